This design comes from an exercise in tuning for small area on the open sky130 flow, not from production work.
RTL that was checked went through simulation tests only; none was proved equivalent to the original.
Runs are listed by start time; runs that overlapped did not see each other's results, and the first one shown may already differ from the original design.
Not every run is shown, and edits may drop behaviour that the tests do not exercise.
No functional check of the RTL was part of runs 2 to 4.
Power figures rest on the tool's default switching activity, not on a simulated workload.

==> design/flow/design.v <==
module	CoinsMatrixBitMap	(	
					input	logic	clk,
					input	logic	resetN,
					input	logic	[10:0] offsetX, 
					input	logic	[10:0] offsetY,
					input	logic	InsideRectangle,  
					input	logic	coinCollision,
					input logic [4:0] randomMapLocationX,
					input logic [3:0] randomMapLocationY,
					input logic placeCoin,		 
					input logic placeMoneyBag,	 
					input logic placeTimeBoost,	 
					output	logic	drawingRequest,  
					output	logic	[7:0] RGBout,   
					output	logic upScore,			 
					output	logic upTime			 
 ) ;
localparam logic [7:0] TRANSPARENT_ENCODING = 8'h00 ; 
localparam  int MAZE_NUMBER_OF_X_LOGICS = 18;
localparam  int MAZE_NUMBER_OF_Y_LOGICS = 12;     
logic pick_anotherCoin_flag ;  
logic pick_anotherMoneyBag_flag ;
logic [3:0] Y_adjustment ;
assign Y_adjustment = (randomMapLocationY[3] & randomMapLocationY[2]) ? {1'b0,randomMapLocationY[2:0]} : randomMapLocationY[3:0] ;
logic offset_inMap ;
logic random_inMap ;
logic [2:0] offsetTile ;
logic [2:0] randomTile ;
assign offset_inMap = (offsetX[9:5] < MAZE_NUMBER_OF_X_LOGICS) && (offsetY[8:5] < MAZE_NUMBER_OF_Y_LOGICS) ;
assign random_inMap = (randomMapLocationX[4:0] < MAZE_NUMBER_OF_X_LOGICS) ;
logic [2:0] MazeBitMapMask [0:MAZE_NUMBER_OF_Y_LOGICS-1] [0:MAZE_NUMBER_OF_X_LOGICS-1] ;
assign offsetTile = offset_inMap ? MazeBitMapMask[offsetY[8:5]][offsetX[9:5]] : 3'h4 ;
assign randomTile = random_inMap ? MazeBitMapMask[Y_adjustment[3:0]][randomMapLocationX[4:0]] : 3'h4 ;
logic [0:MAZE_NUMBER_OF_Y_LOGICS-1] [0:MAZE_NUMBER_OF_X_LOGICS-1] [2:0]  starting_MazeBitMapMask ;
assign starting_MazeBitMapMask = STARTING_MAZE_FLAT ;
localparam logic [MAZE_NUMBER_OF_Y_LOGICS*MAZE_NUMBER_OF_X_LOGICS*3-1:0]  STARTING_MAZE_FLAT= 
{{3'h01, 3'h01, 3'h01, 3'h01, 3'h01, 3'h01, 3'h01, 3'h01, 3'h04, 3'h04, 3'h01, 3'h01, 3'h01, 3'h01, 3'h01, 3'h01, 3'h01, 3'h01},
 {3'h01, 3'h04, 3'h04, 3'h04, 3'h01, 3'h01, 3'h01, 3'h01, 3'h04, 3'h04, 3'h01, 3'h01, 3'h04, 3'h01, 3'h01, 3'h04, 3'h04, 3'h01},
 {3'h01, 3'h01, 3'h01, 3'h01, 3'h01, 3'h01, 3'h01, 3'h01, 3'h01, 3'h01, 3'h01, 3'h01, 3'h01, 3'h01, 3'h01, 3'h01, 3'h01, 3'h01},
 {3'h04, 3'h04, 3'h04, 3'h04, 3'h01, 3'h01, 3'h04, 3'h04, 3'h01, 3'h01, 3'h04, 3'h04, 3'h01, 3'h01, 3'h04, 3'h04, 3'h04, 3'h04},
 {3'h02, 3'h02, 3'h02, 3'h04, 3'h01, 3'h01, 3'h04, 3'h01, 3'h01, 3'h01, 3'h01, 3'h04, 3'h01, 3'h01, 3'h04, 3'h01, 3'h01, 3'h01},
 {3'h02, 3'h04, 3'h02, 3'h04, 3'h01, 3'h01, 3'h01, 3'h01, 3'h04, 3'h04, 3'h01, 3'h01, 3'h01, 3'h01, 3'h04, 3'h01, 3'h04, 3'h01},
 {3'h02, 3'h02, 3'h02, 3'h04, 3'h01, 3'h01, 3'h04, 3'h01, 3'h01, 3'h01, 3'h01, 3'h04, 3'h01, 3'h01, 3'h04, 3'h04, 3'h04, 3'h01},
 {3'h02, 3'h04, 3'h02, 3'h04, 3'h01, 3'h01, 3'h04, 3'h04, 3'h01, 3'h01, 3'h04, 3'h04, 3'h01, 3'h01, 3'h01, 3'h01, 3'h01, 3'h01},
 {3'h02, 3'h04, 3'h02, 3'h04, 3'h01, 3'h01, 3'h01, 3'h01, 3'h01, 3'h01, 3'h01, 3'h01, 3'h01, 3'h01, 3'h01, 3'h01, 3'h01, 3'h01},
 {3'h02, 3'h02, 3'h02, 3'h01, 3'h01, 3'h01, 3'h01, 3'h01, 3'h01, 3'h01, 3'h01, 3'h01, 3'h01, 3'h01, 3'h01, 3'h01, 3'h01, 3'h01},
 {3'h02, 3'h04, 3'h02, 3'h01, 3'h01, 3'h01, 3'h04, 3'h04, 3'h01, 3'h01, 3'h01, 3'h04, 3'h04, 3'h01, 3'h01, 3'h04, 3'h04, 3'h01},
 {3'h02, 3'h02, 3'h02, 3'h04, 3'h01, 3'h01, 3'h01, 3'h01, 3'h01, 3'h01, 3'h01, 3'h01, 3'h01, 3'h01, 3'h01, 3'h01, 3'h01, 3'h01}
 };
logic [11:0] spriteAddr ;
logic [7:0]  spritePixel ;
assign spriteAddr = {offsetTile[1:0] - 2'd1, offsetY[4:0], offsetX[4:0]} ;
always_comb begin
	case (spriteAddr)
		12'h1ad: spritePixel = 8'hfe ;
		12'h1ae: spritePixel = 8'hf8 ;
		12'h1af: spritePixel = 8'hf8 ;
		12'h1b0: spritePixel = 8'hfe ;
		12'h1cc: spritePixel = 8'hfe ;
		12'h1cd: spritePixel = 8'hf8 ;
		12'h1ce: spritePixel = 8'hfd ;
		12'h1cf: spritePixel = 8'hfd ;
		12'h1d0: spritePixel = 8'hf8 ;
		12'h1d1: spritePixel = 8'hfe ;
		12'h1ec: spritePixel = 8'hfe ;
		12'h1ed: spritePixel = 8'hf8 ;
		12'h1ee: spritePixel = 8'hfd ;
		12'h1ef: spritePixel = 8'hf9 ;
		12'h1f0: spritePixel = 8'hf8 ;
		12'h1f1: spritePixel = 8'hf9 ;
		12'h20d: spritePixel = 8'hf9 ;
		12'h20e: spritePixel = 8'hf8 ;
		12'h20f: spritePixel = 8'hf8 ;
		12'h210: spritePixel = 8'hf8 ;
		12'h211: spritePixel = 8'hfe ;
		12'h22e: spritePixel = 8'hf9 ;
		12'h22f: spritePixel = 8'hf9 ;
		12'h230: spritePixel = 8'hfe ;
		12'h46a: spritePixel = 8'h6c ;
		12'h46b: spritePixel = 8'h8c ;
		12'h46c: spritePixel = 8'h8c ;
		12'h46d: spritePixel = 8'hd9 ;
		12'h46e: spritePixel = 8'hf9 ;
		12'h46f: spritePixel = 8'hf9 ;
		12'h470: spritePixel = 8'hd9 ;
		12'h471: spritePixel = 8'hf8 ;
		12'h472: spritePixel = 8'h8d ;
		12'h473: spritePixel = 8'h8c ;
		12'h474: spritePixel = 8'h8c ;
		12'h48a: spritePixel = 8'hf9 ;
		12'h48b: spritePixel = 8'hf9 ;
		12'h48c: spritePixel = 8'hfe ;
		12'h48d: spritePixel = 8'hd4 ;
		12'h48e: spritePixel = 8'hb4 ;
		12'h48f: spritePixel = 8'hd4 ;
		12'h490: spritePixel = 8'hb4 ;
		12'h491: spritePixel = 8'hd4 ;
		12'h492: spritePixel = 8'hfe ;
		12'h493: spritePixel = 8'hfd ;
		12'h494: spritePixel = 8'hf9 ;
		12'h495: spritePixel = 8'h6c ;
		12'h4aa: spritePixel = 8'hd9 ;
		12'h4ab: spritePixel = 8'hb4 ;
		12'h4ad: spritePixel = 8'hb4 ;
		12'h4ae: spritePixel = 8'h90 ;
		12'h4af: spritePixel = 8'h90 ;
		12'h4b0: spritePixel = 8'h90 ;
		12'h4b1: spritePixel = 8'hd5 ;
		12'h4b3: spritePixel = 8'hb4 ;
		12'h4b4: spritePixel = 8'hf9 ;
		12'h4b5: spritePixel = 8'h6c ;
		12'h4cb: spritePixel = 8'hf9 ;
		12'h4cc: spritePixel = 8'hd4 ;
		12'h4d2: spritePixel = 8'hf9 ;
		12'h4d3: spritePixel = 8'hf9 ;
		12'h4eb: spritePixel = 8'hd9 ;
		12'h4ec: spritePixel = 8'hd4 ;
		12'h4ed: spritePixel = 8'hd9 ;
		12'h4ee: spritePixel = 8'hf9 ;
		12'h4ef: spritePixel = 8'hf9 ;
		12'h4f0: spritePixel = 8'hf9 ;
		12'h4f1: spritePixel = 8'hf9 ;
		12'h4f2: spritePixel = 8'hb4 ;
		12'h4f3: spritePixel = 8'hd9 ;
		12'h506: spritePixel = 8'h6c ;
		12'h507: spritePixel = 8'h90 ;
		12'h508: spritePixel = 8'hf9 ;
		12'h509: spritePixel = 8'hf9 ;
		12'h50a: spritePixel = 8'hb4 ;
		12'h50c: spritePixel = 8'hd4 ;
		12'h50d: spritePixel = 8'h90 ;
		12'h50e: spritePixel = 8'hd4 ;
		12'h50f: spritePixel = 8'hd4 ;
		12'h510: spritePixel = 8'hf9 ;
		12'h511: spritePixel = 8'h90 ;
		12'h512: spritePixel = 8'hd5 ;
		12'h514: spritePixel = 8'hb4 ;
		12'h515: spritePixel = 8'hf9 ;
		12'h516: spritePixel = 8'hf9 ;
		12'h517: spritePixel = 8'hf9 ;
		12'h526: spritePixel = 8'hf9 ;
		12'h527: spritePixel = 8'hd8 ;
		12'h528: spritePixel = 8'hd4 ;
		12'h529: spritePixel = 8'hd4 ;
		12'h52a: spritePixel = 8'hb4 ;
		12'h52b: spritePixel = 8'h90 ;
		12'h52e: spritePixel = 8'h90 ;
		12'h52f: spritePixel = 8'hd9 ;
		12'h530: spritePixel = 8'hb0 ;
		12'h533: spritePixel = 8'hd5 ;
		12'h534: spritePixel = 8'hfd ;
		12'h535: spritePixel = 8'hf9 ;
		12'h536: spritePixel = 8'hf9 ;
		12'h537: spritePixel = 8'hfe ;
		12'h538: spritePixel = 8'hd9 ;
		12'h545: spritePixel = 8'hfe ;
		12'h546: spritePixel = 8'hd4 ;
		12'h547: spritePixel = 8'hd4 ;
		12'h548: spritePixel = 8'hb4 ;
		12'h549: spritePixel = 8'hb4 ;
		12'h54a: spritePixel = 8'h90 ;
		12'h54b: spritePixel = 8'hd4 ;
		12'h54c: spritePixel = 8'h90 ;
		12'h54d: spritePixel = 8'h90 ;
		12'h551: spritePixel = 8'h90 ;
		12'h552: spritePixel = 8'h90 ;
		12'h553: spritePixel = 8'hfd ;
		12'h554: spritePixel = 8'hfe ;
		12'h555: spritePixel = 8'hfe ;
		12'h556: spritePixel = 8'hfe ;
		12'h557: spritePixel = 8'hd9 ;
		12'h558: spritePixel = 8'hfe ;
		12'h559: spritePixel = 8'hf9 ;
		12'h565: spritePixel = 8'hfe ;
		12'h566: spritePixel = 8'hd4 ;
		12'h567: spritePixel = 8'hd4 ;
		12'h568: spritePixel = 8'hb4 ;
		12'h569: spritePixel = 8'h8c ;
		12'h56a: spritePixel = 8'hd4 ;
		12'h56b: spritePixel = 8'hd4 ;
		12'h56c: spritePixel = 8'hf9 ;
		12'h56d: spritePixel = 8'hd4 ;
		12'h56e: spritePixel = 8'h90 ;
		12'h56f: spritePixel = 8'hb0 ;
		12'h570: spritePixel = 8'h8c ;
		12'h571: spritePixel = 8'hf9 ;
		12'h572: spritePixel = 8'hf9 ;
		12'h573: spritePixel = 8'hfe ;
		12'h574: spritePixel = 8'hfe ;
		12'h575: spritePixel = 8'hfe ;
		12'h576: spritePixel = 8'hfe ;
		12'h577: spritePixel = 8'hfe ;
		12'h578: spritePixel = 8'hf9 ;
		12'h579: spritePixel = 8'hfe ;
		12'h584: spritePixel = 8'hd9 ;
		12'h585: spritePixel = 8'hb4 ;
		12'h586: spritePixel = 8'hd4 ;
		12'h587: spritePixel = 8'hb0 ;
		12'h588: spritePixel = 8'h8c ;
		12'h589: spritePixel = 8'hd4 ;
		12'h58a: spritePixel = 8'hd4 ;
		12'h58b: spritePixel = 8'hd4 ;
		12'h58c: spritePixel = 8'hb4 ;
		12'h58d: spritePixel = 8'hf9 ;
		12'h58f: spritePixel = 8'hd9 ;
		12'h591: spritePixel = 8'hf9 ;
		12'h592: spritePixel = 8'hfe ;
		12'h593: spritePixel = 8'hfe ;
		12'h594: spritePixel = 8'hfe ;
		12'h595: spritePixel = 8'hfe ;
		12'h596: spritePixel = 8'hfe ;
		12'h597: spritePixel = 8'hfe ;
		12'h598: spritePixel = 8'hfe ;
		12'h599: spritePixel = 8'hfd ;
		12'h59a: spritePixel = 8'hf9 ;
		12'h5a4: spritePixel = 8'hd9 ;
		12'h5a5: spritePixel = 8'hb4 ;
		12'h5a6: spritePixel = 8'h90 ;
		12'h5a7: spritePixel = 8'hb0 ;
		12'h5a8: spritePixel = 8'hd4 ;
		12'h5a9: spritePixel = 8'h8c ;
		12'h5aa: spritePixel = 8'hb4 ;
		12'h5ab: spritePixel = 8'hd4 ;
		12'h5ac: spritePixel = 8'hf9 ;
		12'h5ad: spritePixel = 8'hd4 ;
		12'h5af: spritePixel = 8'hfd ;
		12'h5b1: spritePixel = 8'hf9 ;
		12'h5b2: spritePixel = 8'hfe ;
		12'h5b3: spritePixel = 8'hfe ;
		12'h5b4: spritePixel = 8'hfe ;
		12'h5b5: spritePixel = 8'hfe ;
		12'h5b6: spritePixel = 8'hfe ;
		12'h5b7: spritePixel = 8'hfe ;
		12'h5b8: spritePixel = 8'hf9 ;
		12'h5b9: spritePixel = 8'hfe ;
		12'h5ba: spritePixel = 8'hfd ;
		12'h5c4: spritePixel = 8'hd9 ;
		12'h5c5: spritePixel = 8'hb4 ;
		12'h5c6: spritePixel = 8'hb4 ;
		12'h5c7: spritePixel = 8'hd9 ;
		12'h5c8: spritePixel = 8'hb4 ;
		12'h5c9: spritePixel = 8'hd4 ;
		12'h5ca: spritePixel = 8'hb4 ;
		12'h5cb: spritePixel = 8'hd4 ;
		12'h5cc: spritePixel = 8'hb4 ;
		12'h5d2: spritePixel = 8'hfe ;
		12'h5d3: spritePixel = 8'hfe ;
		12'h5d4: spritePixel = 8'hfe ;
		12'h5d5: spritePixel = 8'hfe ;
		12'h5d6: spritePixel = 8'hfe ;
		12'h5d7: spritePixel = 8'hfd ;
		12'h5d8: spritePixel = 8'hfe ;
		12'h5d9: spritePixel = 8'hf9 ;
		12'h5da: spritePixel = 8'hd9 ;
		12'h5e4: spritePixel = 8'hd9 ;
		12'h5e5: spritePixel = 8'hb4 ;
		12'h5e6: spritePixel = 8'h90 ;
		12'h5e7: spritePixel = 8'hd9 ;
		12'h5e8: spritePixel = 8'hf9 ;
		12'h5e9: spritePixel = 8'hb4 ;
		12'h5ea: spritePixel = 8'hb0 ;
		12'h5eb: spritePixel = 8'hb4 ;
		12'h5ed: spritePixel = 8'hd4 ;
		12'h5ef: spritePixel = 8'hd9 ;
		12'h5f1: spritePixel = 8'hfe ;
		12'h5f3: spritePixel = 8'hfe ;
		12'h5f4: spritePixel = 8'hfe ;
		12'h5f5: spritePixel = 8'hfa ;
		12'h5f6: spritePixel = 8'hfd ;
		12'h5f7: spritePixel = 8'hfe ;
		12'h5f8: spritePixel = 8'hd9 ;
		12'h5f9: spritePixel = 8'hfd ;
		12'h5fa: spritePixel = 8'hd9 ;
		12'h604: spritePixel = 8'hd9 ;
		12'h605: spritePixel = 8'hb4 ;
		12'h606: spritePixel = 8'hd4 ;
		12'h607: spritePixel = 8'hb0 ;
		12'h608: spritePixel = 8'h90 ;
		12'h609: spritePixel = 8'hb4 ;
		12'h60a: spritePixel = 8'h90 ;
		12'h60b: spritePixel = 8'hd4 ;
		12'h60d: spritePixel = 8'hd9 ;
		12'h60f: spritePixel = 8'hd9 ;
		12'h611: spritePixel = 8'hfe ;
		12'h613: spritePixel = 8'hfe ;
		12'h614: spritePixel = 8'hf9 ;
		12'h615: spritePixel = 8'hfd ;
		12'h616: spritePixel = 8'hfd ;
		12'h617: spritePixel = 8'hfd ;
		12'h618: spritePixel = 8'hfd ;
		12'h619: spritePixel = 8'hf9 ;
		12'h61a: spritePixel = 8'hf9 ;
		12'h624: spritePixel = 8'hd9 ;
		12'h625: spritePixel = 8'hb4 ;
		12'h626: spritePixel = 8'hb0 ;
		12'h627: spritePixel = 8'hb4 ;
		12'h628: spritePixel = 8'hd4 ;
		12'h629: spritePixel = 8'h8c ;
		12'h62a: spritePixel = 8'hd4 ;
		12'h62b: spritePixel = 8'hd4 ;
		12'h62c: spritePixel = 8'hd4 ;
		12'h62f: spritePixel = 8'hb4 ;
		12'h631: spritePixel = 8'hd9 ;
		12'h632: spritePixel = 8'hf9 ;
		12'h633: spritePixel = 8'hf9 ;
		12'h634: spritePixel = 8'hf9 ;
		12'h635: spritePixel = 8'hf9 ;
		12'h636: spritePixel = 8'hfd ;
		12'h637: spritePixel = 8'hd9 ;
		12'h638: spritePixel = 8'hd9 ;
		12'h639: spritePixel = 8'hd9 ;
		12'h63a: spritePixel = 8'hf9 ;
		12'h644: spritePixel = 8'hd9 ;
		12'h645: spritePixel = 8'hb4 ;
		12'h646: spritePixel = 8'hd4 ;
		12'h647: spritePixel = 8'hb4 ;
		12'h648: spritePixel = 8'h90 ;
		12'h649: spritePixel = 8'hd4 ;
		12'h64a: spritePixel = 8'h90 ;
		12'h64b: spritePixel = 8'hd4 ;
		12'h64c: spritePixel = 8'hd4 ;
		12'h64d: spritePixel = 8'hb4 ;
		12'h651: spritePixel = 8'hd9 ;
		12'h652: spritePixel = 8'hf9 ;
		12'h653: spritePixel = 8'hd9 ;
		12'h654: spritePixel = 8'hf9 ;
		12'h655: spritePixel = 8'hf9 ;
		12'h656: spritePixel = 8'hf9 ;
		12'h657: spritePixel = 8'hf9 ;
		12'h658: spritePixel = 8'hf9 ;
		12'h659: spritePixel = 8'hd4 ;
		12'h65a: spritePixel = 8'hf9 ;
		12'h664: spritePixel = 8'hd9 ;
		12'h665: spritePixel = 8'hb4 ;
		12'h666: spritePixel = 8'h90 ;
		12'h667: spritePixel = 8'hb0 ;
		12'h668: spritePixel = 8'hd4 ;
		12'h669: spritePixel = 8'h90 ;
		12'h66a: spritePixel = 8'hd4 ;
		12'h66b: spritePixel = 8'h90 ;
		12'h66c: spritePixel = 8'hb4 ;
		12'h66d: spritePixel = 8'hb4 ;
		12'h66f: spritePixel = 8'hd4 ;
		12'h672: spritePixel = 8'hd9 ;
		12'h673: spritePixel = 8'hb4 ;
		12'h674: spritePixel = 8'hf9 ;
		12'h675: spritePixel = 8'hd4 ;
		12'h676: spritePixel = 8'hd4 ;
		12'h677: spritePixel = 8'hf9 ;
		12'h678: spritePixel = 8'hd4 ;
		12'h679: spritePixel = 8'hf9 ;
		12'h67a: spritePixel = 8'hd9 ;
		12'h684: spritePixel = 8'hd9 ;
		12'h685: spritePixel = 8'hb4 ;
		12'h686: spritePixel = 8'hd4 ;
		12'h687: spritePixel = 8'hb0 ;
		12'h688: spritePixel = 8'h90 ;
		12'h689: spritePixel = 8'hd4 ;
		12'h68a: spritePixel = 8'h90 ;
		12'h68b: spritePixel = 8'hd4 ;
		12'h68d: spritePixel = 8'hd4 ;
		12'h68f: spritePixel = 8'hd4 ;
		12'h691: spritePixel = 8'hd9 ;
		12'h693: spritePixel = 8'hf9 ;
		12'h694: spritePixel = 8'hb4 ;
		12'h695: spritePixel = 8'hf9 ;
		12'h696: spritePixel = 8'hf9 ;
		12'h697: spritePixel = 8'hd4 ;
		12'h698: spritePixel = 8'hd9 ;
		12'h699: spritePixel = 8'hd4 ;
		12'h69a: spritePixel = 8'hd9 ;
		12'h6a4: spritePixel = 8'hd9 ;
		12'h6a5: spritePixel = 8'hb4 ;
		12'h6a6: spritePixel = 8'hd4 ;
		12'h6a7: spritePixel = 8'hd4 ;
		12'h6a8: spritePixel = 8'hb4 ;
		12'h6a9: spritePixel = 8'h8c ;
		12'h6aa: spritePixel = 8'hd4 ;
		12'h6ab: spritePixel = 8'h90 ;
		12'h6ad: spritePixel = 8'h90 ;
		12'h6af: spritePixel = 8'hb4 ;
		12'h6b1: spritePixel = 8'hb4 ;
		12'h6b3: spritePixel = 8'hd5 ;
		12'h6b4: spritePixel = 8'hd4 ;
		12'h6b5: spritePixel = 8'hd4 ;
		12'h6b6: spritePixel = 8'hd4 ;
		12'h6b7: spritePixel = 8'hd4 ;
		12'h6b8: spritePixel = 8'hd4 ;
		12'h6b9: spritePixel = 8'hd4 ;
		12'h6ba: spritePixel = 8'hd9 ;
		12'h6c5: spritePixel = 8'h90 ;
		12'h6c6: spritePixel = 8'h24 ;
		12'h6c7: spritePixel = 8'h8c ;
		12'h6c8: spritePixel = 8'hd4 ;
		12'h6c9: spritePixel = 8'hb4 ;
		12'h6ca: spritePixel = 8'h8c ;
		12'h6cb: spritePixel = 8'hd4 ;
		12'h6cc: spritePixel = 8'h90 ;
		12'h6d2: spritePixel = 8'hb4 ;
		12'h6d3: spritePixel = 8'hb4 ;
		12'h6d4: spritePixel = 8'hb4 ;
		12'h6d5: spritePixel = 8'hd4 ;
		12'h6d6: spritePixel = 8'hd0 ;
		12'h6d7: spritePixel = 8'hb4 ;
		12'h6d9: spritePixel = 8'hd4 ;
		12'h6e5: spritePixel = 8'hd5 ;
		12'h6e6: spritePixel = 8'h90 ;
		12'h6e7: spritePixel = 8'h24 ;
		12'h6e9: spritePixel = 8'hd4 ;
		12'h6ea: spritePixel = 8'hb4 ;
		12'h6eb: spritePixel = 8'h90 ;
		12'h6ec: spritePixel = 8'hd4 ;
		12'h6ed: spritePixel = 8'h90 ;
		12'h6ef: spritePixel = 8'h90 ;
		12'h6f1: spritePixel = 8'h90 ;
		12'h6f2: spritePixel = 8'hd4 ;
		12'h6f3: spritePixel = 8'hb0 ;
		12'h6f4: spritePixel = 8'hd4 ;
		12'h6f5: spritePixel = 8'hd4 ;
		12'h6f6: spritePixel = 8'hd5 ;
		12'h6f8: spritePixel = 8'hb0 ;
		12'h6f9: spritePixel = 8'hb4 ;
		12'h705: spritePixel = 8'h90 ;
		12'h706: spritePixel = 8'h24 ;
		12'h707: spritePixel = 8'h8c ;
		12'h708: spritePixel = 8'hd4 ;
		12'h709: spritePixel = 8'h90 ;
		12'h70a: spritePixel = 8'h90 ;
		12'h70b: spritePixel = 8'hd4 ;
		12'h70c: spritePixel = 8'h90 ;
		12'h70d: spritePixel = 8'hb4 ;
		12'h70f: spritePixel = 8'hd4 ;
		12'h711: spritePixel = 8'hb0 ;
		12'h712: spritePixel = 8'hb0 ;
		12'h713: spritePixel = 8'hd4 ;
		12'h714: spritePixel = 8'h90 ;
		12'h715: spritePixel = 8'h90 ;
		12'h716: spritePixel = 8'h90 ;
		12'h717: spritePixel = 8'hb4 ;
		12'h719: spritePixel = 8'h90 ;
		12'h726: spritePixel = 8'hd5 ;
		12'h727: spritePixel = 8'hb4 ;
		12'h728: spritePixel = 8'hd4 ;
		12'h729: spritePixel = 8'hd4 ;
		12'h72a: spritePixel = 8'hb4 ;
		12'h72b: spritePixel = 8'h90 ;
		12'h72c: spritePixel = 8'h90 ;
		12'h72d: spritePixel = 8'h90 ;
		12'h72e: spritePixel = 8'h90 ;
		12'h72f: spritePixel = 8'h90 ;
		12'h730: spritePixel = 8'h90 ;
		12'h731: spritePixel = 8'hb0 ;
		12'h732: spritePixel = 8'h90 ;
		12'h733: spritePixel = 8'h90 ;
		12'h734: spritePixel = 8'hd4 ;
		12'h735: spritePixel = 8'hd4 ;
		12'h736: spritePixel = 8'hb0 ;
		12'h737: spritePixel = 8'hd4 ;
		12'h738: spritePixel = 8'hb4 ;
		12'h74b: spritePixel = 8'hd4 ;
		12'h74c: spritePixel = 8'hd4 ;
		12'h74d: spritePixel = 8'hd4 ;
		12'h74e: spritePixel = 8'hd4 ;
		12'h74f: spritePixel = 8'hd4 ;
		12'h750: spritePixel = 8'hd4 ;
		12'h751: spritePixel = 8'hd4 ;
		12'h752: spritePixel = 8'hd4 ;
		12'h753: spritePixel = 8'hd4 ;
		12'h8ed: spritePixel = 8'h64 ;
		12'h8ee: spritePixel = 8'h6c ;
		12'h8ef: spritePixel = 8'h6c ;
		12'h8f0: spritePixel = 8'h64 ;
		12'h8f1: spritePixel = 8'h64 ;
		12'h8f2: spritePixel = 8'h24 ;
		12'h90d: spritePixel = 8'hcc ;
		12'h90e: spritePixel = 8'hf8 ;
		12'h90f: spritePixel = 8'hf8 ;
		12'h910: spritePixel = 8'hfc ;
		12'h911: spritePixel = 8'hfc ;
		12'h912: spritePixel = 8'h90 ;
		12'h92d: spritePixel = 8'h20 ;
		12'h92e: spritePixel = 8'h64 ;
		12'h92f: spritePixel = 8'hf0 ;
		12'h930: spritePixel = 8'hd0 ;
		12'h931: spritePixel = 8'h24 ;
		12'h932: spritePixel = 8'h20 ;
		12'h94f: spritePixel = 8'h6c ;
		12'h950: spritePixel = 8'h24 ;
		12'h96c: spritePixel = 8'h20 ;
		12'h96d: spritePixel = 8'h60 ;
		12'h96e: spritePixel = 8'ha0 ;
		12'h96f: spritePixel = 8'ha0 ;
		12'h970: spritePixel = 8'ha0 ;
		12'h971: spritePixel = 8'ha0 ;
		12'h972: spritePixel = 8'h60 ;
		12'h98b: spritePixel = 8'h60 ;
		12'h98c: spritePixel = 8'h80 ;
		12'h98d: spritePixel = 8'ha0 ;
		12'h98e: spritePixel = 8'ha4 ;
		12'h98f: spritePixel = 8'hd6 ;
		12'h990: spritePixel = 8'hd6 ;
		12'h991: spritePixel = 8'ha0 ;
		12'h992: spritePixel = 8'hc0 ;
		12'h993: spritePixel = 8'h80 ;
		12'h994: spritePixel = 8'h60 ;
		12'h9aa: spritePixel = 8'h60 ;
		12'h9ab: spritePixel = 8'ha0 ;
		12'h9ac: spritePixel = 8'hac ;
		12'h9ad: spritePixel = 8'hfa ;
		12'h9ae: spritePixel = 8'hff ;
		12'h9af: spritePixel = 8'hff ;
		12'h9b1: spritePixel = 8'hff ;
		12'h9b2: spritePixel = 8'hd1 ;
		12'h9b3: spritePixel = 8'ha4 ;
		12'h9b4: spritePixel = 8'hc0 ;
		12'h9b5: spritePixel = 8'h60 ;
		12'h9ca: spritePixel = 8'ha0 ;
		12'h9cb: spritePixel = 8'hd1 ;
		12'h9cc: spritePixel = 8'hff ;
		12'h9cd: spritePixel = 8'hff ;
		12'h9ce: spritePixel = 8'hff ;
		12'h9cf: spritePixel = 8'hff ;
		12'h9d1: spritePixel = 8'hff ;
		12'h9d2: spritePixel = 8'hff ;
		12'h9d3: spritePixel = 8'hff ;
		12'h9d4: spritePixel = 8'had ;
		12'h9d5: spritePixel = 8'ha0 ;
		12'h9e9: spritePixel = 8'h80 ;
		12'h9ea: spritePixel = 8'ha4 ;
		12'h9eb: spritePixel = 8'hff ;
		12'h9ec: spritePixel = 8'hff ;
		12'h9ed: spritePixel = 8'hff ;
		12'h9ee: spritePixel = 8'hff ;
		12'h9ef: spritePixel = 8'hff ;
		12'h9f1: spritePixel = 8'hff ;
		12'h9f2: spritePixel = 8'hff ;
		12'h9f3: spritePixel = 8'hff ;
		12'h9f4: spritePixel = 8'hd6 ;
		12'h9f5: spritePixel = 8'hc0 ;
		12'h9f6: spritePixel = 8'h60 ;
		12'ha08: spritePixel = 8'h20 ;
		12'ha09: spritePixel = 8'ha0 ;
		12'ha0a: spritePixel = 8'had ;
		12'ha0b: spritePixel = 8'hff ;
		12'ha0c: spritePixel = 8'hff ;
		12'ha0d: spritePixel = 8'hff ;
		12'ha0e: spritePixel = 8'hff ;
		12'ha0f: spritePixel = 8'hff ;
		12'ha11: spritePixel = 8'hff ;
		12'ha12: spritePixel = 8'hff ;
		12'ha13: spritePixel = 8'hff ;
		12'ha14: spritePixel = 8'hff ;
		12'ha15: spritePixel = 8'ha4 ;
		12'ha16: spritePixel = 8'hc0 ;
		12'ha17: spritePixel = 8'h20 ;
		12'ha28: spritePixel = 8'h20 ;
		12'ha29: spritePixel = 8'h80 ;
		12'ha2a: spritePixel = 8'hff ;
		12'ha2c: spritePixel = 8'hff ;
		12'ha2d: spritePixel = 8'hff ;
		12'ha31: spritePixel = 8'hff ;
		12'ha32: spritePixel = 8'hff ;
		12'ha33: spritePixel = 8'hff ;
		12'ha35: spritePixel = 8'hfa ;
		12'ha36: spritePixel = 8'ha0 ;
		12'ha37: spritePixel = 8'h20 ;
		12'ha48: spritePixel = 8'h20 ;
		12'ha49: spritePixel = 8'h80 ;
		12'ha4a: spritePixel = 8'hff ;
		12'ha4c: spritePixel = 8'hff ;
		12'ha4d: spritePixel = 8'hff ;
		12'ha4e: spritePixel = 8'hff ;
		12'ha4f: spritePixel = 8'hff ;
		12'ha50: spritePixel = 8'hff ;
		12'ha51: spritePixel = 8'hff ;
		12'ha52: spritePixel = 8'hff ;
		12'ha53: spritePixel = 8'hff ;
		12'ha55: spritePixel = 8'ha4 ;
		12'ha56: spritePixel = 8'ha0 ;
		12'ha57: spritePixel = 8'h20 ;
		12'ha68: spritePixel = 8'h20 ;
		12'ha69: spritePixel = 8'ha0 ;
		12'ha6a: spritePixel = 8'had ;
		12'ha6b: spritePixel = 8'hff ;
		12'ha6c: spritePixel = 8'hff ;
		12'ha6d: spritePixel = 8'hff ;
		12'ha6e: spritePixel = 8'hff ;
		12'ha6f: spritePixel = 8'hff ;
		12'ha70: spritePixel = 8'hff ;
		12'ha71: spritePixel = 8'hff ;
		12'ha72: spritePixel = 8'hff ;
		12'ha73: spritePixel = 8'hff ;
		12'ha74: spritePixel = 8'hff ;
		12'ha75: spritePixel = 8'ha4 ;
		12'ha76: spritePixel = 8'ha0 ;
		12'ha77: spritePixel = 8'h20 ;
		12'ha89: spritePixel = 8'h80 ;
		12'ha8a: spritePixel = 8'ha0 ;
		12'ha8b: spritePixel = 8'hff ;
		12'ha8c: spritePixel = 8'hff ;
		12'ha8d: spritePixel = 8'hff ;
		12'ha8e: spritePixel = 8'hff ;
		12'ha8f: spritePixel = 8'hff ;
		12'ha90: spritePixel = 8'hff ;
		12'ha91: spritePixel = 8'hff ;
		12'ha92: spritePixel = 8'hff ;
		12'ha93: spritePixel = 8'hff ;
		12'ha94: spritePixel = 8'hd6 ;
		12'ha95: spritePixel = 8'hc0 ;
		12'ha96: spritePixel = 8'h60 ;
		12'haaa: spritePixel = 8'ha0 ;
		12'haab: spritePixel = 8'hd1 ;
		12'haac: spritePixel = 8'hff ;
		12'haad: spritePixel = 8'hff ;
		12'haae: spritePixel = 8'hff ;
		12'haaf: spritePixel = 8'hff ;
		12'hab0: spritePixel = 8'hff ;
		12'hab1: spritePixel = 8'hff ;
		12'hab2: spritePixel = 8'hff ;
		12'hab3: spritePixel = 8'hff ;
		12'hab4: spritePixel = 8'had ;
		12'hab5: spritePixel = 8'ha0 ;
		12'haca: spritePixel = 8'h60 ;
		12'hacb: spritePixel = 8'ha0 ;
		12'hacc: spritePixel = 8'ha4 ;
		12'hacd: spritePixel = 8'hfa ;
		12'hace: spritePixel = 8'hff ;
		12'had1: spritePixel = 8'hff ;
		12'had2: spritePixel = 8'hd5 ;
		12'had3: spritePixel = 8'ha4 ;
		12'had4: spritePixel = 8'hc0 ;
		12'had5: spritePixel = 8'h60 ;
		12'haeb: spritePixel = 8'h60 ;
		12'haec: spritePixel = 8'h80 ;
		12'haed: spritePixel = 8'ha0 ;
		12'haee: spritePixel = 8'h84 ;
		12'haef: spritePixel = 8'hd1 ;
		12'haf0: spritePixel = 8'hd1 ;
		12'haf1: spritePixel = 8'ha0 ;
		12'haf2: spritePixel = 8'hc0 ;
		12'haf3: spritePixel = 8'h80 ;
		12'haf4: spritePixel = 8'h60 ;
		12'hb0c: spritePixel = 8'h20 ;
		12'hb0d: spritePixel = 8'h60 ;
		12'hb0e: spritePixel = 8'ha0 ;
		12'hb0f: spritePixel = 8'ha0 ;
		12'hb10: spritePixel = 8'ha0 ;
		12'hb11: spritePixel = 8'ha0 ;
		12'hb12: spritePixel = 8'h60 ;
		default: spritePixel = 8'h00 ;
	endcase
end
always_ff@(posedge clk or negedge resetN)
begin
	if(!resetN) begin
		RGBout <=	8'h00;
		for (int y = 0; y < MAZE_NUMBER_OF_Y_LOGICS; y++)
			for (int x = 0; x < MAZE_NUMBER_OF_X_LOGICS; x++)
				MazeBitMapMask[y][x] <= starting_MazeBitMapMask[y][x] ;
		pick_anotherCoin_flag <= 1'b0 ;
		pick_anotherMoneyBag_flag <= 1'b0 ;
		upScore <= 1'b0 ;
		upTime <= 1'b0 ;
	end  
	else begin
		RGBout <= TRANSPARENT_ENCODING ; 
		pick_anotherCoin_flag <= 1'b0 ;
		pick_anotherMoneyBag_flag <= 1'b0 ; 
		upScore <= 1'b0 ;
		upTime <= 1'b0 ;
		if (InsideRectangle == 1'b1 ) begin
			case (offsetTile)
				3'h01 : RGBout <= spritePixel ;	 
				3'h02 : RGBout <= spritePixel ;	 
				3'h03 : RGBout <= spritePixel ;	 
				default: RGBout <= TRANSPARENT_ENCODING ;
			endcase
			if (coinCollision == 1'b1) begin									  
				if (offset_inMap)
					MazeBitMapMask[offsetY[8:5]][offsetX[9:5]] <= 0	;		 
				case (offsetTile)
					3'h02 : upScore <= 1'b1 ;
					3'h03 : upTime <= 1'b1 ;
					default: begin
									upScore <= 1'b0 ;
									upTime <= 1'b0 ;
					end  
				endcase
			end
		end  
		if ( placeCoin	|| pick_anotherCoin_flag ) begin	
			if (randomTile == 0) begin
				MazeBitMapMask[Y_adjustment[3:0]][randomMapLocationX[4:0]] <= 3'h01;
				pick_anotherCoin_flag <= 1'b0 ;
			end
			else pick_anotherCoin_flag <= 1'b1;
		end  
		if ( placeMoneyBag	|| pick_anotherMoneyBag_flag ) begin	
			if (randomTile == 0) begin
				MazeBitMapMask[Y_adjustment[3:0]][randomMapLocationX[4:0]] <= 3'h02;
				pick_anotherMoneyBag_flag <= 1'b0;
			end
			else pick_anotherMoneyBag_flag <= 1'b1;
		end  
		if ( placeTimeBoost == 1'b1 )
			MazeBitMapMask[5][15] <= 3'h03;
	end  
end  
assign drawingRequest = (RGBout != TRANSPARENT_ENCODING ) ? 1'b1 : 1'b0 ;  
endmodule
==> design/flow/run.sh <==
#!/bin/bash
# synth_recipe.tcl (not shown) runs the flow's synth.tcl, then flattens the netlist and writes it again
# the make line also repeats each setting of config.mk as NAME=value (left out here)
make -C /OpenROAD-flow-scripts/flow DESIGN_CONFIG=/design/flow/config.mk WORK_HOME=/design/flow/orfs CLKGATE_MAP_FILE= SYNTH_SCRIPT=/design/flow/synth_recipe.tcl finish
==> design/flow/config.mk <==
export PLATFORM = sky130hd
export DESIGN_NAME = CoinsMatrixBitMap
export DESIGN_NICKNAME = CoinsMatrixBitMap
export VERILOG_FILES = /design/flow/design.v
export SDC_FILE = /design/flow/constraint.sdc
export NUM_CORES = 8
export LEC_CHECK = 0
export CAP_MARGIN = 20
export CORE_MARGIN = 2
export CORE_UTILIZATION = 30
export PLACE_DENSITY = 0.5
export SLEW_MARGIN = 20
==> design/flow/constraint.sdc <==
create_clock -name core_clock -period 12.0 [get_ports {clk}]
set_input_delay 2.4000 -clock core_clock [delete_from_list [all_inputs] [get_ports {clk}]]
set_output_delay 2.4000 -clock core_clock [all_outputs]
set_load 0.01 [all_outputs]
==> results by group, run 1 <==
Placement
  • Port Buffers: 45
  • Placed Cells: 6978
  • HPWL after detailed placement: 322000 um
  • GP Congestion: 1.16

STA
  • Fmax achieved: 97.2 MHz
  • Setup_tns: 0 ns
  • Max_slew headroom: 8.27%
  • Unrepaired setup endpoints after global routing: no
  • Slew Limit Fails: 0
  • Tcrit/Tclk final: 85.7%
  • Final hold viol count: 0
  • Clock Skew: 0.0708 ns
  • Final min period: 10.28 ns
  • Final setup fails: 0
  • Worst Tran Pin Value: 1.37 ns
  • Hold_ws: 0.470 ns

Synth
  • Post-synth EDFFs: 0
  • Area leader, netlist: dfrtp_1
  • Synthesis Warnings: 2
  • Synthesized cell area: 43600 um2
  • Yosys top cell area share: 25.5%
  • Primary FF master, synth: dfrtp_1
  • Top post-synthesis cells by area: dfrtp_1 25%, dfstp_2 13%, o21ai_0 6.1%
  • Most common library cells after synthesis: 527 x o21ai_0, 490 x nand2_1, 456 x clkbuf_1
  • Post-synthesis sequential area ratio: 38.5%
  • Synthesized flop and latch total: 660
  • Mean post-synth cell area: 8.35 um2
  • Mapped Nets: 5272
  • Yosys cell types: 98
  • Top-count cell post-synth: o21ai_0
  • Async set-reset flop share out of synthesis: 100%
  • Cells after Synth: 5219

Layout
  • Fillers: 15100
  • Layout cells sized above 1: 18.3%
  • Area grow syn2layout: 17.8%
  • Non-Filler Instances: 7229
  • Final #Nets: 5219

GRT
  • Number of global-route vias before repair: 52400
  • Largest net degree at the start of global routing: 148
  • GRT overflow: 0
  • First-pass GRT wire length: 576000 um
  • GRT Overall Usage: 59.8%
  • Antenna violations before repair: 106

Setup path
  • Crit Path Class: input pin to register
  • Crit Path Max Fanout: 28
  • Critical Path RT: 12.61 ns
  • Arrival time worst endpoint: 10.89 ns
  • R2R cell count: 12
  • Setup crit start kind: input pin
  • Critical Path End Type: register

Clock network
  • H-Tree Depth: 3
  • Clock Tree Root: clkbuf_16
  • Cts bufs inserted: 84
  • CTS tree: yes
  • Post-CTS setup repair buffer count: 0
  • Post-CTS Hold Buffers: 0
  • Clk slew on worst S/H paths: 0.07 ns
  • Clock Path Buffers: 3
  • Clock sink total: 660
  • # resized after CTS: 0
  • Clock latency on the worst-skew pair: 0.78 ns

Pwr
  • VDD IR max: 0.000123 V
  • Static Leak: 18.0 nW
  • Overall Power: 7.40 mW
  • Pwr per Cell Area: 144 nW/um2

Die
  • Chip Width: 385 um
  • Die Footprint: 148000 um2
  • IO Pins: 49
  • Row cnt: 139
  • Area of the core: 144000 um2
  • Starting Density: 30.3%
  • Die H: 385 um

Worst hold path
  • Hold Path Depth: 1
  • Min-Delay Path Class: register to register

Detailed routing
  • DR pass1 iterations: 10
  • DRC viols: 0
  • Detailed Route Iter0 Violations: 12600
  • Routed WL: 455000 um
  • Routed len/inst: 62.9 um
  • Via density: 8.26
  • Antenna Nets Post-Route: 0
  • Via count: 59700

Flow run
  • Max Cap Violations: 0

Run status
  • Status: timing/DRC/antenna clean
## critical path: stages
cell             delay [ns]
clkdlybuf4s50_1        0.78
nor2b_1                0.33
ha_1                   0.22
ha_1                   0.56
nand2_1                0.23
xnor2_2                0.15
buf_4                  0.30
nor3_1                 0.23
o21ai_1                0.93
o21ai_0                0.49
o41ai_1                0.67
nand3_1                0.15
a211oi_1               0.65
nand4_1                0.47
nor4_1                 0.49
a21o_4                 0.39
buf_12                 0.25
buf_4                  0.48
a31oi_1                0.21
a31oi_1                0.42
## layout by cell type (no fill, tap or decap), types with 90 or more instances in the layout
| master | count |
|---|---|
| dfrtp_1 | 444 |
| diode_2 | 90 |
| o21ai_0 | 524 |
| a31oi_1 | 272 |
| a22oi_1 | 211 |
| nor3_1 | 103 |
| o22ai_1 | 102 |
| buf_4 | 364 |
| dfstp_2 | 216 |
| nor2_1 | 211 |
| a2bb2oi_1 | 93 |
| nand2_1 | 475 |
| a21boi_0 | 126 |
| nand4_1 | 124 |
| o21a_1 | 110 |
| nand3_1 | 203 |
| a21oi_1 | 205 |
## metrics by stage
stage / utilization (%) / worst slack (ns) / cell area [um2]
4_1_cts: 35.4 / 2.54 / 51000
3_5_place_dp: 33.4 / 1.80 / 48100
5_1_grt: 35.5 / 2.02 / 51200
2_1_floorplan: - / 5.01 / 43600
6_report: 35.7 / 1.72 / 51400
3_3_place_gp: 33.4 / 1.79 / 48100
## cell type report
cell class,instances,area [um2],share of cell area [%]
well taps,1903,2380,4.64
diodes,90,225,0.438
clock buffers,116,2360,4.60
repair buffers,436,3700,7.21
flip-flops and latches,660,16800,32.7
inverters,15,56.3,0.110
clock inverters,40,542,1.05
multi-input cells,3969,25300,49.3
## state kept, by name, summed over array words and instances, names as in the netlist
register and cells:
pick_anotherCoin_flag 1, pick_anotherMoneyBag_flag 1, MazeBitMapMask 648, upTime 1, upScore 1, RGBout 8
## report_power, final
group	internal [mW]	leakage [nW]	switching, mW
combinational	0.407	8.19	1.94
sequential	2.24	8.40	0.0179
clock	1.59	1.42	1.21
total	4.23	18.0	3.17
## cells by family (layout without fill, tap and decap cells)
family,Yosys count,count (layout),synth area share [%]
XOR/XNOR,19,19,0.525
other,0,90,0
AO/OA/AOI/OAI,2341,2341,36.6
adder cells (fa/ha/maj),15,15,0.465
AND/OR/NAND/NOR,1533,1533,17.1
buffers and inverters,590,607,5.39
multiplexers,61,61,1.46
flip-flops,660,660,38.5
## per-layer routing
layer / routed length, um / track usage (%) / vias to the layer above / share of wire [%]
li1: - / - / 20300 / -
met1: 160000 / 68.2 / 29900 / 35
met2: 166000 / 75.7 / 7034 / 37
met3: 76000 / 38.0 / 2353 / 17
met4: 50800 / 50.4 / 86 / 11
met5: 1500 / 6.82 / - / 0.33
## worst paths after layout
path / from / endpoint / slack (ns)
max: randomMapLocationY[3] / MazeBitMapMask[29][0] / 1.72
min: MazeBitMapMask[187][2] / MazeBitMapMask[187][2] / 0.47
max reg2reg: MazeBitMapMask[182][0] / MazeBitMapMask[29][0] / 6.13
min reg2reg: MazeBitMapMask[187][2] / MazeBitMapMask[187][2] / 0.47
max in group asynchronous: resetN / RGBout[5] / 7.71
min in group asynchronous: resetN / MazeBitMapMask[105][2] / 1.68
==> inputs of run 2 (changes only) <==
--- a/design/flow/design.v
+++ b/design/flow/design.v
@@ -17,37 +17,41 @@
  ) ;
-localparam logic [7:0] TRANSPARENT_ENCODING = 8'h00 ; 
-localparam  int MAZE_NUMBER_OF_X_LOGICS = 18;
-localparam  int MAZE_NUMBER_OF_Y_LOGICS = 12;     
-logic pick_anotherCoin_flag ;  
+localparam int NX = 18 ;
+localparam int NY = 12 ;
+localparam logic [NX*NY-1:0] P_INIT = 216'hfffde673dffffffff5fccd637b7af3d7b7b70ccc3ffff9b3c7fcff ;
+localparam logic [NX*NY-1:0] Q_INIT = 216'h3d98c70001c000f0333dc84f50c3c484ff333c000064c380300 ;
+localparam logic [NX*NY-1:0] PQ_TILE = 216'h2198c200000000a03329c84870c284848f333c000064c380300 ;
+logic [NX*NY-1:0] P, Q, nonEmpty ;
+logic pick_anotherCoin_flag ;
 logic pick_anotherMoneyBag_flag ;
-logic [3:0] Y_adjustment ;
-assign Y_adjustment = (randomMapLocationY[3] & randomMapLocationY[2]) ? {1'b0,randomMapLocationY[2:0]} : randomMapLocationY[3:0] ;
+logic [4:0] oX ; logic [3:0] oY ;
+assign oX = offsetX[9:5] ;
+assign oY = offsetY[8:5] ;
 logic offset_inMap ;
+assign offset_inMap = (oX < NX) && (oY < NY) ;
+logic [3:0] rY ; logic [4:0] rX ;
+assign rY = (randomMapLocationY[3] & randomMapLocationY[2]) ? {1'b0,randomMapLocationY[2:0]} : randomMapLocationY ;
+assign rX = randomMapLocationX ;
 logic random_inMap ;
-logic [2:0] offsetTile ;
-logic [2:0] randomTile ;
-assign offset_inMap = (offsetX[9:5] < MAZE_NUMBER_OF_X_LOGICS) && (offsetY[8:5] < MAZE_NUMBER_OF_Y_LOGICS) ;
-assign random_inMap = (randomMapLocationX[4:0] < MAZE_NUMBER_OF_X_LOGICS) ;
-logic [2:0] MazeBitMapMask [0:MAZE_NUMBER_OF_Y_LOGICS-1] [0:MAZE_NUMBER_OF_X_LOGICS-1] ;
-assign offsetTile = offset_inMap ? MazeBitMapMask[offsetY[8:5]][offsetX[9:5]] : 3'h4 ;
-assign randomTile = random_inMap ? MazeBitMapMask[Y_adjustment[3:0]][randomMapLocationX[4:0]] : 3'h4 ;
-logic [0:MAZE_NUMBER_OF_Y_LOGICS-1] [0:MAZE_NUMBER_OF_X_LOGICS-1] [2:0]  starting_MazeBitMapMask ;
-assign starting_MazeBitMapMask = STARTING_MAZE_FLAT ;
-localparam logic [MAZE_NUMBER_OF_Y_LOGICS*MAZE_NUMBER_OF_X_LOGICS*3-1:0]  STARTING_MAZE_FLAT= 
-{{3'h01, 3'h01, 3'h01, 3'h01, 3'h01, 3'h01, 3'h01, 3'h01, 3'h04, 3'h04, 3'h01, 3'h01, 3'h01, 3'h01, 3'h01, 3'h01, 3'h01, 3'h01},
- {3'h01, 3'h04, 3'h04, 3'h04, 3'h01, 3'h01, 3'h01, 3'h01, 3'h04, 3'h04, 3'h01, 3'h01, 3'h04, 3'h01, 3'h01, 3'h04, 3'h04, 3'h01},
- {3'h01, 3'h01, 3'h01, 3'h01, 3'h01, 3'h01, 3'h01, 3'h01, 3'h01, 3'h01, 3'h01, 3'h01, 3'h01, 3'h01, 3'h01, 3'h01, 3'h01, 3'h01},
- {3'h04, 3'h04, 3'h04, 3'h04, 3'h01, 3'h01, 3'h04, 3'h04, 3'h01, 3'h01, 3'h04, 3'h04, 3'h01, 3'h01, 3'h04, 3'h04, 3'h04, 3'h04},
- {3'h02, 3'h02, 3'h02, 3'h04, 3'h01, 3'h01, 3'h04, 3'h01, 3'h01, 3'h01, 3'h01, 3'h04, 3'h01, 3'h01, 3'h04, 3'h01, 3'h01, 3'h01},
- {3'h02, 3'h04, 3'h02, 3'h04, 3'h01, 3'h01, 3'h01, 3'h01, 3'h04, 3'h04, 3'h01, 3'h01, 3'h01, 3'h01, 3'h04, 3'h01, 3'h04, 3'h01},
- {3'h02, 3'h02, 3'h02, 3'h04, 3'h01, 3'h01, 3'h04, 3'h01, 3'h01, 3'h01, 3'h01, 3'h04, 3'h01, 3'h01, 3'h04, 3'h04, 3'h04, 3'h01},
- {3'h02, 3'h04, 3'h02, 3'h04, 3'h01, 3'h01, 3'h04, 3'h04, 3'h01, 3'h01, 3'h04, 3'h04, 3'h01, 3'h01, 3'h01, 3'h01, 3'h01, 3'h01},
- {3'h02, 3'h04, 3'h02, 3'h04, 3'h01, 3'h01, 3'h01, 3'h01, 3'h01, 3'h01, 3'h01, 3'h01, 3'h01, 3'h01, 3'h01, 3'h01, 3'h01, 3'h01},
- {3'h02, 3'h02, 3'h02, 3'h01, 3'h01, 3'h01, 3'h01, 3'h01, 3'h01, 3'h01, 3'h01, 3'h01, 3'h01, 3'h01, 3'h01, 3'h01, 3'h01, 3'h01},
- {3'h02, 3'h04, 3'h02, 3'h01, 3'h01, 3'h01, 3'h04, 3'h04, 3'h01, 3'h01, 3'h01, 3'h04, 3'h04, 3'h01, 3'h01, 3'h04, 3'h04, 3'h01},
- {3'h02, 3'h02, 3'h02, 3'h04, 3'h01, 3'h01, 3'h01, 3'h01, 3'h01, 3'h01, 3'h01, 3'h01, 3'h01, 3'h01, 3'h01, 3'h01, 3'h01, 3'h01}
- };
+assign random_inMap = (rX < NX) ;
+logic oP, oQ, rNonEmpty ;
+logic [1:0] oPQ ;
+logic [NX-1:0] Prow [NY] ; logic [NX-1:0] Qrow [NY] ; logic [NX-1:0] Nrow [NY] ;
+logic [NY-1:0] Pc, Qc, Nc ;
+always_comb for (int y = 0; y < NY; y++) begin
+  Prow[y] = P[y*NX +: NX] ; Qrow[y] = Q[y*NX +: NX] ; Nrow[y] = nonEmpty[y*NX +: NX] ;
+  Pc[y] = Prow[y][oX] ; Qc[y] = Qrow[y][oX] ; Nc[y] = Nrow[y][rX] ;
+end
+assign oPQ = offset_inMap ? {Pc[oY], Qc[oY]} : 2'b01 ;
+assign oP = oPQ[1] ;
+assign oQ = oPQ[0] ;
+assign rNonEmpty = random_inMap ? Nc[rY] : 1'b1 ;
+logic is515 ;
+assign is515 = (oY == 4'd5) && (oX == 5'd15) ;
+logic code1, code2, code3 ;
+assign code1 = oP & ~oQ ;
+assign code2 = oP & oQ ;
+assign code3 = ~oP & oQ & is515 ;
 logic [11:0] spriteAddr ;
 logic [7:0]  spritePixel ;
-assign spriteAddr = {offsetTile[1:0] - 2'd1, offsetY[4:0], offsetX[4:0]} ;
+assign spriteAddr = {~oP, code2, offsetY[4:0], offsetX[4:0]} ;
 always_comb begin
@@ -652,2 +656,60 @@
 end
+logic erase, coinTry, bagTry, randEmpty, wrCoin, wrBag, wrRand ;
+assign erase = InsideRectangle & coinCollision ;
+assign coinTry = placeCoin | pick_anotherCoin_flag ;
+assign bagTry = placeMoneyBag | pick_anotherMoneyBag_flag ;
+assign randEmpty = ~rNonEmpty ;
+assign wrCoin = coinTry & randEmpty ;
+assign wrBag = bagTry & randEmpty ;
+assign wrRand = wrCoin | wrBag ;
+logic [NX-1:0] colO, colR ;
+logic [NY-1:0] rowO, rowR ;
+always_comb begin
+	for (int x = 0; x < NX; x++) begin
+		colO[x] = (oX == x) ;
+		colR[x] = (rX == x) ;
+	end
+	for (int y = 0; y < NY; y++) begin
+		rowO[y] = (oY == y) ;
+		rowR[y] = (rY == y) ;
+	end
+end
+logic [NY-1:0] rowRW, rowRB, rowOE ;
+assign rowRW = rowR & {NY{wrRand}} ;
+assign rowRB = rowR & {NY{wrBag}} ;
+assign rowOE = rowO & {NY{erase}} ;
+genvar gy, gx ;
+generate
+	for (gy = 0; gy < NY; gy++) begin : row
+		for (gx = 0; gx < NX; gx++) begin : col
+			localparam int I = gy*NX+gx ;
+			logic rs, rsb, oe ;
+			assign rs = rowRW[gy] & colR[gx] ;
+			assign rsb = rowRB[gy] & colR[gx] ;
+			assign oe = rowOE[gy] & colO[gx] ;
+			if (PQ_TILE[I]) begin : pq
+				assign nonEmpty[I] = P[I] | Q[I] ;
+			end else begin : p
+				assign nonEmpty[I] = P[I] ;
+			end
+			logic Pn, Qn ;
+			if ((gy == 5) && (gx == 15)) begin : tb
+				assign Pn = ~placeTimeBoost & (rs | (~oe & P[I])) ;
+				assign Qn = placeTimeBoost | rsb | (~rs & ~oe & Q[I]) ;
+			end else begin : n
+				assign Pn = rs | (~oe & P[I]) ;
+				assign Qn = rsb | (~rs & ~oe & Q[I]) ;
+			end
+			always_ff @(posedge clk or negedge resetN) begin
+				if (!resetN) begin
+					P[I] <= P_INIT[I] ;
+					Q[I] <= Q_INIT[I] ;
+				end else begin
+					P[I] <= Pn ;
+					Q[I] <= Qn ;
+				end
+			end
+		end
+	end
+endgenerate
 always_ff@(posedge clk or negedge resetN)
@@ -655,6 +717,3 @@
 	if(!resetN) begin
-		RGBout <=	8'h00;
-		for (int y = 0; y < MAZE_NUMBER_OF_Y_LOGICS; y++)
-			for (int x = 0; x < MAZE_NUMBER_OF_X_LOGICS; x++)
-				MazeBitMapMask[y][x] <= starting_MazeBitMapMask[y][x] ;
+		RGBout <= 8'h00 ;
 		pick_anotherCoin_flag <= 1'b0 ;
@@ -663,48 +722,11 @@
 		upTime <= 1'b0 ;
-	end  
-	else begin
-		RGBout <= TRANSPARENT_ENCODING ; 
-		pick_anotherCoin_flag <= 1'b0 ;
-		pick_anotherMoneyBag_flag <= 1'b0 ; 
-		upScore <= 1'b0 ;
-		upTime <= 1'b0 ;
-		if (InsideRectangle == 1'b1 ) begin
-			case (offsetTile)
-				3'h01 : RGBout <= spritePixel ;	 
-				3'h02 : RGBout <= spritePixel ;	 
-				3'h03 : RGBout <= spritePixel ;	 
-				default: RGBout <= TRANSPARENT_ENCODING ;
-			endcase
-			if (coinCollision == 1'b1) begin									  
-				if (offset_inMap)
-					MazeBitMapMask[offsetY[8:5]][offsetX[9:5]] <= 0	;		 
-				case (offsetTile)
-					3'h02 : upScore <= 1'b1 ;
-					3'h03 : upTime <= 1'b1 ;
-					default: begin
-									upScore <= 1'b0 ;
-									upTime <= 1'b0 ;
-					end  
-				endcase
-			end
-		end  
-		if ( placeCoin	|| pick_anotherCoin_flag ) begin	
-			if (randomTile == 0) begin
-				MazeBitMapMask[Y_adjustment[3:0]][randomMapLocationX[4:0]] <= 3'h01;
-				pick_anotherCoin_flag <= 1'b0 ;
-			end
-			else pick_anotherCoin_flag <= 1'b1;
-		end  
-		if ( placeMoneyBag	|| pick_anotherMoneyBag_flag ) begin	
-			if (randomTile == 0) begin
-				MazeBitMapMask[Y_adjustment[3:0]][randomMapLocationX[4:0]] <= 3'h02;
-				pick_anotherMoneyBag_flag <= 1'b0;
-			end
-			else pick_anotherMoneyBag_flag <= 1'b1;
-		end  
-		if ( placeTimeBoost == 1'b1 )
-			MazeBitMapMask[5][15] <= 3'h03;
-	end  
-end  
-assign drawingRequest = (RGBout != TRANSPARENT_ENCODING ) ? 1'b1 : 1'b0 ;  
+	end else begin
+		RGBout <= (InsideRectangle & offset_inMap & (code1 | code2 | code3)) ? spritePixel : 8'h00 ;
+		pick_anotherCoin_flag <= coinTry & ~randEmpty ;
+		pick_anotherMoneyBag_flag <= bagTry & ~randEmpty ;
+		upScore <= erase & offset_inMap & code2 ;
+		upTime <= erase & offset_inMap & code3 ;
+	end
+end
+assign drawingRequest = (RGBout != 8'h00) ;
 endmodule
==> run 2 against run 1 <==
Net effect: cell count shrank 42%; still clean on timing, DRC and antenna; core utilization shrank 2.2 points; critical path depth shrank 8; register-to-register slack gained 0.95 ns; die area shrank 35%; worst setup slack gained 2.8 ns; synthesized cell count shrank 42%; largest cell class unchanged.
==> results by group, run 2 <==
Layout
  • Fillers: 9746 (was 15100)
  • Layout cells sized above 1: 20.0% (was 18.3%)
  • Most used cells in the layout excluding fill and tap cells: 716 x o21ai_0, 236 x dfstp_2, 208 x dfrtp_1 (was 524 x o21ai_0, 475 x nand2_1, 444 x dfrtp_1)
  • Most common cell after layout, fill and taps aside: o21ai_0 (unchanged)
  • Largest regs: P (216), Q (216), RGBout (8) (was MazeBitMapMask (648), RGBout (8))
  • Utilization after layout: 33.5% (was 35.7%)
  • # diodes: 0 (was 90)
  • Area grow syn2layout: 11.0% (was 17.8%)
  • Final #Nets: 2969 (was 5219)

Clock network
  • CTS tree: yes (unchanged)
  • Clock Tree Root: clkbuf_16 (unchanged)
  • Clock latency on the worst-skew pair: 0.64 ns (was 0.78 ns)
  • # resized after CTS: 0 (unchanged)
  • Clock Path Buffers: 3 (unchanged)
  • H-Tree Depth: 2 (was 3)
  • Clock sink total: 444 (was 660)
  • Cts bufs inserted: 51 (was 84)
  • Clk slew on worst S/H paths: 0.06 ns (was 0.07 ns)
  • Post-CTS Hold Buffers: 0 (unchanged)
  • Post-CTS setup repair buffer count: 0 (unchanged)

GRT
  • First-pass GRT wire length: 198000 um (was 576000 um)
  • Antenna violations before repair: 2 (was 106)
  • GRT overflow: 0 (unchanged)
  • Largest net degree at the start of global routing: 160 (was 148)
  • Number of global-route vias before repair: 26800 (was 52400)
  • GRT Overall Usage: 28.0% (was 59.8%)

Setup path
  • Crit path cell chain: buf_8 -> buf_4 -> nor2b_1 -> and2_0 -> a22oi_1 -> o21ai_0 -> o31ai_1 -> o2111a_1 -> and2_1 -> nor3_1 -> o2111ai_1 -> a311oi_1 (was clkdlybuf4s50_1 -> nor2b_1 -> ha_1 -> ha_1 -> nand2_1 -> xnor2_2 -> buf_4 -> nor3_1 -> o21ai_1 -> o21ai_0 -> o41ai_1 -> nand3_1 -> a211oi_1 -> nand4_1 -> nor4_1 -> a21o_4 -> buf_12 -> buf_4 -> a31oi_1 -> a31oi_1)
  • Setup crit start kind: input pin (unchanged)
  • Reg2Reg Setup Slack: 7.08 ns (was 6.13 ns)
  • Reg-to-Reg Start: P[123] (was MazeBitMapMask[182][0])
  • Crit Path Max Fanout: 67 (was 28)
  • Arrival time worst endpoint: 7.95 ns (was 10.89 ns)
  • Slowest cell on the critical path: and2_0 (was o21ai_1)
  • Crit Path Class: input pin to register (unchanged)
  • R2R cell count: 10 (was 12)
  • FF-to-FF End: P[68] (was MazeBitMapMask[29][0])
  • Critical Path End Type: register (unchanged)
  • Max stage delay on crit path: 1.07 ns (was 0.93 ns)
  • Critical Path RT: 12.47 ns (was 12.61 ns)

Synth
  • Post-synthesis sequential area ratio: 40.6% (was 38.5%)
  • Async set-reset flop share out of synthesis: 100% (unchanged)
  • Post-synth EDFFs: 0 (unchanged)
  • Yosys cell types: 91 (was 98)
  • Synthesis Warnings: 4 (was 2)
  • Synthesized flop and latch total: 444 (was 660)
  • Most common library cells after synthesis: 716 x o21ai_0, 236 x dfstp_2, 221 x clkbuf_1 (was 527 x o21ai_0, 490 x nand2_1, 456 x clkbuf_1)
  • Synthesized cell area: 28100 um2 (was 43600 um2)
  • Cells after Synth: 3045 (was 5219)
  • Top-count cell post-synth: o21ai_0 (unchanged)
  • Top post-synthesis cells by area: dfstp_2 22%, dfrtp_1 19%, o21ai_0 13% (was dfrtp_1 25%, dfstp_2 13%, o21ai_0 6.1%)
  • Area leader, netlist: dfstp_2 (was dfrtp_1)
  • Mapped Nets: 3083 (was 5272)
  • Yosys top cell area share: 22.1% (was 25.5%)
  • Primary FF master, synth: dfstp_2 (was dfrtp_1)
  • Mean post-synth cell area: 9.22 um2 (was 8.35 um2)

Die
  • Starting Density: 30.2% (was 30.3%)
  • IO Pins: 49 (unchanged)
  • Row cnt: 112 (was 139)
  • Area of the core: 93000 um2 (was 144000 um2)
  • Die H: 310 um (was 385 um)
  • Chip Width: 310 um (was 385 um)
  • Die Footprint: 96000 um2 (was 148000 um2)

Worst hold path
  • Hold Path Depth: 2 (was 1)
  • Hold path endpoint: P[58] (was MazeBitMapMask[187][2])
  • Min-Delay Path Class: register to register (unchanged)
  • Hold Startpoint: P[58] (was MazeBitMapMask[187][2])

STA
  • Unrepaired setup endpoints after global routing: no (unchanged)
  • Tcrit/Tclk final: 62.3% (was 85.7%)
  • Fmax achieved: 134 MHz (was 97.2 MHz)
  • Final min period: 7.47 ns (was 10.28 ns)
  • Clock Skew: 0.0453 ns (was 0.0708 ns)
  • Max_slew headroom: 13.2% (was 8.27%)
  • Worst Tran Pin Value: 1.30 ns (was 1.37 ns)
  • Final hold viol count: 0 (unchanged)
  • Setup_tns: 0 ns (unchanged)
  • Final setup fails: 0 (unchanged)
  • Slew Limit Fails: 0 (unchanged)

Placement
  • HPWL after detailed placement: 88800 um (was 322000 um)
  • GP Congestion: 1.01 (was 1.16)
  • Port Buffers: 45 (unchanged)

Run status
  • Status: timing/DRC/antenna clean (unchanged)

Detailed routing
  • DR pass1 iterations: 7 (was 10)
  • Routed len/inst: 32.4 um (was 62.9 um)
  • Via density: 6.58 (was 8.26)
  • Antenna Nets Post-Route: 0 (unchanged)
  • Via count: 27800 (was 59700)
  • Detailed Route Iter0 Violations: 4219 (was 12600)
  • Routed WL: 137000 um (was 455000 um)
  • DRC viols: 0 (unchanged)

Pwr
  • Pwr per Cell Area: 125 nW/um2 (was 144 nW/um2)
  • Static Leak: 10.9 nW (was 18.0 nW)
  • VDD IR max: 0.000121 V (was 0.000123 V)
  • Overall Power: 3.90 mW (was 7.40 mW)

Flow run
  • Max Cap Violations: 0 (unchanged)
-- run 2: area by class of cell --
type	count	area [um2]	share of cell area [%]
Multi-Input combinational cell	2276	15300	49.2
Sequential cell	444	11400	36.6
Inverter	15	56.3	0.181
Timing Repair Buffer	143	1170	3.74
Clock inverter	9	113	0.361
Tap cell	1254	1570	5.04
Clock buffer	87	1500	4.82
-- run 2: critical path, delay by kind of cell --
kind | cells | cell delay, ns
buffers and inverters | 2 | 1.14
and+or+nand+nor | 4 | 2.47
AOI/OAI and AO/OA | 6 | 1.85
-- run 2: kinds of logic after synthesis --
kind of cell	Yosys count	share of synthesized area (%)
compound gates	1305	28.1
xor+xnor	5	0.156
buf+inv	325	5.01
flops	444	40.6
mux	226	12.3
simple gates	740	13.8
-- run 2: report_power, final --
part / internal, mW / leakage (nW) / switching (mW) / total (mW)
Combinational: 0.211 / 4.84 / 0.422 / 0.633
Sequential: 1.65 / 5.30 / 0.0665 / 1.71
Clock: 0.875 / 0.779 / 0.681 / 1.56
Total: 2.73 / 10.9 / 1.17 / 3.90
-- run 2: worst max-delay path by stage --
stage,startpoint,cells after the start,end
after floorplan,offsetX[5],15,RGBout[3]
after global placement,offsetX[5],12,RGBout[1]
after detailed placement,offsetX[7],13,RGBout[3]
after CTS,offsetX[7],13,RGBout[3]
after global routing,offsetX[7],13,RGBout[3]
final,offsetX[5],12,RGBout[1]
-- run 2: routing by layer --
layer	vias up	GRT usage, %	part of all wire, %
met2	1776	42.1	44
met4	0	13.1	5.4
met3	407	7.08	11
met1	14100	37.6	40
met5	-	0	0
li1	11500	-	-
-- run 2: through the flow --
stage          hold slack, ns  cells  cell area (um2)  setup WS [ns]
2_1_floorplan           0.461   3045            28100           6.65
3_3_place_gp            0.478   4132            29500           4.11
3_5_place_dp            0.477   4132            29500           4.10
4_1_cts                 0.487   4228            31200           4.65
5_1_grt                 0.511   4228            31200           4.36
6_report                0.488   4228            31200           4.53
==> inputs of run 3 (changes only) <==
--- a/design/flow/design.v
+++ b/design/flow/design.v
@@ -37,12 +37,12 @@
 logic [1:0] oPQ ;
-logic [NX-1:0] Prow [NY] ; logic [NX-1:0] Qrow [NY] ; logic [NX-1:0] Nrow [NY] ;
 logic [NY-1:0] Pc, Qc, Nc ;
 always_comb for (int y = 0; y < NY; y++) begin
-  Prow[y] = P[y*NX +: NX] ; Qrow[y] = Q[y*NX +: NX] ; Nrow[y] = nonEmpty[y*NX +: NX] ;
-  Pc[y] = Prow[y][oX] ; Qc[y] = Qrow[y][oX] ; Nc[y] = Nrow[y][rX] ;
+  Pc[y] = |(colO & P[y*NX +: NX]) ;
+  Qc[y] = |(colO & Q[y*NX +: NX]) ;
+  Nc[y] = |(colR & nonEmpty[y*NX +: NX]) ;
 end
-assign oPQ = offset_inMap ? {Pc[oY], Qc[oY]} : 2'b01 ;
+assign oPQ = offset_inMap ? {|(rowO & Pc), |(rowO & Qc)} : 2'b01 ;
 assign oP = oPQ[1] ;
 assign oQ = oPQ[0] ;
-assign rNonEmpty = random_inMap ? Nc[rY] : 1'b1 ;
+assign rNonEmpty = random_inMap ? |(rowR & Nc) : 1'b1 ;
 logic is515 ;
@@ -685,6 +685,6 @@
 			localparam int I = gy*NX+gx ;
-			logic rs, rsb, oe ;
-			assign rs = rowRW[gy] & colR[gx] ;
-			assign rsb = rowRB[gy] & colR[gx] ;
-			assign oe = rowOE[gy] & colO[gx] ;
+			logic rs_n, rsb_n, oe_n ;
+			assign rs_n = ~(rowRW[gy] & colR[gx]) ;
+			assign rsb_n = ~(rowRB[gy] & colR[gx]) ;
+			assign oe_n = ~(rowOE[gy] & colO[gx]) ;
 			if (PQ_TILE[I]) begin : pq
@@ -696,7 +696,7 @@
 			if ((gy == 5) && (gx == 15)) begin : tb
-				assign Pn = ~placeTimeBoost & (rs | (~oe & P[I])) ;
-				assign Qn = placeTimeBoost | rsb | (~rs & ~oe & Q[I]) ;
+				assign Pn = ~placeTimeBoost & ~(rs_n & ~(oe_n & P[I])) ;
+				assign Qn = placeTimeBoost | ~(rsb_n & ~(rs_n & oe_n & Q[I])) ;
 			end else begin : n
-				assign Pn = rs | (~oe & P[I]) ;
-				assign Qn = rsb | (~rs & ~oe & Q[I]) ;
+				assign Pn = ~(rs_n & ~(oe_n & P[I])) ;
+				assign Qn = ~(rsb_n & ~(rs_n & oe_n & Q[I])) ;
 			end
--- a/design/flow/config.mk
+++ b/design/flow/config.mk
@@ -10,2 +10,4 @@
 export CORE_UTILIZATION = 30
+export CTS_BUF_LIST = sky130_fd_sc_hd__clkbuf_4
+export CTS_CLUSTER_SIZE = 30
 export PLACE_DENSITY = 0.5
==> run 3 against run 2 <==
Net effect: clock skew is 0.016 ns higher; global-route usage down 1.4 points; hold slack worse by 0.019 ns; non-clock buffer count grew 7; largest power group unchanged; synthesized cell count down 0.66%; clock power decreased by 9.6%; critical path depth is 1 higher; still clean; sequential share of layout area rose by 1.3 points; sequential power about the same; total power shrank 9.9%; first-iteration DRC count shrank 7.6%; core utilization increased by 0.075 points.
==> results by group, run 3 <==
Run status
  • Status: timing/DRC/antenna clean (unchanged)

Setup path
  • Crit Path Max Fanout: 20 (was 67)
  • Crit Path Class: input pin to register (unchanged)
  • Max stage delay on crit path: 0.97 ns (was 1.07 ns)
  • Critical Path End Type: register (unchanged)
  • Buf/Inv on CP: 2 (unchanged)
  • Slowest cell on the critical path: and3_1 (was and2_0)
  • Critical Path RT: 12.83 ns (was 12.47 ns)
  • Setup crit start kind: input pin (unchanged)
  • CP delay by family, top: simple AND/OR/NAND/NOR gates (unchanged)
  • Crit path cell chain: clkdlybuf4s50_1 -> and3b_1 -> and2_2 -> buf_4 -> o21ai_0 -> nand4b_1 -> o311ai_1 -> a21o_1 -> nand3_2 -> nor3_4 -> and3_1 -> nand2_1 -> a32o_1 (was buf_8 -> buf_4 -> nor2b_1 -> and2_0 -> a22oi_1 -> o21ai_0 -> o31ai_1 -> o2111a_1 -> and2_1 -> nor3_1 -> o2111ai_1 -> a311oi_1)
  • Arrival time worst endpoint: 8.75 ns (was 7.95 ns)

Layout
  • Final #Nets: 3042 (was 2969)
  • Fin area: 30100 um2 (was 31200 um2)
  • Largest regs: P (216), Q (216), RGBout (8) (unchanged)
  • Most used cells in the layout excluding fill and tap cells: 720 x nand2_1, 236 x dfstp_2, 208 x dfrtp_1 (was 716 x o21ai_0, 236 x dfstp_2, 208 x dfrtp_1)
  • Fillers: 9325 (was 9746)
  • Most common cell after layout, fill and taps aside: nand2_1 (was o21ai_0)
  • Area grow syn2layout: 11.3% (was 11.0%)
  • Layout cells sized above 1: 21.3% (was 20.0%)
  • FF/Latch Area: 11400 um2 (unchanged)
  • Area of the multi-input gates: 14400 um2 (was 15300 um2)

GRT
  • GRT overflow: 0 (unchanged)
  • GRT Overall Usage: 26.6% (was 28.0%)
  • Antenna violations before repair: 7 (was 2)
  • Number of global-route vias before repair: 26300 (was 26800)
  • Largest net degree at the start of global routing: 154 (was 160)
  • First-pass GRT wire length: 185000 um (was 198000 um)

Synth
  • Area leader, netlist: dfstp_2 (unchanged)
  • Largest family of logic cells by synthesized area: compound AO/OA/AOI/OAI gates (unchanged)
  • Primary FF master, synth: dfstp_2 (unchanged)
  • Synth Area in XOR/XNOR: 0.194% (was 0.156%)
  • Synthesis Warnings: 1 (was 4)
  • Async set-reset flop share out of synthesis: 100% (unchanged)
  • Yosys top cell area share: 22.9% (was 22.1%)
  • Yosys cell types: 98 (was 91)
  • Synthesized flop and latch total: 444 (unchanged)
  • Post-Synth Simple-Gate Area: 23.5% (was 13.8%)
  • Mean post-synth cell area: 8.94 um2 (was 9.22 um2)
  • Post-Synth Adder-Cell Area: 0% (unchanged)
  • Mapped Nets: 3063 (was 3083)
  • Synthesized cell area: 27000 um2 (was 28100 um2)
  • Cells after Synth: 3025 (was 3045)
  • Post-synthesis sequential area ratio: 42.2% (was 40.6%)
  • Post-synth EDFFs: 0 (unchanged)
  • Most common library cells after synthesis: 720 x nand2_1, 236 x dfstp_2, 208 x dfrtp_1 (was 716 x o21ai_0, 236 x dfstp_2, 221 x clkbuf_1)
  • Top post-synthesis cells by area: dfstp_2 23%, dfrtp_1 19%, nand2_1 10% (was dfstp_2 22%, dfrtp_1 19%, o21ai_0 13%)
  • Synth Area in Compound Gates: 26.2% (was 28.1%)
  • Multiplexer share of the synthesized area: 2.37% (was 12.3%)
  • Top-count cell post-synth: nand2_1 (was o21ai_0)

Detailed routing
  • Routed len/inst: 29.6 um (was 32.4 um)
  • Antenna Nets Post-Route: 0 (unchanged)
  • DR pass1 iterations: 6 (was 7)
  • Via density: 6.44 (was 6.58)
  • Via count: 27600 (was 27800)
  • DRC viols: 0 (unchanged)
  • Detailed Route Iter0 Violations: 3900 (was 4219)
  • Routed WL: 127000 um (was 137000 um)

Pwr
  • Overall Power: 3.52 mW (was 3.90 mW)
  • Pwr per Cell Area: 117 nW/um2 (was 125 nW/um2)
  • Static Leak: 11.4 nW (was 10.9 nW)
  • VDD IR max: 0.0000615 V (was 0.000121 V)

STA
  • Final min period: 7.92 ns (was 7.47 ns)
  • Setup_tns: 0 ns (unchanged)
  • Max_slew headroom: 21.0% (was 13.2%)
  • Final hold viol count: 0 (unchanged)
  • Tcrit/Tclk final: 66.0% (was 62.3%)
  • Fmax achieved: 126 MHz (was 134 MHz)
  • Unrepaired setup endpoints after global routing: no (unchanged)
  • Clock Skew: 0.0612 ns (was 0.0453 ns)
  • Slew Limit Fails: 0 (unchanged)
  • Final setup fails: 0 (unchanged)
  • Worst Tran Pin Value: 1.18 ns (was 1.30 ns)

Die
  • Die Footprint: 92600 um2 (was 96000 um2)
  • Starting Density: 30.1% (was 30.2%)
  • Row cnt: 110 (was 112)
  • Chip Width: 304 um (was 310 um)
  • Area of the core: 89700 um2 (was 93000 um2)
  • IO Pins: 49 (unchanged)
  • Die H: 304 um (was 310 um)

Clock network
  • Clock sink total: 444 (unchanged)
  • Clk slew on worst S/H paths: 0.07 ns (was 0.06 ns)
  • # resized after CTS: 0 (unchanged)
  • Post-CTS setup repair buffer count: 0 (unchanged)
  • Post-CTS Hold Buffers: 0 (unchanged)
  • H-Tree Depth: 3 (was 2)
  • Cts bufs inserted: 116 (was 51)
  • Clock Path Buffers: 3 (unchanged)
  • Clock latency on the worst-skew pair: 0.96 ns (was 0.64 ns)
  • CTS tree: yes (unchanged)
  • Clock Tree Root: clkbuf_4 (was clkbuf_16)

Worst hold path
  • Min-Delay Path Class: register to register (unchanged)

Flow run
  • Max Cap Violations: 0 (unchanged)

Placement
  • GP Congestion: 1.00 (was 1.01)
  • HPWL after detailed placement: 81700 um (was 88800 um)
  • Port Buffers: 45 (unchanged)
  • Dpl cell area: 28500 um2 (was 29500 um2)
[run 3: cell count changes in the layout (fill, tap and decap cells not counted), sizes merged, moves of 93 or more]
cell    before  now
nand2      190  742
o21ai      755   85
a32o         4  164
a22o         0  161
clkbuf      87  186
a22oi       47  154
o221ai     100    4
mux4        94    1
[run 3: cell type report]
| cell class | count | share of cell area, % |
|---|---|---|
| multi-input combinational | 2277 | 47.8 |
| sequential | 444 | 37.9 |
| tap | 1176 | 4.89 |
| clock buffer | 185 | 4.61 |
| timing repair buffer | 150 | 4.09 |
| clock inverter | 30 | 0.478 |
| inverter | 15 | 0.187 |
| antenna | 8 | 0.0665 |
[run 3: path summary, 6_finish.rpt]
path | start | endpoint | slack, ns | cells after the start
worst max-delay path | randomMapLocationX[1] | Q[159] | 4.08 | 13
max in group asynchronous | resetN | RGBout[6] | 8.45 | 3
worst min register to register | P[204] | P[204] | 0.47 | 2
worst max register to register | P[98] | Q[159] | 6.96 | 11
worst min-delay path | P[204] | P[204] | 0.47 | 2
min in group asynchronous | resetN | Q[183] | 1.48 | 1
[run 3: through the flow]
step	std cells	util, %	hold WS (ns)	worst slack [ns]
finish	4285	33.6	0.469	4.08
global route	4283	33.5	0.479	4.09
detailed placement	4058	31.8	0.459	3.48
floorplan	3025	-	0.444	6.63
CTS	4273	33.5	0.469	4.47
global placement	4057	31.8	0.454	3.50
[run 3: kinds of logic (layout without fill, tap and decap cells)]
| family | Yosys count | after routing |
|---|---|---|
| mux | 61 | 61 |
| compound gates | 901 | 901 |
| buf+inv | 304 | 380 |
| xor+xnor | 6 | 6 |
| other cells | 0 | 8 |
| flops | 444 | 444 |
| simple gates | 1309 | 1309 |
[run 3: worst register-to-register path, cell delays in order, from the launching register on]
cell,delay [ns]
dfrtp_1,0.40
nor2_1,0.27
or4_1,0.23
o2111ai_1,0.14
nand4b_1,0.19
o311ai_1,0.86
a21o_1,0.22
nand3_2,0.36
nor3_4,0.83
and3_1,0.97
nand2_1,0.20
a32o_1,0.30
[run 3: layer usage]
layer | vias up | part of all wire [%] | GRT usage [%]
met3 | 368 | 11 | 6.18
met2 | 1887 | 42 | 38.5
met4 | 4 | 4.2 | 10.5
li1 | 11500 | - | -
met5 | - | 0.020 | 0
met1 | 13800 | 43 | 38.0
[run 3: where the power goes]
part | internal (mW) | total [mW] | switching (mW)
sequential | 1.61 | 1.68 | 0.0692
combinational | 0.131 | 0.425 | 0.294
clock | 0.716 | 1.41 | 0.694
==> inputs of run 4 (changes only) <==
--- a/design/flow/config.mk
+++ b/design/flow/config.mk
@@ -9,6 +9,7 @@
 export CORE_MARGIN = 2
-export CORE_UTILIZATION = 30
-export CTS_BUF_LIST = sky130_fd_sc_hd__clkbuf_4
-export CTS_CLUSTER_SIZE = 30
-export PLACE_DENSITY = 0.5
+export CORE_UTILIZATION = 65
+export CTS_BUF_LIST = sky130_fd_sc_hd__clkbuf_16
+export CTS_CLUSTER_DIAMETER = 60
+export CTS_CLUSTER_SIZE = 40
+export PLACE_DENSITY = 0.75
 export SLEW_MARGIN = 20
==> run 4 against run 3 <==
Net effect: still clean; sequential share of layout area increased by 1.7 points; total power decreased by 6.2%; routed wire length decreased by 3.9%; register-to-register slack improved by 0.37 ns; critical path depth decreased by 1; combinational power increased by 2%; sequential power about the same; sequential cell count unchanged; cell area decreased by 4.4%; first-iteration DRC count increased by 45%; synthesized cell count unchanged; fmax decreased by 1.3%; largest power group unchanged; highest routed layer unchanged.
==> results by group, run 4 <==
Synth
  • Primary FF master, synth: dfstp_2 (unchanged)
  • Area leader, netlist: dfstp_2 (unchanged)
  • Yosys cell types: 98 (unchanged)
  • Yosys top cell area share: 22.9% (unchanged)
  • Mean post-synth cell area: 8.94 um2 (unchanged)
  • Most common library cells after synthesis: 720 x nand2_1, 236 x dfstp_2, 208 x dfrtp_1 (unchanged)
  • Synthesized flop and latch total: 444 (unchanged)
  • Cells after Synth: 3025 (unchanged)
  • Top-count cell post-synth: nand2_1 (unchanged)
  • Post-synthesis sequential area ratio: 42.2% (unchanged)
  • Mapped Nets: 3063 (unchanged)
  • Async set-reset flop share out of synthesis: 100% (unchanged)
  • Synthesis Warnings: 1 (unchanged)
  • Post-synth EDFFs: 0 (unchanged)
  • Synthesized cell area: 27000 um2 (unchanged)
  • Top post-synthesis cells by area: dfstp_2 23%, dfrtp_1 19%, nand2_1 10% (unchanged)

Flow run
  • Max Cap Violations: 0 (unchanged)

Placement
  • Placed Cells: 3410 (was 4058)
  • HPWL after detailed placement: 77500 um (was 81700 um)
  • Port Buffers: 45 (unchanged)
  • Dpl cell area: 27700 um2 (was 28500 um2)
  • GP Congestion: 1.06 (was 1.00)

Pwr
  • Switching power: 1.04 mW (was 1.06 mW)
  • VDD IR max: 0.000164 V (was 0.0000615 V)
  • Static Leak: 11.0 nW (was 11.4 nW)
  • Int Power: 2.26 mW (was 2.46 mW)
  • Switching share of power: 31.6% (was 30.1%)
  • Clock Power Share: 35.8% (was 40.1%)
  • Combinational Power Share: 13.1% (was 12.1%)
  • Sequential share of power: 51.1% (was 47.8%)
  • Pwr per Cell Area: 115 nW/um2 (was 117 nW/um2)

Layout
  • FF/Latch Area: 11400 um2 (unchanged)
  • Fillers: 2871 (was 9325)
  • Layout cells sized above 1: 17.9% (was 21.3%)
  • Final #Nets: 2948 (was 3042)
  • Most common cell after layout, fill and taps aside: nand2_1 (unchanged)
  • Non-Filler Instances: 3470 (was 4285)
  • Area of the multi-input gates: 14400 um2 (about the same)
  • Fin area: 28800 um2 (was 30100 um2)
  • Area grow syn2layout: 6.49% (was 11.3%)
  • Largest regs: P (216), Q (216), RGBout (8) (unchanged)
  • Utilization after layout: 70.4% (was 33.6%)
  • Most used cells in the layout excluding fill and tap cells: 720 x nand2_1, 236 x dfstp_2, 208 x dfrtp_1 (unchanged)

Clock network
  • Clock Tree Root: clkbuf_16 (was clkbuf_4)
  • CTS tree: yes (unchanged)
  • Post-CTS setup repair buffer count: 0 (unchanged)
  • Cts bufs inserted: 30 (was 116)
  • Clock Path Buffers: 3 (unchanged)
  • H-Tree Depth: 1 (was 3)
  • Clock latency on the worst-skew pair: 0.66 ns (was 0.96 ns)
  • Clk slew on worst S/H paths: 0.10 ns (was 0.07 ns)
  • Clock sink total: 444 (unchanged)
  • # resized after CTS: 0 (unchanged)
  • Post-CTS Hold Buffers: 0 (unchanged)

Setup path
  • Setup crit start kind: input pin (unchanged)
  • Critical Path End Type: register (unchanged)
  • R2R cell count: 9 (was 11)
  • Critical Path RT: 12.54 ns (was 12.83 ns)
  • Crit Path Max Fanout: 26 (was 20)
  • Crit Path Class: input pin to register (unchanged)
  • Arrival time worst endpoint: 8.56 ns (was 8.75 ns)

Die
  • Area of the core: 40900 um2 (was 89700 um2)
  • Chip Width: 208 um (was 304 um)
  • IO Pins: 49 (unchanged)
  • Die H: 208 um (was 304 um)
  • Die Footprint: 43300 um2 (was 92600 um2)
  • Starting Density: 66.1% (was 30.1%)
  • Row cnt: 74 (was 110)

GRT
  • GR Util met3: 26.1% (was 6.18%)
  • Met2 track demand over resource: 75.0% (was 38.5%)
  • M1 GR Usage: 66.1% (was 38.0%)
  • First-pass GRT wire length: 180000 um (was 185000 um)
  • GRT Overall Usage: 54.7% (was 26.6%)
  • GRT overflow: 0 (unchanged)
  • Number of global-route vias before repair: 29000 (was 26300)
  • Antenna violations before repair: 7 (unchanged)
  • Most used routing layer: met2 (unchanged)
  • Largest net degree at the start of global routing: 169 (was 154)

Detailed routing
  • Routed len/inst: 35.1 um (was 29.6 um)
  • Antenna Nets Post-Route: 0 (unchanged)
  • Detailed Route Iter0 Violations: 5641 (was 3900)
  • Via density: 8.48 (was 6.44)
  • Routed WL: 122000 um (was 127000 um)
  • DR pass1 iterations: 14 (was 6)
  • Via count: 29400 (was 27600)
  • DRC viols: 0 (unchanged)

Run status
  • Status: timing/DRC/antenna clean (unchanged)

STA
  • Max_slew headroom: 14.1% (was 21.0%)
  • Tcrit/Tclk final: 66.9% (was 66.0%)
  • Final setup fails: 0 (unchanged)
  • Slew Limit Fails: 0 (unchanged)
  • Clock Skew: 0.0782 ns (was 0.0612 ns)
  • Setup_tns: 0 ns (unchanged)
  • Worst Tran Pin Value: 1.28 ns (was 1.18 ns)
  • Unrepaired setup endpoints after global routing: no (unchanged)
  • Fmax achieved: 125 MHz (was 126 MHz)
  • Final hold viol count: 0 (unchanged)
  • Hold_ws: 0.475 ns (was 0.469 ns)
  • Final min period: 8.03 ns (was 7.92 ns)

Worst hold path
  • Min-Delay Path Class: register to register (unchanged)
  • Hold Path Depth: 2 (unchanged)
==> run 4: critical path, cell delays in order <==
cell and delay, ns:
clkdlybuf4s50_1 0.87, nand2b_1 0.64, nor3_4 0.24, buf_4 0.38
a221oi_1 0.33, nand4_1 0.15, o31ai_2 0.56, a21o_1 0.22
nand3_2 0.38, nor3_2 1.16, and3_1 0.91, a221o_1 0.28
==> run 4: path summary, 6_finish.rpt <==
check                      endpoint  slack, ns                  start
max                          Q[105]       3.97  randomMapLocationX[2]
max reg2reg                  Q[105]       7.33                  P[61]
max in group asynchronous     Q[88]       8.58                 resetN
min                           P[50]       0.48                  P[50]
min in group asynchronous     Q[67]       1.91                 resetN
min reg2reg                   P[50]       0.48                  P[50]
==> run 4: per-layer routing <==
layer	wire, um	share of wire [%]
met5	94	0.077
met4	12600	10
met3	22200	18
met2	48100	39
met1	38900	32
==> run 4: layout make-up <==
type	instances	area share [%]
repair buffers	142	4.08
multi-input cells	2277	49.9
diodes	4	0.0348
flip-flops and latches	444	39.6
clock buffers	30	2.61
inverters	15	0.196
well taps	532	2.31
clock inverters	26	1.26
==> run 4: cells by family (layout without fill, tap and decap cells) <==
logic type	Yosys count	count (layout)	share of synthesized area, %
and+or+nand+nor	1309	1309	23.5
AOI/OAI and AO/OA	901	901	26.2
DFF	444	444	42.2
buffers and inverters	304	213	5.54
muxes	61	61	2.37
xor gates and xnor gates	6	6	0.194
other	0	4	0
==> run 4: power by group through the flow <==
stage	sequential, mW	clock (mW)	combinational, mW
finish	1.69	1.18	0.432
global route	1.69	1.21	0.438
global placement	1.70	0	0.385
CTS	1.68	1.16	0.399
floorplan	1.68	0	0.243
detailed placement	1.70	0	0.396
==> run 4: stage by stage <==
stage,setup slack [ns],power [mW]
after floorplan,6.63,1.92
after global placement,3.86,2.08
after detailed placement,3.63,2.10
after CTS,4.26,3.24
after global routing,3.94,3.34
final,3.97,3.30
==> inputs of run 5 (changes only) <==
--- a/design/flow/design.v
+++ b/design/flow/design.v
@@ -19,9 +19,10 @@
 localparam int NY = 12 ;
-localparam logic [NX*NY-1:0] P_INIT = 216'hfffde673dffffffff5fccd637b7af3d7b7b70ccc3ffff9b3c7fcff ;
-localparam logic [NX*NY-1:0] Q_INIT = 216'h3d98c70001c000f0333dc84f50c3c484ff333c000064c380300 ;
+localparam logic [NX*NY-1:0] NP_INIT = 216'h2198c200000000a03329c84850c284848f333c000064c380300 ;
+localparam logic [NX*NY-1:0] Q_INIT  = 216'h3d98c70001c000f0333dc84f50c3c484ff333c000064c380300 ;
 localparam logic [NX*NY-1:0] PQ_TILE = 216'h2198c200000000a03329c84870c284848f333c000064c380300 ;
-logic [NX*NY-1:0] P, Q, nonEmpty ;
-logic pick_anotherCoin_flag ;
+logic [NX*NY-1:0] nP, Q, empty ;
+logic pick_anotherCoin_flag ;    
 logic pick_anotherMoneyBag_flag ;
-logic [4:0] oX ; logic [3:0] oY ;
+logic [4:0] oX ;
+logic [3:0] oY ;
 assign oX = offsetX[9:5] ;
@@ -30,28 +31,42 @@
 assign offset_inMap = (oX < NX) && (oY < NY) ;
-logic [3:0] rY ; logic [4:0] rX ;
-assign rY = (randomMapLocationY[3] & randomMapLocationY[2]) ? {1'b0,randomMapLocationY[2:0]} : randomMapLocationY ;
+logic [4:0] rX ;
+logic [3:0] rY ;
 assign rX = randomMapLocationX ;
+assign rY = (randomMapLocationY[3] & randomMapLocationY[2]) ? {1'b0, randomMapLocationY[2:0]} : randomMapLocationY ;
 logic random_inMap ;
 assign random_inMap = (rX < NX) ;
-logic oP, oQ, rNonEmpty ;
-logic [1:0] oPQ ;
-logic [NY-1:0] Pc, Qc, Nc ;
-always_comb for (int y = 0; y < NY; y++) begin
-  Pc[y] = |(colO & P[y*NX +: NX]) ;
-  Qc[y] = |(colO & Q[y*NX +: NX]) ;
-  Nc[y] = |(colR & nonEmpty[y*NX +: NX]) ;
+logic [NX-1:0] colO, colR ;
+logic [NY-1:0] rowO, rowR ;
+always_comb begin
+	for (int x = 0; x < NX; x++) begin
+		colO[x] = (oX == x) ;
+		colR[x] = (rX == x) ;
+	end
+	for (int y = 0; y < NY; y++) begin
+		rowO[y] = (oY == y) ;
+		rowR[y] = (rY == y) ;
+	end
+end
+logic [NY-1:0] nPc, Qc, Ec ;
+always_comb begin
+	for (int y = 0; y < NY; y++) begin
+		nPc[y] = |(colO & nP[y*NX +: NX]) ;
+		Qc[y]  = |(colO & Q[y*NX +: NX]) ;
+		Ec[y]  = |(colR & empty[y*NX +: NX]) ;
+	end
 end
-assign oPQ = offset_inMap ? {|(rowO & Pc), |(rowO & Qc)} : 2'b01 ;
-assign oP = oPQ[1] ;
-assign oQ = oPQ[0] ;
-assign rNonEmpty = random_inMap ? |(rowR & Nc) : 1'b1 ;
+logic oItem, oQ ;    
+assign oItem = offset_inMap & ~|(rowO & nPc) ;
+assign oQ = offset_inMap & |(rowO & Qc) ;
+logic randEmpty ;
+assign randEmpty = random_inMap & |(rowR & Ec) ;
 logic is515 ;
 assign is515 = (oY == 4'd5) && (oX == 5'd15) ;
-logic code1, code2, code3 ;
-assign code1 = oP & ~oQ ;
-assign code2 = oP & oQ ;
-assign code3 = ~oP & oQ & is515 ;
+logic code2, code3, codeItem ;
+assign code2 = oItem & oQ ;             
+assign code3 = ~oItem & oQ & is515 ;    
+assign codeItem = oItem | code3 ;       
 logic [11:0] spriteAddr ;
 logic [7:0]  spritePixel ;
-assign spriteAddr = {~oP, code2, offsetY[4:0], offsetX[4:0]} ;
+assign spriteAddr = {~oItem, oQ, offsetY[4:0], offsetX[4:0]} ;
 always_comb begin
@@ -473,182 +488,363 @@
 		12'h8ed: spritePixel = 8'h64 ;
+		12'hced: spritePixel = 8'h64 ;
 		12'h8ee: spritePixel = 8'h6c ;
+		12'hcee: spritePixel = 8'h6c ;
 		12'h8ef: spritePixel = 8'h6c ;
+		12'hcef: spritePixel = 8'h6c ;
 		12'h8f0: spritePixel = 8'h64 ;
+		12'hcf0: spritePixel = 8'h64 ;
 		12'h8f1: spritePixel = 8'h64 ;
+		12'hcf1: spritePixel = 8'h64 ;
 		12'h8f2: spritePixel = 8'h24 ;
+		12'hcf2: spritePixel = 8'h24 ;
 		12'h90d: spritePixel = 8'hcc ;
+		12'hd0d: spritePixel = 8'hcc ;
 		12'h90e: spritePixel = 8'hf8 ;
+		12'hd0e: spritePixel = 8'hf8 ;
 		12'h90f: spritePixel = 8'hf8 ;
+		12'hd0f: spritePixel = 8'hf8 ;
 		12'h910: spritePixel = 8'hfc ;
+		12'hd10: spritePixel = 8'hfc ;
 		12'h911: spritePixel = 8'hfc ;
+		12'hd11: spritePixel = 8'hfc ;
 		12'h912: spritePixel = 8'h90 ;
+		12'hd12: spritePixel = 8'h90 ;
 		12'h92d: spritePixel = 8'h20 ;
+		12'hd2d: spritePixel = 8'h20 ;
 		12'h92e: spritePixel = 8'h64 ;
+		12'hd2e: spritePixel = 8'h64 ;
 		12'h92f: spritePixel = 8'hf0 ;
+		12'hd2f: spritePixel = 8'hf0 ;
 		12'h930: spritePixel = 8'hd0 ;
+		12'hd30: spritePixel = 8'hd0 ;
 		12'h931: spritePixel = 8'h24 ;
+		12'hd31: spritePixel = 8'h24 ;
 		12'h932: spritePixel = 8'h20 ;
+		12'hd32: spritePixel = 8'h20 ;
 		12'h94f: spritePixel = 8'h6c ;
+		12'hd4f: spritePixel = 8'h6c ;
 		12'h950: spritePixel = 8'h24 ;
+		12'hd50: spritePixel = 8'h24 ;
 		12'h96c: spritePixel = 8'h20 ;
+		12'hd6c: spritePixel = 8'h20 ;
 		12'h96d: spritePixel = 8'h60 ;
+		12'hd6d: spritePixel = 8'h60 ;
 		12'h96e: spritePixel = 8'ha0 ;
+		12'hd6e: spritePixel = 8'ha0 ;
 		12'h96f: spritePixel = 8'ha0 ;
+		12'hd6f: spritePixel = 8'ha0 ;
 		12'h970: spritePixel = 8'ha0 ;
+		12'hd70: spritePixel = 8'ha0 ;
 		12'h971: spritePixel = 8'ha0 ;
+		12'hd71: spritePixel = 8'ha0 ;
 		12'h972: spritePixel = 8'h60 ;
+		12'hd72: spritePixel = 8'h60 ;
 		12'h98b: spritePixel = 8'h60 ;
+		12'hd8b: spritePixel = 8'h60 ;
 		12'h98c: spritePixel = 8'h80 ;
+		12'hd8c: spritePixel = 8'h80 ;
 		12'h98d: spritePixel = 8'ha0 ;
+		12'hd8d: spritePixel = 8'ha0 ;
 		12'h98e: spritePixel = 8'ha4 ;
+		12'hd8e: spritePixel = 8'ha4 ;
 		12'h98f: spritePixel = 8'hd6 ;
+		12'hd8f: spritePixel = 8'hd6 ;
 		12'h990: spritePixel = 8'hd6 ;
+		12'hd90: spritePixel = 8'hd6 ;
 		12'h991: spritePixel = 8'ha0 ;
+		12'hd91: spritePixel = 8'ha0 ;
 		12'h992: spritePixel = 8'hc0 ;
+		12'hd92: spritePixel = 8'hc0 ;
 		12'h993: spritePixel = 8'h80 ;
+		12'hd93: spritePixel = 8'h80 ;
 		12'h994: spritePixel = 8'h60 ;
+		12'hd94: spritePixel = 8'h60 ;
 		12'h9aa: spritePixel = 8'h60 ;
+		12'hdaa: spritePixel = 8'h60 ;
 		12'h9ab: spritePixel = 8'ha0 ;
+		12'hdab: spritePixel = 8'ha0 ;
 		12'h9ac: spritePixel = 8'hac ;
+		12'hdac: spritePixel = 8'hac ;
 		12'h9ad: spritePixel = 8'hfa ;
+		12'hdad: spritePixel = 8'hfa ;
 		12'h9ae: spritePixel = 8'hff ;
+		12'hdae: spritePixel = 8'hff ;
 		12'h9af: spritePixel = 8'hff ;
+		12'hdaf: spritePixel = 8'hff ;
 		12'h9b1: spritePixel = 8'hff ;
+		12'hdb1: spritePixel = 8'hff ;
 		12'h9b2: spritePixel = 8'hd1 ;
+		12'hdb2: spritePixel = 8'hd1 ;
 		12'h9b3: spritePixel = 8'ha4 ;
+		12'hdb3: spritePixel = 8'ha4 ;
 		12'h9b4: spritePixel = 8'hc0 ;
+		12'hdb4: spritePixel = 8'hc0 ;
 		12'h9b5: spritePixel = 8'h60 ;
+		12'hdb5: spritePixel = 8'h60 ;
 		12'h9ca: spritePixel = 8'ha0 ;
+		12'hdca: spritePixel = 8'ha0 ;
 		12'h9cb: spritePixel = 8'hd1 ;
+		12'hdcb: spritePixel = 8'hd1 ;
 		12'h9cc: spritePixel = 8'hff ;
+		12'hdcc: spritePixel = 8'hff ;
 		12'h9cd: spritePixel = 8'hff ;
+		12'hdcd: spritePixel = 8'hff ;
 		12'h9ce: spritePixel = 8'hff ;
+		12'hdce: spritePixel = 8'hff ;
 		12'h9cf: spritePixel = 8'hff ;
+		12'hdcf: spritePixel = 8'hff ;
 		12'h9d1: spritePixel = 8'hff ;
+		12'hdd1: spritePixel = 8'hff ;
 		12'h9d2: spritePixel = 8'hff ;
+		12'hdd2: spritePixel = 8'hff ;
 		12'h9d3: spritePixel = 8'hff ;
+		12'hdd3: spritePixel = 8'hff ;
 		12'h9d4: spritePixel = 8'had ;
+		12'hdd4: spritePixel = 8'had ;
 		12'h9d5: spritePixel = 8'ha0 ;
+		12'hdd5: spritePixel = 8'ha0 ;
 		12'h9e9: spritePixel = 8'h80 ;
+		12'hde9: spritePixel = 8'h80 ;
 		12'h9ea: spritePixel = 8'ha4 ;
+		12'hdea: spritePixel = 8'ha4 ;
 		12'h9eb: spritePixel = 8'hff ;
+		12'hdeb: spritePixel = 8'hff ;
 		12'h9ec: spritePixel = 8'hff ;
+		12'hdec: spritePixel = 8'hff ;
 		12'h9ed: spritePixel = 8'hff ;
+		12'hded: spritePixel = 8'hff ;
 		12'h9ee: spritePixel = 8'hff ;
+		12'hdee: spritePixel = 8'hff ;
 		12'h9ef: spritePixel = 8'hff ;
+		12'hdef: spritePixel = 8'hff ;
 		12'h9f1: spritePixel = 8'hff ;
+		12'hdf1: spritePixel = 8'hff ;
 		12'h9f2: spritePixel = 8'hff ;
+		12'hdf2: spritePixel = 8'hff ;
 		12'h9f3: spritePixel = 8'hff ;
+		12'hdf3: spritePixel = 8'hff ;
 		12'h9f4: spritePixel = 8'hd6 ;
+		12'hdf4: spritePixel = 8'hd6 ;
 		12'h9f5: spritePixel = 8'hc0 ;
+		12'hdf5: spritePixel = 8'hc0 ;
 		12'h9f6: spritePixel = 8'h60 ;
+		12'hdf6: spritePixel = 8'h60 ;
 		12'ha08: spritePixel = 8'h20 ;
+		12'he08: spritePixel = 8'h20 ;
 		12'ha09: spritePixel = 8'ha0 ;
+		12'he09: spritePixel = 8'ha0 ;
 		12'ha0a: spritePixel = 8'had ;
+		12'he0a: spritePixel = 8'had ;
 		12'ha0b: spritePixel = 8'hff ;
+		12'he0b: spritePixel = 8'hff ;
 		12'ha0c: spritePixel = 8'hff ;
+		12'he0c: spritePixel = 8'hff ;
 		12'ha0d: spritePixel = 8'hff ;
+		12'he0d: spritePixel = 8'hff ;
 		12'ha0e: spritePixel = 8'hff ;
+		12'he0e: spritePixel = 8'hff ;
 		12'ha0f: spritePixel = 8'hff ;
+		12'he0f: spritePixel = 8'hff ;
 		12'ha11: spritePixel = 8'hff ;
+		12'he11: spritePixel = 8'hff ;
 		12'ha12: spritePixel = 8'hff ;
+		12'he12: spritePixel = 8'hff ;
 		12'ha13: spritePixel = 8'hff ;
+		12'he13: spritePixel = 8'hff ;
 		12'ha14: spritePixel = 8'hff ;
+		12'he14: spritePixel = 8'hff ;
 		12'ha15: spritePixel = 8'ha4 ;
+		12'he15: spritePixel = 8'ha4 ;
 		12'ha16: spritePixel = 8'hc0 ;
+		12'he16: spritePixel = 8'hc0 ;
 		12'ha17: spritePixel = 8'h20 ;
+		12'he17: spritePixel = 8'h20 ;
 		12'ha28: spritePixel = 8'h20 ;
+		12'he28: spritePixel = 8'h20 ;
 		12'ha29: spritePixel = 8'h80 ;
+		12'he29: spritePixel = 8'h80 ;
 		12'ha2a: spritePixel = 8'hff ;
+		12'he2a: spritePixel = 8'hff ;
 		12'ha2c: spritePixel = 8'hff ;
+		12'he2c: spritePixel = 8'hff ;
 		12'ha2d: spritePixel = 8'hff ;
+		12'he2d: spritePixel = 8'hff ;
 		12'ha31: spritePixel = 8'hff ;
+		12'he31: spritePixel = 8'hff ;
 		12'ha32: spritePixel = 8'hff ;
+		12'he32: spritePixel = 8'hff ;
 		12'ha33: spritePixel = 8'hff ;
+		12'he33: spritePixel = 8'hff ;
 		12'ha35: spritePixel = 8'hfa ;
+		12'he35: spritePixel = 8'hfa ;
 		12'ha36: spritePixel = 8'ha0 ;
+		12'he36: spritePixel = 8'ha0 ;
 		12'ha37: spritePixel = 8'h20 ;
+		12'he37: spritePixel = 8'h20 ;
 		12'ha48: spritePixel = 8'h20 ;
+		12'he48: spritePixel = 8'h20 ;
 		12'ha49: spritePixel = 8'h80 ;
+		12'he49: spritePixel = 8'h80 ;
 		12'ha4a: spritePixel = 8'hff ;
+		12'he4a: spritePixel = 8'hff ;
 		12'ha4c: spritePixel = 8'hff ;
+		12'he4c: spritePixel = 8'hff ;
 		12'ha4d: spritePixel = 8'hff ;
+		12'he4d: spritePixel = 8'hff ;
 		12'ha4e: spritePixel = 8'hff ;
+		12'he4e: spritePixel = 8'hff ;
 		12'ha4f: spritePixel = 8'hff ;
+		12'he4f: spritePixel = 8'hff ;
 		12'ha50: spritePixel = 8'hff ;
+		12'he50: spritePixel = 8'hff ;
 		12'ha51: spritePixel = 8'hff ;
+		12'he51: spritePixel = 8'hff ;
 		12'ha52: spritePixel = 8'hff ;
+		12'he52: spritePixel = 8'hff ;
 		12'ha53: spritePixel = 8'hff ;
+		12'he53: spritePixel = 8'hff ;
 		12'ha55: spritePixel = 8'ha4 ;
+		12'he55: spritePixel = 8'ha4 ;
 		12'ha56: spritePixel = 8'ha0 ;
+		12'he56: spritePixel = 8'ha0 ;
 		12'ha57: spritePixel = 8'h20 ;
+		12'he57: spritePixel = 8'h20 ;
 		12'ha68: spritePixel = 8'h20 ;
+		12'he68: spritePixel = 8'h20 ;
 		12'ha69: spritePixel = 8'ha0 ;
+		12'he69: spritePixel = 8'ha0 ;
 		12'ha6a: spritePixel = 8'had ;
+		12'he6a: spritePixel = 8'had ;
 		12'ha6b: spritePixel = 8'hff ;
+		12'he6b: spritePixel = 8'hff ;
 		12'ha6c: spritePixel = 8'hff ;
+		12'he6c: spritePixel = 8'hff ;
 		12'ha6d: spritePixel = 8'hff ;
+		12'he6d: spritePixel = 8'hff ;
 		12'ha6e: spritePixel = 8'hff ;
+		12'he6e: spritePixel = 8'hff ;
 		12'ha6f: spritePixel = 8'hff ;
+		12'he6f: spritePixel = 8'hff ;
 		12'ha70: spritePixel = 8'hff ;
+		12'he70: spritePixel = 8'hff ;
 		12'ha71: spritePixel = 8'hff ;
+		12'he71: spritePixel = 8'hff ;
 		12'ha72: spritePixel = 8'hff ;
+		12'he72: spritePixel = 8'hff ;
 		12'ha73: spritePixel = 8'hff ;
+		12'he73: spritePixel = 8'hff ;
 		12'ha74: spritePixel = 8'hff ;
+		12'he74: spritePixel = 8'hff ;
 		12'ha75: spritePixel = 8'ha4 ;
+		12'he75: spritePixel = 8'ha4 ;
 		12'ha76: spritePixel = 8'ha0 ;
+		12'he76: spritePixel = 8'ha0 ;
 		12'ha77: spritePixel = 8'h20 ;
+		12'he77: spritePixel = 8'h20 ;
 		12'ha89: spritePixel = 8'h80 ;
+		12'he89: spritePixel = 8'h80 ;
 		12'ha8a: spritePixel = 8'ha0 ;
+		12'he8a: spritePixel = 8'ha0 ;
 		12'ha8b: spritePixel = 8'hff ;
+		12'he8b: spritePixel = 8'hff ;
 		12'ha8c: spritePixel = 8'hff ;
+		12'he8c: spritePixel = 8'hff ;
 		12'ha8d: spritePixel = 8'hff ;
+		12'he8d: spritePixel = 8'hff ;
 		12'ha8e: spritePixel = 8'hff ;
+		12'he8e: spritePixel = 8'hff ;
 		12'ha8f: spritePixel = 8'hff ;
+		12'he8f: spritePixel = 8'hff ;
 		12'ha90: spritePixel = 8'hff ;
+		12'he90: spritePixel = 8'hff ;
 		12'ha91: spritePixel = 8'hff ;
+		12'he91: spritePixel = 8'hff ;
 		12'ha92: spritePixel = 8'hff ;
+		12'he92: spritePixel = 8'hff ;
 		12'ha93: spritePixel = 8'hff ;
+		12'he93: spritePixel = 8'hff ;
 		12'ha94: spritePixel = 8'hd6 ;
+		12'he94: spritePixel = 8'hd6 ;
 		12'ha95: spritePixel = 8'hc0 ;
+		12'he95: spritePixel = 8'hc0 ;
 		12'ha96: spritePixel = 8'h60 ;
+		12'he96: spritePixel = 8'h60 ;
 		12'haaa: spritePixel = 8'ha0 ;
+		12'heaa: spritePixel = 8'ha0 ;
 		12'haab: spritePixel = 8'hd1 ;
+		12'heab: spritePixel = 8'hd1 ;
 		12'haac: spritePixel = 8'hff ;
+		12'heac: spritePixel = 8'hff ;
 		12'haad: spritePixel = 8'hff ;
+		12'head: spritePixel = 8'hff ;
 		12'haae: spritePixel = 8'hff ;
+		12'heae: spritePixel = 8'hff ;
 		12'haaf: spritePixel = 8'hff ;
+		12'heaf: spritePixel = 8'hff ;
 		12'hab0: spritePixel = 8'hff ;
+		12'heb0: spritePixel = 8'hff ;
 		12'hab1: spritePixel = 8'hff ;
+		12'heb1: spritePixel = 8'hff ;
 		12'hab2: spritePixel = 8'hff ;
+		12'heb2: spritePixel = 8'hff ;
 		12'hab3: spritePixel = 8'hff ;
+		12'heb3: spritePixel = 8'hff ;
 		12'hab4: spritePixel = 8'had ;
+		12'heb4: spritePixel = 8'had ;
 		12'hab5: spritePixel = 8'ha0 ;
+		12'heb5: spritePixel = 8'ha0 ;
 		12'haca: spritePixel = 8'h60 ;
+		12'heca: spritePixel = 8'h60 ;
 		12'hacb: spritePixel = 8'ha0 ;
+		12'hecb: spritePixel = 8'ha0 ;
 		12'hacc: spritePixel = 8'ha4 ;
+		12'hecc: spritePixel = 8'ha4 ;
 		12'hacd: spritePixel = 8'hfa ;
+		12'hecd: spritePixel = 8'hfa ;
 		12'hace: spritePixel = 8'hff ;
+		12'hece: spritePixel = 8'hff ;
 		12'had1: spritePixel = 8'hff ;
+		12'hed1: spritePixel = 8'hff ;
 		12'had2: spritePixel = 8'hd5 ;
+		12'hed2: spritePixel = 8'hd5 ;
 		12'had3: spritePixel = 8'ha4 ;
+		12'hed3: spritePixel = 8'ha4 ;
 		12'had4: spritePixel = 8'hc0 ;
+		12'hed4: spritePixel = 8'hc0 ;
 		12'had5: spritePixel = 8'h60 ;
+		12'hed5: spritePixel = 8'h60 ;
 		12'haeb: spritePixel = 8'h60 ;
+		12'heeb: spritePixel = 8'h60 ;
 		12'haec: spritePixel = 8'h80 ;
+		12'heec: spritePixel = 8'h80 ;
 		12'haed: spritePixel = 8'ha0 ;
+		12'heed: spritePixel = 8'ha0 ;
 		12'haee: spritePixel = 8'h84 ;
+		12'heee: spritePixel = 8'h84 ;
 		12'haef: spritePixel = 8'hd1 ;
+		12'heef: spritePixel = 8'hd1 ;
 		12'haf0: spritePixel = 8'hd1 ;
+		12'hef0: spritePixel = 8'hd1 ;
 		12'haf1: spritePixel = 8'ha0 ;
+		12'hef1: spritePixel = 8'ha0 ;
 		12'haf2: spritePixel = 8'hc0 ;
+		12'hef2: spritePixel = 8'hc0 ;
 		12'haf3: spritePixel = 8'h80 ;
+		12'hef3: spritePixel = 8'h80 ;
 		12'haf4: spritePixel = 8'h60 ;
+		12'hef4: spritePixel = 8'h60 ;
 		12'hb0c: spritePixel = 8'h20 ;
+		12'hf0c: spritePixel = 8'h20 ;
 		12'hb0d: spritePixel = 8'h60 ;
+		12'hf0d: spritePixel = 8'h60 ;
 		12'hb0e: spritePixel = 8'ha0 ;
+		12'hf0e: spritePixel = 8'ha0 ;
 		12'hb0f: spritePixel = 8'ha0 ;
+		12'hf0f: spritePixel = 8'ha0 ;
 		12'hb10: spritePixel = 8'ha0 ;
+		12'hf10: spritePixel = 8'ha0 ;
 		12'hb11: spritePixel = 8'ha0 ;
+		12'hf11: spritePixel = 8'ha0 ;
 		12'hb12: spritePixel = 8'h60 ;
+		12'hf12: spritePixel = 8'h60 ;
 		default: spritePixel = 8'h00 ;
@@ -656,3 +852,3 @@
 end
-logic erase, coinTry, bagTry, randEmpty, wrCoin, wrBag, wrRand ;
+logic erase, coinTry, bagTry, wrCoin, wrBag, wrRand ;
 assign erase = InsideRectangle & coinCollision ;
@@ -660,3 +856,2 @@
 assign bagTry = placeMoneyBag | pick_anotherMoneyBag_flag ;
-assign randEmpty = ~rNonEmpty ;
 assign wrCoin = coinTry & randEmpty ;
@@ -664,14 +859,2 @@
 assign wrRand = wrCoin | wrBag ;
-logic [NX-1:0] colO, colR ;
-logic [NY-1:0] rowO, rowR ;
-always_comb begin
-	for (int x = 0; x < NX; x++) begin
-		colO[x] = (oX == x) ;
-		colR[x] = (rX == x) ;
-	end
-	for (int y = 0; y < NY; y++) begin
-		rowO[y] = (oY == y) ;
-		rowR[y] = (rY == y) ;
-	end
-end
 logic [NY-1:0] rowRW, rowRB, rowOE ;
@@ -684,4 +867,4 @@
 		for (gx = 0; gx < NX; gx++) begin : col
-			localparam int I = gy*NX+gx ;
-			logic rs_n, rsb_n, oe_n ;
+			localparam int I = gy*NX + gx ;
+			logic rs_n, rsb_n, oe_n ;     
 			assign rs_n = ~(rowRW[gy] & colR[gx]) ;
@@ -690,13 +873,16 @@
 			if (PQ_TILE[I]) begin : pq
-				assign nonEmpty[I] = P[I] | Q[I] ;
+				assign empty[I] = nP[I] & ~Q[I] ;
 			end else begin : p
-				assign nonEmpty[I] = P[I] ;
+				assign empty[I] = nP[I] ;
 			end
-			logic Pn, Qn ;
+			logic nPn, Qn ;
 			if ((gy == 5) && (gx == 15)) begin : tb
-				assign Pn = ~placeTimeBoost & ~(rs_n & ~(oe_n & P[I])) ;
+				assign nPn = placeTimeBoost | (rs_n & (~oe_n | nP[I])) ;
 				assign Qn = placeTimeBoost | ~(rsb_n & ~(rs_n & oe_n & Q[I])) ;
-			end else begin : n
-				assign Pn = ~(rs_n & ~(oe_n & P[I])) ;
+			end else if (PQ_TILE[I]) begin : npq
+				assign nPn = rs_n & (~oe_n | nP[I]) ;
 				assign Qn = ~(rsb_n & ~(rs_n & oe_n & Q[I])) ;
+			end else begin : n
+				assign nPn = rs_n & (~oe_n | nP[I]) ;
+				assign Qn = ~(rsb_n & ~(rs_n & Q[I])) ;
 			end
@@ -704,6 +890,6 @@
 				if (!resetN) begin
-					P[I] <= P_INIT[I] ;
+					nP[I] <= NP_INIT[I] ;
 					Q[I] <= Q_INIT[I] ;
 				end else begin
-					P[I] <= Pn ;
+					nP[I] <= nPn ;
 					Q[I] <= Qn ;
@@ -714,5 +900,4 @@
 endgenerate
-always_ff@(posedge clk or negedge resetN)
-begin
-	if(!resetN) begin
+always_ff @(posedge clk or negedge resetN) begin
+	if (!resetN) begin
 		RGBout <= 8'h00 ;
@@ -723,7 +908,7 @@
 	end else begin
-		RGBout <= (InsideRectangle & offset_inMap & (code1 | code2 | code3)) ? spritePixel : 8'h00 ;
+		RGBout <= (InsideRectangle & codeItem) ? spritePixel : 8'h00 ;
 		pick_anotherCoin_flag <= coinTry & ~randEmpty ;
 		pick_anotherMoneyBag_flag <= bagTry & ~randEmpty ;
-		upScore <= erase & offset_inMap & code2 ;
-		upTime <= erase & offset_inMap & code3 ;
+		upScore <= erase & code2 ;
+		upTime <= erase & code3 ;
 	end
==> design/flow/flow/run.sh (new file) <==
#!/bin/bash
# Own layout flow: the standard synthesis, then the combinational logic is mapped again
# for area with ABC (registers kept as they are: same instances, names and cells), then
# the standard layout steps with a smaller clock tree and lighter port buffers.
set -uo pipefail
WORK=$(pwd)
FLOWDIR=$WORK/flow
R=$WORK/orfs/results/$FLOW_PLATFORM/CoinsMatrixBitMap/base
YOSYS=$(dirname "$FLOW_HOME")/tools/install/yosys/bin/yosys
LIB=$FLOW_HOME/platforms/$FLOW_PLATFORM/lib/sky130_fd_sc_hd__tt_025C_1v80.lib

# 1. standard synthesis
bash standard.sh synth > synth_standard.log 2>&1 || { echo "standard synthesis failed"; exit 1; }
cp "$R/1_2_yosys.v" std_1_2_yosys.v

# 2. area re-mapping of the combinational logic
python3 "$FLOWDIR/libcells.py" "$LIB" comb_cells.v > libcells.log 2>&1
# the platform's don't-use cells
DONTUSE=""
for c in probe_p_8 probec_p_8 lpflow_bleeder_1 lpflow_clkbufkapwr_1 lpflow_clkbufkapwr_16 \
    lpflow_clkbufkapwr_2 lpflow_clkbufkapwr_4 lpflow_clkbufkapwr_8 lpflow_clkinvkapwr_1 \
    lpflow_clkinvkapwr_16 lpflow_clkinvkapwr_2 lpflow_clkinvkapwr_4 lpflow_clkinvkapwr_8 \
    lpflow_decapkapwr_12 lpflow_decapkapwr_3 lpflow_decapkapwr_4 lpflow_decapkapwr_6 \
    lpflow_decapkapwr_8 lpflow_inputiso0n_1 lpflow_inputiso0p_1 lpflow_inputiso1n_1 \
    lpflow_inputiso1p_1 lpflow_inputisolatch_1 lpflow_isobufsrc_1 lpflow_isobufsrc_16 \
    lpflow_isobufsrc_2 lpflow_isobufsrc_4 lpflow_isobufsrc_8 lpflow_isobufsrckapwr_16 \
    lpflow_lsbuf_lh_hl_isowell_tap_1 lpflow_lsbuf_lh_hl_isowell_tap_2 \
    lpflow_lsbuf_lh_hl_isowell_tap_4 lpflow_lsbuf_lh_isowell_4 lpflow_lsbuf_lh_isowell_tap_1 \
    lpflow_lsbuf_lh_isowell_tap_2 lpflow_lsbuf_lh_isowell_tap_4; do
  DONTUSE="$DONTUSE -dont_use sky130_fd_sc_hd__$c"
done
sed "s|@ABCSCRIPT@|$FLOWDIR/area.abc|; s|@LIB@|$LIB|g; s|@DONTUSE@|$DONTUSE|; s|@IN@|std_1_2_yosys.v|; s|@OUT@|resyn.v|" "$FLOWDIR/resyn.ys" > resyn.ys
if "$YOSYS" -l resyn.log -q resyn.ys > resyn.stdout 2>&1 && python3 "$FLOWDIR/sameregs.py" std_1_2_yosys.v resyn.v > sameregs.log 2>&1; then
  cp resyn.v "$R/1_2_yosys.v"
  touch "$R/1_2_yosys.v"
  echo "using the re-mapped netlist"
else
  echo "re-mapping failed; using the standard netlist"
fi

# 3. standard layout steps
export CTS_ARGS="-sink_clustering_enable -repair_clock_nets -dont_use_dummy_load -buf_list sky130_fd_sc_hd__clkbuf_8 -sink_clustering_size 24 -sink_clustering_max_diameter 45"
export BUFFER_PORTS_ARGS="-buffer_cell sky130_fd_sc_hd__buf_1"
bash standard.sh > layout.log 2>&1 || { echo "layout failed"; exit 1; }
==> design/flow/flow/area.abc (new file) <==
&get -n
&st
&deepsyn -T 240
&dch
&nf -R 1000
&put
==> design/flow/flow/libcells.py (new file) <==
#!/usr/bin/env python3
"""Write Verilog modules giving the logic function of every combinational cell of a liberty file."""
import re, sys
lib, out = sys.argv[1], sys.argv[2]
t = open(lib).read()
# split into cells
pos = [m for m in re.finditer(r'\n\s*cell\s*\(\s*"?([\w]+)"?\s*\)\s*\{', t)]
mods = []
for i, m in enumerate(pos):
    body = t[m.end(): pos[i + 1].start() if i + 1 < len(pos) else len(t)]
    name = m.group(1)
    if re.search(r'\b(ff|latch|statetable)\s*\(', body):
        continue
    pins = []
    for pm in re.finditer(r'\n\s*pin\s*\(\s*"?(\w+)"?\s*\)\s*\{', body):
        seg = body[pm.end(): pm.end() + 3000]
        d = re.search(r'direction\s*:\s*"?(\w+)"?', seg)
        f = re.search(r'function\s*:\s*"([^"]*)"', seg.split('\n    pin')[0] if False else seg[:seg.find('timing')] if 'timing' in seg else seg)
        pins.append((pm.group(1), d.group(1) if d else None, f.group(1) if f else None))
    ins = [p for p, d, f in pins if d == 'input']
    outs = [(p, f) for p, d, f in pins if d == 'output']
    if not outs or any(f is None for p, f in outs):
        continue
    if any(re.search(r'VPWR|VGND|KAPWR|SLEEP', f) for p, f in outs):
        continue
    L = [f"module {name}(" + ", ".join([f"input {p}" for p in ins] + [f"output {p}" for p, f in outs]) + ");"]
    for p, f in outs:
        e = f.replace('!', '~').replace('+', '|').replace('*', '&')
        L.append(f"  assign {p} = {e};")
    L.append("endmodule")
    mods.append("\n".join(L))
open(out, 'w').write("\n".join(mods) + "\n")
print(len(mods), "cells")
==> design/flow/flow/resyn.ys (new file) <==
read_verilog comb_cells.v
read_liberty -lib -ignore_redef @LIB@
read_verilog @IN@
hierarchy -top CoinsMatrixBitMap
flatten
techmap
opt -fast -purge
abc -script @ABCSCRIPT@ -liberty @LIB@ @DONTUSE@
opt_clean -purge
hilomap -singleton -hicell sky130_fd_sc_hd__conb_1 HI -locell sky130_fd_sc_hd__conb_1 LO
splitnets
opt_clean -purge
stat -liberty @LIB@
write_verilog -noattr -noexpr -nohex -nodec @OUT@
==> design/flow/flow/sameregs.py (new file) <==
#!/usr/bin/env python3
"""Check that two netlists hold the same register instances (name and cell type)."""
import re, sys
def regs(f):
    t = open(f).read()
    return {(n, c) for c, n in re.findall(r"^\s*(sky130_fd_sc_hd__(?:df|sdf|edf|dl)\w*)\s+(\S+)\s*\(", t, re.M)}
a, b = regs(sys.argv[1]), regs(sys.argv[2])
print(len(a), "registers in the standard netlist,", len(b), "in the re-mapped one")
sys.exit(0 if a == b and a else 1)
==> design/flow/standard.sh (new file) <==
#!/bin/bash
# synth_recipe.tcl (not shown) runs the flow's synth.tcl, then flattens the netlist and writes it again
# the make line also repeats each setting of config.mk as NAME=value (left out here)
make -C /OpenROAD-flow-scripts/flow DESIGN_CONFIG=/design/flow/config.mk WORK_HOME=/design/flow/orfs CLKGATE_MAP_FILE= SYNTH_SCRIPT=/design/flow/synth_recipe.tcl "${@:-finish}"
--- a/design/flow/config.mk
+++ b/design/flow/config.mk
@@ -9,7 +9,4 @@
 export CORE_MARGIN = 2
-export CORE_UTILIZATION = 65
-export CTS_BUF_LIST = sky130_fd_sc_hd__clkbuf_16
-export CTS_CLUSTER_DIAMETER = 60
-export CTS_CLUSTER_SIZE = 40
-export PLACE_DENSITY = 0.75
+export CORE_UTILIZATION = 50
+export PLACE_DENSITY = 0.6
 export SLEW_MARGIN = 20
removed: design/flow/run.sh
==> run 5 against run 4 <==
Net effect: via count fell by 7.8%; clock power down 21%; cell area down 8.9%; hold slack better by 0.017 ns; cell count rose by 2.4%; global-route usage is 5.7 points lower; synthesized area decreased by 14%; die area up 12%; critical path type unchanged.
==> results by group, run 5 <==
Detailed routing
  • DR pass1 iterations: 11 (was 14)
  • Via count: 27100 (was 29400)
  • Detailed Route Iter0 Violations: 5392 (was 5641)
  • Antenna Nets Post-Route: 0 (unchanged)
  • Via density: 7.63 (was 8.48)
  • Routed WL: 120000 um (was 122000 um)
  • DRC viols: 0 (unchanged)
  • Routed len/inst: 33.6 um (was 35.1 um)

STA
  • Worst Tran Pin Value: 1.31 ns (was 1.28 ns)
  • Final hold viol count: 0 (unchanged)
  • Final setup fails: 0 (unchanged)
  • Unrepaired setup endpoints after global routing: no (unchanged)
  • Hold_ws: 0.493 ns (was 0.475 ns)
  • Fmax achieved: 133 MHz (was 125 MHz)
  • Clock Skew: 0.129 ns (was 0.0782 ns)
  • Final Worst Setup Slack: 4.48 ns (was 3.97 ns)
  • Slew Limit Fails: 0 (unchanged)
  • Tcrit/Tclk final: 62.7% (was 66.9%)
  • Setup_tns: 0 ns (unchanged)
  • Max_slew headroom: 12.3% (was 14.1%)
  • Final min period: 7.52 ns (was 8.03 ns)

Layout
  • Most common cell after layout, fill and taps aside: nor2_1 (was nand2_1)
  • Layout cells sized above 1: 11.5% (was 17.9%)
  • Most used cells in the layout excluding fill and tap cells: 575 x nor2_1, 444 x o21ai_0, 316 x dfrtp_1 (was 720 x nand2_1, 236 x dfstp_2, 208 x dfrtp_1)
  • Utilization after layout: 56.6% (was 70.4%)
  • Fin area: 26200 um2 (was 28800 um2)
  • Final #Nets: 2980 (was 2948)
  • Area grow syn2layout: 12.4% (was 6.49%)
  • Largest regs: Q (216), nP (216), RGBout (8) (was P (216), Q (216), RGBout (8))

GRT
  • GRT Overall Usage: 49.0% (was 54.7%)
  • Antenna violations before repair: 7 (unchanged)
  • GRT overflow: 0 (unchanged)
  • Largest net degree at the start of global routing: 167 (was 169)
  • Number of global-route vias before repair: 25800 (was 29000)
  • First-pass GRT wire length: 172000 um (was 180000 um)

Clock network
  • Post-CTS Hold Buffers: 0 (unchanged)
  • Cts bufs inserted: 53 (was 30)
  • H-Tree Depth: 2 (was 1)
  • # resized after CTS: 0 (unchanged)
  • Clock Path Buffers: 3 (unchanged)
  • Clk slew on worst S/H paths: 0.07 ns (was 0.10 ns)
  • Clock latency on the worst-skew pair: 0.73 ns (was 0.66 ns)
  • Clock sink total: 444 (unchanged)
  • Post-CTS setup repair buffer count: 0 (unchanged)
  • Clock Tree Root: clkbuf_8 (was clkbuf_16)
  • CTS tree: yes (unchanged)

Synth
  • Synthesized cell area: 23300 um2 (was 27000 um2)
  • Mean post-synth cell area: 8.52 um2 (was 8.94 um2)
  • Synthesis Warnings: 1 (unchanged)
  • Cells after Synth: 2741 (was 3025)
  • Mapped Nets: 2779 (was 3063)

Pwr
  • Int Power: 2.00 mW (was 2.26 mW)
  • Combinational Power Share: 11.0% (was 13.1%)
  • Switching power: 0.815 mW (was 1.04 mW)
  • VDD IR max: 0.000110 V (was 0.000164 V)
  • Sequential share of power: 56.0% (was 51.1%)
  • Pwr per Cell Area: 107 nW/um2 (was 115 nW/um2)
  • Static Leak: 9.99 nW (was 11.0 nW)
  • Clock Power Share: 33.0% (was 35.8%)
  • Switching share of power: 29.0% (was 31.6%)

Flow run
  • Max Cap Violations: 0 (unchanged)

Setup path
  • Crit Path Max Fanout: 20 (was 26)
  • Crit path cell chain: buf_1 -> nand2_1 -> nor2_1 -> buf_4 -> a22o_1 -> a221oi_1 -> nand4_1 -> o21ai_0 -> a21oi_1 -> a21oi_1 -> nor2_4 -> nor2_1 -> nor2b_1 -> nand2_1 -> o31ai_1 (was clkdlybuf4s50_1 -> nand2b_1 -> nor3_4 -> buf_4 -> a221oi_1 -> nand4_1 -> o31ai_2 -> a21o_1 -> nand3_2 -> nor3_2 -> and3_1 -> a221o_1)
  • Critical Path RT: 12.55 ns (was 12.54 ns)
  • Critical Path End Type: register (unchanged)
  • Arrival time worst endpoint: 8.07 ns (was 8.56 ns)
  • Reg-to-Reg Start: Q[21] (was P[61])
  • Crit Path Class: input pin to register (unchanged)
  • Max stage delay on crit path: 0.97 ns (was 1.16 ns)
  • R2R cell count: 12 (was 9)
  • Slowest cell on the critical path: nor2_1 (was nor3_2)
  • Setup crit start kind: input pin (unchanged)
  • Setup crit start: randomMapLocationX[3] (was randomMapLocationX[2])

Die
  • IO Pins: 49 (unchanged)
  • Die H: 220 um (was 208 um)
  • Chip Width: 220 um (was 208 um)
  • Starting Density: 50.4% (was 66.1%)
  • Area of the core: 46400 um2 (was 40900 um2)
  • Row cnt: 79 (was 74)
  • Die Footprint: 48400 um2 (was 43300 um2)

Placement
  • Pre-CTS setup slack: 4.34 ns (was 3.63 ns)
  • Port Buffers: 45 (unchanged)
  • Dpl cell area: 25500 um2 (was 27700 um2)
  • HPWL after detailed placement: 79300 um (was 77500 um)
  • GP Congestion: 1.04 (was 1.06)

Worst hold path
  • Min-Delay Path Class: register to register (unchanged)
  • Hold Path Depth: 1 (was 2)
  • Hold Startpoint: pick_anotherCoin_flag (was P[50])

Run status
  • Status: timing/DRC/antenna clean (unchanged)
==> run 5: cell types whose count changed in the layout (fill, tap and decap cells not counted), sizes merged, moves of 65 or more <==
cell / previous run / this run
nor2: 162 / 598
a21oi: 79 / 293
a222oi: 9 / 74
a32o: 164 / 7
o21ai: 85 / 463
dfrtp: 208 / 316
a22o: 161 / 17
dfstp: 236 / 128
nand2: 742 / 234
==> run 5: critical path: cells and delay by family <==
family,cells,cell delay (ns)
compound gates,6,1.31
buf+inv,2,0.82
simple gates,7,3.50
==> run 5: path summary, 6_finish.rpt <==
| check | to | slack [ns] |
|---|---|---|
| setup / recovery | Q[26] | 4.48 |
| hold / removal | pick_anotherCoin_flag | 0.49 |
| setup reg to reg | Q[39] | 7.00 |
| hold reg to reg | pick_anotherCoin_flag | 0.49 |
| max in group asynchronous | Q[15] | 8.76 |
| min in group asynchronous | Q[185] | 1.73 |
==> run 5: power groups by stage <==
stage	sequential, mW	combinational [mW]	clock (mW)
after detailed placement	1.60	0.288	0
final	1.58	0.308	0.929
after global routing	1.58	0.318	0.982
after floorplan	1.59	0.124	0
after global placement	1.60	0.286	0
after CTS	1.57	0.288	0.916
==> run 5: layout make-up <==
class / instances / area, um2
diodes: 8 / 20.0
fillers: 4269 / 20100
multi-input cells: 2274 / 12400
clock buffers: 53 / 729
well taps: 607 / 759
inverters: 23 / 86.3
repair buffers: 146 / 976
flip-flops and latches: 444 / 11300
==> run 5: per-layer routing <==
metal | up-vias | global-route usage, % | share of wire, % | wire (um)
met1 | 12800 | 61.9 | 35 | 41700
met4 | 18 | 32.2 | 8.5 | 10200
met3 | 871 | 24.3 | 18 | 21000
met5 | - | 3.13 | 0.37 | 437
li1 | 10800 | - | - | -
met2 | 2580 | 65.6 | 39 | 46100
==> run 5: stage by stage <==
stage / total power [mW] / std cells
after global routing: 2.88 / 3550
after detailed placement: 1.89 / 3494
after floorplan: 1.71 / 2741
after global placement: 1.88 / 3493
after CTS: 2.78 / 3547
final: 2.81 / 3555
==> inputs of run 6 (changes only) <==
--- a/design/flow/config.mk
+++ b/design/flow/config.mk
@@ -9,4 +9,4 @@
 export CORE_MARGIN = 2
-export CORE_UTILIZATION = 50
-export PLACE_DENSITY = 0.6
+export CORE_UTILIZATION = 40
+export PLACE_DENSITY = 0.5
 export SLEW_MARGIN = 20
==> run 6 against run 5 <==
Net effect: critical path depth fell by 1; sequential share of layout area fell by 0.92 points; total power rose by 6.2%; cell area rose by 2.2%; synthesized cell count did not move; hold slack improved by 0.0034 ns; sequential power barely moved; via count fell by 1.2%; first-iteration DRC count fell by 17%; fmax fell by 3.1%; worst setup slack got worse by 0.24 ns; critical endpoint is now Q[183]; largest power group unchanged.
==> results by group, run 6 <==
Run status
  • Status: timing/DRC/antenna clean (unchanged)

Detailed routing
  • Routed WL: 130000 um (was 120000 um)
  • Routed len/inst: 34.6 um (was 33.6 um)
  • Detailed Route Iter0 Violations: 4487 (was 5392)
  • Antenna Nets Post-Route: 0 (unchanged)
  • Via count: 26800 (was 27100)
  • DRC viols: 0 (unchanged)
  • DR pass1 iterations: 9 (was 11)
  • Via density: 7.16 (was 7.63)

Pwr
  • Static Leak: 10.2 nW (was 9.99 nW)
  • Pwr per Cell Area: 111 nW/um2 (was 107 nW/um2)
  • VDD IR max: 0.0000957 V (was 0.000110 V)

STA
  • Max_slew headroom: 18.2% (was 12.3%)
  • Final hold viol count: 0 (unchanged)
  • Fmax achieved: 129 MHz (was 133 MHz)
  • Clock Skew: 0.144 ns (was 0.129 ns)
  • Hold_ws: 0.496 ns (was 0.493 ns)
  • Unrepaired setup endpoints after global routing: no (unchanged)
  • Tcrit/Tclk final: 64.6% (was 62.7%)
  • Final min period: 7.76 ns (was 7.52 ns)
  • Setup_tns: 0 ns (unchanged)
  • Final setup fails: 0 (unchanged)
  • Final Worst Setup Slack: 4.24 ns (was 4.48 ns)
  • Slew Limit Fails: 0 (unchanged)
  • Worst Tran Pin Value: 1.22 ns (was 1.31 ns)

Worst hold path
  • Min-Delay Path Class: register to register (unchanged)
  • Hold path endpoint: Q[66] (was pick_anotherCoin_flag)
  • Hold Startpoint: Q[66] (was pick_anotherCoin_flag)
  • Hold Path Depth: 1 (unchanged)

Clock network
  • Clock Tree Root: clkbuf_8 (unchanged)
  • Clock latency on the worst-skew pair: 0.73 ns (about the same)
  • Post-CTS setup repair buffer count: 0 (unchanged)
  • Clock Path Buffers: 3 (unchanged)
  • Clock sink total: 444 (unchanged)
  • Clk slew on worst S/H paths: 0.06 ns (was 0.07 ns)
  • H-Tree Depth: 3 (was 2)
  • CTS tree: yes (unchanged)
  • Cts bufs inserted: 69 (was 53)
  • # resized after CTS: 0 (unchanged)
  • Post-CTS Hold Buffers: 0 (unchanged)

Setup path
  • Crit Path Class: input pin to register (unchanged)
  • Reg-to-Reg Start: Q[119] (was Q[21])
  • Reg2Reg Setup Slack: 6.66 ns (was 7.00 ns)
  • R2R cell count: 12 (unchanged)
  • Arrival time worst endpoint: 8.30 ns (was 8.07 ns)
  • Critical Path End Type: register (unchanged)
  • FF-to-FF End: Q[183] (was Q[39])
  • Crit Path Max Fanout: 20 (unchanged)
  • Setup crit start kind: input pin (unchanged)
  • Critical Path RT: 12.55 ns (about the same)

Layout
  • Fin area: 26800 um2 (was 26200 um2)
  • Fillers: 5770 (was 4269)
  • Largest regs: Q (216), nP (216), RGBout (8) (unchanged)
  • Area grow syn2layout: 14.8% (was 12.4%)
  • Final #Nets: 3011 (was 2980)
  • Most common cell after layout, fill and taps aside: nor2_1 (unchanged)
  • Layout cells sized above 1: 12.8% (was 11.5%)
  • Most used cells in the layout excluding fill and tap cells: 570 x nor2_1, 445 x o21ai_0, 316 x dfrtp_1 (was 575 x nor2_1, 444 x o21ai_0, 316 x dfrtp_1)

Placement
  • Dpl cell area: 25800 um2 (was 25500 um2)
  • Pre-CTS setup slack: 3.94 ns (was 4.34 ns)
  • HPWL after detailed placement: 83900 um (was 79300 um)
  • GP Congestion: 1.06 (was 1.04)
  • Port Buffers: 45 (unchanged)

GRT
  • GRT Overall Usage: 42.4% (was 49.0%)
  • Antenna violations before repair: 6 (was 7)
  • Number of global-route vias before repair: 25700 (was 25800)
  • Largest net degree at the start of global routing: 174 (was 167)
  • First-pass GRT wire length: 184000 um (was 172000 um)
  • GRT overflow: 0 (unchanged)

Die
  • Starting Density: 40.5% (was 50.4%)
  • IO Pins: 49 (unchanged)
  • Die Footprint: 60300 um2 (was 48400 um2)
  • Chip Width: 246 um (was 220 um)
  • Die H: 246 um (was 220 um)
  • Area of the core: 57700 um2 (was 46400 um2)
  • Row cnt: 88 (was 79)

Synth
  • Synthesis Warnings: 1 (unchanged)
  • Mapped Nets: 2779 (unchanged)
  • Mean post-synth cell area: 8.52 um2 (unchanged)
  • Synthesized cell area: 23300 um2 (unchanged)
  • Cells after Synth: 2741 (unchanged)

Flow run
  • Max Cap Violations: 0 (unchanged)
==> run 6: per-layer routing <==
metal	track usage, %	vias to the layer above	wire length [um]
met1	54.8	13000	48400
li1	-	10900	-
met4	27.5	2	10200
met5	0	-	17
met3	14.2	663	18000
met2	60.4	2285	52900
==> run 6: how the worst max path moves through the flow <==
stage / depth (start not counted) / from / slack, ns / to
2_1_floorplan: 15 / offsetX[6] / 4.59 / RGBout[6]
3_3_place_gp: 14 / randomMapLocationX[1] / 3.97 / Q[39]
3_5_place_dp: 15 / randomMapLocationX[2] / 3.94 / Q[183]
4_1_cts: 15 / randomMapLocationX[2] / 4.61 / Q[183]
5_1_grt: 15 / randomMapLocationX[2] / 4.24 / Q[183]
6_report: 14 / randomMapLocationX[1] / 4.24 / Q[183]
==> run 6: final cells by class <==
type | instances | area, um2 | share of cell area (%)
sequential | 444 | 11300 | 42.0
timing repair buffer | 161 | 1080 | 4.05
clock buffer | 69 | 950 | 3.54
inverter | 23 | 86.3 | 0.322
antenna | 7 | 17.5 | 0.0653
multi-input combinational | 2274 | 12400 | 46.4
tap | 765 | 957 | 3.57
==> run 6: through the flow <==
stage,total power [mW],std cells,utilization [%]
2_1_floorplan,1.71,2741,-
3_3_place_gp,1.90,3665,44.7
3_5_place_dp,1.90,3666,44.7
4_1_cts,2.97,3735,46.4
5_1_grt,3.06,3737,46.4
6_report,2.99,3743,46.5
==> run 6: report_power, final <==
part	switching (mW)	leakage, nW	internal [mW]	total [mW]
Clock	0.582	0.496	0.506	1.09
Sequential	0.0311	5.69	1.55	1.58
Combinational	0.254	3.99	0.0677	0.322
Total	0.867	10.2	2.12	2.99
==> run 6: worst max-delay path, stage by stage <==
cell,delay [ns]
buf_1,0.46
nand2b_1,0.46
nor2_2,0.21
buf_4,0.28
a221oi_1,0.31
nand4_1,0.13
o21ai_0,0.77
a31oi_1,0.27
o21ai_0,0.32
nand3_2,0.81
o21ai_2,1.10
buf_4,0.46
o21ai_0,0.14
o21ai_0,0.11
==> inputs of run 7 (changes only) <==
--- a/design/flow/flow/run.sh
+++ b/design/flow/flow/run.sh
@@ -41,3 +41,3 @@
 # 3. standard layout steps
-export CTS_ARGS="-sink_clustering_enable -repair_clock_nets -dont_use_dummy_load -buf_list sky130_fd_sc_hd__clkbuf_8 -sink_clustering_size 24 -sink_clustering_max_diameter 45"
+export CTS_ARGS="-sink_clustering_enable -repair_clock_nets -dont_use_dummy_load -buf_list sky130_fd_sc_hd__clkbuf_16 -sink_clustering_size 30 -sink_clustering_max_diameter 70"
 export BUFFER_PORTS_ARGS="-buffer_cell sky130_fd_sc_hd__buf_1"
--- a/design/flow/config.mk
+++ b/design/flow/config.mk
@@ -7,6 +7,7 @@
 export LEC_CHECK = 0
-export CAP_MARGIN = 20
+export CAP_MARGIN = 10
 export CORE_MARGIN = 2
 export CORE_UTILIZATION = 40
+export GPL_TIMING_DRIVEN = 0
 export PLACE_DENSITY = 0.5
-export SLEW_MARGIN = 20
+export SLEW_MARGIN = 10
==> run 7 against run 6 <==
Net effect: still clean on timing, DRC and antenna; worst setup slack gained 0.22 ns; cell count fell by 1.9%; critical path depth grew 7; hold slack gained 0.0056 ns; non-clock buffer count is 30 lower; via count shrank 1.3%; sequential cell count is the same; synthesized area is the same; largest cell class unchanged; largest power group unchanged; highest routed layer unchanged.
==> results by group, run 7 <==
Run status
  • Status: timing/DRC/antenna clean (unchanged)

Detailed routing
  • DR pass1 iterations: 8 (was 9)
  • Detailed Route Iter0 Violations: 4287 (was 4487)
  • Via density: 7.21 (was 7.16)
  • DRC viols: 0 (unchanged)
  • Via count: 26500 (was 26800)
  • Routed len/inst: 35.0 um (was 34.6 um)
  • Routed WL: 129000 um (was 130000 um)
  • Antenna Nets Post-Route: 0 (unchanged)

Setup path
  • FF-to-FF End: Q[94] (was Q[183])
  • Critical Path End Type: register (unchanged)
  • Reg2Reg Setup Slack: 7.03 ns (was 6.66 ns)
  • Arrival time worst endpoint: 8.09 ns (was 8.30 ns)
  • Crit Path Class: input pin to register (unchanged)
  • Setup crit start kind: input pin (unchanged)
  • Crit Path Max Fanout: 18 (was 20)
  • Reg-to-Reg Start: Q[127] (was Q[119])
  • R2R cell count: 12 (unchanged)
  • Critical Path RT: 12.55 ns (about the same)

Die
  • Starting Density: 40.5% (unchanged)
  • Die H: 246 um (unchanged)
  • Chip Width: 246 um (unchanged)
  • Area of the core: 57700 um2 (unchanged)
  • Row cnt: 88 (unchanged)
  • Die Footprint: 60300 um2 (unchanged)
  • IO Pins: 49 (unchanged)

STA
  • Tcrit/Tclk final: 62.8% (was 64.6%)
  • Worst Tran Pin Value: 1.40 ns (was 1.22 ns)
  • Max_slew headroom: 6.29% (was 18.2%)
  • Final min period: 7.53 ns (was 7.76 ns)
  • Unrepaired setup endpoints after global routing: no (unchanged)
  • Final setup fails: 0 (unchanged)
  • Slew Limit Fails: 0 (unchanged)
  • Final hold viol count: 0 (unchanged)
  • Fmax achieved: 133 MHz (was 129 MHz)
  • Clock Skew: 0.136 ns (was 0.144 ns)

GRT
  • Antenna violations before repair: 4 (was 6)
  • Number of global-route vias before repair: 25200 (was 25700)
  • GRT overflow: 0 (unchanged)
  • First-pass GRT wire length: 183000 um (was 184000 um)
  • GRT Overall Usage: 42.0% (was 42.4%)
  • Largest net degree at the start of global routing: 39 (was 174)

Placement
  • Port Buffers: 45 (unchanged)
  • HPWL after detailed placement: 89300 um (was 83900 um)
  • Placed Cells: 3636 (was 3666)
  • GP Congestion: 1.07 (was 1.06)

Clock network
  • # resized after CTS: 0 (unchanged)
  • Post-CTS setup repair buffer count: 0 (unchanged)
  • Clock Tree Root: clkbuf_16 (was clkbuf_8)
  • Cts bufs inserted: 31 (was 69)
  • Clock latency on the worst-skew pair: 0.68 ns (was 0.73 ns)
  • CTS tree: yes (unchanged)
  • Post-CTS Hold Buffers: 0 (unchanged)
  • H-Tree Depth: 1 (was 3)
  • Clk slew on worst S/H paths: 0.07 ns (was 0.06 ns)
  • Clock Path Buffers: 3 (unchanged)
  • Clock sink total: 444 (unchanged)

Synth
  • Cells after Synth: 2741 (unchanged)
  • Synthesized cell area: 23300 um2 (unchanged)
  • Mapped Nets: 2779 (unchanged)
  • Synthesis Warnings: 1 (unchanged)
  • Mean post-synth cell area: 8.52 um2 (unchanged)

Layout
  • Final #Nets: 2943 (was 3011)
  • Largest regs: Q (216), nP (216), RGBout (8) (unchanged)
  • Layout cells sized above 1: 10.9% (was 12.8%)
  • Most common cell after layout, fill and taps aside: nor2_1 (unchanged)
  • Area grow syn2layout: 17.1% (was 14.8%)
  • Non-Filler Instances: 3671 (was 3743)
  • Most used cells in the layout excluding fill and tap cells: 564 x nor2_1, 445 x o21ai_0, 316 x dfrtp_1 (was 570 x nor2_1, 445 x o21ai_0, 316 x dfrtp_1)

Pwr
  • VDD IR max: 0.000108 V (was 0.0000957 V)
  • Pwr per Cell Area: 106 nW/um2 (was 111 nW/um2)
  • Overall Power: 2.89 mW (was 2.99 mW)
  • Static Leak: 10.3 nW (was 10.2 nW)

Worst hold path
  • Min-Delay Path Class: register to register (unchanged)
  • Hold path endpoint: Q[90] (was Q[66])
  • Hold Path Depth: 2 (was 1)
  • Hold Startpoint: Q[90] (was Q[66])

Flow run
  • Max Cap Violations: 0 (unchanged)
==> run 7: how the worst max path moves through the flow <==
stage	start	slack [ns]	to
floorplan	offsetX[6]	4.59	RGBout[6]
global placement	resetN	-14.43	Q[204]
global route	randomMapLocationX[3]	4.46	Q[90]
detailed placement	offsetX[9]	4.28	RGBout[4]
CTS	offsetX[9]	4.92	RGBout[4]
finish	offsetX[9]	4.47	RGBout[4]
==> run 7: stage by stage <==
step	setup slack (ns)	hold WS, ns	utilization (%)	setup TNS, ns	area, um2
global placement	-14.43	0.462	42.4	-5500.50	24500
CTS	4.92	0.506	47.4	0	27300
global route	4.46	0.523	47.4	0	27300
detailed placement	4.28	0.489	46.0	0	26500
finish	4.47	0.502	47.4	0	27300
floorplan	4.59	0.452	-	0	23300
==> run 7: per-layer routing <==
| metal | part of all wire [%] | up-vias | global-route usage (%) | wire, um |
|---|---|---|---|---|
| met1 | 38 | 13000 | 56.1 | 48700 |
| met2 | 41 | 2203 | 60.1 | 53300 |
| met4 | 6.2 | 4 | 21.1 | 7990 |
| met3 | 14 | 533 | 14.3 | 18600 |
| li1 | - | 10700 | - | - |
| met5 | 0.020 | - | 0 | 26 |
==> run 7: power breakdown <==
part / total (mW) / internal, mW / leakage [nW] / switching, mW
registers: 1.57 / 1.54 / 5.69 / 0.0310
logic: 0.325 / 0.0727 / 4.19 / 0.252
clock network: 0.989 / 0.452 / 0.382 / 0.537
total: 2.89 / 2.07 / 10.3 / 0.820
==> run 7: layout make-up <==
cell class / count / area (um2)
fillers: 5655 / 30300
flip-flops and latches: 444 / 11300
clock buffers: 31 / 776
diodes: 3 / 7.51
inverters: 23 / 86.3
well taps: 765 / 957
multi-input cells: 2274 / 12500
repair buffers: 131 / 1770
==> run 7: critical path, stage by stage <==
cell and delay, ns:
buf_1 0.62, clkinv_1 0.57, nand3_1 0.54, nor2_4 0.28
buf_16 0.25, a22o_1 0.25, a221oi_1 0.22, nand4_1 0.12
nor2_1 0.50, o21ai_0 0.19, nor3_1 0.19, nand3_1 0.22
nor3_2 0.51, buf_4 0.31, nand2b_1 0.10, o211a_1 0.12
a21oi_1 0.24, nor2_1 0.11, nand2_1 0.08, nand2_1 0.09
o211ai_1 0.14
==> inputs of run 8 (changes only) <==
--- a/design/flow/flow/run.sh
+++ b/design/flow/flow/run.sh
@@ -41,3 +41,3 @@
 # 3. standard layout steps
-export CTS_ARGS="-sink_clustering_enable -repair_clock_nets -dont_use_dummy_load -buf_list sky130_fd_sc_hd__clkbuf_16 -sink_clustering_size 30 -sink_clustering_max_diameter 70"
+export CTS_ARGS="-sink_clustering_enable -repair_clock_nets -dont_use_dummy_load -buf_list sky130_fd_sc_hd__clkbuf_8 -sink_clustering_size 16 -sink_clustering_max_diameter 70"
 export BUFFER_PORTS_ARGS="-buffer_cell sky130_fd_sc_hd__buf_1"
==> run 8 against run 7 <==
Net effect: combinational power barely moved; total power fell by 6.3%; sequential cell count did not move; cell area fell by 0.88%; fmax barely moved; clock skew fell by 0.030 ns; cell count rose by 0.22%; synthesized cell count did not move; worst setup slack improved by 0.0060 ns; synthesized area did not move; critical path type unchanged; largest cell class unchanged; largest power group unchanged.
==> results by group, run 8 <==
Setup path
  • Critical Path RT: 12.52 ns (was 12.55 ns)
  • Critical Path End Type: register (unchanged)
  • Setup crit start kind: input pin (unchanged)
  • Crit path cell chain: buf_1 -> clkinv_1 -> nand3_1 -> nor2_4 -> buf_16 -> a22o_1 -> a221oi_1 -> nand4_1 -> nor2_1 -> o21ai_0 -> nor3_1 -> nand3_1 -> nor3_2 -> buf_4 -> nand2b_1 -> o211a_1 -> a21oi_1 -> nor2_1 -> nand2_1 -> nand2_1 -> o211ai_1 (unchanged)
  • Max stage delay on crit path: 0.62 ns (about the same)
  • Slowest cell on the critical path: buf_1 (unchanged)
  • Arrival time worst endpoint: 8.05 ns (was 8.09 ns)
  • Crit Path Class: input pin to register (unchanged)
  • Crit Path Max Fanout: 18 (unchanged)

Layout
  • Most used cells in the layout excluding fill and tap cells: 564 x nor2_1, 445 x o21ai_0, 316 x dfrtp_1 (unchanged)
  • Final #Nets: 2951 (was 2943)
  • Most common cell after layout, fill and taps aside: nor2_1 (unchanged)
  • Fillers: 5701 (was 5655)
  • Layout cells sized above 1: 11.2% (was 10.9%)
  • Area grow syn2layout: 16.1% (was 17.1%)
  • Largest regs: Q (216), nP (216), RGBout (8) (unchanged)
  • Non-Filler Instances: 3679 (was 3671)

Worst hold path
  • Min-Delay Path Class: register to register (unchanged)

STA
  • Slew Limit Fails: 0 (unchanged)
  • Final setup fails: 0 (unchanged)
  • Final min period: 7.53 ns (about the same)
  • Fmax achieved: 133 MHz (about the same)
  • Hold_ws: 0.503 ns (was 0.502 ns)
  • Tcrit/Tclk final: 62.7% (was 62.8%)
  • Worst Tran Pin Value: 1.34 ns (was 1.40 ns)
  • Clock Skew: 0.106 ns (was 0.136 ns)
  • Max_slew headroom: 9.80% (was 6.29%)
  • Final hold viol count: 0 (unchanged)
  • Unrepaired setup endpoints after global routing: no (unchanged)

GRT
  • GRT Overall Usage: 42.1% (was 42.0%)
  • Number of global-route vias before repair: 25200 (about the same)
  • Largest net degree at the start of global routing: 39 (unchanged)
  • First-pass GRT wire length: 183000 um (about the same)
  • Antenna violations before repair: 3 (was 4)
  • GRT overflow: 0 (unchanged)

Placement
  • Placed Cells: 3636 (unchanged)
  • HPWL after detailed placement: 89300 um (unchanged)
  • Port Buffers: 45 (unchanged)
  • GP Congestion: 1.07 (unchanged)

Clock network
  • Clock sink total: 444 (unchanged)
  • Clock Tree Root: clkbuf_8 (was clkbuf_16)
  • Post-CTS setup repair buffer count: 0 (unchanged)
  • Clock latency on the worst-skew pair: 0.69 ns (was 0.68 ns)
  • # resized after CTS: 0 (unchanged)
  • Post-CTS Hold Buffers: 0 (unchanged)
  • H-Tree Depth: 2 (was 1)
  • CTS tree: yes (unchanged)
  • Cts bufs inserted: 37 (was 31)
  • Clk slew on worst S/H paths: 0.10 ns (was 0.07 ns)
  • Clock Path Buffers: 3 (unchanged)

Pwr
  • Overall Power: 2.71 mW (was 2.89 mW)
  • VDD IR max: 0.0000934 V (was 0.000108 V)
  • Pwr per Cell Area: 99.9 nW/um2 (was 106 nW/um2)
  • Static Leak: 10.2 nW (was 10.3 nW)

Detailed routing
  • Antenna Nets Post-Route: 0 (unchanged)
  • Via count: 26600 (was 26500)
  • Via density: 7.22 (was 7.21)
  • Routed len/inst: 35.0 um (about the same)
  • DR pass1 iterations: 9 (was 8)
  • Routed WL: 129000 um (about the same)
  • Detailed Route Iter0 Violations: 4403 (was 4287)
  • DRC viols: 0 (unchanged)

Synth
  • Mean post-synth cell area: 8.52 um2 (unchanged)
  • Synthesis Warnings: 1 (unchanged)
  • Cells after Synth: 2741 (unchanged)
  • Mapped Nets: 2779 (unchanged)
  • Synthesized cell area: 23300 um2 (unchanged)

Die
  • Row cnt: 88 (unchanged)
  • Die H: 246 um (unchanged)
  • Starting Density: 40.5% (unchanged)
  • Chip Width: 246 um (unchanged)
  • Area of the core: 57700 um2 (unchanged)
  • IO Pins: 49 (unchanged)
  • Die Footprint: 60300 um2 (unchanged)

Run status
  • Status: timing/DRC/antenna clean (unchanged)

Flow run
  • Max Cap Violations: 0 (unchanged)
run 8: stage by stage:
step / setup TNS, ns / util [%] / instance area [um2] / worst slack (ns)
floorplan: 0 / - / 23300 / 4.59
global placement: -5500.50 / 42.4 / 24500 / -14.43
detailed placement: 0 / 46.0 / 26500 / 4.28
CTS: 0 / 46.9 / 27100 / 4.93
global route: 0 / 47.0 / 27100 / 4.50
finish: 0 / 47.0 / 27100 / 4.47
run 8: final timing paths:
kind                       startpoint         to  slack [ns]  cells after the start
hold reg to reg                Q[199]     Q[199]        0.50                      2
setup / recovery           offsetX[9]  RGBout[4]        4.47                     21
max in group asynchronous      resetN     Q[145]        8.22                      7
hold / removal                 Q[199]     Q[199]        0.50                      2
setup reg to reg               Q[127]     Q[166]        7.14                     12
min in group asynchronous      resetN      Q[23]        1.71                      1
run 8: worst max-delay path, delay by kind of cell:
kind	cells	cell delay, ns
simple gates	11	2.70
compound gates	6	1.16
buf+inv	4	1.73
run 8: final cells by class:
class / count / area [um2] / share of cell area (%)
multi-input combinational: 2274 / 12500 / 46.0
sequential: 444 / 11300 / 41.6
timing repair buffer: 133 / 1790 / 6.62
tap: 765 / 957 / 3.53
clock buffer: 37 / 509 / 1.88
inverter: 23 / 86.3 / 0.318
antenna: 3 / 7.51 / 0.0277
run 8: per-layer routing:
metal	GRT usage, %	vias up	part of all wire, %
met5	0	-	0.010
met4	22.3	2	6.6
met3	14.8	571	15
met2	59.8	2210	41
met1	56.0	13000	38
li1	-	10800	-
run 8: power by group:
group / internal, mW / leakage (nW) / total, mW / switching [mW]
sequential: 1.54 / 5.69 / 1.57 / 0.0310
combinational: 0.0731 / 4.20 / 0.325 / 0.252
clock: 0.277 / 0.266 / 0.807 / 0.530
==> inputs of run 9 (changes only) <==
==> design/flow/flow/run.sh (replaced) <==
#!/bin/bash
# Own layout flow:
#  2. the same synthesis script again, with ABC's delay-oriented mapping script replaced by an
#     area-oriented one (area.abc); the registers come out the same (same instances, names and
#     cells, checked against step 1), only the combinational logic is mapped differently;
#  3. the standard layout steps on that netlist, with a clock tree without dummy loads and
#     lighter port buffers.
set -uo pipefail
WORK=$(pwd)
FLOWDIR=$WORK/flow
R=$WORK/orfs/results/$FLOW_PLATFORM/CoinsMatrixBitMap/base

# 1. standard synthesis
bash standard.sh synth > synth_standard.log 2>&1 || { echo "standard synthesis failed"; exit 1; }
cp "$R/1_2_yosys.v" std_1_2_yosys.v

# 2. area-oriented synthesis
rm -rf scripts_area orfs_area
cp -r "$FLOW_HOME/scripts" scripts_area
cp "$FLOWDIR/area.abc" scripts_area/abc_speed.script
A=$WORK/orfs_area/results/$FLOW_PLATFORM/CoinsMatrixBitMap/base
if make -C "$FLOW_HOME" DESIGN_CONFIG="$WORK/config.mk" WORK_HOME="$WORK/orfs_area" CLKGATE_MAP_FILE= \
     SYNTH_SCRIPT="$WORK/synth_recipe.tcl" SCRIPTS_DIR="$WORK/scripts_area" "$A/1_2_yosys.v" > synth_area.log 2>&1 \
   && python3 "$FLOWDIR/sameregs.py" std_1_2_yosys.v "$A/1_2_yosys.v" > sameregs.log 2>&1; then
  cp "$A/1_2_yosys.v" "$R/1_2_yosys.v"
  touch "$R/1_2_yosys.v"
  echo "using the area-mapped netlist"
else
  echo "area synthesis failed or changed the registers; using the standard netlist"
fi

# 3. standard layout steps
export CTS_ARGS="-sink_clustering_enable -repair_clock_nets -dont_use_dummy_load -buf_list sky130_fd_sc_hd__clkbuf_8 -sink_clustering_size 24 -sink_clustering_max_diameter 45"
export BUFFER_PORTS_ARGS="-buffer_cell sky130_fd_sc_hd__buf_1"
bash standard.sh > layout.log 2>&1 || { echo "layout failed"; exit 1; }
==> design/flow/flow/area.abc (replaced) <==
strash
&get -n
&deepsyn -T 200
&dch
&nf -R 1000 -p -F 8 -C 32
&put
--- a/design/flow/config.mk
+++ b/design/flow/config.mk
@@ -7,7 +7,6 @@
 export LEC_CHECK = 0
-export CAP_MARGIN = 10
+export CAP_MARGIN = 20
 export CORE_MARGIN = 2
-export CORE_UTILIZATION = 40
-export GPL_TIMING_DRIVEN = 0
-export PLACE_DENSITY = 0.5
-export SLEW_MARGIN = 10
+export CORE_UTILIZATION = 50
+export PLACE_DENSITY = 0.6
+export SLEW_MARGIN = 20
removed: design/flow/flow/libcells.py
removed: design/flow/flow/resyn.ys
==> run 9 against run 8 <==
Net effect: synthesized cell count decreased by 9.7%; critical path depth shrank 1; largest power group unchanged; sequential cell count unchanged; cell area fell by 7.1%; critical endpoint unchanged; combinational power is 26% lower; worst setup slack worse by 0.70 ns.
==> results by group, run 9 <==
Layout
  • Final #Nets: 2707 (was 2951)
  • Most common cell after layout, fill and taps aside: a21oi_1 (was nor2_1)
  • FF/Latch Area: 11300 um2 (unchanged)
  • Area of the multi-input gates: 11500 um2 (was 12500 um2)
  • Area grow syn2layout: 11.6% (was 16.1%)
  • Fillers: 4010 (was 5701)
  • Largest regs: Q (216), nP (216), RGBout (8) (unchanged)
  • Layout cells sized above 1: 12.3% (was 11.2%)
  • Most used cells in the layout excluding fill and tap cells: 483 x a21oi_1, 413 x o21ai_0, 316 x dfrtp_1 (was 564 x nor2_1, 445 x o21ai_0, 316 x dfrtp_1)

Setup path
  • Most frequent cell on the critical path: nand2b_1
  • Crit Path Max Fanout: 24 (was 18)
  • Setup crit start kind: input pin (unchanged)
  • Critical Path RT: 12.47 ns (was 12.52 ns)
  • Reg2Reg Setup Slack: 6.75 ns (was 7.14 ns)
  • Buf/Inv on CP: 2 (was 4)
  • FF-to-FF End: RGBout[4] (was Q[166])
  • R2R cell count: 16 (was 12)
  • Crit path cell chain: buf_1 -> nand2b_1 -> nand2b_1 -> nor2_4 -> buf_4 -> a22o_1 -> a221oi_1 -> nand4_1 -> nor2_1 -> o2111ai_1 -> or4_1 -> nand2b_1 -> nand2b_1 -> o32ai_1 -> a211oi_1 -> o211ai_1 -> a211o_1 -> a311oi_1 -> and4b_1 -> a31oi_1 (was buf_1 -> clkinv_1 -> nand3_1 -> nor2_4 -> buf_16 -> a22o_1 -> a221oi_1 -> nand4_1 -> nor2_1 -> o21ai_0 -> nor3_1 -> nand3_1 -> nor3_2 -> buf_4 -> nand2b_1 -> o211a_1 -> a21oi_1 -> nor2_1 -> nand2_1 -> nand2_1 -> o211ai_1)
  • Setup crit start: offsetX[7] (was offsetX[9])
  • Arrival time worst endpoint: 8.70 ns (was 8.05 ns)
  • CP delay by family, top: simple AND/OR/NAND/NOR gates (unchanged)
  • Slowest cell on the critical path: nor2_4 (was buf_1)
  • Crit Path Class: input pin to register (unchanged)
  • Max stage delay on crit path: 0.63 ns (was 0.62 ns)
  • Critical Path End Type: register (unchanged)
  • Reg-to-Reg Start: Q[124] (was Q[127])

Clock network
  • Clk slew on worst S/H paths: 0.06 ns (was 0.10 ns)
  • Clock sink total: 444 (unchanged)
  • Clock latency on the worst-skew pair: 0.71 ns (was 0.69 ns)
  • Cts bufs inserted: 51 (was 37)
  • Post-CTS setup repair buffer count: 0 (unchanged)
  • Clock Path Buffers: 3 (unchanged)
  • Clock Tree Root: clkbuf_8 (unchanged)
  • CTS tree: yes (unchanged)
  • Post-CTS Hold Buffers: 0 (unchanged)
  • # resized after CTS: 0 (unchanged)
  • H-Tree Depth: 2 (unchanged)

Placement
  • Port Buffers: 45 (unchanged)
  • HPWL after detailed placement: 67900 um (was 89300 um)
  • GP Congestion: 1.04 (was 1.07)

Synth
  • Cells after Synth: 2476 (was 2741)
  • Synthesis Warnings: 1 (unchanged)
  • Synthesized cell area: 22600 um2 (was 23300 um2)
  • Mapped Nets: 2514 (was 2779)
  • Mean post-synth cell area: 9.11 um2 (was 8.52 um2)

Worst hold path
  • Min-Delay Path Class: register to register (unchanged)
  • Hold Path Depth: 2 (unchanged)
  • Hold Startpoint: Q[59] (was Q[199])
  • Hold path endpoint: Q[59] (was Q[199])

Detailed routing
  • Antenna Nets Post-Route: 0 (unchanged)
  • Routed len/inst: 32.7 um (was 35.0 um)
  • Via count: 25100 (was 26600)
  • Routed WL: 107000 um (was 129000 um)
  • DRC viols: 0 (unchanged)
  • DR pass1 iterations: 11 (was 9)
  • Detailed Route Iter0 Violations: 5171 (was 4403)
  • Via density: 7.69 (was 7.22)

Die
  • Row cnt: 77 (was 88)
  • Chip Width: 216 um (was 246 um)
  • Die Footprint: 46900 um2 (was 60300 um2)
  • IO Pins: 49 (unchanged)
  • Starting Density: 50.8% (was 40.5%)
  • Area of the core: 44400 um2 (was 57700 um2)
  • Die H: 216 um (was 246 um)

STA
  • Final hold viol count: 0 (unchanged)
  • Final setup fails: 0 (unchanged)
  • Fmax achieved: 121 MHz (was 133 MHz)
  • Slew Limit Fails: 0 (unchanged)
  • Clock Skew: 0.116 ns (was 0.106 ns)
  • Unrepaired setup endpoints after global routing: no (unchanged)
  • Worst Tran Pin Value: 1.19 ns (was 1.34 ns)
  • Setup_tns: 0 ns (unchanged)
  • Tcrit/Tclk final: 68.6% (was 62.7%)
  • Final min period: 8.23 ns (was 7.53 ns)
  • Max_slew headroom: 19.7% (was 9.80%)

Pwr
  • Pwr per Cell Area: 107 nW/um2 (was 99.9 nW/um2)
  • Overall Power: 2.70 mW (was 2.71 mW)
  • Static Leak: 9.43 nW (was 10.2 nW)
  • VDD IR max: 0.000108 V (was 0.0000934 V)

Flow run
  • Max Cap Violations: 0 (unchanged)

GRT
  • GRT overflow: 0 (unchanged)
  • Antenna violations before repair: 1 (was 3)
  • Number of global-route vias before repair: 23800 (was 25200)
  • GRT Overall Usage: 44.6% (was 42.1%)
  • Largest net degree at the start of global routing: 181 (was 39)
  • First-pass GRT wire length: 156000 um (was 183000 um)

Run status
  • Status: timing/DRC/antenna clean (unchanged)
run 9: how the worst max path moves through the flow:
stage | end | cells past startpoint
after global placement | RGBout[2] | 18
after floorplan | RGBout[4] | 18
final | RGBout[4] | 20
after global routing | RGBout[6] | 20
after detailed placement | RGBout[4] | 20
after CTS | RGBout[4] | 20
run 9: stage by stage:
stage	cells	hold WS, ns	worst slack [ns]	util [%]	area [um2]
after global placement	3207	0.466	3.55	55.0	24400
after CTS	3258	0.487	4.08	56.6	25100
after global routing	3260	0.496	3.62	56.7	25200
after floorplan	2476	0.450	3.60	-	22600
after detailed placement	3207	0.471	3.47	55.0	24400
final	3261	0.491	3.77	56.7	25200
run 9: cell type report:
type	count	share of cell area (%)
inverter	10	0.149
timing repair buffer	140	3.63
multi-input combinational	2022	45.7
sequential	444	44.8
tap	592	2.94
antenna	2	0.0199
clock buffer	51	2.79
run 9: metal layers:
metal	up-vias	part of all wire [%]	global-route usage [%]	wire length [um]
met3	572	16	15.3	17200
met1	12000	36	59.2	38000
met5	-	0	0	0
met2	2367	41	63.7	43700
li1	10200	-	-	-
met4	0	7.1	25.3	7590
run 9: worst min-delay path, stage by stage, from the launching register on:
cell and delay (ns):
dfrtp_1 0.34, nand2_1 0.05, o21ai_0 0.06
run 9: report_power, final:
group	switching [mW]	internal [mW]	leakage, nW
Sequential	0.0264	1.54	5.70
Clock	0.522	0.375	0.367
Combinational	0.190	0.0498	3.37
Total	0.739	1.96	9.43
==> inputs of run 10 (changes only) <==
--- a/design/flow/flow/run.sh
+++ b/design/flow/flow/run.sh
@@ -32,3 +32,3 @@
 # 3. standard layout steps
-export CTS_ARGS="-sink_clustering_enable -repair_clock_nets -dont_use_dummy_load -buf_list sky130_fd_sc_hd__clkbuf_8 -sink_clustering_size 24 -sink_clustering_max_diameter 45"
+export CTS_ARGS="-sink_clustering_enable -repair_clock_nets -dont_use_dummy_load -buf_list sky130_fd_sc_hd__clkbuf_8 -sink_clustering_size 16 -sink_clustering_max_diameter 70"
 export BUFFER_PORTS_ARGS="-buffer_cell sky130_fd_sc_hd__buf_1"
==> run 10 against run 9 <==
Net effect: largest cell class unchanged; synthesized cell count grew 0.57%; routed wire length grew 1.3%; critical endpoint unchanged; register-to-register slack lost 0.72 ns; hold slack lost 0.0036 ns; clock skew shrank 0.019 ns; non-clock buffer count grew 8; combinational power shrank 8%.
==> results by group, run 10 <==
Pwr
  • Int Power: 1.83 mW (was 1.96 mW)
  • VDD IR max: 0.000118 V (was 0.000108 V)
  • Sequential share of power: 61.0% (was 57.9%)
  • Switching share of power: 27.6% (was 27.4%)
  • Combinational Power Share: 8.8% (was 8.9%)
  • Static Leak: 9.49 nW (was 9.43 nW)
  • Pwr per Cell Area: 101 nW/um2 (was 107 nW/um2)
  • Switching power: 0.697 mW (was 0.739 mW)
  • Overall Power: 2.53 mW (was 2.70 mW)
  • Clock Power Share: 30.2% (was 33.2%)

STA
  • Max_slew headroom: 21.1% (was 19.7%)
  • Final min period: 8.53 ns (was 8.23 ns)
  • Final Worst Setup Slack: 3.47 ns (was 3.77 ns)
  • Clock Skew: 0.0974 ns (was 0.116 ns)
  • Final setup fails: 0 (unchanged)
  • Fmax achieved: 117 MHz (was 121 MHz)
  • Hold_ws: 0.488 ns (was 0.491 ns)
  • Worst Tran Pin Value: 1.18 ns (was 1.19 ns)
  • Tcrit/Tclk final: 71.1% (was 68.6%)
  • Slew Limit Fails: 0 (unchanged)
  • Final hold viol count: 0 (unchanged)
  • Setup_tns: 0 ns (unchanged)
  • Unrepaired setup endpoints after global routing: no (unchanged)

Clock network
  • CTS tree: yes (unchanged)
  • Clock Tree Root: clkbuf_8 (unchanged)
  • Clock sink total: 444 (unchanged)
  • Clk slew on worst S/H paths: 0.11 ns (was 0.06 ns)
  • H-Tree Depth: 2 (unchanged)
  • Post-CTS setup repair buffer count: 0 (unchanged)
  • Clock Path Buffers: 3 (unchanged)
  • # resized after CTS: 0 (unchanged)
  • Cts bufs inserted: 35 (was 51)
  • Post-CTS Hold Buffers: 0 (unchanged)
  • Clock latency on the worst-skew pair: 0.65 ns (was 0.71 ns)

Synth
  • Synthesis Warnings: 1 (unchanged)
  • Mapped Nets: 2528 (was 2514)
  • Synthesized cell area: 22600 um2 (about the same)
  • Cells after Synth: 2490 (was 2476)
  • Mean post-synth cell area: 9.07 um2 (was 9.11 um2)

Setup path
  • Most frequent cell on the critical path: nand3_1 (was nand2b_1)
  • Critical Path RT: 12.43 ns (was 12.47 ns)
  • Arrival time worst endpoint: 8.96 ns (was 8.70 ns)
  • Max stage delay on crit path: 0.95 ns (was 0.63 ns)
  • Crit Path Class: input pin to register (unchanged)
  • CP delay by family, top: simple AND/OR/NAND/NOR gates (unchanged)
  • Buf/Inv on CP: 2 (unchanged)
  • Crit Path Max Fanout: 36 (was 24)
  • Slowest cell on the critical path: a2111oi_2 (was nor2_4)
  • Setup crit start kind: input pin (unchanged)
  • Crit path cell chain: buf_1 -> nand2b_1 -> nor4_2 -> buf_4 -> a222oi_1 -> nand3_1 -> a2111oi_2 -> o22ai_1 -> nor3_1 -> nand3_1 -> nand3_1 -> or3b_1 -> a41oi_1 -> nor3_1 -> nand2_1 -> nor4_1 -> o311a_1 -> nor4bb_1 -> a31oi_1 (was buf_1 -> nand2b_1 -> nand2b_1 -> nor2_4 -> buf_4 -> a22o_1 -> a221oi_1 -> nand4_1 -> nor2_1 -> o2111ai_1 -> or4_1 -> nand2b_1 -> nand2b_1 -> o32ai_1 -> a211oi_1 -> o211ai_1 -> a211o_1 -> a311oi_1 -> and4b_1 -> a31oi_1)
  • Critical Path End Type: register (unchanged)

Placement
  • GP Congestion: 1.03 (was 1.04)
  • HPWL after detailed placement: 70400 um (was 67900 um)
  • Pre-CTS setup slack: 3.19 ns (was 3.47 ns)
  • Port Buffers: 45 (unchanged)
  • Dpl cell area: 24500 um2 (was 24400 um2)

Die
  • IO Pins: 49 (unchanged)
  • Starting Density: 50.9% (was 50.8%)
  • Chip Width: 217 um (was 216 um)
  • Row cnt: 77 (unchanged)
  • Area of the core: 44400 um2 (unchanged)
  • Die H: 217 um (was 216 um)
  • Die Footprint: 46900 um2 (about the same)

Layout
  • Fin area: 25000 um2 (was 25200 um2)
  • Largest regs: Q (216), nP (216), RGBout (8) (unchanged)
  • Final #Nets: 2713 (was 2707)
  • Layout cells sized above 1: 11.8% (was 12.3%)
  • Most used cells in the layout excluding fill and tap cells: 473 x a21oi_1, 429 x o21ai_0, 316 x dfrtp_1 (was 483 x a21oi_1, 413 x o21ai_0, 316 x dfrtp_1)
  • Area grow syn2layout: 10.7% (was 11.6%)
  • Most common cell after layout, fill and taps aside: a21oi_1 (unchanged)

Flow run
  • Max Cap Violations: 0 (unchanged)

Detailed routing
  • Detailed Route Iter0 Violations: 4963 (was 5171)
  • DR pass1 iterations: 9 (was 11)
  • Routed len/inst: 33.0 um (was 32.7 um)
  • Antenna Nets Post-Route: 0 (unchanged)
  • Routed WL: 108000 um (was 107000 um)
  • DRC viols: 0 (unchanged)
  • Via count: 25300 (was 25100)
  • Via density: 7.74 (was 7.69)

GRT
  • GRT Overall Usage: 45.1% (was 44.6%)
  • Antenna violations before repair: 3 (was 1)
  • First-pass GRT wire length: 156000 um (about the same)
  • Number of global-route vias before repair: 24100 (was 23800)
  • GRT overflow: 0 (unchanged)
  • Largest net degree at the start of global routing: 169 (was 181)

Run status
  • Status: timing/DRC/antenna clean (unchanged)

Worst hold path
  • Min-Delay Path Class: register to register (unchanged)
==> run 10: worst register-to-register path: cells and delay by family, from the launching register on <==
| kind | cells | cell delay, ns |
|---|---|---|
| compound gates | 6 | 2.34 |
| flops | 1 | 0.40 |
| simple gates | 9 | 3.03 |
==> run 10: power groups by stage <==
stage                     clock network (mW)  logic [mW]  registers, mW
after floorplan                            0      0.0817           1.56
after global placement                     0       0.207           1.57
after detailed placement                   0       0.210           1.57
after CTS                              0.758       0.210           1.54
after global routing                   0.806       0.229           1.55
final                                  0.764       0.222           1.54
==> run 10: path summary, 6_finish.rpt <==
check / from / to / slack [ns] / cells past startpoint
setup / recovery: offsetX[9] / RGBout[4] / 3.47 / 19
hold / removal: nP[27] / nP[27] / 0.49 / 2
setup reg to reg: Q[173] / RGBout[4] / 6.03 / 15
hold reg to reg: nP[27] / nP[27] / 0.49 / 2
max in group asynchronous: resetN / nP[81] / 7.80 / 3
min in group asynchronous: resetN / Q[166] / 1.88 / 1
==> run 10: final cells by class <==
class	instances	area, um2
Fill cell	3982	19400
Antenna cell	4	10.0
Multi-Input combinational cell	2032	11500
Inverter	14	52.6
Clock buffer	35	482
Sequential cell	444	11300
Timing Repair Buffer	148	971
Tap cell	592	741
==> run 10: metal layers <==
| metal | track usage [%] | vias to the layer above | routed length [um] |
|---|---|---|---|
| li1 | - | 10200 | - |
| met1 | 59.2 | 12100 | 38800 |
| met2 | 63.4 | 2399 | 44200 |
| met3 | 13.7 | 619 | 16300 |
| met4 | 31.7 | 4 | 8650 |
| met5 | 0 | - | 25 |
==> run 10: metrics by stage <==
step                      cells  utilization (%)
after global routing       3266             56.3
after CTS                  3264             56.2
after detailed placement   3229             55.1
final                      3269             56.3
after global placement     3228             55.1
after floorplan            2490                -
==> inputs of run 11 (changes only) <==
--- a/design/flow/config.mk
+++ b/design/flow/config.mk
@@ -7,3 +7,3 @@
 export LEC_CHECK = 0
-export CAP_MARGIN = 20
+export CAP_MARGIN = 5
 export CORE_MARGIN = 2
@@ -11,2 +11,2 @@
 export PLACE_DENSITY = 0.6
-export SLEW_MARGIN = 20
+export SLEW_MARGIN = 5
==> run 11 against run 10 <==
Net effect: routed wire length shrank 1.5%; sequential cell count did not move; fmax increased by 3.3%; global-route usage is 0.67 points lower; total power grew 0.96%; sequential share of layout area is 0.20 points higher; clock power decreased by 1%; worst setup slack improved by 0.27 ns; synthesized area shrank 0.12%; cell count decreased by 0.76%; still clean; cell area decreased by 0.44%.
==> results by group, run 11 <==
STA
  • Clock Skew: 0.0774 ns (was 0.0974 ns)
  • Final hold viol count: 0 (unchanged)
  • Hold_ws: 0.498 ns (was 0.488 ns)
  • Final min period: 8.26 ns (was 8.53 ns)
  • Final Worst Setup Slack: 3.74 ns (was 3.47 ns)
  • Final setup fails: 0 (unchanged)
  • Unrepaired setup endpoints after global routing: no (unchanged)
  • Slew Limit Fails: 0 (unchanged)
  • Tcrit/Tclk final: 68.8% (was 71.1%)
  • Max_slew headroom: 13.3% (was 21.1%)
  • Fmax achieved: 121 MHz (was 117 MHz)
  • Worst Tran Pin Value: 1.28 ns (was 1.18 ns)
  • Setup_tns: 0 ns (unchanged)

Clock network
  • Clock Tree Root: clkbuf_8 (unchanged)
  • Clk slew on worst S/H paths: 0.09 ns (was 0.11 ns)
  • H-Tree Depth: 2 (unchanged)
  • Clock latency on the worst-skew pair: 0.65 ns (about the same)
  • Post-CTS Hold Buffers: 0 (unchanged)
  • Clock sink total: 444 (unchanged)
  • Clock Path Buffers: 3 (unchanged)
  • # resized after CTS: 0 (unchanged)
  • CTS tree: yes (unchanged)
  • Post-CTS setup repair buffer count: 0 (unchanged)
  • Cts bufs inserted: 34 (was 35)

Setup path
  • Max stage delay on crit path: 0.63 ns (was 0.95 ns)
  • Critical Path RT: 12.43 ns (about the same)
  • Critical Path End Type: register (unchanged)
  • Crit Path Class: input pin to register (unchanged)
  • Buf/Inv on CP: 2 (unchanged)
  • Crit Path Max Fanout: 24 (was 36)
  • Arrival time worst endpoint: 8.69 ns (was 8.96 ns)
  • Most frequent cell on the critical path: nand2b_1 (was nand3_1)
  • Setup crit start kind: input pin (unchanged)
  • Crit path cell chain: buf_1 -> nand2b_1 -> nand2b_1 -> nor2_4 -> buf_4 -> a22o_1 -> a221oi_1 -> nand4_1 -> nor2_1 -> o2111ai_1 -> or4_1 -> nand2b_1 -> nand2b_1 -> o32ai_1 -> a211oi_1 -> o211ai_1 -> a211o_1 -> a311oi_1 -> and4b_1 -> a31oi_1 (was buf_1 -> nand2b_1 -> nor4_2 -> buf_4 -> a222oi_1 -> nand3_1 -> a2111oi_2 -> o22ai_1 -> nor3_1 -> nand3_1 -> nand3_1 -> or3b_1 -> a41oi_1 -> nor3_1 -> nand2_1 -> nor4_1 -> o311a_1 -> nor4bb_1 -> a31oi_1)
  • CP delay by family, top: simple AND/OR/NAND/NOR gates (unchanged)
  • Slowest cell on the critical path: nor2_4 (was a2111oi_2)

Die
  • Row cnt: 77 (unchanged)
  • Chip Width: 216 um (was 217 um)
  • Die H: 216 um (was 217 um)
  • Area of the core: 44400 um2 (unchanged)
  • IO Pins: 49 (unchanged)
  • Die Footprint: 46900 um2 (about the same)
  • Starting Density: 50.8% (was 50.9%)

Placement
  • Dpl cell area: 24400 um2 (was 24500 um2)
  • Placed Cells: 3207 (was 3229)
  • Pre-CTS setup slack: 3.47 ns (was 3.19 ns)
  • HPWL after detailed placement: 67900 um (was 70400 um)
  • Port Buffers: 45 (unchanged)
  • GP Congestion: 1.04 (was 1.03)

Detailed routing
  • Antenna Nets Post-Route: 0 (unchanged)
  • Routed WL: 106000 um (was 108000 um)
  • Via count: 25000 (was 25300)
  • DR pass1 iterations: 8 (was 9)
  • Routed len/inst: 32.8 um (was 33.0 um)
  • Detailed Route Iter0 Violations: 4958 (was 4963)
  • Via density: 7.70 (was 7.74)
  • DRC viols: 0 (unchanged)

Layout
  • Fin area: 24900 um2 (was 25000 um2)
  • Area grow syn2layout: 10.4% (was 10.7%)
  • Layout cells sized above 1: 11.4% (was 11.8%)
  • Fillers: 4044 (was 3982)
  • Most common cell after layout, fill and taps aside: a21oi_1 (unchanged)
  • Non-Filler Instances: 3244 (was 3269)
  • Largest regs: Q (216), nP (216), RGBout (8) (unchanged)
  • Final #Nets: 2689 (was 2713)
  • Most used cells in the layout excluding fill and tap cells: 483 x a21oi_1, 413 x o21ai_0, 316 x dfrtp_1 (was 473 x a21oi_1, 429 x o21ai_0, 316 x dfrtp_1)

Synth
  • Synthesized cell area: 22600 um2 (about the same)
  • Mapped Nets: 2514 (was 2528)
  • Mean post-synth cell area: 9.11 um2 (was 9.07 um2)
  • Synthesis Warnings: 1 (unchanged)
  • Cells after Synth: 2476 (was 2490)

Flow run
  • Max Cap Violations: 0 (unchanged)

Run status
  • Status: timing/DRC/antenna clean (unchanged)

GRT
  • Antenna violations before repair: 4 (was 3)
  • Largest net degree at the start of global routing: 181 (was 169)
  • GRT Overall Usage: 44.4% (was 45.1%)
  • GRT overflow: 0 (unchanged)
  • Number of global-route vias before repair: 23700 (was 24100)
  • First-pass GRT wire length: 155000 um (was 156000 um)

Pwr
  • VDD IR max: 0.000119 V (was 0.000118 V)
  • Pwr per Cell Area: 103 nW/um2 (was 101 nW/um2)
  • Static Leak: 9.30 nW (was 9.49 nW)

Worst hold path
  • Min-Delay Path Class: register to register (unchanged)
[run 11: report_power, final]
group	switching, mW	total (mW)	leakage (nW)	internal (mW)
Sequential	0.0263	1.56	5.70	1.54
Clock	0.497	0.753	0.244	0.256
Combinational	0.189	0.239	3.36	0.0496
Total	0.712	2.55	9.30	1.84
[run 11: worst paths after layout]
kind / startpoint / end / slack, ns / cells past startpoint
setup reg to reg: Q[124] / RGBout[4] / 6.66 / 16
min in group asynchronous: resetN / nP[49] / 1.77 / 1
setup / recovery: offsetX[7] / RGBout[4] / 3.74 / 20
hold / removal: nP[106] / nP[106] / 0.50 / 2
max in group asynchronous: resetN / Q[153] / 7.72 / 3
hold reg to reg: nP[106] / nP[106] / 0.50 / 2
[run 11: final cells by class]
type | instances | area, um2 | area share, %
Inverter | 10 | 37.5 | 0.151
Clock buffer | 34 | 468 | 1.88
Timing Repair Buffer | 139 | 903 | 3.63
Sequential cell | 444 | 11300 | 45.2
Multi-Input combinational cell | 2022 | 11500 | 46.1
Tap cell | 592 | 741 | 2.97
Antenna cell | 3 | 7.51 | 0.0301
[run 11: worst reg2reg max path, stage by stage, from the launching register on]
cell       delay (ns)
dfstp_2          0.41
a22o_1           0.19
a221oi_1         0.24
nand4_1          0.34
o211ai_1         0.29
o2111ai_1        0.15
nor4_1           0.22
nand4_1          0.47
nand2b_1         0.33
nand2b_1         0.59
o32ai_1          0.16
a211oi_1         0.40
o211ai_1         0.22
a211o_1          0.31
a311oi_1         0.42
and4b_1          0.29
a31oi_1          0.09
[run 11: per-layer routing]
metal | vias up | track usage [%] | share of wire, %
met5 | - | 0 | 0.039
met4 | 6 | 25.3 | 7.1
met3 | 570 | 16.1 | 16
met2 | 2300 | 63.1 | 41
met1 | 12000 | 58.4 | 36
li1 | 10100 | - | -
[run 11: per-stage QoR]
step                util (%)  power (mW)
floorplan                  -        1.67
global placement        55.0        1.81
detailed placement      55.0        1.81
CTS                     56.1        2.53
global route            56.1        2.61
finish                  56.1        2.55
==> inputs of run 12 (changes only) <==
==> design/flow/flow/run.sh (replaced) <==
#!/bin/bash
# Own layout flow:
#  2. the same synthesis script again, once per area-oriented ABC script in flow/abc_*.script,
#     each replacing ABC's delay-oriented script; the registers come out the same (same
#     instances, names and cells, checked against step 1), only the combinational logic is
#     mapped differently; the smallest netlist is kept;
#  3. the standard layout steps on that netlist, with a clock tree without dummy loads and
#     lighter port buffers.
set -uo pipefail
WORK=$(pwd)
FLOWDIR=$WORK/flow
R=$WORK/orfs/results/$FLOW_PLATFORM/CoinsMatrixBitMap/base

# 1. standard synthesis
bash standard.sh synth > synth_standard.log 2>&1 || { echo "standard synthesis failed"; exit 1; }
cp "$R/1_2_yosys.v" std_1_2_yosys.v

# 2. area-oriented synthesis, one run per ABC script, in parallel
synth_area() {
  local name=$1 script=$2
  rm -rf "scripts_$name" "orfs_$name"
  cp -r "$FLOW_HOME/scripts" "scripts_$name"
  cp "$script" "scripts_$name/abc_speed.script"
  local A=$WORK/orfs_$name/results/$FLOW_PLATFORM/CoinsMatrixBitMap/base
  make -C "$FLOW_HOME" DESIGN_CONFIG="$WORK/config.mk" WORK_HOME="$WORK/orfs_$name" CLKGATE_MAP_FILE= \
    SYNTH_SCRIPT="$WORK/synth_recipe.tcl" SCRIPTS_DIR="$WORK/scripts_$name" "$A/1_2_yosys.v" > "synth_$name.log" 2>&1 \
  && python3 "$FLOWDIR/sameregs.py" std_1_2_yosys.v "$A/1_2_yosys.v" > "sameregs_$name.log" 2>&1 \
  && touch "ok_$name"
}
names=()
for s in "$FLOWDIR"/abc_*.script; do
  n=$(basename "$s" .script); n=${n#abc_}
  names+=("$n")
  synth_area "$n" "$s" &
done
wait
best=""; best_area=""
for n in "${names[@]}"; do
  st=$WORK/orfs_$n/reports/$FLOW_PLATFORM/CoinsMatrixBitMap/base/synth_stat.txt
  if [[ -f ok_$n && -f $st ]]; then
    a=$(sed -n "s/.*Chip area for module.*: *\([0-9.]*\).*/\1/p" "$st" | tail -1)
    echo "$n: $a" >> synth_areas.log
    if [[ -n $a ]] && { [[ -z $best_area ]] || python3 -c "import sys; sys.exit(0 if $a < $best_area else 1)"; }; then
      best=$n; best_area=$a
    fi
  else
    echo "$n: failed" >> synth_areas.log
  fi
done
if [[ -n $best ]]; then
  cp "$WORK/orfs_$best/results/$FLOW_PLATFORM/CoinsMatrixBitMap/base/1_2_yosys.v" "$R/1_2_yosys.v"
  touch "$R/1_2_yosys.v"
  echo "using the area-mapped netlist from $best ($best_area um2)" | tee -a synth_areas.log
else
  echo "area synthesis failed; using the standard netlist" | tee -a synth_areas.log
fi

# 3. standard layout steps
export CTS_ARGS="-sink_clustering_enable -repair_clock_nets -dont_use_dummy_load -buf_list sky130_fd_sc_hd__clkbuf_8 -sink_clustering_size 16 -sink_clustering_max_diameter 70"
export BUFFER_PORTS_ARGS="-buffer_cell sky130_fd_sc_hd__buf_1"
bash standard.sh > layout.log 2>&1 || { echo "layout failed"; exit 1; }
==> design/flow/flow/abc_dc4.script (new file) <==
strash
dc2
dc2
dc2
dc2
&get -n
&dch
&nf -R 1000 -p -F 8 -C 32
&put
==> design/flow/flow/abc_dc4mfs.script (new file) <==
strash
dc2
dc2
dc2
dc2
&get -n
&dch
&nf -R 1000 -p -F 8 -C 32
&put
mfs3 -a
==> design/flow/flow/abc_deep0.script (new file) <==
strash
&get -n
&deepsyn -T 200 -S 0
&dch
&nf -R 1000 -p -F 8 -C 32
&put
==> design/flow/flow/abc_deep1.script (new file) <==
strash
&get -n
&deepsyn -T 200 -S 1
&dch
&nf -R 1000 -p -F 8 -C 32
&put
==> design/flow/flow/abc_deep2.script (new file) <==
strash
&get -n
&deepsyn -T 200 -S 2
&dch
&nf -R 1000 -p -F 8 -C 32
&put
==> design/flow/flow/abc_deep4.script (new file) <==
strash
&get -n
&deepsyn -T 200 -S 4
&dch
&nf -R 1000 -p -F 8 -C 32
&put
--- a/design/flow/config.mk
+++ b/design/flow/config.mk
@@ -7,3 +7,3 @@
 export LEC_CHECK = 0
-export CAP_MARGIN = 5
+export CAP_MARGIN = 10
 export CORE_MARGIN = 2
@@ -11,2 +11,2 @@
 export PLACE_DENSITY = 0.6
-export SLEW_MARGIN = 5
+export SLEW_MARGIN = 10
removed: design/flow/flow/area.abc
==> run 12 against run 11 <==
Net effect: cell count shrank 1.8%; combinational power is 12% lower; non-clock buffer count is 15 lower; clock-buffer cell count grew 2; synthesized area about the same; fmax is 4.6% higher; critical endpoint unchanged; via count down 2.9%; sequential power hardly changed.
==> results by group, run 12 <==
GRT
  • GRT overflow: 0 (unchanged)
  • Number of global-route vias before repair: 23200 (was 23700)
  • GRT Overall Usage: 42.6% (was 44.4%)
  • Largest net degree at the start of global routing: 176 (was 181)
  • First-pass GRT wire length: 150000 um (was 155000 um)
  • Antenna violations before repair: 1 (was 4)

Layout
  • Most used cells in the layout excluding fill and tap cells: 468 x a21oi_1, 316 x dfrtp_1, 310 x nand2_1 (was 483 x a21oi_1, 413 x o21ai_0, 316 x dfrtp_1)
  • Area of the multi-input gates: 11500 um2 (about the same)
  • Area grow syn2layout: 10.0% (was 10.4%)
  • Most common cell after layout, fill and taps aside: a21oi_1 (unchanged)
  • Utilization after layout: 56.0% (was 56.1%)
  • Layout cells sized above 1: 11.3% (was 11.4%)
  • Largest regs: Q (216), nP (216), RGBout (8) (unchanged)
  • Final #Nets: 2632 (was 2689)
  • Fillers: 4023 (was 4044)
  • FF/Latch Area: 11300 um2 (unchanged)

STA
  • Unrepaired setup endpoints after global routing: no (unchanged)
  • Setup_tns: 0 ns (unchanged)
  • Final Worst Setup Slack: 4.10 ns (was 3.74 ns)
  • Hold_ws: 0.486 ns (was 0.498 ns)
  • Tcrit/Tclk final: 65.8% (was 68.8%)
  • Final min period: 7.90 ns (was 8.26 ns)
  • Final hold viol count: 0 (unchanged)
  • Fmax achieved: 127 MHz (was 121 MHz)
  • Clock Skew: 0.145 ns (was 0.0774 ns)
  • Max_slew headroom: 14.1% (was 13.3%)
  • Final setup fails: 0 (unchanged)
  • Worst Tran Pin Value: 1.27 ns (was 1.28 ns)
  • Slew Limit Fails: 0 (unchanged)

Worst hold path
  • Min-Delay Path Class: register to register (unchanged)

Clock network
  • Post-CTS Hold Buffers: 0 (unchanged)
  • Clock sink total: 444 (unchanged)
  • Cts bufs inserted: 36 (was 34)
  • Clock Path Buffers: 3 (unchanged)
  • H-Tree Depth: 2 (unchanged)
  • Clk slew on worst S/H paths: 0.07 ns (was 0.09 ns)
  • Clock Tree Root: clkbuf_8 (unchanged)
  • CTS tree: yes (unchanged)
  • Clock latency on the worst-skew pair: 0.67 ns (was 0.65 ns)
  • Post-CTS setup repair buffer count: 0 (unchanged)
  • # resized after CTS: 0 (unchanged)

Synth
  • Cells after Synth: 2432 (was 2476)
  • Mapped Nets: 2470 (was 2514)
  • Synthesis Warnings: 1 (unchanged)
  • Mean post-synth cell area: 9.27 um2 (was 9.11 um2)
  • Synthesized cell area: 22500 um2 (was 22600 um2)

Pwr
  • Sequential share of power: 61.3% (was 61.2%)
  • Pwr per Cell Area: 102 nW/um2 (was 103 nW/um2)
  • Int Power: 1.84 mW (about the same)
  • Static Leak: 9.43 nW (was 9.30 nW)
  • Clock Power Share: 30.3% (was 29.5%)
  • Switching power: 0.683 mW (was 0.712 mW)
  • Combinational Power Share: 8.4% (was 9.3%)
  • Switching share of power: 27.1% (was 27.9%)
  • VDD IR max: 0.000106 V (was 0.000119 V)

Detailed routing
  • DR pass1 iterations: 9 (was 8)
  • Routed len/inst: 31.8 um (was 32.8 um)
  • Routed WL: 101000 um (was 106000 um)
  • Via density: 7.61 (was 7.70)
  • Detailed Route Iter0 Violations: 4306 (was 4958)
  • Via count: 24300 (was 25000)
  • DRC viols: 0 (unchanged)
  • Antenna Nets Post-Route: 0 (unchanged)

Die
  • Die Footprint: 46800 um2 (was 46900 um2)
  • Die H: 216 um (about the same)
  • Chip Width: 216 um (about the same)
  • Starting Density: 50.9% (was 50.8%)
  • Row cnt: 77 (unchanged)
  • Area of the core: 44300 um2 (was 44400 um2)
  • IO Pins: 49 (unchanged)

Setup path
  • Crit path cell chain: buf_1 -> nand2b_1 -> nor2_4 -> buf_4 -> a222oi_1 -> nand4_1 -> o311ai_0 -> o2111ai_1 -> or4_1 -> nand2_1 -> nor3b_1 -> buf_4 -> o41ai_1 -> o41ai_1 -> a221o_1 -> nor2_1 -> and3_1 -> nand3_1 -> nor4b_1 -> a31oi_1 (was buf_1 -> nand2b_1 -> nand2b_1 -> nor2_4 -> buf_4 -> a22o_1 -> a221oi_1 -> nand4_1 -> nor2_1 -> o2111ai_1 -> or4_1 -> nand2b_1 -> nand2b_1 -> o32ai_1 -> a211oi_1 -> o211ai_1 -> a211o_1 -> a311oi_1 -> and4b_1 -> a31oi_1)
  • Buf/Inv on CP: 3 (was 2)
  • Reg-to-Reg Start: Q[185] (was Q[124])
  • Critical Path End Type: register (unchanged)
  • Crit Path Class: input pin to register (unchanged)
  • Worst path depth: 20 (unchanged)
  • Setup crit start kind: input pin (unchanged)
  • Slowest cell on the critical path: o311ai_0 (was nor2_4)
  • Arrival time worst endpoint: 8.26 ns (was 8.69 ns)
  • Max stage delay on crit path: 1.04 ns (was 0.63 ns)
  • FF-to-FF End: RGBout[4] (unchanged)
  • CP delay by family, top: simple AND/OR/NAND/NOR gates (unchanged)
  • R2R cell count: 16 (unchanged)
  • Reg2Reg Setup Slack: 6.82 ns (was 6.66 ns)
  • Crit Path Max Fanout: 36 (was 24)
  • Worst Setup EP: RGBout[4] (unchanged)
  • Critical Path RT: 12.36 ns (was 12.43 ns)
  • Setup crit start: offsetX[6] (was offsetX[7])

Placement
  • Port Buffers: 45 (unchanged)
  • HPWL after detailed placement: 61300 um (was 67900 um)
  • GP Congestion: 0.993 (was 1.04)
  • Pre-CTS setup slack: 3.77 ns (was 3.47 ns)

Flow run
  • Max Cap Violations: 0 (unchanged)

Run status
  • Status: timing/DRC/antenna clean (unchanged)
run 12: cell count changes in the layout (fill, tap and decap cells not counted), sizes merged, moves of 12 or more:
cell	previous run	this run
o21ai	413	279
a21oi	483	468
or3	18	5
a22oi	121	60
a22o	18	91
nand2b	38	18
nor3	59	39
buf	138	123
nand2	251	310
a222oi	93	117
nor2	160	172
run 12: worst min-delay path by stage:
stage / end / depth (start not counted) / start / slack (ns)
6_report: pick_anotherCoin_flag / 2 / pick_anotherCoin_flag / 0.49
5_1_grt: nP[64] / 2 / nP[64] / 0.52
4_1_cts: pick_anotherCoin_flag / 2 / pick_anotherCoin_flag / 0.49
3_5_place_dp: pick_anotherCoin_flag / 2 / pick_anotherCoin_flag / 0.47
3_3_place_gp: pick_anotherCoin_flag / 2 / pick_anotherCoin_flag / 0.46
2_1_floorplan: pick_anotherCoin_flag / 2 / pick_anotherCoin_flag / 0.45
run 12: cell type report:
class	instances	share of cell area [%]
inverters	18	0.272
multi-input cells	1970	46.2
clock buffers	36	2.00
diodes	1	0.0101
repair buffers	124	3.14
well taps	592	2.99
flip-flops and latches	444	45.4
run 12: through the flow:
step                instance area, um2  instances  total power [mW]
floorplan                        22500       2432              1.65
global placement                 24300       3147              1.77
detailed placement               24300       3147              1.77
CTS                              24800       3183              2.51
global route                     24800       3184              2.58
finish                           24800       3185              2.52
run 12: worst reg2reg max path: cells and delay by family, from the launching register on:
kind	cells	cell delay, ns
flops	1	0.40
simple gates	8	1.92
compound gates	7	2.37
buf+inv	1	0.24
run 12: per-layer routing:
layer	up-vias	global-route usage, %	part of all wire [%]
met3	407	11.9	14
met1	11800	57.3	37
met5	-	0	0.012
li1	9972	-	-
met4	2	23.8	6.5
met2	2021	62.1	43
run 12: power groups by stage:
stage	clock network [mW]	registers, mW	logic [mW]
floorplan	0	1.57	0.0822
global placement	0	1.57	0.201
detailed placement	0	1.57	0.202
CTS	0.763	1.54	0.203
global route	0.815	1.55	0.222
finish	0.764	1.54	0.211
==> inputs of run 13 (changes only) <==
--- a/design/flow/config.mk
+++ b/design/flow/config.mk
@@ -9,4 +9,4 @@
 export CORE_MARGIN = 2
-export CORE_UTILIZATION = 50
-export PLACE_DENSITY = 0.6
+export CORE_UTILIZATION = 58
+export PLACE_DENSITY = 0.68
 export SLEW_MARGIN = 10
==> run 13 against run 12 <==
Net effect: core utilization is 8.1 points higher; clock-buffer cell count unchanged; via count up 2.0%; sequential cell count is the same; die area shrank 14%; critical path type unchanged; total power is essentially flat; highest routed layer unchanged; critical path depth did not move; global-route usage increased by 5.0 points; still clean; first-iteration DRC count rose by 10%; cell area fell by 0.70%; critical endpoint unchanged.
==> results by group, run 13 <==
Setup path
  • Crit Path Max Fanout: 27 (was 36)
  • R2R cell count: 16 (unchanged)
  • Critical Path RT: 12.45 ns (was 12.36 ns)
  • Critical Path End Type: register (unchanged)
  • Arrival time worst endpoint: 8.18 ns (was 8.26 ns)
  • Setup crit start kind: input pin (unchanged)
  • Crit Path Class: input pin to register (unchanged)

Detailed routing
  • Detailed Route Iter0 Violations: 4742 (was 4306)
  • Routed len/inst: 31.5 um (was 31.8 um)
  • Antenna Nets Post-Route: 0 (unchanged)
  • DR pass1 iterations: 11 (was 9)
  • Routed WL: 97900 um (was 101000 um)
  • Via count: 24700 (was 24300)
  • DRC viols: 0 (unchanged)
  • Via density: 7.97 (was 7.61)

Run status
  • Status: timing/DRC/antenna clean (unchanged)

STA
  • Tcrit/Tclk final: 64.4% (was 65.8%)
  • Worst Tran Pin Value: 1.35 ns (was 1.27 ns)
  • Final setup fails: 0 (unchanged)
  • Clock Skew: 0.109 ns (was 0.145 ns)
  • Fmax achieved: 129 MHz (was 127 MHz)
  • Slew Limit Fails: 0 (unchanged)
  • Hold_ws: 0.496 ns (was 0.486 ns)
  • Unrepaired setup endpoints after global routing: no (unchanged)
  • Max_slew headroom: 9.94% (was 14.1%)
  • Final min period: 7.73 ns (was 7.90 ns)
  • Final Worst Setup Slack: 4.27 ns (was 4.10 ns)
  • Setup_tns: 0 ns (unchanged)
  • Final hold viol count: 0 (unchanged)

Pwr
  • Int Power: 1.84 mW (about the same)
  • Combinational Power Share: 8.2% (was 8.4%)
  • VDD IR max: 0.000106 V (about the same)
  • Static Leak: 9.40 nW (was 9.43 nW)
  • Switching share of power: 27.2% (was 27.1%)
  • Overall Power: 2.52 mW (about the same)
  • Pwr per Cell Area: 102 nW/um2 (about the same)
  • Clock Power Share: 30.5% (was 30.3%)
  • Sequential share of power: 61.3% (about the same)
  • Switching power: 0.686 mW (was 0.683 mW)

Placement
  • GP Congestion: 0.998 (was 0.993)
  • Pre-CTS setup slack: 3.94 ns (was 3.77 ns)
  • HPWL after detailed placement: 59900 um (was 61300 um)
  • Port Buffers: 45 (unchanged)
  • Placed Cells: 3067 (was 3147)

Die
  • Row cnt: 72 (was 77)
  • IO Pins: 49 (unchanged)
  • Die Footprint: 40500 um2 (was 46800 um2)
  • Chip Width: 201 um (was 216 um)
  • Starting Density: 58.6% (was 50.9%)
  • Area of the core: 38500 um2 (was 44300 um2)
  • Die H: 201 um (was 216 um)

Layout
  • Non-Filler Instances: 3106 (was 3185)
  • Area grow syn2layout: 9.27% (was 10.0%)
  • Final #Nets: 2625 (was 2632)
  • Largest regs: Q (216), nP (216), RGBout (8) (unchanged)
  • Most used cells in the layout excluding fill and tap cells: 468 x a21oi_1, 316 x dfrtp_1, 310 x nand2_1 (unchanged)
  • Layout cells sized above 1: 10.8% (was 11.3%)
  • Most common cell after layout, fill and taps aside: a21oi_1 (unchanged)

GRT
  • Most used routing layer: met2 (unchanged)
  • GRT overflow: 0 (unchanged)
  • First-pass GRT wire length: 146000 um (was 150000 um)
  • Number of global-route vias before repair: 23700 (was 23200)
  • M1 GR Usage: 60.9% (was 57.3%)
  • Largest net degree at the start of global routing: 166 (was 176)
  • Met2 track demand over resource: 68.9% (was 62.1%)
  • GR Util met3: 15.7% (was 11.9%)
  • GRT Overall Usage: 47.6% (was 42.6%)
  • Antenna violations before repair: 6 (was 1)

Clock network
  • Clock Path Buffers: 3 (unchanged)
  • Post-CTS Hold Buffers: 0 (unchanged)
  • Clock Tree Root: clkbuf_8 (unchanged)
  • # resized after CTS: 0 (unchanged)
  • CTS tree: yes (unchanged)
  • Clock latency on the worst-skew pair: 0.66 ns (was 0.67 ns)
  • Post-CTS setup repair buffer count: 0 (unchanged)
  • Clock sink total: 444 (unchanged)
  • Cts bufs inserted: 36 (unchanged)
  • H-Tree Depth: 2 (unchanged)
  • Clk slew on worst S/H paths: 0.11 ns (was 0.07 ns)

Flow run
  • Max Cap Violations: 0 (unchanged)

Synth
  • Synthesized cell area: 22500 um2 (unchanged)
  • Mean post-synth cell area: 9.27 um2 (unchanged)
  • Mapped Nets: 2470 (unchanged)
  • Synthesis Warnings: 1 (unchanged)
  • Cells after Synth: 2432 (unchanged)

Worst hold path
  • Hold Path Depth: 2 (unchanged)
  • Min-Delay Path Class: register to register (unchanged)
## run 13: cell types whose count changed in the layout (fill, tap and decap cells not counted)
cell      delta
nor2_4       -4
a21boi_0     +1
nor2_1       +3
buf_4        -7
and3_2       -1
and3_1       +1
and2_1       -1
diode_2      +2
nor2b_1      +2
nor2b_2      -2
a21boi_1     -1
nor2_2       +1
and2_0       +1
## run 13: layout make-up
| cell class | instances | area [um2] |
|---|---|---|
| inverter | 18 | 67.6 |
| timing repair buffer | 117 | 726 |
| clock buffer | 36 | 495 |
| fill | 3262 | 13800 |
| tap | 518 | 648 |
| multi-input combinational | 1970 | 11400 |
| sequential | 444 | 11300 |
| antenna | 3 | 7.51 |
## run 13: power groups by stage
| stage | Clock, mW | Combinational (mW) | Sequential [mW] |
|---|---|---|---|
| final | 0.769 | 0.207 | 1.54 |
| after global routing | 0.813 | 0.216 | 1.55 |
| after CTS | 0.761 | 0.196 | 1.54 |
| after detailed placement | 0 | 0.195 | 1.57 |
| after global placement | 0 | 0.193 | 1.57 |
| after floorplan | 0 | 0.0822 | 1.57 |
## run 13: worst paths after layout
check	from	to	slack (ns)
setup / recovery	offsetX[6]	RGBout[4]	4.27
hold / removal	pick_anotherCoin_flag	pick_anotherCoin_flag	0.50
setup reg to reg	Q[184]	RGBout[4]	6.97
hold reg to reg	pick_anotherCoin_flag	pick_anotherCoin_flag	0.50
max in group asynchronous	resetN	Q[14]	7.81
min in group asynchronous	resetN	Q[210]	1.86
## run 13: per-stage QoR
stage | instance area, um2 | utilization (%)
global placement | 24100 | 62.7
finish | 24600 | 64.0
global route | 24600 | 64.0
CTS | 24600 | 64.0
detailed placement | 24100 | 62.7
floorplan | 22500 | -
## run 13: layer usage
metal | up-vias | wire length (um)
met4 | 6 | 7940
met2 | 2415 | 41100
met1 | 11700 | 33300
met5 | - | 35
li1 | 9987 | -
met3 | 601 | 15500
## run 13: critical path: stages
cell	delay, ns
buf_1	0.38
nand2b_1	0.49
nor2_4	0.27
buf_4	0.35
a22oi_1	0.25
nand4_1	0.11
o311ai_0	0.92
o2111ai_1	0.22
or4_1	0.61
nand2_1	0.27
nor3b_1	0.08
buf_4	0.23
o41ai_1	0.10
o41ai_1	0.14
a221o_1	0.34
nor2_1	0.14
and3_1	0.19
nand3_1	0.09
nor4b_1	0.44
a31oi_1	0.14
==> inputs of run 14 (changes only) <==
==> design/flow/flow/abc_deep0mfs.script (new file) <==
strash
&get -n
&deepsyn -T 200 -S 0
&dch
&nf -R 1000 -p -F 8 -C 32
&put
mfs3 -a
==> design/flow/flow/abc_deep1mfs.script (new file) <==
strash
&get -n
&deepsyn -T 200 -S 1
&dch
&nf -R 1000 -p -F 8 -C 32
&put
mfs3 -a
==> design/flow/flow/abc_deep2mfs.script (new file) <==
strash
&get -n
&deepsyn -T 200 -S 2
&dch
&nf -R 1000 -p -F 8 -C 32
&put
mfs3 -a
==> design/flow/flow/abc_deep4mfs.script (new file) <==
strash
&get -n
&deepsyn -T 200 -S 4
&dch
&nf -R 1000 -p -F 8 -C 32
&put
mfs3 -a
==> design/flow/flow/abc_deep5mfs.script (new file) <==
strash
&get -n
&deepsyn -T 200 -S 5
&dch
&nf -R 1000 -p -F 8 -C 32
&put
mfs3 -a
removed: design/flow/flow/abc_dc4.script
removed: design/flow/flow/abc_deep0.script
removed: design/flow/flow/abc_deep1.script
removed: design/flow/flow/abc_deep2.script
removed: design/flow/flow/abc_deep4.script
==> run 14 against run 13 <==
Net effect: still clean; die area decreased by 0.36%; critical path depth up 1; combinational power about the same; clock skew increased by 0.028 ns; core utilization down 0.094 points; via count fell by 0.49%; synthesized cell count shrank 0.49%; critical path type unchanged; highest routed layer unchanged.
==> results by group, run 14 <==
Run status
  • Status: timing/DRC/antenna clean (unchanged)

Pwr
  • Static Leak: 9.41 nW (was 9.40 nW)
  • Clock Power Share: 30.2% (was 30.5%)
  • Switching share of power: 27.3% (was 27.2%)
  • Combinational Power Share: 8.4% (was 8.2%)
  • Overall Power: 2.52 mW (about the same)
  • Int Power: 1.83 mW (was 1.84 mW)
  • Switching power: 0.686 mW (about the same)
  • VDD IR max: 0.000107 V (was 0.000106 V)
  • Pwr per Cell Area: 102 nW/um2 (about the same)
  • Sequential share of power: 61.4% (was 61.3%)

Placement
  • Port Buffers: 45 (unchanged)
  • HPWL after detailed placement: 61700 um (was 59900 um)
  • GP Congestion: 0.998 (about the same)
  • Dpl cell area: 24100 um2 (about the same)

Worst hold path
  • Hold path endpoint: pick_anotherCoin_flag (unchanged)
  • Min-Delay Path Class: register to register (unchanged)
  • Hold Path Depth: 2 (unchanged)
  • Hold Startpoint: pick_anotherCoin_flag (unchanged)

Die
  • Die Footprint: 40300 um2 (was 40500 um2)
  • Die H: 201 um (about the same)
  • IO Pins: 49 (unchanged)
  • Starting Density: 58.4% (was 58.6%)
  • Chip Width: 201 um (about the same)
  • Area of the core: 38500 um2 (unchanged)
  • Row cnt: 72 (unchanged)

Clock network
  • CTS tree: yes (unchanged)
  • # resized after CTS: 0 (unchanged)
  • Clock Path Buffers: 3 (unchanged)
  • Post-CTS Hold Buffers: 0 (unchanged)
  • Clock Tree Root: clkbuf_8 (unchanged)
  • Cts bufs inserted: 35 (was 36)
  • Clk slew on worst S/H paths: 0.05 ns (was 0.11 ns)
  • H-Tree Depth: 2 (unchanged)
  • Post-CTS setup repair buffer count: 0 (unchanged)
  • Clock latency on the worst-skew pair: 0.68 ns (was 0.66 ns)
  • Clock sink total: 444 (unchanged)

Layout
  • Area of the multi-input gates: 11300 um2 (was 11400 um2)
  • Fillers: 3218 (was 3262)
  • Layout cells sized above 1: 10.9% (was 10.8%)
  • Final #Nets: 2616 (was 2625)
  • Fin area: 24600 um2 (about the same)
  • Most used cells in the layout excluding fill and tap cells: 467 x a21oi_1, 316 x dfrtp_1, 311 x nand2_1 (was 468 x a21oi_1, 316 x dfrtp_1, 310 x nand2_1)
  • Most common cell after layout, fill and taps aside: a21oi_1 (unchanged)
  • Area grow syn2layout: 9.50% (was 9.27%)
  • Largest regs: Q (216), nP (216), RGBout (8) (unchanged)
  • FF/Latch Area: 11300 um2 (unchanged)

Detailed routing
  • Detailed Route Iter0 Violations: 4513 (was 4742)
  • DRC viols: 0 (unchanged)
  • Antenna Nets Post-Route: 0 (unchanged)
  • Via count: 24600 (was 24700)
  • Via density: 7.95 (was 7.97)
  • DR pass1 iterations: 13 (was 11)
  • Routed WL: 97900 um (about the same)
  • Routed len/inst: 31.6 um (was 31.5 um)

Synth
  • Mean post-synth cell area: 9.28 um2 (was 9.27 um2)
  • Synthesized cell area: 22500 um2 (about the same)
  • Cells after Synth: 2420 (was 2432)
  • Mapped Nets: 2458 (was 2470)
  • Synthesis Warnings: 1 (unchanged)

STA
  • Unrepaired setup endpoints after global routing: no (unchanged)
  • Slew Limit Fails: 0 (unchanged)
  • Tcrit/Tclk final: 70.3% (was 64.4%)
  • Final min period: 8.44 ns (was 7.73 ns)
  • Final hold viol count: 0 (unchanged)
  • Max_slew headroom: 12.6% (was 9.94%)
  • Final setup fails: 0 (unchanged)
  • Clock Skew: 0.137 ns (was 0.109 ns)
  • Fmax achieved: 118 MHz (was 129 MHz)
  • Setup_tns: 0 ns (unchanged)
  • Worst Tran Pin Value: 1.31 ns (was 1.35 ns)

Setup path
  • Setup crit start kind: input pin (unchanged)
  • Arrival time worst endpoint: 8.83 ns (was 8.18 ns)
  • Buf/Inv on CP: 4 (was 3)
  • FF-to-FF End: RGBout[6] (was RGBout[4])
  • Crit Path Max Fanout: 27 (unchanged)
  • Critical Path End Type: register (unchanged)
  • Max stage delay on crit path: 0.67 ns (was 0.92 ns)
  • Slowest cell on the critical path: nor2_4 (was o311ai_0)
  • CP delay by family, top: simple AND/OR/NAND/NOR gates (unchanged)
  • Reg-to-Reg Start: Q[183] (was Q[184])
  • R2R cell count: 16 (unchanged)
  • Worst path depth: 21 (was 20)
  • Crit path cell chain: buf_1 -> nand2_1 -> nor2_4 -> buf_4 -> a222oi_1 -> nand4_1 -> nor2_1 -> o221ai_1 -> or4_1 -> clkinv_1 -> nand2_1 -> nor3b_1 -> buf_4 -> o41ai_1 -> o41ai_1 -> a221o_1 -> nor2_1 -> and3_1 -> nand3_1 -> nor4b_1 -> a31oi_1 (was buf_1 -> nand2b_1 -> nor2_4 -> buf_4 -> a22oi_1 -> nand4_1 -> o311ai_0 -> o2111ai_1 -> or4_1 -> nand2_1 -> nor3b_1 -> buf_4 -> o41ai_1 -> o41ai_1 -> a221o_1 -> nor2_1 -> and3_1 -> nand3_1 -> nor4b_1 -> a31oi_1)
  • Critical Path RT: 12.38 ns (was 12.45 ns)
  • Reg2Reg Setup Slack: 6.66 ns (was 6.97 ns)
  • Crit Path Class: input pin to register (unchanged)

GRT
  • Number of global-route vias before repair: 24100 (was 23700)
  • GRT overflow: 0 (unchanged)
  • GRT Overall Usage: 48.0% (was 47.6%)
  • Antenna violations before repair: 3 (was 6)
  • First-pass GRT wire length: 147000 um (was 146000 um)
  • Largest net degree at the start of global routing: 179 (was 166)

Flow run
  • Max Cap Violations: 0 (unchanged)
-- run 14: per-stage QoR --
step | setup WS (ns) | utilization [%] | cells | hold WS (ns)
final | 3.56 | 63.9 | 3096 | 0.501
after global routing | 3.56 | 63.9 | 3095 | 0.512
after CTS | 4.01 | 63.9 | 3094 | 0.493
after detailed placement | 3.47 | 62.6 | 3059 | 0.477
after global placement | 3.62 | 62.6 | 3059 | 0.463
after floorplan | 3.82 | - | 2420 | 0.447
-- run 14: cell type report --
class	count	area share (%)
multi-input combinational	1952	46.1
sequential	444	45.8
timing repair buffer	121	3.07
tap	518	2.63
clock buffer	35	1.96
inverter	24	0.366
antenna	2	0.0203
-- run 14: power by group through the flow --
stage	Clock (mW)	Combinational [mW]	Sequential, mW
floorplan	0	0.0816	1.57
global placement	0	0.195	1.57
detailed placement	0	0.198	1.57
CTS	0.749	0.199	1.54
global route	0.803	0.219	1.55
finish	0.760	0.210	1.54
-- run 14: metal layers --
metal	wire length (um)	vias up	global-route usage (%)
met4	7980	2	32.7
met5	23	-	0
met2	39800	2388	67.3
met1	33500	11600	62.0
met3	16500	672	17.9
li1	-	9919	-
-- run 14: worst reg2reg max path, stage by stage, from the launching register on --
cell and delay [ns]:
dfrtp_1 0.39, a222oi_1 0.39, nand2_1 0.10, o311ai_0 0.89
o2111ai_1 0.22, or4_1 0.65, nand2_1 0.30, nor3b_1 0.09
buf_4 0.22, o41ai_1 0.19, o41ai_1 0.18, a221o_1 0.35
nor2_1 0.20, and3_1 0.21, nand3_1 0.09, nor4b_1 0.52
a31oi_1 0.15
-- run 14: worst max-delay path by stage --
stage / start / end / slack, ns
finish: offsetX[6] / RGBout[6] / 3.56
global route: offsetX[6] / RGBout[6] / 3.56
CTS: offsetX[6] / RGBout[6] / 4.01
detailed placement: offsetX[6] / RGBout[6] / 3.47
global placement: offsetX[6] / RGBout[6] / 3.62
floorplan: offsetX[8] / RGBout[3] / 3.82
==> inputs of run 15 (changes only) <==
--- a/design/flow/design.v
+++ b/design/flow/design.v
@@ -23,2 +23,4 @@
 logic [NX*NY-1:0] nP, Q, empty ;
+logic [NX*NY-1:0] Qs ;
+assign Q = Qs ^ Q_INIT ;
 logic pick_anotherCoin_flag ;    
@@ -891,6 +893,6 @@
 					nP[I] <= NP_INIT[I] ;
-					Q[I] <= Q_INIT[I] ;
+					Qs[I] <= 1'b0 ;
 				end else begin
 					nP[I] <= nPn ;
-					Q[I] <= Qn ;
+					Qs[I] <= Qn ^ Q_INIT[I] ;
 				end
==> run 15 against run 14 <==
Net effect: critical path depth decreased by 2; sequential power about the same; cell area is 0.67% lower; non-clock buffer count down 2; total power rose by 0.99%; via count increased by 5.0%; critical endpoint is now RGBout[4]; largest cell class unchanged.
==> results by group, run 15 <==
Run status
  • Status: timing/DRC/antenna clean (unchanged)

Detailed routing
  • Routed WL: 105000 um (was 97900 um)
  • DRC viols: 0 (unchanged)
  • Via density: 8.24 (was 7.95)
  • Detailed Route Iter0 Violations: 5039 (was 4513)
  • Via count: 25900 (was 24600)
  • Antenna Nets Post-Route: 0 (unchanged)
  • DR pass1 iterations: 14 (was 13)
  • Routed len/inst: 33.3 um (was 31.6 um)

Setup path
  • Setup crit start kind: input pin (unchanged)
  • Reg-to-Reg Start: Qs[67] (was Q[183])
  • FF-to-FF End: RGBout[4] (was RGBout[6])
  • Critical Path RT: 12.40 ns (was 12.38 ns)
  • Crit path cell chain: buf_1 -> nand2b_1 -> nand2b_1 -> nor3_2 -> buf_4 -> a222oi_1 -> nand4_1 -> nor2_1 -> o22ai_1 -> nor4_1 -> nand3_1 -> a31oi_1 -> and3_1 -> o21ai_0 -> nand2_1 -> a311oi_1 -> o211ai_1 -> nor4_1 -> a41oi_1 (was buf_1 -> nand2_1 -> nor2_4 -> buf_4 -> a222oi_1 -> nand4_1 -> nor2_1 -> o221ai_1 -> or4_1 -> clkinv_1 -> nand2_1 -> nor3b_1 -> buf_4 -> o41ai_1 -> o41ai_1 -> a221o_1 -> nor2_1 -> and3_1 -> nand3_1 -> nor4b_1 -> a31oi_1)
  • CP delay by family, top: simple AND/OR/NAND/NOR gates (unchanged)
  • Critical Path End Type: register (unchanged)
  • Crit Path Class: input pin to register (unchanged)
  • Arrival time worst endpoint: 8.76 ns (was 8.83 ns)
  • Slowest cell on the critical path: nor3_2 (was nor2_4)
  • Reg2Reg Setup Slack: 6.91 ns (was 6.66 ns)
  • R2R cell count: 13 (was 16)
  • Crit Path Max Fanout: 26 (was 27)
  • Max stage delay on crit path: 0.89 ns (was 0.67 ns)
  • Buf/Inv on CP: 2 (was 4)

GRT
  • Largest net degree at the start of global routing: 195 (was 179)
  • GRT Overall Usage: 50.8% (was 48.0%)
  • First-pass GRT wire length: 154000 um (was 147000 um)
  • Antenna violations before repair: 6 (was 3)
  • GRT overflow: 0 (unchanged)
  • Number of global-route vias before repair: 25000 (was 24100)

Worst hold path
  • Hold Startpoint: Qs[108] (was pick_anotherCoin_flag)
  • Min-Delay Path Class: register to register (unchanged)
  • Hold path endpoint: Qs[108] (was pick_anotherCoin_flag)
  • Hold Path Depth: 2 (unchanged)

Clock network
  • Post-CTS Hold Buffers: 0 (unchanged)
  • Clock Path Buffers: 3 (unchanged)
  • Post-CTS setup repair buffer count: 0 (unchanged)
  • H-Tree Depth: 2 (unchanged)
  • Clock latency on the worst-skew pair: 0.66 ns (was 0.68 ns)
  • # resized after CTS: 0 (unchanged)
  • Clock sink total: 444 (unchanged)
  • Clk slew on worst S/H paths: 0.07 ns (was 0.05 ns)
  • Clock Tree Root: clkbuf_8 (unchanged)
  • Cts bufs inserted: 35 (unchanged)
  • CTS tree: yes (unchanged)

Synth
  • Mapped Nets: 2507 (was 2458)
  • Mean post-synth cell area: 9.04 um2 (was 9.28 um2)
  • Cells after Synth: 2469 (was 2420)
  • Synthesis Warnings: 1 (unchanged)
  • Synthesized cell area: 22300 um2 (was 22500 um2)

STA
  • Unrepaired setup endpoints after global routing: no (unchanged)
  • Max_slew headroom: 11.3% (was 12.6%)
  • Final hold viol count: 0 (unchanged)
  • Final setup fails: 0 (unchanged)
  • Clock Skew: 0.102 ns (was 0.137 ns)
  • Worst Tran Pin Value: 1.33 ns (was 1.31 ns)
  • Fmax achieved: 120 MHz (was 118 MHz)
  • Setup_tns: 0 ns (unchanged)
  • Tcrit/Tclk final: 69.7% (was 70.3%)
  • Final min period: 8.37 ns (was 8.44 ns)
  • Slew Limit Fails: 0 (unchanged)

Die
  • Chip Width: 200 um (was 201 um)
  • IO Pins: 49 (unchanged)
  • Die H: 200 um (was 201 um)
  • Die Footprint: 40100 um2 (was 40300 um2)
  • Row cnt: 71 (was 72)
  • Starting Density: 59.1% (was 58.4%)
  • Area of the core: 37800 um2 (was 38500 um2)

Pwr
  • Combinational Power Share: 9.2% (was 8.4%)
  • Static Leak: 9.73 nW (was 9.41 nW)
  • VDD IR max: 0.000114 V (was 0.000107 V)
  • Int Power: 1.84 mW (was 1.83 mW)
  • Switching power: 0.704 mW (was 0.686 mW)
  • Sequential share of power: 61.1% (was 61.4%)
  • Switching share of power: 27.7% (was 27.3%)
  • Pwr per Cell Area: 104 nW/um2 (was 102 nW/um2)
  • Clock Power Share: 29.6% (was 30.2%)

Placement
  • GP Congestion: 1.03 (was 0.998)
  • Port Buffers: 45 (unchanged)
  • HPWL after detailed placement: 65500 um (was 61700 um)
  • Dpl cell area: 23900 um2 (was 24100 um2)

Layout
  • Fin area: 24400 um2 (was 24600 um2)
  • Most used cells in the layout excluding fill and tap cells: 569 x a21oi_1, 390 x dfrtp_1, 326 x o21ai_0 (was 467 x a21oi_1, 316 x dfrtp_1, 311 x nand2_1)
  • Final #Nets: 2663 (was 2616)
  • Layout cells sized above 1: 8.04% (was 10.9%)
  • Area grow syn2layout: 9.49% (was 9.50%)
  • Most common cell after layout, fill and taps aside: a21oi_1 (unchanged)
  • Largest regs: Qs (216), nP (216), RGBout (8) (was Q (216), nP (216), RGBout (8))

Flow run
  • Max Cap Violations: 0 (unchanged)
-- run 15: worst max path at each step --
stage | slack (ns) | from | cells after the start | endpoint
finish | 3.63 | offsetX[6] | 19 | RGBout[4]
global placement | 3.76 | offsetX[6] | 17 | RGBout[4]
floorplan | 3.60 | randomMapLocationX[4] | 13 | Qs[144]
CTS | 4.16 | offsetX[6] | 17 | RGBout[4]
detailed placement | 3.61 | offsetX[6] | 17 | RGBout[4]
global route | 3.51 | offsetX[6] | 19 | RGBout[4]
-- run 15: routing by layer --
layer	vias up	wire length [um]	part of all wire (%)	GRT usage [%]
met4	2	11400	11	41.4
met2	2820	40900	39	69.2
met1	12000	33300	32	61.5
li1	10100	-	-	-
met3	922	19000	18	23.3
met5	-	12	0.011	0
-- run 15: through the flow --
step	hold slack (ns)	utilization (%)	total power, mW	worst slack (ns)	cells
2_1_floorplan	0.447	-	1.66	3.60	2469
3_3_place_gp	0.478	63.4	1.79	3.76	3099
3_5_place_dp	0.488	63.4	1.80	3.61	3099
4_1_cts	0.506	64.6	2.51	4.16	3134
5_1_grt	0.530	64.7	2.59	3.51	3139
6_report	0.511	64.7	2.54	3.63	3140
-- run 15: cell type report --
cell class                      instances  area [um2]
Antenna cell                            6        15.0
Multi-Input combinational cell       1975       11200
Sequential cell                       444       11200
Timing Repair Buffer                  119         753
Clock buffer                           35         482
Fill cell                            3118       13300
Tap cell                              511         639
Inverter                               50         188
-- run 15: power groups by stage --
stage / clock network [mW] / logic (mW) / registers (mW)
2_1_floorplan: 0 / 0.0930 / 1.57
3_3_place_gp: 0 / 0.214 / 1.58
3_5_place_dp: 0 / 0.218 / 1.58
4_1_cts: 0.742 / 0.218 / 1.55
5_1_grt: 0.793 / 0.241 / 1.55
6_report: 0.752 / 0.235 / 1.55
-- run 15: tightest hold or removal path, cell delays in order, from the launching register on --
cell and delay (ns):
dfrtp_1 0.35, a21oi_1 0.05, nor2_1 0.08
==> inputs of run 16 (changes only) <==
--- a/design/flow/flow/run.sh
+++ b/design/flow/flow/run.sh
@@ -58,3 +58,3 @@
 # 3. standard layout steps
-export CTS_ARGS="-sink_clustering_enable -repair_clock_nets -dont_use_dummy_load -buf_list sky130_fd_sc_hd__clkbuf_8 -sink_clustering_size 16 -sink_clustering_max_diameter 70"
+export CTS_ARGS="-sink_clustering_enable -repair_clock_nets -dont_use_dummy_load -buf_list sky130_fd_sc_hd__clkbuf_16 -sink_clustering_size 28 -sink_clustering_max_diameter 80"
 export BUFFER_PORTS_ARGS="-buffer_cell sky130_fd_sc_hd__buf_1"
--- a/design/flow/config.mk
+++ b/design/flow/config.mk
@@ -9,4 +9,4 @@
 export CORE_MARGIN = 2
-export CORE_UTILIZATION = 58
-export PLACE_DENSITY = 0.68
+export CORE_UTILIZATION = 55
+export PLACE_DENSITY = 0.65
 export SLEW_MARGIN = 10
==> run 16 against run 15 <==
Net effect: sequential power about the same; sequential share of layout area down 0.29 points; clock-buffer cell count down 10; still clean on timing, DRC and antenna; critical path depth down 2; largest power group unchanged.
==> results by group, run 16 <==
Run status
  • Status: timing/DRC/antenna clean (unchanged)

GRT
  • Largest net degree at the start of global routing: 188 (was 195)
  • GR Util met3: 17.1% (was 23.3%)
  • Number of global-route vias before repair: 23800 (was 25000)
  • GRT overflow: 0 (unchanged)
  • First-pass GRT wire length: 149000 um (was 154000 um)
  • Most used routing layer: met2 (unchanged)
  • GRT Overall Usage: 47.5% (was 50.8%)
  • M1 GR Usage: 62.7% (was 61.5%)
  • Antenna violations before repair: 7 (was 6)
  • Met2 track demand over resource: 65.8% (was 69.2%)

Setup path
  • Crit Path Max Fanout: 20 (was 26)
  • R2R cell count: 13 (unchanged)
  • Arrival time worst endpoint: 8.92 ns (was 8.76 ns)
  • Slowest cell on the critical path: nor4_1 (was nor3_2)
  • Crit path cell chain: buf_1 -> nand2b_1 -> nand2b_1 -> nor2_4 -> buf_4 -> a222oi_1 -> o211ai_1 -> nor2_1 -> o22ai_1 -> nor3_1 -> a31oi_1 -> nand3b_1 -> o22ai_1 -> a221oi_1 -> o311ai_0 -> nor4_1 -> a41oi_1 (was buf_1 -> nand2b_1 -> nand2b_1 -> nor3_2 -> buf_4 -> a222oi_1 -> nand4_1 -> nor2_1 -> o22ai_1 -> nor4_1 -> nand3_1 -> a31oi_1 -> and3_1 -> o21ai_0 -> nand2_1 -> a311oi_1 -> o211ai_1 -> nor4_1 -> a41oi_1)
  • Reg2Reg Setup Slack: 6.31 ns (was 6.91 ns)
  • Critical Path RT: 12.38 ns (was 12.40 ns)
  • Crit Path Class: input pin to register (unchanged)
  • Setup crit start kind: input pin (unchanged)
  • FF-to-FF End: RGBout[4] (unchanged)
  • Critical Path End Type: register (unchanged)
  • Max stage delay on crit path: 0.77 ns (was 0.89 ns)
  • Reg-to-Reg Start: Qs[9] (was Qs[67])

Clock network
  • H-Tree Depth: 1 (was 2)
  • CTS tree: yes (unchanged)
  • Clock latency on the worst-skew pair: 0.62 ns (was 0.66 ns)
  • Clk slew on worst S/H paths: 0.07 ns (about the same)
  • # resized after CTS: 0 (unchanged)
  • Post-CTS setup repair buffer count: 0 (unchanged)
  • Clock sink total: 444 (unchanged)
  • Cts bufs inserted: 25 (was 35)
  • Clock Tree Root: clkbuf_16 (was clkbuf_8)
  • Post-CTS Hold Buffers: 0 (unchanged)
  • Clock Path Buffers: 3 (unchanged)

Layout
  • Most used cells in the layout excluding fill and tap cells: 569 x a21oi_1, 390 x dfrtp_1, 326 x o21ai_0 (unchanged)
  • Layout cells sized above 1: 7.61% (was 8.04%)
  • Most common cell after layout, fill and taps aside: a21oi_1 (unchanged)
  • Area of the multi-input gates: 11200 um2 (about the same)
  • Fillers: 3423 (was 3118)
  • Final #Nets: 2655 (was 2663)
  • Area grow syn2layout: 10.2% (was 9.49%)
  • Largest regs: Qs (216), nP (216), RGBout (8) (unchanged)
  • FF/Latch Area: 11200 um2 (unchanged)

Synth
  • Synthesis Warnings: 1 (unchanged)
  • Cells after Synth: 2469 (unchanged)
  • Mapped Nets: 2507 (unchanged)
  • Mean post-synth cell area: 9.04 um2 (unchanged)
  • Synthesized cell area: 22300 um2 (unchanged)

Placement
  • GP Congestion: 1.04 (was 1.03)
  • HPWL after detailed placement: 64100 um (was 65500 um)
  • Pre-CTS setup slack: 3.40 ns (was 3.61 ns)
  • Port Buffers: 45 (unchanged)

STA
  • Unrepaired setup endpoints after global routing: no (unchanged)
  • Tcrit/Tclk final: 71.2% (was 69.7%)
  • Final Worst Setup Slack: 3.46 ns (was 3.63 ns)
  • Worst Tran Pin Value: 1.33 ns (about the same)
  • Fmax achieved: 117 MHz (was 120 MHz)
  • Final min period: 8.54 ns (was 8.37 ns)
  • Setup_tns: 0 ns (unchanged)
  • Final setup fails: 0 (unchanged)
  • Clock Skew: 0.108 ns (was 0.102 ns)
  • Slew Limit Fails: 0 (unchanged)
  • Max_slew headroom: 10.8% (was 11.3%)
  • Final hold viol count: 0 (unchanged)

Flow run
  • Max Cap Violations: 0 (unchanged)

Pwr
  • Static Leak: 9.79 nW (was 9.73 nW)
  • Pwr per Cell Area: 107 nW/um2 (was 104 nW/um2)
  • VDD IR max: 0.000129 V (was 0.000114 V)

Die
  • Chip Width: 205 um (was 200 um)
  • Die H: 205 um (was 200 um)
  • IO Pins: 49 (unchanged)
  • Area of the core: 39900 um2 (was 37800 um2)
  • Die Footprint: 42200 um2 (was 40100 um2)
  • Row cnt: 73 (was 71)
  • Starting Density: 55.9% (was 59.1%)

Worst hold path
  • Hold Path Depth: 2 (unchanged)
  • Hold Startpoint: Qs[108] (unchanged)
  • Hold path endpoint: Qs[108] (unchanged)
  • Min-Delay Path Class: register to register (unchanged)

Detailed routing
  • DR pass1 iterations: 11 (was 14)
  • Routed len/inst: 32.2 um (was 33.3 um)
  • Detailed Route Iter0 Violations: 4698 (was 5039)
  • Via density: 7.98 (was 8.24)
  • Via count: 25100 (was 25900)
  • Routed WL: 101000 um (was 105000 um)
  • Antenna Nets Post-Route: 0 (unchanged)
  • DRC viols: 0 (unchanged)
[run 16: layer usage]
| metal | part of all wire (%) | routed length [um] |
|---|---|---|
| met4 | 8.4 | 8520 |
| met2 | 40 | 41000 |
| met5 | 0.011 | 11 |
| met1 | 34 | 34800 |
| met3 | 17 | 16900 |
[run 16: power breakdown]
group	internal [mW]	total (mW)	leakage [nW]	switching, mW
combinational	0.0464	0.229	3.52	0.182
clock	0.370	0.856	0.308	0.486
sequential	1.53	1.55	5.97	0.0256
[run 16: critical path, delay by kind of cell]
kind,cells,cell delay [ns]
AND/OR/NAND/NOR,7,3.21
AO/OA/AOI/OAI,8,2.63
buffers and inverters,2,0.65
[run 16: layout make-up]
class                           count  area share [%]
Antenna cell                        5          0.0509
Clock buffer                       25            2.54
Inverter                           50           0.763
Multi-Input combinational cell   1975            45.4
Sequential cell                   444            45.5
Tap cell                          525            2.67
Timing Repair Buffer              121            3.12
[run 16: per-stage QoR]
step | hold slack, ns | cell area (um2) | utilization, % | instances | total power [mW]
after CTS | 0.504 | 24600 | 61.5 | 3138 | 2.62
final | 0.507 | 24600 | 61.6 | 3145 | 2.64
after global placement | 0.468 | 23900 | 60.0 | 3113 | 1.79
after floorplan | 0.447 | 22300 | - | 2469 | 1.66
after detailed placement | 0.488 | 23900 | 60.0 | 3113 | 1.79
after global routing | 0.530 | 24600 | 61.6 | 3144 | 2.70
[run 16: worst max-delay path by stage]
stage          slack, ns        end             startpoint  cells after the start
6_report            3.46  RGBout[4]             offsetX[9]                     17
5_1_grt             3.41  RGBout[4]             offsetX[9]                     17
4_1_cts             3.89  RGBout[4]             offsetX[9]                     17
3_5_place_dp        3.40  RGBout[4]             offsetX[9]                     17
3_3_place_gp        3.42  RGBout[4]             offsetX[9]                     17
2_1_floorplan       3.60    Qs[144]  randomMapLocationX[4]                     13
==> inputs of run 17 (changes only) <==
--- a/design/flow/flow/run.sh
+++ b/design/flow/flow/run.sh
@@ -58,3 +58,3 @@
 # 3. standard layout steps
-export CTS_ARGS="-sink_clustering_enable -repair_clock_nets -dont_use_dummy_load -buf_list sky130_fd_sc_hd__clkbuf_16 -sink_clustering_size 28 -sink_clustering_max_diameter 80"
+export CTS_ARGS="-sink_clustering_enable -repair_clock_nets -dont_use_dummy_load -buf_list sky130_fd_sc_hd__clkbuf_8 -sink_clustering_size 16 -sink_clustering_max_diameter 70"
 export BUFFER_PORTS_ARGS="-buffer_cell sky130_fd_sc_hd__buf_1"
--- a/design/flow/config.mk
+++ b/design/flow/config.mk
@@ -9,4 +9,4 @@
 export CORE_MARGIN = 2
-export CORE_UTILIZATION = 55
-export PLACE_DENSITY = 0.65
+export CORE_UTILIZATION = 58
+export PLACE_DENSITY = 0.75
 export SLEW_MARGIN = 10
==> run 17 against run 16 <==
Net effect: register-to-register slack lost 0.87 ns; via count is 3.2% higher; clock skew shrank 0.014 ns; critical path depth is the same; clock-buffer cell count increased by 9; clock power down 12%; sequential power barely moved; core utilization is 3.1 points higher; synthesized cell count rose by 0.61%; routed wire length up 2.9%; largest power group unchanged.
==> results by group, run 17 <==
Worst hold path
  • Hold Startpoint: pick_anotherMoneyBag_flag (was Qs[108])
  • Min-Delay Path Class: register to register (unchanged)

Setup path
  • Max stage delay on crit path: 1.13 ns (was 0.77 ns)
  • Crit Path Class: input pin to register (unchanged)
  • Setup crit start: offsetX[6] (was offsetX[9])
  • Setup crit start kind: input pin (unchanged)
  • Slowest cell on the critical path: nor4_1 (unchanged)
  • CP delay by family, top: simple AND/OR/NAND/NOR gates (unchanged)
  • Arrival time worst endpoint: 9.68 ns (was 8.92 ns)
  • Critical Path RT: 12.46 ns (was 12.38 ns)
  • Critical Path End Type: register (unchanged)
  • Reg-to-Reg Start: Qs[8] (was Qs[9])
  • Crit path cell chain: buf_1 -> nand2b_1 -> nor2_4 -> clkinv_1 -> o32ai_1 -> a211oi_1 -> o2111ai_1 -> a2111oi_0 -> a31oi_1 -> nor4_1 -> a31oi_1 -> nand2_1 -> a21oi_1 -> nor4_1 -> o311ai_0 -> nor3_1 -> a41oi_1 (was buf_1 -> nand2b_1 -> nand2b_1 -> nor2_4 -> buf_4 -> a222oi_1 -> o211ai_1 -> nor2_1 -> o22ai_1 -> nor3_1 -> a31oi_1 -> nand3b_1 -> o22ai_1 -> a221oi_1 -> o311ai_0 -> nor4_1 -> a41oi_1)
  • Buf/Inv on CP: 2 (unchanged)
  • Crit Path Max Fanout: 13 (was 20)

GRT
  • Largest net degree at the start of global routing: 87 (was 188)
  • Number of global-route vias before repair: 25200 (was 23800)
  • GRT Overall Usage: 50.9% (was 47.5%)
  • GRT overflow: 0 (unchanged)
  • First-pass GRT wire length: 154000 um (was 149000 um)
  • Antenna violations before repair: 4 (was 7)

STA
  • Final min period: 9.22 ns (was 8.54 ns)
  • Slew Limit Fails: 0 (unchanged)
  • Setup_tns: 0 ns (unchanged)
  • Worst Tran Pin Value: 1.34 ns (was 1.33 ns)
  • Final setup fails: 0 (unchanged)
  • Final Worst Setup Slack: 2.78 ns (was 3.46 ns)
  • Fmax achieved: 108 MHz (was 117 MHz)
  • Clock Skew: 0.0941 ns (was 0.108 ns)
  • Max_slew headroom: 9.75% (was 10.8%)
  • Final hold viol count: 0 (unchanged)
  • Unrepaired setup endpoints after global routing: no (unchanged)
  • Tcrit/Tclk final: 76.8% (was 71.2%)

Synth
  • Synthesized cell area: 22300 um2 (about the same)
  • Cells after Synth: 2484 (was 2469)
  • Mean post-synth cell area: 8.99 um2 (was 9.04 um2)
  • Synthesis Warnings: 1 (unchanged)
  • Mapped Nets: 2522 (was 2507)

Layout
  • Layout cells sized above 1: 8.09% (was 7.61%)
  • Largest regs: Qs (216), nP (216), RGBout (8) (unchanged)
  • FF/Latch Area: 11200 um2 (unchanged)
  • Fillers: 3140 (was 3423)
  • Area grow syn2layout: 9.47% (was 10.2%)
  • Most used cells in the layout excluding fill and tap cells: 551 x a21oi_1, 390 x dfrtp_1, 347 x o21ai_0 (was 569 x a21oi_1, 390 x dfrtp_1, 326 x o21ai_0)
  • Most common cell after layout, fill and taps aside: a21oi_1 (unchanged)
  • Final #Nets: 2685 (was 2655)
  • Fin area: 24400 um2 (was 24600 um2)
  • Area of the multi-input gates: 11200 um2 (about the same)

Clock network
  • # resized after CTS: 0 (unchanged)
  • Clock Tree Root: clkbuf_8 (was clkbuf_16)
  • Cts bufs inserted: 34 (was 25)
  • Clk slew on worst S/H paths: 0.09 ns (was 0.07 ns)
  • Clock sink total: 444 (unchanged)
  • CTS tree: yes (unchanged)
  • Clock Path Buffers: 3 (unchanged)
  • Post-CTS Hold Buffers: 0 (unchanged)
  • H-Tree Depth: 2 (was 1)
  • Post-CTS setup repair buffer count: 0 (unchanged)
  • Clock latency on the worst-skew pair: 0.67 ns (was 0.62 ns)

Detailed routing
  • Detailed Route Iter0 Violations: 4992 (was 4698)
  • DR pass1 iterations: 12 (was 11)
  • DRC viols: 0 (unchanged)
  • Via density: 8.19 (was 7.98)
  • Via count: 25900 (was 25100)
  • Routed WL: 104000 um (was 101000 um)
  • Antenna Nets Post-Route: 0 (unchanged)
  • Routed len/inst: 32.9 um (was 32.2 um)

Pwr
  • Switching power: 0.708 mW (was 0.694 mW)
  • Clock Power Share: 29.7% (was 32.5%)
  • Int Power: 1.83 mW (was 1.94 mW)
  • Pwr per Cell Area: 104 nW/um2 (was 107 nW/um2)
  • Static Leak: 9.81 nW (was 9.79 nW)
  • Combinational Power Share: 9.2% (was 8.7%)
  • Sequential share of power: 61.2% (was 58.9%)
  • Switching share of power: 27.9% (was 26.3%)
  • VDD IR max: 0.000119 V (was 0.000129 V)

Flow run
  • Max Cap Violations: 0 (unchanged)

Run status
  • Status: timing/DRC/antenna clean (unchanged)

Placement
  • Port Buffers: 45 (unchanged)
  • Dpl cell area: 24000 um2 (was 23900 um2)
  • Pre-CTS setup slack: 2.96 ns (was 3.40 ns)
  • HPWL after detailed placement: 65700 um (was 64100 um)
  • GP Congestion: 1.06 (was 1.04)

Die
  • Chip Width: 200 um (was 205 um)
  • Die H: 200 um (was 205 um)
  • Row cnt: 71 (was 73)
  • Area of the core: 37800 um2 (was 39900 um2)
  • IO Pins: 49 (unchanged)
  • Starting Density: 59.2% (was 55.9%)
  • Die Footprint: 40100 um2 (was 42200 um2)
## run 17: cell types whose count changed in the layout (fill, tap and decap cells not counted), sizes merged, moves of 7 or more
cell	previous run	this run
o22ai	41	49
nor2	208	242
o21ai	326	347
a32oi	15	32
clkbuf	26	35
a31oi	59	52
a22oi	92	78
clkinv	50	39
a221oi	25	18
a21oi	569	551
a2111oi	5	13
## run 17: through the flow
step	total power, mW	std cells	hold WS, ns	util, %
3_5_place_dp	1.79	3122	0.490	63.5
4_1_cts	2.51	3156	0.513	64.7
6_report	2.54	3161	0.508	64.8
5_1_grt	2.59	3157	0.529	64.7
2_1_floorplan	1.66	2484	0.447	-
3_3_place_gp	1.79	3122	0.466	63.5
## run 17: area by class of cell
| cell class | count | share of cell area [%] |
|---|---|---|
| inverters | 39 | 0.599 |
| clock buffers | 34 | 1.91 |
| diodes | 5 | 0.0512 |
| multi-input cells | 2001 | 45.9 |
| flip-flops and latches | 444 | 45.7 |
| well taps | 511 | 2.62 |
| repair buffers | 127 | 3.22 |
## run 17: layer usage
| layer | global-route usage (%) | routed length, um | vias up |
|---|---|---|---|
| met5 | 1.31 | 98 | - |
| met4 | 38.4 | 9670 | 6 |
| met3 | 25.4 | 19800 | 862 |
| met2 | 68.5 | 41100 | 2773 |
| met1 | 62.1 | 33500 | 12100 |
| li1 | - | - | 10200 |
## run 17: final timing paths
kind | endpoint | slack, ns | depth (start not counted)
max | RGBout[7] | 2.78 | 17
min | pick_anotherMoneyBag_flag | 0.51 | 2
max reg2reg | RGBout[7] | 5.44 | 13
min reg2reg | pick_anotherMoneyBag_flag | 0.51 | 2
max in group asynchronous | nP[13] | 7.62 | 3
min in group asynchronous | Qs[52] | 1.88 | 1
## run 17: power groups by stage
stage / registers (mW) / clock network (mW) / logic, mW
2_1_floorplan: 1.57 / 0 / 0.0922
3_3_place_gp: 1.58 / 0 / 0.213
3_5_place_dp: 1.58 / 0 / 0.215
4_1_cts: 1.55 / 0.740 / 0.216
5_1_grt: 1.55 / 0.791 / 0.240
6_report: 1.55 / 0.753 / 0.233
## run 17: worst reg2reg max path, stage by stage, from the launching register on
cell	delay, ns
dfrtp_1	0.67
o21ai_0	0.29
a221oi_1	0.25
nand4_1	0.16
nor2_1	0.52
o22ai_1	0.21
nor4_1	0.84
a31oi_1	0.58
nand2_1	0.72
a21oi_1	0.09
nor4_1	0.98
o311ai_0	0.41
nor3_1	0.42
a41oi_1	0.18
==> inputs of run 18 (changes only) <==
--- a/design/flow/flow/run.sh
+++ b/design/flow/flow/run.sh
@@ -60,2 +60,3 @@
 export BUFFER_PORTS_ARGS="-buffer_cell sky130_fd_sc_hd__buf_1"
+export RECOVER_POWER=100
 bash standard.sh > layout.log 2>&1 || { echo "layout failed"; exit 1; }
==> run 18 against run 17 <==
Net effect: the layout now fails its checks (capacitance limit, slew limit); hold slack lost 0.014 ns; clock-buffer cell count increased by 2; die area barely moved; synthesized cell count shrank 0.60%; routed wire length is 2.6% lower; combinational power is 2% lower; cell count shrank 0.57%; cell area decreased by 0.26%; critical path type unchanged; largest cell class is now sequential cells.
==> results by group, run 18 <==
Placement
  • Dpl cell area: 23900 um2 (was 24000 um2)
  • GP Congestion: 1.05 (was 1.06)
  • Placed Cells: 3102 (was 3122)
  • Port Buffers: 45 (unchanged)
  • HPWL after detailed placement: 64400 um (was 65700 um)

Setup path
  • Crit Path Class: input pin to register (unchanged)
  • Slowest cell on the critical path: clkbuf_1 (was nor4_1)
  • R2R cell count: 12 (was 13)
  • Buf/Inv on CP: 3 (was 2)
  • Critical Path End Type: register (unchanged)
  • Max stage delay on crit path: 1.30 ns (was 1.13 ns)
  • CP delay by family, top: simple AND/OR/NAND/NOR gates (unchanged)
  • Critical Path RT: 12.49 ns (was 12.46 ns)
  • Crit path cell chain: clkbuf_1 -> or3_1 -> nor3_1 -> clkbuf_1 -> clkinv_1 -> o22ai_1 -> a221oi_1 -> and4_1 -> a31oi_1 -> nor3_1 -> a31oi_1 -> nand3b_1 -> o311ai_0 -> nor2_1 -> nand2_1 -> nor3_1 -> a31oi_1 (was buf_1 -> nand2b_1 -> nor2_4 -> clkinv_1 -> o32ai_1 -> a211oi_1 -> o2111ai_1 -> a2111oi_0 -> a31oi_1 -> nor4_1 -> a31oi_1 -> nand2_1 -> a21oi_1 -> nor4_1 -> o311ai_0 -> nor3_1 -> a41oi_1)
  • FF-to-FF End: Qs[146] (was RGBout[7])
  • Reg2Reg Setup Slack: 6.00 ns (was 5.44 ns)
  • Reg-to-Reg Start: nP[64] (was Qs[8])
  • Crit Path Max Fanout: 20 (was 13)
  • Setup crit start kind: input pin (unchanged)
  • Arrival time worst endpoint: 10.53 ns (was 9.68 ns)

Clock network
  • # resized after CTS: 0 (unchanged)
  • Post-CTS setup repair buffer count: 0 (unchanged)
  • CTS tree: yes (unchanged)
  • Clock Path Buffers: 3 (unchanged)
  • Clock Tree Root: clkbuf_8 (unchanged)
  • Post-CTS Hold Buffers: 0 (unchanged)
  • Cts bufs inserted: 36 (was 34)
  • H-Tree Depth: 2 (unchanged)
  • Clock sink total: 444 (unchanged)
  • Clock latency on the worst-skew pair: 0.71 ns (was 0.67 ns)
  • Clk slew on worst S/H paths: 0.09 ns (about the same)

Layout
  • Largest regs: Qs (216), nP (216), RGBout (8) (unchanged)
  • Most common cell after layout, fill and taps aside: a21oi_1 (unchanged)
  • FF/Latch Area: 11200 um2 (unchanged)
  • Most used cells in the layout excluding fill and tap cells: 569 x a21oi_1, 390 x dfrtp_1, 326 x o21ai_0 (was 551 x a21oi_1, 390 x dfrtp_1, 347 x o21ai_0)
  • Layout cells sized above 1: 7.54% (was 8.09%)
  • Fillers: 3159 (was 3140)
  • Final #Nets: 2667 (was 2685)
  • Utilization after layout: 64.6% (was 64.8%)
  • Non-Filler Instances: 3143 (was 3161)
  • Area of the multi-input gates: 11200 um2 (about the same)
  • Area grow syn2layout: 9.26% (was 9.47%)
  • Fin area: 24400 um2 (about the same)

Die
  • Starting Density: 59.1% (was 59.2%)
  • Die Footprint: 40100 um2 (about the same)
  • Chip Width: 200 um (about the same)
  • Row cnt: 71 (unchanged)
  • IO Pins: 49 (unchanged)
  • Die H: 200 um (about the same)
  • Area of the core: 37800 um2 (unchanged)

Worst hold path
  • Min-Delay Path Class: register to register (unchanged)
  • Hold path endpoint: pick_anotherCoin_flag (was pick_anotherMoneyBag_flag)
  • Hold Path Depth: 2 (unchanged)
  • Hold Startpoint: pick_anotherCoin_flag (was pick_anotherMoneyBag_flag)

STA
  • Fmax achieved: 99.7 MHz (was 108 MHz)
  • Final hold viol count: 0 (unchanged)
  • Worst Tran Pin Value: 4.15 ns (was 1.34 ns)
  • Setup_tns: 0 ns (unchanged)
  • Slew Limit Fails: 316 (was 0)
  • Clock Skew: 0.130 ns (was 0.0941 ns)
  • Unrepaired setup endpoints after global routing: no (unchanged)
  • Final setup fails: 0 (unchanged)
  • Final min period: 10.03 ns (was 9.22 ns)
  • Max_slew headroom: -177% (was 9.75%)
  • Tcrit/Tclk final: 83.6% (was 76.8%)

Detailed routing
  • Routed len/inst: 32.3 um (was 32.9 um)
  • Routed WL: 101000 um (was 104000 um)
  • Via density: 8.09 (was 8.19)
  • Antenna Nets Post-Route: 0 (unchanged)
  • Via count: 25400 (was 25900)
  • Detailed Route Iter0 Violations: 5145 (was 4992)
  • DR pass1 iterations: 12 (unchanged)
  • DRC viols: 0 (unchanged)

Synth
  • Cells after Synth: 2469 (was 2484)
  • Synthesis Warnings: 1 (unchanged)
  • Mean post-synth cell area: 9.04 um2 (was 8.99 um2)
  • Mapped Nets: 2507 (was 2522)
  • Synthesized cell area: 22300 um2 (about the same)

Pwr
  • Pwr per Cell Area: 105 nW/um2 (was 104 nW/um2)
  • VDD IR max: 0.000130 V (was 0.000119 V)
  • Static Leak: 9.69 nW (was 9.81 nW)
  • Overall Power: 2.55 mW (was 2.54 mW)

GRT
  • Antenna violations before repair: 2 (was 4)
  • GRT Overall Usage: 49.4% (was 50.9%)
  • Largest net degree at the start of global routing: 178 (was 87)
  • First-pass GRT wire length: 150000 um (was 154000 um)
  • Number of global-route vias before repair: 24200 (was 25200)
  • GRT overflow: 0 (unchanged)

Flow run
  • Max Cap Violations: 7 (was 0)

Run status
  • Status: failed layout checks (was timing/DRC/antenna clean)
  • Layout violations: capacitance limit, slew limit
-- run 18: metal layers --
metal | global-route usage, % | part of all wire, % | up-vias
met4 | 34.6 | 9.1 | 0
met3 | 19.5 | 17 | 745
met1 | 62.8 | 33 | 11900
li1 | - | - | 10100
met2 | 68.9 | 40 | 2685
met5 | 0 | 0 | -
-- run 18: stage by stage --
stage          setup slack [ns]  hold slack, ns
3_5_place_dp               3.45           0.482
4_1_cts                    4.06           0.505
6_report                   1.97           0.494
5_1_grt                    2.01           0.521
2_1_floorplan              3.60           0.447
3_3_place_gp               3.51           0.468
-- run 18: how the worst max path moves through the flow --
stage	start	to	slack (ns)	depth (start not counted)
global route	offsetX[8]	RGBout[5]	2.01	17
CTS	offsetX[8]	RGBout[5]	4.06	17
floorplan	randomMapLocationX[4]	Qs[144]	3.60	13
detailed placement	offsetX[6]	RGBout[4]	3.45	20
finish	offsetX[8]	RGBout[5]	1.97	17
global placement	offsetX[6]	RGBout[4]	3.51	20
-- run 18: cell type report --
class	instances	area share, %
sequential	444	45.8
multi-input combinational	1975	45.7
timing repair buffer	122	2.94
tap	511	2.62
clock buffer	36	2.03
inverter	50	0.770
antenna	5	0.0513
-- run 18: worst min-delay path: stages (launching register included) --
cell     delay, ns
dfrtp_1       0.33
nor2_1        0.05
nor2_1        0.08
-- run 18: power breakdown --
group	leakage, nW	internal [mW]	switching (mW)
clock network	0.259	0.269	0.498
logic	3.46	0.0458	0.184
registers	5.97	1.53	0.0254

==> static timing again, ports no longer ideal <==
Ports are ideal in the flow. The routed layouts listed here were re-timed in OpenROAD. Step 1 (the two cells are an assumption about what drives the block):
set clk [get_ports {clk}]
set_driving_cell -lib_cell sky130_fd_sc_hd__clkbuf_16 $clk
set_driving_cell -lib_cell sky130_fd_sc_hd__buf_2 [delete_from_list [all_inputs] $clk]
Step 2 moves the port delays by t, midway between the first and last clock arrival at a register: inputs arrive t later, outputs are due t later. That takes back most of the time a late clock gives input paths. a / b / c = no drivers / after step 1 / after step 2; a / b = the first two.
run | shift t [ns] | setup slack, ns | clock arrival spread, ns
run 1 | 0.826 | 1.717 / 1.763 / 0.937 | 0.071 / 0.070
run 2 | 0.681 | 4.527 / 4.464 / 3.782 | 0.045 / 0.045
run 3 | 0.990 | 4.076 / 4.118 / 3.127 | 0.062 / 0.061
run 4 | 0.693 | 3.975 / 4.018 / 3.325 | 0.079 / 0.078
run 5 | 0.720 | 4.482 / 4.510 / 3.791 | 0.129 / 0.129
run 6 | 0.712 | 4.245 / 4.277 / 3.565 | 0.144 / 0.144
run 7 | 0.672 | 4.467 / 4.428 / 3.756 | 0.136 / 0.136
run 8 | 0.695 | 4.473 / 4.440 / 3.745 | 0.105 / 0.106
run 9 | 0.701 | 3.769 / 3.782 / 3.082 | 0.117 / 0.117
run 10 | 0.653 | 3.468 / 3.469 / 2.815 | 0.097 / 0.097
run 11 | 0.658 | 3.741 / 3.752 / 3.094 | 0.077 / 0.077
run 12 | 0.652 | 4.104 / 4.137 / 3.484 | 0.145 / 0.145
run 13 | 0.659 | 4.271 / 4.300 / 3.641 | 0.110 / 0.109
run 14 | 0.664 | 3.558 / 3.586 / 2.922 | 0.138 / 0.138
run 15 | 0.664 | 3.633 / 3.661 / 2.997 | 0.102 / 0.103
run 16 | 0.623 | 3.455 / 3.488 / 2.865 | 0.108 / 0.109
run 17 | 0.677 | 2.780 / 2.805 / 2.128 | 0.094 / 0.094
run 18 | 0.695 | 1.967 / 2.001 / 1.307 | 0.130 / 0.131
For run 3, which loses most, drivers alone change the setup slack by +0.042 ns; drivers and shift together by -0.949 ns.
